What follows belongs to an exercise in optimizing a design on an open flow for small area, a short achievable clock period and few clock cycles; a production flow would make more cautious choices.
Where RTL was checked, it was by simulation tests only, not by an equivalence proof against the original.
The runs stand in the order in which they began. Some may have run side by side, so a run need not build on the results above it, and the first need not be the original design.
The series may have gaps, and a smaller design here may also do less where the tests do not look.
No functional check of the RTL was part of runs 2 and 3.
No activity file was given, so power comes from the tool's default toggle rates.

File: design.v
`timescale 1ns / 1ps
module mips_pipeline(
input clk,
input rst_n,
output [6:0] imem_addr,
input [31:0] imem_rdata,
output [6:0] dmem_addr,
output [31:0] dmem_wdata,
output dmem_we,
input [31:0] dmem_rdata,
output wb_en,
output [4:0] wb_addr,
output [31:0] wb_data
    );
wire RegWriteW;
wire Zero;
assign wb_en = RegWriteW;
assign wb_addr = RegWriteAddrW;
assign wb_data = RegWriteDataW;
wire [31:0] InstrF;
wire [31:0] InstrD;
wire [31:0] PCF;
wire [31:0] PCD;
wire [31:0] PCPlus4F;
wire [31:0] PCPlus4D;
wire [31:0] PCBranch;
wire [31:0] RegD1D;
wire [31:0]	RegD2D;
wire [31:0] RegD1E;
wire [31:0] RegD2E1;
wire [31:0] RegD2E;
wire [31:0] RegD2M;
wire [4:0]  ShamtD;
wire [4:0]  ShamtE;
wire [31:0] SignImmD;
wire [31:0] SignImmE;
wire [4:0]  RegWriteAddrE1;
wire [4:0]  RegWriteAddrE2;
wire [4:0]  RegWriteAddrM;
wire [4:0]  RegWriteAddrW;
wire [4:0]  RegWriteAddrE;
wire [31:0] ALUResE;
wire [31:0] ALUResM;
wire [31:0] ALUResW;
wire [31:0] DataMemDM;
wire [31:0] DataMemDW;
wire [31:0] RegWriteDataW;
wire RegWriteD;
wire RegWriteE;
wire RegWriteM;
wire MemtoRegD;
wire MemtoRegE;
wire MemtoRegM;
wire MemtoRegW;
wire MemWriteD;
wire MemWriteE;
wire MemWriteM;
wire ALUSrcAD;
wire ALUSrcAE;
wire ALUSrcBD;
wire ALUSrcBE;
wire RegDstD;
wire RegDstE;
wire [4:0] ALUopD;
wire [4:0] ALUopE;
wire PCSrcD;
wire PCSrcE;
wire BranchD;
wire BranchE;
wire JumpD;
wire JumpE;
wire JumpRD;
wire JumpRE;
wire JumpPredictF;
wire JumpPredictD;
wire JumpPredictE;
wire [4:0]  RegRsE;
wire [4:0]  RegRtE;
wire StallF;
wire StallD;
wire [1:0] ForwardAE;
wire [1:0] ForwardBE;
wire FlushD;
wire [1:0] ForwardDs;
wire [1:0] ForwardDt;
IF					u_IF(
.clk				(clk),
.rst_n			(rst_n),
.PCSrcD			(PCSrcD),
.PCBranch		(PCBranch),
.PCD				(PCD),
.PCPlus4F		(PCPlus4F),
.InstrF			(InstrF),
.PC				(PCF),
.imem_addr		(imem_addr),
.imem_rdata		(imem_rdata),
.JumpPredictF	(JumpPredictF),
.JumpPredictD	(JumpPredictD),
.StallF			(StallF)
);
IFID 				u_IFID(
.clk				(clk),
.rst_n			(rst_n),
.PCPlus4F		(PCPlus4F),
.InstrF			(InstrF),
.JumpPredictF	(JumpPredictF),
.PCF				(PCF),
.PCPlus4D		(PCPlus4D),
.InstrD			(InstrD),
.JumpPredictD	(JumpPredictD),
.PCD				(PCD),
.StallD			(StallD)
);
ID					u_ID(
.clk				(clk),
.rst_n			(rst_n),
.InstrD			(InstrD),
.RegWriteW		(RegWriteW),
.RegWriteAddrW	(RegWriteAddrW),
.RegWriteDataW	(RegWriteDataW),
.SignImmD		(SignImmD),
.RegD1D			(RegD1D),
.RegD2D			(RegD2D),
.ShamtD			(ShamtD)
);
IDEX				u_IDEX(
.clk					(clk),
.rst_n				(rst_n),
.PCPlus4D			(PCPlus4D),
.RegD1D				(RegD1D),
.RegD2D				(RegD2D),
.SignImmD			(SignImmD),
.ShamtD				(ShamtD),
.RegWriteAddrD1	(InstrD[20:16]),
.RegWriteAddrD2	(InstrD[15:11]),
.RegD1E				(RegD1E),		
.RegD2E1				(RegD2E1),		
.SignImmE			(SignImmE),
.ShamtE				(ShamtE),
.RegWriteAddrE1	(RegWriteAddrE1),
.RegWriteAddrE2	(RegWriteAddrE2),
.RegWriteD			(RegWriteD),
.MemtoRegD			(MemtoRegD),
.MemWriteD			(MemWriteD),
.ALUSrcAD			(ALUSrcAD),
.ALUSrcBD			(ALUSrcBD),
.RegDstD				(RegDstD),	
.ALUopD				(ALUopD),
.JumpD				(JumpD),
.JumpRD				(JumpRD),
.BranchD				(BranchD),
.PCSrcD				(PCSrcD),
.JumpPredictD		(JumpPredictD),
.RegWriteE			(RegWriteE),
.MemtoRegE			(MemtoRegE),
.MemWriteE			(MemWriteE),
.ALUSrcAE			(ALUSrcAE),
.ALUSrcBE			(ALUSrcBE),
.RegDstE				(RegDstE),
.ALUopE				(ALUopE),
.JumpE				(JumpE),
.JumpRE				(JumpRE),
.BranchE				(BranchE),
.PCSrcE				(PCSrcE),
.JumpPredictE		(JumpPredictE),
.RegRsD				(InstrD[25:21]),
.RegRtD				(InstrD[20:16]),
.RegRsE				(RegRsE),
.RegRtE				(RegRtE)
);
EX						u_EX(
.rst_n				(rst_n),
.RegD1E				(RegD1E),
.RegD2E1				(RegD2E1),
.SignImmE			(SignImmE),
.ShamtE				(ShamtE),
.RegWriteAddrE1 	(RegWriteAddrE1),
.RegWriteAddrE2	(RegWriteAddrE2),
.ALUSrcAE			(ALUSrcAE),
.ALUSrcBE			(ALUSrcBE),
.ALUopE				(ALUopE),
.RegDstE				(RegDstE),	
.Zero					(Zero),
.ALUResE				(ALUResE),
.RegWriteAddrE		(RegWriteAddrE),
.RegD2E				(RegD2E),
.ALUResM				(ALUResM),
.RegWriteDataW		(RegWriteDataW),
.DataMemDM			(DataMemDM),
.ForwardAE			(ForwardAE),
.ForwardBE			(ForwardBE)
);
EXMEM				u_EXMEM(
.clk					(clk),
.rst_n				(rst_n),
.ALUResE				(ALUResE),
.RegD2E				(RegD2E),
.RegWriteAddrE		(RegWriteAddrE),
.ALUResM				(ALUResM),
.RegD2M				(RegD2M),
.RegWriteAddrM		(RegWriteAddrM),
.RegWriteE			(RegWriteE),
.MemtoRegE			(MemtoRegE),
.MemWriteE			(MemWriteE),
.RegWriteM			(RegWriteM),
.MemtoRegM			(MemtoRegM),
.MemWriteM			(MemWriteM)
);
MEM				u_MEM(
.clk				(clk),
.rst_n			(rst_n),
.ALUResM			(ALUResM),
.RegD2M			(RegD2M),
.MemWriteM		(MemWriteM),
.DataMemDM		(DataMemDM),
.dmem_addr		(dmem_addr),
.dmem_wdata		(dmem_wdata),
.dmem_we			(dmem_we),
.dmem_rdata		(dmem_rdata)
);
MEMWB				u_MEMWB(
.clk					(clk),
.rst_n				(rst_n),
.DataMemDM			(DataMemDM),		 
.ALUResM				(ALUResM),
.RegWriteAddrM		(RegWriteAddrM),
.DataMemDW			(DataMemDW),
.ALUResW				(ALUResW),
.RegWriteAddrW		(RegWriteAddrW),
.MemtoRegM			(MemtoRegM),
.RegWriteM			(RegWriteM),
.MemtoRegW			(MemtoRegW),
.RegWriteW			(RegWriteW)
);
WB					u_WB(
.rst_n			(rst_n),
.MemtoRegW		(MemtoRegW),
.DataMemDW		(DataMemDW),
.ALUResW			(ALUResW),
.RegWriteDataW	(RegWriteDataW)
);
control			u_control(
.clk				(clk),
.rst_n			(rst_n),
.op				(InstrD[31:26]),
.funct			(InstrD[5:0]),
.SignImmD		(SignImmD),
.Zero				(Zero),
.RegAddrD1		(InstrD[25:21]),
.RegAddrD2		(InstrD[20:16]),
.RegD1D			(RegD1D),
.RegD2D			(RegD2D),
.ALUResM			(ALUResM),
.RegWriteDataW	(RegWriteDataW),
.PCPlus4D		(PCPlus4D),
.ALUopD			(ALUopD),
.ALUSrcAD		(ALUSrcAD),
.ALUSrcBD		(ALUSrcBD),
.RegDstD			(RegDstD),
.MemWriteD		(MemWriteD),
.MemtoRegD		(MemtoRegD),
.RegWriteD		(RegWriteD),
.JumpD			(JumpD),
.JumpRD			(JumpRD),
.BranchD			(BranchD),
.PCSrcD			(PCSrcD),
.PCBranch		(PCBranch),
.ForwardDs		(ForwardDs),
.ForwardDt		(ForwardDt),
.FlushD			(FlushD),
.ALUResE			(ALUResE)
);
HazardSignal		u_HazardSignal(
.rst_n				(rst_n),
.MemtoRegE			(MemtoRegE),
.MemtoRegW			(MemtoRegW),
.MemtoRegM			(MemtoRegM),
.RegWriteM			(RegWriteM),
.RegWriteD			(RegWriteD),
.RegWriteE			(RegWriteE),
.RegWriteW			(RegWriteW),
.RegDstD				(RegDstD),
.JumpE				(JumpE),
.JumpRE				(JumpRE),
.BranchE				(BranchE),
.PCSrcE				(PCSrcE),
.JumpPredictE		(JumpPredictE),
.RegRsE				(RegRsE),
.RegRtE				(RegRtE),
.RegRsD				(InstrD[25:21]),
.RegRtD				(InstrD[20:16]),
.RegWriteAddrE		(RegWriteAddrE),
.RegWriteAddrM		(RegWriteAddrM),
.RegWriteAddrW		(RegWriteAddrW),
.StallF				(StallF),
.StallD				(StallD),
.ForwardAE			(ForwardAE),
.ForwardBE			(ForwardBE),
.FlushD				(FlushD),
.ForwardDs			(ForwardDs),
.ForwardDt			(ForwardDt)
);
endmodule
`timescale 1ns / 1ps
module IF(
input clk,
input rst_n,
input PCSrcD,
input [31:0] PCBranch,
input [31:0] PCD,
output reg [31:0] PCPlus4F,
output [31:0] InstrF,
output reg [31:0] PC,
output [6:0] imem_addr,
input [31:0] imem_rdata,
output reg JumpPredictF,
input JumpPredictD,
input StallF
    );
reg [31:0] nPC;
reg [31:0] JPC;
reg [31:0] JPCStore;
assign imem_addr = PC[8:2];
assign InstrF = imem_rdata;
always@(posedge clk or negedge rst_n) begin
	if(~rst_n) begin
		PC <= 0;
	end
	else begin
		if(StallF)
			PC <= PC;
		else
			PC <= nPC;
	end
end
always@(*) begin
	if(~rst_n) begin
		PCPlus4F <= 0; 
	end
	else begin
		PCPlus4F <= PC + 32'd4;
	end
end
always@(*) begin
	if(~rst_n) begin
		nPC <= 0;
		JumpPredictF <= 0;
	end
	else if(PC == JPC && PC != 0) begin
		nPC <= JPCStore;
		JumpPredictF <= 1;
	end
	else if(StallF) begin
		nPC <= PC;
		JumpPredictF <= 0;
	end
	else begin
		if(~JumpPredictD && PCSrcD) begin
			nPC <= PCBranch;
			JumpPredictF <= 0;
		end
		else if(JumpPredictD && ~PCSrcD) begin
			nPC <= PCD + 32'd4;
			JumpPredictF <= 0;
		end
		else begin
			nPC <= PCPlus4F;
			JumpPredictF <= 0;
		end
	end
end
always@(negedge clk or negedge rst_n) begin
	if(~rst_n) begin
		JPCStore <= 0; JPC <= 0;
	end
	else begin
		if(~JumpPredictD && PCSrcD) begin
			JPCStore <= PCBranch;
			JPC <= PCD;
		end
		else begin
			JPCStore <= JPCStore;
			JPC <= JPC;
		end
	end
end
endmodule
`timescale 1ns / 1ps
module IFID(
input clk,
input rst_n,
input [31:0] InstrF,
input [31:0] PCPlus4F,
input JumpPredictF,
input [31:0] PCF,
output reg [31:0] InstrD,
output reg [31:0] PCPlus4D,
output reg JumpPredictD,
output reg [31:0] PCD,
input StallD
    );
always@(posedge clk or negedge rst_n) begin
	if(~rst_n) begin
		InstrD <= 0; PCPlus4D <= 0; JumpPredictD <= 0; PCD <= 0;
	end
	else begin
		if(StallD) begin
			InstrD <= InstrD;
			PCPlus4D <= PCPlus4D;
			JumpPredictD <= JumpPredictD;
			PCD <= PCD;
		end
		else begin
			InstrD <= InstrF;
			PCPlus4D <= PCPlus4F;
			JumpPredictD <= JumpPredictF;
			PCD <= PCF;
		end
	end
end
endmodule
`timescale 1ns / 1ps
module ID(
input clk,
input rst_n,
input [31:0] InstrD,
input RegWriteW,
input [4:0] RegWriteAddrW,
input [31:0] RegWriteDataW,
output [31:0] SignImmD,
output [31:0] RegD1D,
output [31:0] RegD2D,
output [4:0] ShamtD
    );
SignExtend		u_SignExtend(		 
.Imm				(InstrD[15:0]),
.SignImm			(SignImmD)
);
RegFile			u_RegFile(
.clk				(clk),
.rst_n			(rst_n),
.r1_addr			(InstrD[25:21]),
.r2_addr			(InstrD[20:16]),
.r3_addr			(RegWriteAddrW),
.r3_wr			(RegWriteW),
.din				(RegWriteDataW),
.r1_dout			(RegD1D),
.r2_dout			(RegD2D)
);
assign ShamtD = InstrD[10:6];
endmodule
`timescale 1ns / 1ps
module RegFile(
    input clk,
    input rst_n,
    input [4:0] r1_addr,
    input [4:0] r2_addr,
    input [4:0] r3_addr,
    input [31:0] din,
    input r3_wr,
    output reg [31:0] r1_dout,
    output reg [31:0] r2_dout
);
reg [31:0] Reg[0:31];
integer i;
always@(*) begin
  r1_dout = Reg[r1_addr];
  r2_dout = Reg[r2_addr];
end
always@(negedge clk or negedge rst_n) begin
	if(~rst_n) begin
		for(i=0;i<32;i=i+1)
			Reg[i] <= 0;
	end
	else begin
		if(r3_wr == 1'b1 && r3_addr != 5'd0)
			Reg[r3_addr] <= din;
	end
end
endmodule
`timescale 1ns / 1ps
module SignExtend(
input signed [15:0] Imm,
output reg [31:0] SignImm
    );
always@(*) begin
	if(Imm[15:15] == 1)
		SignImm = {16'b1111111111111111,Imm};
	else
		SignImm = {16'b0,Imm};
end
endmodule
`timescale 1ns / 1ps
module control(
input clk,
input rst_n,
input [5:0] op,
input [5:0] funct,
input Zero,
input [31:0] RegD1D,
input [31:0] RegD2D,
input [4:0] RegAddrD1,
input [4:0] RegAddrD2,
input [31:0] SignImmD,
input [31:0] PCPlus4D,
input [31:0] ALUResE,
input [31:0] ALUResM,
input [31:0] RegWriteDataW,
output reg [4:0] ALUopD,
output reg ALUSrcAD,
output reg ALUSrcBD,
output reg RegDstD,
output reg MemWriteD,
output reg MemtoRegD,
output reg RegWriteD,
output reg JumpD,
output reg JumpRD,
output reg BranchD,
output reg PCSrcD,
output reg [31:0] PCBranch,
input [1:0] ForwardDs,
input [1:0] ForwardDt,
input FlushD
    );
reg [31:0] Compares;
reg [31:0] Comparet;
reg [2:0] BranchOp;
reg ConditionD;
always@(*) begin
	if(~rst_n) begin
		Compares <= 0; Comparet <= 0;
	end
	else begin
		case(ForwardDs)
		2'b00: Compares <= RegD1D;
		2'b01: Compares <= ALUResE;
		2'b10: Compares <= ALUResM;
		2'b11: Compares <= RegWriteDataW;
		endcase
		case(ForwardDt)
		2'b00: Comparet <= RegD2D;
		2'b01: Comparet <= ALUResE;
		2'b10: Comparet <= ALUResM;
		2'b11: Comparet <= RegWriteDataW;
		endcase
	end
end
always@(*) begin    
	if(~rst_n) begin
		MemtoRegD <= 0; MemWriteD <= 0; BranchD <= 0; JumpD <= 0; BranchOp <= 0;
		RegWriteD <= 0; ALUopD <= 0; ALUSrcAD <= 0; ALUSrcBD <= 0; RegDstD <= 0; JumpRD <= 0;
	end
	else if(FlushD) begin
		MemtoRegD <= 0; MemWriteD <= 0; BranchD <= 0; JumpD <= 0; BranchOp <= 0;
		RegWriteD <= 0; ALUopD <= 0; ALUSrcAD <= 0; ALUSrcBD <= 0; RegDstD <= 0; JumpRD <= 0;
	end
	else begin
		case(op)
		6'b000000: begin 
			case(funct)
			6'b100000: begin	 
				MemtoRegD <= 0; MemWriteD <= 0; BranchD <= 0; JumpD <= 0; BranchOp <= 0;
				RegWriteD <= 1; ALUopD <= 5'h1; ALUSrcAD <= 0; ALUSrcBD <= 0; RegDstD <= 1; JumpRD <= 0;
			end
			6'b100001: begin  
				MemtoRegD <= 0; MemWriteD <= 0; BranchD <= 0; JumpD <= 0; BranchOp <= 0;
				RegWriteD <= 1; ALUopD <= 5'h1; ALUSrcAD <= 0; ALUSrcBD <= 0; RegDstD <= 1; JumpRD <= 0;
			end
			6'b100010: begin   
				MemtoRegD <= 0; MemWriteD <= 0; BranchD <= 0; JumpD <= 0; BranchOp <= 0;
				RegWriteD <= 1; ALUopD <= 5'h2; ALUSrcAD <= 0; ALUSrcBD <= 0; RegDstD <= 1; JumpRD <= 0;
			end
			6'b100011: begin  
				MemtoRegD <= 0; MemWriteD <= 0; BranchD <= 0; JumpD <= 0; BranchOp <= 0;
				RegWriteD <= 1; ALUopD <= 5'h2; ALUSrcAD <= 0; ALUSrcBD <= 0; RegDstD <= 1; JumpRD <= 0;
			end
			6'b100100: begin  
				MemtoRegD <= 0; MemWriteD <= 0; BranchD <= 0; JumpD <= 0; BranchOp <= 0;
				RegWriteD <= 1; ALUopD <= 5'h3; ALUSrcAD <= 0; ALUSrcBD <= 0; RegDstD <= 1; JumpRD <= 0;
			end
			6'b100110: begin  
				MemtoRegD <= 0; MemWriteD <= 0; BranchD <= 0; JumpD <= 0; BranchOp <= 0;
				RegWriteD <= 1; ALUopD <= 5'h5; ALUSrcAD <= 0; ALUSrcBD <= 0; RegDstD <= 1; JumpRD <= 0;
			end
			6'b100101: begin  
				MemtoRegD <= 0; MemWriteD <= 0; BranchD <= 0; JumpD <= 0; BranchOp <= 0;
				RegWriteD <= 1; ALUopD <= 5'h4;ALUSrcAD <= 0; ALUSrcBD <= 0; RegDstD <= 1; JumpRD <= 0;
			end
			6'b100111: begin  
				MemtoRegD <= 0; MemWriteD <= 0; BranchD <= 0; JumpD <= 0; BranchOp <= 0;
				RegWriteD <= 1; ALUopD <= 5'h6; ALUSrcAD <= 0; ALUSrcBD <= 0; RegDstD <= 1; JumpRD <= 0;
			end
			6'b001000: begin  
				MemtoRegD <= 0; MemWriteD <= 0; BranchD <= 0; JumpD <= 0; BranchOp <= 3'h2;
				RegWriteD <= 0; ALUopD <= 5'h7; ALUSrcAD <= 0; ALUSrcBD <= 0; RegDstD <= 0; JumpRD <= 1;
			end
			6'b000000: begin  
				MemtoRegD <= 0; MemWriteD <= 0; BranchD <= 0; JumpD <= 0; BranchOp <= 0;
				RegWriteD <= 1; ALUopD <= 5'h9; ALUSrcAD <= 1; ALUSrcBD <= 0; RegDstD <= 1; JumpRD <= 0;
			end
			6'b000100: begin  
				MemtoRegD <= 0; MemWriteD <= 0; BranchD <= 0; JumpD <= 0; BranchOp <= 0;
				RegWriteD <= 1; ALUopD <= 5'h9; ALUSrcAD <= 0; ALUSrcBD <= 0; RegDstD <= 1; JumpRD <= 0;
			end
			6'b000010: begin  
				MemtoRegD <= 0; MemWriteD <= 0; BranchD <= 0; JumpD <= 0; BranchOp <= 0;
				RegWriteD <= 1; ALUopD <= 5'h10; ALUSrcAD <= 1; ALUSrcBD <= 0; RegDstD <= 1; JumpRD <= 0;
			end
			6'b000110: begin  
				MemtoRegD <= 0; MemWriteD <= 0; BranchD <= 0; JumpD <= 0; BranchOp <= 0;
				RegWriteD <= 1; ALUopD <= 5'h10; ALUSrcAD <= 0; ALUSrcBD <= 0; RegDstD <= 1; JumpRD <= 0;
			end
			default: begin
				MemtoRegD <= 0; MemWriteD <= 0; BranchD <= 0; JumpD <= 0; BranchOp <= 0;
				RegWriteD <= 0; ALUopD <= 5'h7; ALUSrcAD <= 0; ALUSrcBD <= 0; RegDstD <= 1; JumpRD <= 0;
			end
			endcase
		end
		6'b001000: begin  
			MemtoRegD <= 0; MemWriteD <= 0; BranchD <= 0; JumpD <= 0; BranchOp <= 0;
			RegWriteD <= 1; ALUopD <= 5'h1;ALUSrcAD <= 0; ALUSrcBD <= 1;; RegDstD <= 0; JumpRD <= 0;
		end
		6'b001100: begin  
			MemtoRegD <= 0; MemWriteD <= 0; BranchD <= 0; JumpD <= 0; BranchOp <= 0;
			RegWriteD <= 1; ALUopD <= 5'h3; ALUSrcAD <= 0; ALUSrcBD <= 1; RegDstD <= 0; JumpRD <= 0;
		end
		6'b100011: begin  
			MemtoRegD <= 1; MemWriteD <= 0; BranchD <= 0; JumpD <= 0; BranchOp <= 0;
			RegWriteD <= 1; ALUopD <= 5'h1; ALUSrcAD <= 0; ALUSrcBD <= 1; RegDstD <= 0; JumpRD <= 0;
		end
		6'b101011: begin  
			MemtoRegD <= 1; MemWriteD <= 1; BranchD <= 0; JumpD <= 0; BranchOp <= 0;
			RegWriteD <= 0; ALUopD <= 5'h1; ALUSrcAD <= 0; ALUSrcBD <= 1; RegDstD <= 0;JumpRD <= 0;
		end
		6'b000111: begin  
			MemtoRegD <= 0; MemWriteD <= 0; BranchD <= 1;JumpD <= 0; BranchOp <= 3'h1;
			RegWriteD <= 0; ALUopD <= 5'h7; ALUSrcAD <= 0; ALUSrcBD <= 0; RegDstD <= 0; JumpRD <= 0;
		end
		6'b000101: begin  
			MemtoRegD <= 0; MemWriteD <= 0; BranchD <= 1; JumpD <= 0; BranchOp <= 3'h4;
			RegWriteD <= 0; ALUopD <= 5'h7; ALUSrcAD <= 0; ALUSrcBD <= 0; RegDstD <= 0; JumpRD <= 0;
		end
		6'b000100: begin  
			MemtoRegD <= 0; MemWriteD <= 0; BranchD <= 1; JumpD <= 0; BranchOp <= 3'h5;
			RegWriteD <= 0; ALUopD <= 5'h7; ALUSrcAD <= 0; ALUSrcBD <= 0; RegDstD <= 0; JumpRD <= 0;
		end
		6'b000001: begin
			case(RegAddrD2)
			5'b00000: begin  
				MemtoRegD <= 0; MemWriteD <= 0; BranchD <= 1; JumpD <= 0; BranchOp <= 3'h3;
				RegWriteD <= 0; ALUopD <= 5'h7; ALUSrcAD <= 0; ALUSrcBD <= 0; RegDstD <= 0; JumpRD <= 0;
			end
			5'b00001: begin  
				MemtoRegD <= 0; MemWriteD <= 0; BranchD <= 1; JumpD <= 0; BranchOp <= 3'h6;
				RegWriteD <= 0; ALUopD <= 5'h7; ALUSrcAD <= 0; ALUSrcBD <= 0; RegDstD <= 0; JumpRD <= 0;
			end
			default: begin
				MemtoRegD <= 0; MemWriteD <= 0; BranchD <= 0; JumpD <= 0; BranchOp <= 3'h6;
				RegWriteD <= 0; ALUopD <= 5'h7; ALUSrcAD <= 0; ALUSrcBD <= 0; RegDstD <= 0; JumpRD <= 0;
			end
			endcase
		end
		6'b000010: begin  
			MemtoRegD <= 0; MemWriteD <= 0; BranchD <= 0; JumpD <= 1; BranchOp <= 3'h2;
			RegWriteD <= 0; ALUopD <= 5'h7; ALUSrcAD <= 0; ALUSrcBD <= 0; RegDstD <= 0; JumpRD <= 0;
		end
		6'b001101: begin  
			MemtoRegD <= 0; MemWriteD <= 0; BranchD <= 0; JumpD <= 0; BranchOp <= 0;
			RegWriteD <= 1; ALUopD <= 5'h4; ALUSrcAD <= 0; ALUSrcBD <= 1; RegDstD <= 0; JumpRD <= 0;
		end
		6'b001111: begin  
			MemtoRegD <= 0; MemWriteD <= 0; BranchD <= 0; JumpD <= 0; BranchOp <= 0;
			RegWriteD <= 1; ALUopD <= 5'h8; ALUSrcAD <= 0; ALUSrcBD <= 1; RegDstD <= 0; JumpRD <= 0;
		end
		6'b000000: begin  
			MemtoRegD <= 0; MemWriteD <= 0; BranchD <= 0; JumpD <= 0; BranchOp <= 0;
			RegWriteD <= 0; ALUopD <= 5'h0; ALUSrcAD <= 0; ALUSrcBD <= 0; RegDstD <= 0; JumpRD <= 0;
		end
		default: begin
			MemtoRegD <= 0; MemWriteD <= 0; BranchD <= 0; JumpD <= 0; BranchOp <= 0;
			RegWriteD <= 0; ALUopD <= 5'h0; ALUSrcAD <= 0; ALUSrcBD <= 0; RegDstD <= 0; JumpRD <= 0;
		end
		endcase
	end
end
always@(*) begin
	if(~rst_n) begin
		ConditionD <= 0;
	end
	else begin
		case(BranchOp)
			3'h0: ConditionD <= 0;
			3'h1: begin									 
				if(Compares[31:31] == 0 && Compares > 0)
					ConditionD <= 1;
				else
					ConditionD <= 0;
			end
			3'h2: ConditionD <= 1;					 
			3'h3: begin									 
				if(Compares[31:31] == 1)
					ConditionD <= 1;
				else
					ConditionD <= 0;
			end
			3'h4: begin									 
				if(Compares != Comparet) 
					ConditionD <= 1;
				else
					ConditionD <= 0;
			end
			3'h5: begin									 
				if(Compares == Comparet)
					ConditionD <= 1;
				else
					ConditionD <= 0;
			end
			3'h6: begin									 
				if(Compares[31:31] == 0)
					ConditionD <= 1;
				else
					ConditionD <= 0;
			end
			default: ConditionD <= 0;
		endcase
	end
end
always@(*) begin
	PCSrcD <= ConditionD;
end
always@(*) begin
	if(~rst_n) begin
		PCBranch <= 0;
	end
	else begin
		if(JumpD == 1)
			PCBranch <= (SignImmD << 2);
		else if(JumpRD == 1)
			PCBranch <= Compares;
		else 
			PCBranch <= PCPlus4D + (SignImmD << 2);
	end
end
endmodule
`timescale 1ns / 1ps
module IDEX(
input clk,
input rst_n,
input [31:0] PCPlus4D,
input [31:0] RegD1D,
input [31:0] RegD2D,
input [31:0] SignImmD,
input [4:0]  ShamtD,
input [4:0]  RegWriteAddrD1,
input [4:0]  RegWriteAddrD2,
output reg [31:0] RegD1E,
output reg [31:0] RegD2E1,
output reg [31:0] SignImmE,
output reg [4:0]  ShamtE,
output reg [4:0]  RegWriteAddrE1,
output reg [4:0]  RegWriteAddrE2,
input RegWriteD,
input MemtoRegD,
input MemWriteD,
input ALUSrcAD,
input ALUSrcBD,
input RegDstD,
input [4:0] ALUopD,
input JumpD,
input JumpRD,
input BranchD,
input PCSrcD,
input JumpPredictD,
output reg RegWriteE,
output reg MemtoRegE,
output reg MemWriteE,
output reg ALUSrcAE,
output reg ALUSrcBE,
output reg RegDstE,
output reg [4:0] ALUopE,
output reg JumpE,
output reg JumpRE,
output reg BranchE,
output reg PCSrcE,
output reg JumpPredictE,
input [4:0] RegRsD,
input [4:0] RegRtD,
output reg [4:0] RegRsE,
output reg [4:0] RegRtE
    );
always@(posedge clk or negedge rst_n) begin
	if(~rst_n) begin
		RegD1E <= 0; RegD2E1 <= 0; ShamtE <= 0; PCSrcE <= 0;
		SignImmE <= 0; RegWriteAddrE1 <= 0; RegWriteAddrE2 <= 0;
		RegWriteE <= 0; MemtoRegE <= 0; MemWriteE <= 0; JumpPredictE <= 0;
		RegDstE <= 0; ALUopE <= 0; ALUSrcAE <= 0; ALUSrcBE <= 0;
		RegRsE <= 0; RegRtE <= 0; JumpE <= 0; JumpRE <= 0; BranchE <= 0;
	end
	else begin
		RegD1E <= RegD1D;
		RegD2E1 <= RegD2D;
		SignImmE <= SignImmD;
		ShamtE <= ShamtD;
		RegWriteAddrE1 <= RegWriteAddrD1;
		RegWriteAddrE2 <= RegWriteAddrD2;
		RegWriteE <= RegWriteD;
		MemtoRegE <= MemtoRegD;
		MemWriteE <= MemWriteD;
		ALUSrcAE <= ALUSrcAD;
		ALUSrcBE <= ALUSrcBD;
		RegDstE <= RegDstD;
		ALUopE <= ALUopD;
		RegRsE <= RegRsD;
		RegRtE <= RegRtD;
		JumpE <= JumpD;
		JumpRE <= JumpRD;
		BranchE <= BranchD;
		PCSrcE <= PCSrcD;
		JumpPredictE <= JumpPredictD;
	end
end
endmodule
`timescale 1ns / 1ps
module EX(
input rst_n,
input [31:0] RegD1E,
input [31:0] RegD2E1,
input [31:0] SignImmE,
input [4:0]  ShamtE,
input [4:0] RegWriteAddrE1,
input [4:0] RegWriteAddrE2,
input ALUSrcAE,
input ALUSrcBE,
input [4:0] ALUopE,
input RegDstE,
output Zero,
output [31:0] ALUResE,
output reg [4:0] RegWriteAddrE,
output reg [31:0] RegD2E,
input [31:0] ALUResM,
input [31:0] RegWriteDataW,
input [31:0] DataMemDM,
input [1:0] ForwardAE,
input [1:0] ForwardBE
    );
reg [31:0] ALUR2;
reg [31:0] ALUR1;
reg [31:0] ALUR2t;
reg [31:0] ALUR1t;
ALU				u_ALU(
.alu_a			(ALUR1),
.alu_b			(ALUR2),
.alu_op			(ALUopE),
.zero				(Zero),
.alu_out			(ALUResE)
);
always@(*) begin
	case(ForwardAE)
	2'b00: ALUR1t = RegD1E;
	2'b01: ALUR1t = RegWriteDataW;
	2'b10: ALUR1t = ALUResM;
	2'b11: ALUR1t = DataMemDM;
	endcase
	case(ForwardBE)
	2'b00: ALUR2t = RegD2E1;
	2'b01: ALUR2t = RegWriteDataW;
	2'b10: ALUR2t = ALUResM;
	2'b11: ALUR2t = DataMemDM;
	endcase
end
always@(*) begin
	if(~rst_n) begin
		ALUR2 <= 0; ALUR1<= 0;
		RegD2E <= 0;
		RegWriteAddrE <= 0;
	end
	else begin
		if(ALUSrcBE == 1)
			ALUR2 <= SignImmE;
		else
			ALUR2 <= ALUR2t;
		if(ALUSrcAE == 1)
			ALUR1 <= ShamtE;
		else
			ALUR1 <= ALUR1t;
		RegD2E <= ALUR2t;
		if(RegDstE == 1)
			RegWriteAddrE <= RegWriteAddrE2;
		else
			RegWriteAddrE <= RegWriteAddrE1;
	end
end
endmodule
`timescale 1ns / 1ps
module ALU(
input signed [31:0] alu_a,
input signed [31:0] alu_b,
input [4:0] alu_op,
output reg [31:0] alu_out,
output reg zero
);
parameter A_NOP = 5'h0, A_ADD = 5'h1, A_SUB = 5'h2;
parameter A_AND = 5'h3, A_OR = 5'h4, A_XOR = 5'h5;
parameter A_NOR = 5'h6, A_ZERO = 5'h7, A_LShift16 = 5'h8;
parameter A_SLL = 5'h9, A_SRL = 5'h10;
always@(*) begin
	case(alu_op)
	A_ADD: alu_out = alu_a + alu_b;
	A_SUB: alu_out = alu_a - alu_b;
	A_AND: alu_out = alu_a & alu_b;
	A_OR : alu_out = alu_a | alu_b;
	A_XOR: alu_out = alu_a ^ alu_b;
	A_NOR: alu_out = ~(alu_a | alu_b);
	A_ZERO: alu_out = 0;
	A_LShift16: alu_out = alu_b << 16;
	A_SLL: alu_out = alu_b << alu_a[4:0];
	A_SRL: alu_out = alu_b >> alu_a[4:0];
	default: alu_out = 0;
	endcase
end
always@(*) begin
	if(alu_out == 0)
		zero = 1'b1;
	else
		zero = 1'b0;
end
endmodule
`timescale 1ns / 1ps
module EXMEM(
input clk,
input rst_n,
input [31:0] ALUResE,
input [31:0] RegD2E,
input [4:0] RegWriteAddrE,
output reg [31:0] ALUResM,
output reg [31:0] RegD2M,
output reg [4:0] RegWriteAddrM,
input RegWriteE,
input MemtoRegE,
input MemWriteE,
output reg RegWriteM,
output reg MemtoRegM,
output reg MemWriteM
    );
always@(posedge clk or negedge rst_n) begin
	if(~rst_n) begin
		ALUResM <= 0; RegD2M <= 0; RegWriteAddrM <= 0;
		RegWriteM <= 0; MemtoRegM <= 0; MemWriteM <= 0;
	end
	else begin
		ALUResM <= ALUResE;
		RegD2M <= RegD2E;
		RegWriteAddrM <= RegWriteAddrE;
		RegWriteM <= RegWriteE;
		MemtoRegM <= MemtoRegE;
		MemWriteM <= MemWriteE;
	end
end	
endmodule
`timescale 1ns / 1ps
module MEM(
input clk,
input rst_n,
input [31:0] ALUResM,
input [31:0] RegD2M,
input MemWriteM,
output [31:0] DataMemDM,
output [6:0] dmem_addr,
output [31:0] dmem_wdata,
output dmem_we,
input [31:0] dmem_rdata
    );
reg [6:0] DataAddrChoice;
assign dmem_addr = DataAddrChoice;
assign dmem_wdata = RegD2M;
assign dmem_we = MemWriteM;
assign DataMemDM = dmem_rdata;
always@(*) begin
	if(~rst_n) begin
		DataAddrChoice <= 0;
	end
	else
		DataAddrChoice <= ALUResM[8:2];
end
endmodule
`timescale 1ns / 1ps
module MEMWB(
input clk,
input rst_n,
input [31:0] DataMemDM,
input [31:0] ALUResM,
input [4:0] RegWriteAddrM,
output reg [31:0] DataMemDW,
output reg [31:0] ALUResW,
output reg [4:0] RegWriteAddrW,
input MemtoRegM,
input RegWriteM,
output reg MemtoRegW,
output reg RegWriteW
);
always@(posedge clk or negedge rst_n) begin
	if(~rst_n) begin
		DataMemDW <= 0; ALUResW <= 0; RegWriteAddrW <= 0; MemtoRegW <= 0; RegWriteW <= 0;
	end
	else begin
		DataMemDW <= DataMemDM;
		ALUResW <= ALUResM;
		RegWriteAddrW <= RegWriteAddrM;
		MemtoRegW <= MemtoRegM;
		RegWriteW <= RegWriteM;
	end
end
endmodule
`timescale 1ns / 1ps
module WB(
input rst_n,
input MemtoRegW,
input [31:0] DataMemDW,
input [31:0] ALUResW,
output reg [31:0] RegWriteDataW
    );
always@(*) begin
	if(~rst_n) begin
		RegWriteDataW <= 0;
	end
	else begin
		if(MemtoRegW == 1)
			RegWriteDataW <= DataMemDW;
		else
			RegWriteDataW <= ALUResW;
	end
end
endmodule
`timescale 1ns / 1ps
module HazardSignal(
input rst_n,
input BranchE,
input MemtoRegE,
input MemtoRegM,
input MemtoRegW,
input RegWriteM,
input RegWriteD,
input RegWriteE,
input RegWriteW,
input RegDstD,
input JumpE,
input JumpRE,
input PCSrcE,
input JumpPredictE,
input [4:0] RegRsE,
input [4:0] RegRtE,
input [4:0] RegRsD,
input [4:0] RegRtD,
input [4:0] RegWriteAddrE,
input [4:0] RegWriteAddrM,
input [4:0] RegWriteAddrW,
output reg StallF,
output reg StallD,
output reg [1:0] ForwardAE,
output reg [1:0] ForwardBE,
output reg FlushD,
output reg [1:0] ForwardDs,		 
output reg [1:0] ForwardDt
    );
always@(*) begin
	if(~rst_n) begin
		StallF = 0; StallD = 0; FlushD = 0;
		ForwardAE = 0; ForwardBE = 0;
		ForwardDt = 0; ForwardDs = 0;
	end
	else begin
		StallF = 0; StallD = 0; FlushD = 0;
		ForwardAE = 0; ForwardBE = 0;
		ForwardDt = 0; ForwardDs = 0;
		if(RegWriteW) begin		 
			if(RegWriteAddrW) begin
				if(RegWriteAddrW == RegRsE)
					ForwardAE = 2'b01;
				if(RegWriteAddrW == RegRtE)
					ForwardBE = 2'b01;
				if(RegWriteAddrW == RegRsD)
					ForwardDs = 2'b11;
				if(RegWriteAddrW == RegRtD)
					ForwardDt = 2'b11;
			end
		end
		if(RegWriteM & ~MemtoRegM) begin	 
			if(RegWriteAddrM) begin
				if(RegWriteAddrM == RegRsE)
					ForwardAE = 2'b10;
				if(RegWriteAddrM == RegRtE)
					ForwardBE = 2'b10;
				if(RegWriteAddrM == RegRsD)
					ForwardDs = 2'b10;
				if(RegWriteAddrM == RegRtD)
					ForwardDt = 2'b10;
			end		
		end
		if(RegWriteE & ~MemtoRegE) begin  
			if(RegWriteAddrE) begin
				if(RegWriteAddrE == RegRsD)
					ForwardDs = 2'b01;
				if(RegWriteAddrE == RegRtD)
					ForwardDt = 2'b01;
			end
		end
		if(RegWriteM & MemtoRegM) begin		 
			if(RegWriteAddrM) begin
				if(RegWriteAddrM == RegRsE)
					ForwardAE = 2'b11;
				if(RegWriteAddrM == RegRtE)
					ForwardBE = 2'b11;
			end
		end
		if(BranchE || JumpE || JumpRE) begin
			if((PCSrcE && ~JumpPredictE) || (~PCSrcE && JumpPredictE))
				FlushD = 1;
			else 
				FlushD = 0;
		end
	end
end
endmodule
File: run.sh
#!/bin/bash
# synth_recipe.tcl (not shown) runs the flow's synth.tcl, then flattens the netlist and writes it again
# the make line also repeats each setting of config.mk as NAME=value (left out here)
make -C /OpenROAD-flow-scripts/flow DESIGN_CONFIG=/design/flow/config.mk WORK_HOME=/design/flow/orfs CLKGATE_MAP_FILE= SYNTH_SCRIPT=/design/flow/synth_recipe.tcl finish
File: config.mk
export PLATFORM = sky130hd
export DESIGN_NAME = mips_pipeline
export DESIGN_NICKNAME = mips_pipeline
export VERILOG_FILES = /design/flow/design.v
export SDC_FILE = /design/flow/constraint.sdc
export NUM_CORES = 4
export LEC_CHECK = 0
export CAP_MARGIN = 20
export CORE_MARGIN = 2
export CORE_UTILIZATION = 30
export PLACE_DENSITY = 0.5
export SLEW_MARGIN = 20
File: constraint.sdc
create_clock -name core_clock -period 24.0 [get_ports {clk}]
set_input_delay 4.8000 -clock core_clock [delete_from_list [all_inputs] [get_ports {clk}]]
set_output_delay 4.8000 -clock core_clock [all_outputs]
set_load 0.01 [all_outputs]
==> impl_metrics.py, run 1 <==
metrics = {
    "status": {
        "outcome": "complete, no violations",
    },
    "yosys": {
        "netlist_top_cells_count": "sky130_fd_sc_hd__nand2_1 (1,706), sky130_fd_sc_hd__o21ai_0 (1,344), sky130_fd_sc_hd__dfrtn_1 (1,088), sky130_fd_sc_hd__a22oi_1 (775), sky130_fd_sc_hd__clkbuf_1 (697)",
        "yosys.cell_count.top_type": "sky130_fd_sc_hd__nand2_1",
        "synth_xor_area_share_pct": 2.33,
        "synth_area_leaders": "sky130_fd_sc_hd__dfrtn_1 (33%), sky130_fd_sc_hd__dfrtp_1 (12%), sky130_fd_sc_hd__o21ai_0 (8.2%), sky130_fd_sc_hd__nand2_1 (7.8%), sky130_fd_sc_hd__a22oi_1 (7.1%)",
        "synth_adder_area_share_pct": 2.04,
        "edff_count_synth": 0,
        "post_synth_top_area_cell": "sky130_fd_sc_hd__dfrtn_1",
        "synth_compound_area_share_pct": 27.0,
        "synthesis.nets": 9823,
        "seq_area_frac_synth_pct": 44.6,
        "ys_async_sr_fraction_pct": 100,
        "share_of_the_synthesized_area_in_the_top_cell_type_pct": 33.1,
        "synth_top_family_by_area": "compound AO/OA/AOI/OAI gates",
        "post_synth.cell_area_avg_um2": 8.55,
        "synth.mux.area_fraction_pct": 1.28,
        "ys_seq_elements": 1466,
        "synthesis.area_um2": 82200,
        "synth_cell_types": 115,
        "synth_simple_gate_area_share_pct": 17.7,
        "yosys_most_used_dff": "sky130_fd_sc_hd__dfrtn_1",
        "synth-warning-count": 14,
        "synthesis.instances": 9624,
    },
    "worst_setup_path": {
        "critical_path_buf_inv_count": 8,
        "timing.setup.critical_path_class": "in2reg",
        "critical_path_most_common_cell": "sky130_fd_sc_hd__nand2_1",
        "cp_max_fo": 12,
        "worst_path_max_delay_cell": "sky130_fd_sc_hd__or4_4",
        "r2r_setup_slack_ps": 2160,
        "worst_setup_path_start_kind": "input pin",
        "timing.reg2reg.worst_path_depth": 38,
        "required_ps": 12620,
        "cpPeakStageDelay_ps": 490,
        "r2r-end": "u_IF.JPCStore[31]",
        "critical_path.top_delay_family": "simple AND/OR/NAND/NOR gates",
        "setup.worst_path.end_class": "flip-flop",
        "critPathArrivalTime_ps": 12190,
        "timing.rr.start": "u_MEMWB.RegWriteAddrW[1]",
    },
    "floorplanning": {
        "core_region_area_um2": 273000,
        "die_w_um": 528,
        "core_rows": 192,
        "floorplan.initialDensity_pct": 30.1,
        "dieArea_um2": 278000,
        "top_level_ports": 151,
        "chipHeight_um": 528,
    },
    "drt": {
        "drt-initial-drc-count": 16400,
        "post_dr_vias_cell": 6.49,
        "totalWireLength_um": 533000,
        "drt.antenna.violating_nets": 0,
        "post_dr_wirelength_cell_um": 38.1,
        "dr.pass1.iters": 13,
        "detail_route.drc_violations": 0,
        "vias": 90800,
    },
    "hold_path": {
        "worstHoldStart": "u_ID.u_RegFile.Reg[0][0]",
        "worst_hold_path.num_cells": 0,
        "hold-path-endpoint": "u_ID.u_RegFile.Reg[0][0]",
        "hold_path.class": "reg2reg",
    },
    "run": {
        "timing.max_cap.violations": 0,
    },
    "clocking": {
        "cts_buffer_depth": 4,
        "cts-hold-fix-buffers": 0,
        "cts_made_buffers": 179,
        "cts-htree-levels": 4,
        "clock_slew_at_the_register_clock_pins_of_the_worst_setup_and_hold_paths_ps": 50,
        "clock_root_cell": "sky130_fd_sc_hd__clkbuf_16",
        "clock_insertion_delay_worst_skew_ps": 870,
        "clock_sink_count": 1466,
        "tritoncts": "yes",
    },
    "power": {
        "leakagePower_nw": 45.1,
        "power.density_cell_area_nw_per_um2": 80.6,
        "vdd.ir_drop.worst_v": 0.0000583,
    },
    "timing": {
        "unrepaired_setup_endpoints_after_global_routing": "no",
        "final.hold.worst_slack_ps": 352,
        "worst_slew_pin_slew_ps": 1320,
        "report.final.hold_viol_count": 0,
        "finalSetupViolCount": 0,
        "fin_worst_skew_ps": 110,
        "slew_headroom_pct": 10.9,
        "setup_ws_final_ps": 426,
        "fin_max_slew_vios": 0,
    },
    "placed_design": {
        "routability_congestion_estimate_from_global_placement": 1.11,
        "io_buffers": 150,
        "placement.cell_area_um2": 94200,
        "dp_hpwl_um": 359000,
        "preCtsSetupSlack_ps": -1170,
    },
    "final_layout": {
        "nNetsFinal": 10400,
        "share_of_post_route_cells_with_drive_strength_above_1_pct": 16.7,
        "flow.area_growth_from_synthesis_pct": 22.6,
        "post-route-util_pct": 36.9,
        "final_design_area_no_fill_um2": 101000,
    },
    "global_route": {
        "wire_length_of_the_first_global_routing_pass_um": 721000,
        "grt_pass1_vias": 84400,
        "overflow": 0,
        "number_of_antenna_violations_at_the_first_check_in_global_routing": 56,
        "grt_util_met3_pct": 14.2,
        "grt.total_usage_pct": 37.0,
        "groute.layer.met2.usage_pct": 49.9,
        "maximum_number_of_pins_on_one_net_before_global_route_repair": 162,
        "global_route.usage.met1_pct": 48.6,
        "grt-busiest-layer": "met2",
    },
}
## flip-flops by register name, summed over array words and instances, names as in the netlist, 4 cells and up
signal,cells
u_ID.u_RegFile.Reg,1024
u_EXMEM.ALUResM,32
u_EXMEM.RegD2M,32
u_IDEX.RegD1E,32
u_IDEX.RegD2E1,32
u_IF.JPCStore,32
u_IF.JPC,32
u_IF.PC,32
u_IFID.InstrD,32
u_IFID.PCD,32
u_IFID.PCPlus4D,32
u_MEMWB.ALUResW,32
u_MEMWB.DataMemDW,32
u_IDEX.SignImmE,12
u_EXMEM.RegWriteAddrM,5
u_IDEX.ALUopE,5
u_IDEX.RegRsE,5
u_IDEX.RegWriteAddrE1,5
u_MEMWB.RegWriteAddrW,5
u_IDEX.ShamtE,4
## cell usage in the layout, fill, tap and decap left out, drive strengths merged, types with 192 or more instances in the layout
| master | instances |
|---|---|
| a21oi | 380 |
| a22oi | 775 |
| buf | 1136 |
| clkbuf | 255 |
| dfrtn | 1088 |
| dfrtp | 378 |
| nand2 | 1708 |
| nand3 | 244 |
| nor2 | 505 |
| nor3 | 192 |
| o21ai | 1362 |
## worst max-delay path by stage
stage | slack, ps | startpoint | cells after the start | endpoint
finish | 430 | rst_n | 40 | u_IF.JPCStore[31]
global placement | -1080 | dmem_rdata[0] | 39 | u_IF.JPCStore[3]
CTS | 8 | dmem_rdata[0] | 41 | u_IF.JPCStore[3]
detailed placement | -1170 | dmem_rdata[0] | 39 | u_IF.JPCStore[3]
floorplan | 40 | rst_n | 36 | u_IF.JPCStore[31]
global route | 140 | rst_n | 34 | u_IF.JPCStore[9]
## metal layers
layer	share of wire [%]	routed length, um	up-vias
met5	0.043	229	-
met4	8.0	42700	26
met3	14	75300	1984
met2	39	207000	7754
met1	39	208000	44600
li1	-	-	36400
## layout make-up
cell class / instances / area (um2)
Fill cell: 27800 / 172000
Multi-Input combinational cell: 7122 / 42500
Sequential cell: 1466 / 36700
Timing Repair Buffer: 1288 / 10400
Clock buffer: 252 / 5150
Tap cell: 3589 / 4490
Clock inverter: 64 / 817
Inverter: 170 / 643
Antenna cell: 40 / 100
## stage by stage
step	setup TNS (ps)	instances	power, mW
2_1_floorplan	0	9624	3.94
3_3_place_gp	-57590	13600	5.18
3_5_place_dp	-63740	13600	5.18
4_1_cts	0	13900	8.02
5_1_grt	0	14000	8.34
6_report	0	14000	8.13
## logic make-up (layout without fill, tap and decap cells)
group                      count (synthesis)  count (layout)
DFF                                     1466            1466
buffers and inverters                   1036            1774
other                                      0              40
muxes                                     98              98
adders and majority gates                133             133
xor gates and xnor gates                 218             218
AOI/OAI and AO/OA                       3424            3424
and+or+nand+nor                         3249            3249
## worst register-to-register path: cells and delay by family, from the launching register on
| family | cells | cell delay [ps] |
|---|---|---|
| and+or+nand+nor | 18 | 3600 |
| AOI/OAI and AO/OA | 12 | 3330 |
| DFF | 1 | 770 |
| muxes | 1 | 740 |
| buffers and inverters | 5 | 690 |
| adders and majority gates | 1 | 320 |
| xor gates and xnor gates | 1 | 140 |
## report_power, final
part / leakage, nW / switching [mW] / internal [mW]
clock network: 2.94 / 1.17 / 1.68
logic: 27.2 / 1.46 / 0.815
registers: 14.9 / 0.282 / 2.72
total: 45.1 / 2.91 / 5.22
## timing repair
| action | CTS | global route |
|---|---|---|
| cloned | 0 | 3 |
| buffers inserted | 0 | 9 |
| resized for setup | 10 | 58 |
| pin swaps | 0 | 30 |
| endpoints found under the setup margin | 64 | 64 |
Testbench counts, summed over its fixed seeds: cycles 29,124.
==> run 2: changes to the inputs <==
==> design.v (replaced) <==
module mips_pipeline(
input clk,
input rst_n,
output [6:0] imem_addr,
input [31:0] imem_rdata,
output [6:0] dmem_addr,
output [31:0] dmem_wdata,
output dmem_we,
input [31:0] dmem_rdata,
output wb_en,
output [4:0] wb_addr,
output [31:0] wb_data
    );
parameter BTB_N = 4;
reg  [6:0]  pc_f;           
reg  [31:0] ir;             
reg  [6:0]  pc_e;           
reg         v_e;            
reg         m_we;           
reg         m_load;         
reg         m_store;        
reg  [4:0]  m_rd;
reg  [31:0] m_res;          
reg  [6:0]  m_addr;         
reg         w_en;
reg  [4:0]  w_rd;
reg  [31:0] w_data;
reg  [31:0] rf [1:31];
reg  [31:1] rf_v;           
wire [5:0] op = ir[31:26];
wire [4:0] rs = ir[25:21];
wire [4:0] rt = ir[20:16];
wire [4:0] rd = ir[15:11];
wire [4:0] sa = ir[10:6];
wire [5:0] fn = ir[5:0];
wire [31:0] simm = {{16{ir[15]}}, ir[15:0]};
wire op_r    = (op == 6'h00);
wire op_jr   = op_r & fn[3];
wire op_sh   = op_r & ~fn[5] & ~fn[3];    
wire op_shv  = op_sh & fn[2];             
wire op_addi = (op == 6'h08);
wire op_andi = (op == 6'h0C);
wire op_ori  = (op == 6'h0D);
wire op_lui  = (op == 6'h0F);
wire op_lw   = (op == 6'h23);
wire op_sw   = (op == 6'h2B);
wire op_beq  = (op == 6'h04);
wire op_bne  = (op == 6'h05);
wire op_bgtz = (op == 6'h07);
wire op_bz   = (op == 6'h01);             
wire op_j    = (op == 6'h02);
wire wr_rt   = op_addi | op_andi | op_ori | op_lui | op_lw;
wire wr_rd   = op_r & ~op_jr;
wire [4:0] dst = op_r ? rd : rt;
wire use_rs  = ~(op_j | op_lui | (op_sh & ~op_shv));
wire use_rt  = op_r | op_beq | op_bne | op_sw;
wire [31:0] rf_rs = (rs != 5'd0 && rf_v[rs]) ? rf[rs] : 32'd0;
wire [31:0] rf_rt = (rt != 5'd0 && rf_v[rt]) ? rf[rt] : 32'd0;
wire fwd_rs = m_we & ~m_load & (m_rd == rs) & (rs != 5'd0);
wire fwd_rt = m_we & ~m_load & (m_rd == rt) & (rt != 5'd0);
wire [31:0] a  = fwd_rs ? m_res : rf_rs;
wire [31:0] bt = fwd_rt ? m_res : rf_rt;
wire stall = v_e & m_we & m_load & (m_rd != 5'd0) &
             ((use_rs & (m_rd == rs)) | (use_rt & (m_rd == rt)));
wire [31:0] b = op_r ? bt : simm;
wire sub = op_r & fn[1];
wire [31:0] sum = a + (sub ? ~b : b) + {31'd0, sub};
wire [1:0] lsel = op_r ? fn[1:0] : {1'b0, op_ori};
reg  [31:0] logic_r;
always @(*) begin
	case (lsel)
	2'd0: logic_r = a & b;
	2'd1: logic_r = a | b;
	2'd2: logic_r = a ^ b;
	default: logic_r = ~(a | b);
	endcase
end
wire [4:0]  shamt = op_lui ? 5'd16 : (op_shv ? a[4:0] : sa);
wire        shr   = op_sh & fn[1];
wire [31:0] shifted = shr ? (b >> shamt) : (b << shamt);
wire is_logic = (op_r & fn[5] & fn[2]) | op_andi | op_ori;
wire is_shift = op_sh | op_lui;
wire [31:0] result = op_sw ? bt : is_shift ? shifted : is_logic ? logic_r : sum;
wire eq    = (a == bt);
wire azero = (a == 32'd0);
wire cond  = (op_beq & eq) | (op_bne & ~eq) | (op_bgtz & ~a[31] & ~azero) |
             (op_bz & (rt[0] ^ a[31]));
wire [6:0] pc_seq = pc_e + 7'd1;
wire [6:0] pc_br  = pc_seq + ir[6:0];
wire [6:0] pc_next = op_j ? ir[6:0] : op_jr ? a[8:2] : cond ? pc_br : pc_seq;
wire go = v_e & ~stall;
wire redirect = go & (pc_next != pc_f);
reg  [6:0] btb_tag [0:BTB_N-1];
reg  [6:0] btb_tgt [0:BTB_N-1];
reg  [BTB_N-1:0] btb_v;
reg  [$clog2(BTB_N)-1:0] btb_ptr;
reg  [6:0] pred;
integer k;
always @(*) begin
	pred = pc_f + 7'd1;
	for (k = 0; k < BTB_N; k = k + 1)
		if (btb_v[k] && btb_tag[k] == pc_f) pred = btb_tgt[k];
end
reg btb_hit_e;
reg [$clog2(BTB_N)-1:0] btb_idx_e;
always @(*) begin
	btb_hit_e = 1'b0; btb_idx_e = btb_ptr;
	for (k = 0; k < BTB_N; k = k + 1)
		if (btb_v[k] && btb_tag[k] == pc_e) begin btb_hit_e = 1'b1; btb_idx_e = k; end
end
wire jumped = (pc_next != pc_seq);
always @(posedge clk or negedge rst_n) begin
	if (!rst_n) begin
		btb_v <= 0; btb_ptr <= 0;
	end else if (go) begin
		if (jumped) begin
			btb_v[btb_idx_e] <= 1'b1;
			if (!btb_hit_e) btb_ptr <= btb_ptr + 1'b1;
		end else if (btb_hit_e) begin
			btb_v[btb_idx_e] <= 1'b0;
		end
	end
end
always @(posedge clk) begin
	if (go && jumped) begin
		btb_tag[btb_idx_e] <= pc_e;
		btb_tgt[btb_idx_e] <= pc_next;
	end
end
assign imem_addr = pc_f;
always @(posedge clk or negedge rst_n) begin
	if (!rst_n) begin
		pc_f <= 7'd0; v_e <= 1'b0;
	end else if (redirect) begin
		pc_f <= pc_next; v_e <= 1'b0;
	end else if (!stall) begin
		pc_f <= pred; v_e <= 1'b1;
	end
end
always @(posedge clk) begin
	if (!stall) begin
		ir <= imem_rdata; pc_e <= pc_f;
	end
end
always @(posedge clk or negedge rst_n) begin
	if (!rst_n) begin
		m_we <= 1'b0; m_store <= 1'b0;
	end else begin
		m_we <= go & (wr_rt | wr_rd);
		m_store <= go & op_sw;
	end
end
always @(posedge clk) begin
	m_load <= op_lw;
	m_rd <= dst;
	m_res <= result;
	m_addr <= sum[8:2];
end
assign dmem_addr = m_addr;
assign dmem_wdata = m_res;
assign dmem_we = m_store;
wire [31:0] wr_data = m_load ? dmem_rdata : m_res;
always @(posedge clk) begin
	if (m_we && m_rd != 5'd0) rf[m_rd] <= wr_data;
end
always @(posedge clk or negedge rst_n) begin
	if (!rst_n) rf_v <= 31'd0;
	else if (m_we && m_rd != 5'd0) rf_v[m_rd] <= 1'b1;
end
always @(posedge clk or negedge rst_n) begin
	if (!rst_n) w_en <= 1'b0;
	else w_en <= m_we;
end
always @(posedge clk) begin
	w_rd <= m_rd;
	w_data <= wr_data;
end
assign wb_en = w_en;
assign wb_addr = w_rd;
assign wb_data = w_data;
endmodule
==> impl_metrics.py, run 2 <==
metrics = {
    "power": {
        "power.density_cell_area_nw_per_um2": 77.9,
        "leakagePower_nw": 25.9,
        "report.power.total_mw": 5.98,
        "vdd.ir_drop.worst_v": 0.0000745,
    },
    "timing": {
        "slew_headroom_pct": 11.3,
        "worst_slew_pin_slew_ps": 1330,
        "unrepaired_setup_endpoints_after_global_routing": "no",
        "setup_ws_final_ps": 14830,
        "min_period_ps": 9170,
        "timing.final.crit_share_pct": 38.2,
        "fin_tns_setup_ps": 0,
        "report.final.hold_viol_count": 0,
        "final.hold.worst_slack_ps": 466,
        "finalSetupViolCount": 0,
        "fin_worst_skew_ps": 44.4,
        "fin_max_slew_vios": 0,
        "clock.fmax_ghz": 0.109,
    },
    "clocking": {
        "tritoncts": "yes",
        "cts-hold-fix-buffers": 0,
        "clock_root_cell": "sky130_fd_sc_hd__clkbuf_16",
        "cts_post_setup_buffers_inserted": 0,
        "cts.repair.resized": 0,
        "cts_buffer_depth": 3,
        "cts-htree-levels": 4,
        "clock_insertion_delay_worst_skew_ps": 800,
        "cts_made_buffers": 141,
        "clock_slew_at_the_register_clock_pins_of_the_worst_setup_and_hold_paths_ps": 60,
        "clock_sink_count": 1227,
    },
    "yosys": {
        "ys_seq_elements": 1227,
        "synthesis.nets": 5145,
        "yosys.cell_count.top_type": "sky130_fd_sc_hd__edfxtp_1",
        "edff_count_synth": 1087,
        "netlist_top_cells_count": "sky130_fd_sc_hd__edfxtp_1 (1,087), sky130_fd_sc_hd__mux4_2 (443), sky130_fd_sc_hd__nand2_1 (396), sky130_fd_sc_hd__nor2_1 (313), sky130_fd_sc_hd__mux2i_1 (311)",
        "ys_async_sr_fraction_pct": 3.91,
        "seq_area_frac_synth_pct": 53.5,
        "post_synth_top_area_cell": "sky130_fd_sc_hd__edfxtp_1",
        "yosys_most_used_dff": "sky130_fd_sc_hd__edfxtp_1",
        "synth_cell_types": 100,
        "synthesis.instances": 4961,
        "synthesis.area_um2": 66700,
        "synth-warning-count": 1,
        "synth_area_leaders": "sky130_fd_sc_hd__edfxtp_1 (49%), sky130_fd_sc_hd__mux4_2 (15%), sky130_fd_sc_hd__mux2i_1 (4.7%), sky130_fd_sc_hd__dfxtp_1 (2.8%), sky130_fd_sc_hd__nand2_1 (2.2%)",
        "post_synth.cell_area_avg_um2": 13.4,
        "share_of_the_synthesized_area_in_the_top_cell_type_pct": 48.9,
    },
    "worst_setup_path": {
        "timing.setup.critical_path_class": "reg2reg",
        "setup.worst_path.end_class": "flip-flop",
        "required_ps": 24390,
        "r2r-end": "btb_tgt[3][0]",
        "critPathArrivalTime_ps": 9560,
        "cp_max_fo": 79,
        "critical_path.top_delay_family": "compound AO/OA/AOI/OAI gates",
        "cp.depth": 20,
        "worst_setup_path_start_kind": "flip-flop",
        "r2r_setup_slack_ps": 14830,
        "critical_path_most_common_cell": "sky130_fd_sc_hd__a211oi_1",
        "cpPeakStageDelay_ps": 880,
        "critical_path_buf_inv_count": 4,
        "critical_path.cell_chain": "buf_12 > buf_4 > buf_4 > mux2i_1 > a211oi_1 > a211oi_1 > a211oi_1 > a21oi_1 > o21ai_0 > inv_1 > xnor2_1 > nor4_1 > nand4_1 > o41ai_4 > nand4_1 > a31oi_1 > a21o_1 > xnor2_1 > o311ai_2 > nor3b_4",
        "timing.reg2reg.worst_path_depth": 20,
        "worst_path_max_delay_cell": "sky130_fd_sc_hd__dfxtp_4",
    },
    "final_layout": {
        "layoutNonFillerInstCount": 8133,
        "flow.area_growth_from_synthesis_pct": 15.1,
        "largest_register_ff_count": 992,
        "mostFrequentLayoutCell": "sky130_fd_sc_hd__edfxtp_1",
        "fill_cells": 21500,
        "top_register": "rf",
        "sequential_cell_area_um2": 35700,
        "multi_input_comb_area_um2": 29300,
        "nNetsFinal": 5220,
        "share_of_post_route_cells_with_drive_strength_above_1_pct": 19.6,
        "final_cell_mix": "sky130_fd_sc_hd__edfxtp_1 (1,087), sky130_fd_sc_hd__mux4_2 (443), sky130_fd_sc_hd__nand2_1 (394)",
    },
    "hold_path": {
        "worst_hold_path.num_cells": 1,
        "worstHoldStart": "btb_ptr[1]",
        "hold-path-endpoint": "btb_ptr[1]",
        "hold_path.class": "reg2reg",
    },
    "global_route": {
        "grt.total_usage_pct": 22.9,
        "overflow": 0,
        "wire_length_of_the_first_global_routing_pass_um": 366000,
        "maximum_number_of_pins_on_one_net_before_global_route_repair": 98,
        "number_of_antenna_violations_at_the_first_check_in_global_routing": 12,
        "grt_pass1_vias": 46000,
    },
    "placed_design": {
        "io_buffers": 150,
        "routability_congestion_estimate_from_global_placement": 0.918,
        "dp_hpwl_um": 165000,
        "post-place-cells": 7868,
        "preCtsSetupSlack_ps": 14520,
    },
    "status": {
        "outcome": "complete, no violations",
    },
    "floorplanning": {
        "core_region_area_um2": 222000,
        "chipHeight_um": 476,
        "core_rows": 173,
        "die_w_um": 476,
        "dieArea_um2": 226000,
        "floorplan.initialDensity_pct": 30.1,
        "top_level_ports": 151,
    },
    "run": {
        "timing.max_cap.violations": 0,
    },
    "drt": {
        "detail_route.drc_violations": 0,
        "vias": 47800,
        "drt.antenna.violating_nets": 0,
        "totalWireLength_um": 264000,
        "post_dr_wirelength_cell_um": 32.5,
        "post_dr_vias_cell": 5.87,
        "drt-initial-drc-count": 6829,
        "dr.pass1.iters": 8,
    },
}
run 2: worst max-delay path by stage:
stage | slack, ps | end | startpoint
2_1_floorplan | 16910 | btb_tag[0][0] | ir[16]
3_3_place_gp | 14360 | btb_tgt[3][0] | flip-flop
3_5_place_dp | 14520 | btb_tag[1][4] | flip-flop
4_1_cts | 14470 | btb_tag[1][1] | flip-flop
5_1_grt | 14320 | btb_tgt[3][0] | flip-flop
6_report | 14830 | btb_tgt[3][0] | flip-flop
run 2: metal layers:
| metal | track usage [%] | routed length, um | up-vias |
|---|---|---|---|
| met4 | 7.66 | 9380 | 2 |
| met2 | 36.1 | 121000 | 2497 |
| li1 | - | - | 19800 |
| met5 | 0 | 14 | - |
| met1 | 32.0 | 111000 | 25000 |
| met3 | 3.70 | 22300 | 421 |
run 2: where the power goes:
group          switching [mW]  internal [mW]
clock network           0.942           1.35
logic                   0.691          0.408
registers               0.113           2.48
run 2: final cells by class:
type,instances,area share [%]
Antenna cell,4,0.0130
Clock buffer,174,4.93
Clock inverter,87,1.42
Inverter,121,0.591
Multi-Input combinational cell,3246,38.2
Sequential cell,1227,46.5
Tap cell,2975,4.85
Timing Repair Buffer,299,3.48
run 2: through the flow:
stage | util, % | instance area (um2)
final | 34.6 | 76800
after global routing | 34.6 | 76800
after CTS | 34.6 | 76800
after detailed placement | 32.4 | 71900
after global placement | 32.4 | 71900
after floorplan | - | 66700
run 2: cell families after synthesis:
logic type                 count (synthesis)  synth area share, %
DFF                                     1227                 53.5
buffers and inverters                    488                 3.12
AOI/OAI and AO/OA                       1035                 10.5
and+or+nand+nor                         1091                 7.49
xor gates and xnor gates                 166                 2.19
muxes                                    836                 21.0
adders and majority gates                118                 2.24
==> run 3: changes to the inputs <==
--- a/design.v
+++ b/design.v
@@ -11,9 +11,11 @@
 output [4:0] wb_addr,
 output [31:0] wb_data
     );
-parameter BTB_N = 4;
+parameter BTB_N = 0;        
+parameter STATIC = 1;       
 reg  [6:0]  pc_f;           
 reg  [31:0] ir;             
+reg  [31:1] s_rs, s_rt;     
 reg  [6:0]  pc_e;           
 reg         v_e;            
 reg         m_we;           
@@ -27,6 +29,19 @@
 reg  [31:0] w_data;
 reg  [31:0] rf [1:31];
 reg  [31:1] rf_v;           
+integer i;
+function [6:0] spred(input [31:0] w, input [6:0] pc);
+	reg [5:0] o;
+	begin
+		o = w[31:26];
+		if (o == 6'h02)
+			spred = w[6:0];
+		else if (w[15] && (o == 6'h04 || o == 6'h05 || o == 6'h07 || o == 6'h01))
+			spred = pc + 7'd1 + w[6:0];
+		else
+			spred = pc + 7'd1;
+	end
+endfunction
 wire [5:0] op = ir[31:26];
 wire [4:0] rs = ir[25:21];
 wire [4:0] rt = ir[20:16];
@@ -54,14 +69,21 @@
 wire [4:0] dst = op_r ? rd : rt;
 wire use_rs  = ~(op_j | op_lui | (op_sh & ~op_shv));
 wire use_rt  = op_r | op_beq | op_bne | op_sw;
-wire [31:0] rf_rs = (rs != 5'd0 && rf_v[rs]) ? rf[rs] : 32'd0;
-wire [31:0] rf_rt = (rt != 5'd0 && rf_v[rt]) ? rf[rt] : 32'd0;
-wire fwd_rs = m_we & ~m_load & (m_rd == rs) & (rs != 5'd0);
-wire fwd_rt = m_we & ~m_load & (m_rd == rt) & (rt != 5'd0);
-wire [31:0] a  = fwd_rs ? m_res : rf_rs;
-wire [31:0] bt = fwd_rt ? m_res : rf_rt;
-wire stall = v_e & m_we & m_load & (m_rd != 5'd0) &
-             ((use_rs & (m_rd == rs)) | (use_rt & (m_rd == rt)));
+reg  [31:0] rf_rs, rf_rt;
+always @(*) begin
+	rf_rs = 32'd0; rf_rt = 32'd0;
+	for (i = 1; i < 32; i = i + 1) begin
+		rf_rs = rf_rs | ({32{s_rs[i]}} & rf[i]);
+		rf_rt = rf_rt | ({32{s_rt[i]}} & rf[i]);
+	end
+end
+wire v_rs = |(s_rs & rf_v);
+wire v_rt = |(s_rt & rf_v);
+wire fwd_rs = m_we & (m_rd == rs);
+wire fwd_rt = m_we & (m_rd == rt);
+wire [31:0] a  = ({32{fwd_rs}} & m_res) | ({32{~fwd_rs & v_rs}} & rf_rs);
+wire [31:0] bt = ({32{fwd_rt}} & m_res) | ({32{~fwd_rt & v_rt}} & rf_rt);
+wire replay = m_load & ((fwd_rs & use_rs) | (fwd_rt & use_rt));
 wire [31:0] b = op_r ? bt : simm;
 wire sub = op_r & fn[1];
 wire [31:0] sum = a + (sub ? ~b : b) + {31'd0, sub};
@@ -88,65 +110,85 @@
 wire [6:0] pc_seq = pc_e + 7'd1;
 wire [6:0] pc_br  = pc_seq + ir[6:0];
 wire [6:0] pc_next = op_j ? ir[6:0] : op_jr ? a[8:2] : cond ? pc_br : pc_seq;
-wire go = v_e & ~stall;
-wire redirect = go & (pc_next != pc_f);
-reg  [6:0] btb_tag [0:BTB_N-1];
-reg  [6:0] btb_tgt [0:BTB_N-1];
-reg  [BTB_N-1:0] btb_v;
-reg  [$clog2(BTB_N)-1:0] btb_ptr;
+wire go = v_e & ~replay;
+wire redirect = v_e & (replay | (pc_next != pc_f));
+wire [6:0] pc_redir = replay ? pc_e : pc_next;
+wire [6:0] pred_s = STATIC ? spred(imem_rdata, pc_f) : pc_f + 7'd1;
 reg  [6:0] pred;
-integer k;
-always @(*) begin
-	pred = pc_f + 7'd1;
-	for (k = 0; k < BTB_N; k = k + 1)
-		if (btb_v[k] && btb_tag[k] == pc_f) pred = btb_tgt[k];
-end
-reg btb_hit_e;
-reg [$clog2(BTB_N)-1:0] btb_idx_e;
-always @(*) begin
-	btb_hit_e = 1'b0; btb_idx_e = btb_ptr;
-	for (k = 0; k < BTB_N; k = k + 1)
-		if (btb_v[k] && btb_tag[k] == pc_e) begin btb_hit_e = 1'b1; btb_idx_e = k; end
-end
-wire jumped = (pc_next != pc_seq);
-always @(posedge clk or negedge rst_n) begin
-	if (!rst_n) begin
-		btb_v <= 0; btb_ptr <= 0;
-	end else if (go) begin
-		if (jumped) begin
-			btb_v[btb_idx_e] <= 1'b1;
-			if (!btb_hit_e) btb_ptr <= btb_ptr + 1'b1;
-		end else if (btb_hit_e) begin
-			btb_v[btb_idx_e] <= 1'b0;
+generate if (BTB_N > 0) begin : g_btb
+	localparam IW = (BTB_N > 1) ? $clog2(BTB_N) : 1;
+	reg  [6:0] btb_tag [0:BTB_N-1];
+	reg  [6:0] btb_tgt [0:BTB_N-1];
+	reg  [BTB_N-1:0] btb_v;
+	reg  [IW-1:0] btb_ptr;
+	integer k;
+	always @(*) begin
+		pred = pred_s;
+		for (k = 0; k < BTB_N; k = k + 1)
+			if (btb_v[k] && btb_tag[k] == pc_f) pred = btb_tgt[k];
+	end
+	reg        u_go, u_hit, u_ins;
+	reg  [IW-1:0] u_idx;
+	reg  [6:0] u_pc, u_tgt;
+	reg        hit_e;
+	reg  [IW-1:0] idx_e;
+	always @(*) begin
+		hit_e = 1'b0; idx_e = btb_ptr;
+		for (k = 0; k < BTB_N; k = k + 1)
+			if (btb_v[k] && btb_tag[k] == pc_e) begin hit_e = 1'b1; idx_e = k; end
+	end
+	wire [6:0] spred_e = STATIC ? spred(ir, pc_e) : pc_seq;
+	always @(posedge clk or negedge rst_n) begin
+		if (!rst_n) u_go <= 1'b0;
+		else u_go <= go;
+	end
+	always @(posedge clk) begin
+		u_hit <= hit_e; u_idx <= idx_e; u_pc <= pc_e; u_tgt <= pc_next;
+		u_ins <= (pc_next != spred_e);
+	end
+	always @(posedge clk or negedge rst_n) begin
+		if (!rst_n) begin
+			btb_v <= 0; btb_ptr <= 0;
+		end else if (u_go) begin
+			if (u_ins) begin
+				btb_v[u_idx] <= 1'b1;
+				if (!u_hit) btb_ptr <= btb_ptr + 1'b1;
+			end else if (u_hit) begin
+				btb_v[u_idx] <= 1'b0;
+			end
 		end
 	end
-end
-always @(posedge clk) begin
-	if (go && jumped) begin
-		btb_tag[btb_idx_e] <= pc_e;
-		btb_tgt[btb_idx_e] <= pc_next;
-	end
-end
+	always @(posedge clk) begin
+		if (u_go && u_ins) begin
+			btb_tag[u_idx] <= u_pc;
+			btb_tgt[u_idx] <= u_tgt;
+		end
+	end
+end else begin : g_nobtb
+	always @(*) pred = pred_s;
+end endgenerate
 assign imem_addr = pc_f;
 always @(posedge clk or negedge rst_n) begin
 	if (!rst_n) begin
 		pc_f <= 7'd0; v_e <= 1'b0;
 	end else if (redirect) begin
-		pc_f <= pc_next; v_e <= 1'b0;
-	end else if (!stall) begin
+		pc_f <= pc_redir; v_e <= 1'b0;
+	end else begin
 		pc_f <= pred; v_e <= 1'b1;
 	end
 end
 always @(posedge clk) begin
-	if (!stall) begin
-		ir <= imem_rdata; pc_e <= pc_f;
+	ir <= imem_rdata; pc_e <= pc_f;
+	for (i = 1; i < 32; i = i + 1) begin
+		s_rs[i] <= (imem_rdata[25:21] == i);
+		s_rt[i] <= (imem_rdata[20:16] == i);
 	end
 end
 always @(posedge clk or negedge rst_n) begin
 	if (!rst_n) begin
 		m_we <= 1'b0; m_store <= 1'b0;
 	end else begin
-		m_we <= go & (wr_rt | wr_rd);
+		m_we <= go & (wr_rt | wr_rd) & (dst != 5'd0);
 		m_store <= go & op_sw;
 	end
 end
@@ -161,11 +203,11 @@
 assign dmem_we = m_store;
 wire [31:0] wr_data = m_load ? dmem_rdata : m_res;
 always @(posedge clk) begin
-	if (m_we && m_rd != 5'd0) rf[m_rd] <= wr_data;
+	if (m_we) rf[m_rd] <= wr_data;
 end
 always @(posedge clk or negedge rst_n) begin
 	if (!rst_n) rf_v <= 31'd0;
-	else if (m_we && m_rd != 5'd0) rf_v[m_rd] <= 1'b1;
+	else if (m_we) rf_v[m_rd] <= 1'b1;
 end
 always @(posedge clk or negedge rst_n) begin
 	if (!rst_n) w_en <= 1'b0;
==> impl_metrics.py, run 3 <==
metrics = {
    "status": {
        "outcome": "complete, no violations",
    },
    "drt": {
        "post_dr_wirelength_cell_um": 40.2,
        "drt-initial-drc-count": 10800,
        "detail_route.drc_violations": 0,
        "dr.pass1.iters": 13,
        "post_dr_vias_cell": 6.71,
        "vias": 50100,
        "drt.antenna.violating_nets": 0,
        "totalWireLength_um": 300000,
    },
    "final_layout": {
        "nNetsFinal": 5009,
        "mostFrequentLayoutCell": "sky130_fd_sc_hd__edfxtp_1",
        "flow.area_growth_from_synthesis_pct": 15.5,
        "final_cell_mix": "sky130_fd_sc_hd__edfxtp_1 (992), sky130_fd_sc_hd__a22oi_1 (800), sky130_fd_sc_hd__nand2_1 (251)",
        "share_of_post_route_cells_with_drive_strength_above_1_pct": 11.3,
        "largest_register_ff_count": 992,
        "top_register": "rf",
    },
    "worst_setup_path": {
        "r2r_setup_slack_ps": 16170,
        "setup.worst_path.end_class": "flip-flop",
        "timing.setup.critical_path_class": "reg2reg",
        "cp_max_fo": 19,
        "worst_path_max_delay_cell": "sky130_fd_sc_hd__or4_1",
        "critical_path.cell_chain": "buf_4 > a22o_1 > a221oi_1 > nand3_1 > or4_1 > a22oi_1 > o21ai_1 > inv_1 > o21ai_0 > ha_1 > o21ai_0 > a21boi_0 > o21ai_0 > a21boi_0 > nor2_1 > o31ai_1 > o41ai_1 > o21ai_0 > a211oi_1 > nor3_1 > o32ai_1 > o21bai_1 > or4b_2 > a31oi_1",
        "critPathArrivalTime_ps": 8570,
        "worst_setup_path_start_kind": "flip-flop",
        "required_ps": 24730,
        "critical_path_most_common_cell": "sky130_fd_sc_hd__o21ai_0",
        "cpPeakStageDelay_ps": 690,
    },
    "hold_path": {
        "hold_path.class": "reg2reg",
    },
    "run": {
        "timing.max_cap.violations": 0,
    },
    "global_route": {
        "grt-busiest-layer": "met2",
        "overflow": 0,
        "grt_pass1_vias": 47600,
        "global_route.usage.met1_pct": 36.0,
        "grt.total_usage_pct": 29.3,
        "maximum_number_of_pins_on_one_net_before_global_route_repair": 91,
        "number_of_antenna_violations_at_the_first_check_in_global_routing": 31,
        "groute.layer.met2.usage_pct": 43.8,
        "wire_length_of_the_first_global_routing_pass_um": 402000,
        "grt_util_met3_pct": 11.7,
    },
    "clocking": {
        "clock_sink_count": 1217,
        "clock_root_cell": "sky130_fd_sc_hd__clkbuf_16",
        "cts-hold-fix-buffers": 0,
        "clock_slew_at_the_register_clock_pins_of_the_worst_setup_and_hold_paths_ps": 60,
        "cts_post_setup_buffers_inserted": 0,
        "cts_buffer_depth": 3,
        "tritoncts": "yes",
        "cts_made_buffers": 138,
        "cts.repair.resized": 0,
        "cts-htree-levels": 4,
        "clock_insertion_delay_worst_skew_ps": 830,
    },
    "timing": {
        "fin_worst_skew_ps": 59.5,
        "clock.fmax_ghz": 0.128,
        "unrepaired_setup_endpoints_after_global_routing": "no",
        "fin_tns_setup_ps": 0,
        "final.hold.worst_slack_ps": 507,
        "timing.final.crit_share_pct": 32.6,
        "finalSetupViolCount": 0,
        "report.final.hold_viol_count": 0,
        "slew_headroom_pct": 22.5,
        "fin_max_slew_vios": 0,
        "worst_slew_pin_slew_ps": 1160,
        "min_period_ps": 7830,
    },
    "yosys": {
        "share_of_the_synthesized_area_in_the_top_cell_type_pct": 51.0,
        "ys_seq_elements": 1217,
        "post_synth_top_area_cell": "sky130_fd_sc_hd__edfxtp_1",
        "netlist_top_cells_count": "sky130_fd_sc_hd__edfxtp_1 (992), sky130_fd_sc_hd__a22oi_1 (800), sky130_fd_sc_hd__nand2_1 (253), sky130_fd_sc_hd__clkbuf_1 (226), sky130_fd_sc_hd__nand3_1 (212)",
        "yosys_most_used_dff": "sky130_fd_sc_hd__edfxtp_1",
        "ys_async_sr_fraction_pct": 3.45,
        "synth_area_leaders": "sky130_fd_sc_hd__edfxtp_1 (51%), sky130_fd_sc_hd__a22oi_1 (10%), sky130_fd_sc_hd__dfxtp_1 (6.3%), sky130_fd_sc_hd__mux2i_1 (2.8%), sky130_fd_sc_hd__ha_1 (2.6%)",
        "yosys.cell_count.top_type": "sky130_fd_sc_hd__edfxtp_1",
        "post_synth.cell_area_avg_um2": 12.3,
        "seq_area_frac_synth_pct": 59.1,
        "synth-warning-count": 1,
        "synthesis.instances": 4761,
        "synth_cell_types": 86,
        "synthesis.area_um2": 58400,
        "edff_count_synth": 992,
        "synthesis.nets": 4950,
    },
    "power": {
        "leakagePower_nw": 22.9,
        "power.density_cell_area_nw_per_um2": 80.9,
        "report.power.total_mw": 5.45,
        "vdd.ir_drop.worst_v": 0.0000677,
    },
    "floorplanning": {
        "core_region_area_um2": 193000,
        "dieArea_um2": 198000,
        "top_level_ports": 151,
        "die_w_um": 445,
        "core_rows": 161,
        "chipHeight_um": 445,
        "floorplan.initialDensity_pct": 30.2,
    },
    "placed_design": {
        "io_buffers": 150,
        "routability_congestion_estimate_from_global_placement": 0.956,
        "dp_hpwl_um": 173000,
    },
}
[run 3: cell count changes in the layout (fill, tap and decap cells not counted), sizes merged, moves of 64 or more]
cell	previous run	this run
nand2	397	253
o21ai	230	140
a22oi	29	807
edfxtp	1087	992
a22o	12	99
a221oi	18	99
a222oi	2	66
mux2i	311	167
nand4	35	123
mux4	443	0
a21oi	214	136
nor2	313	183
dfxtp	92	183
nand3	62	212
[run 3: cell type report]
cell class | instances | area, um2
diodes | 8 | 20.0
clock buffers | 176 | 3750
clock inverters | 79 | 911
fillers | 18900 | 126000
inverters | 105 | 394
multi-input cells | 3063 | 22000
flip-flops and latches | 1217 | 34600
well taps | 2526 | 3160
repair buffers | 295 | 2590
[run 3: kinds of logic after synthesis]
| group | Yosys count | synth area share, % |
|---|---|---|
| AO/OA/AOI/OAI | 1597 | 20.5 |
| XOR/XNOR | 94 | 1.41 |
| adder cells (fa/ha/maj) | 123 | 2.68 |
| buffers and inverters | 481 | 3.65 |
| flip-flops | 1217 | 59.1 |
| multiplexers | 210 | 3.73 |
| AND/OR/NAND/NOR | 1039 | 8.94 |
[run 3: final timing paths]
path | cells past startpoint | to | startpoint
max | 24 | m_res[30] | s_rt[16]
min in group asynchronous | 1 | rf_v[11] | rst_n
max in group asynchronous | 1 | w_en | rst_n
min | 2 | m_rd[0] | ir[11]
max reg2reg | 24 | m_res[30] | s_rt[16]
min reg2reg | 2 | m_rd[0] | ir[11]
[run 3: where the power goes]
part / leakage (nW) / switching (mW) / total (mW) / internal (mW)
Clock: 2.26 / 0.957 / 2.19 / 1.24
Sequential: 11.0 / 0.0773 / 2.46 / 2.39
Combinational: 9.62 / 0.518 / 0.797 / 0.278
[run 3: layer usage]
layer / vias up / part of all wire, %
met4: 48 / 6.9
li1: 19400 / -
met5: - / 0.16
met2: 4722 / 42
met1: 24500 / 36
met3: 1422 / 15
[run 3: metrics by stage]
stage / utilization, % / instance area, um2 / worst slack, ps / cells
floorplan: - / 58400 / 17260 / 4761
CTS: 34.9 / 67400 / 16500 / 7461
finish: 34.9 / 67400 / 16170 / 7469
detailed placement: 32.5 / 62700 / 16520 / 7206
global route: 34.9 / 67400 / 15850 / 7461
global placement: 32.5 / 62700 / 16510 / 7206
[run 3: critical path: cells and delay by family (launching register included)]
kind | cells | cell delay [ps]
AOI/OAI and AO/OA | 16 | 4340
and+or+nand+nor | 5 | 1750
adders and majority gates | 1 | 380
buffers and inverters | 2 | 580
DFF | 1 | 640
==> run 4: changes to the inputs <==
==> design.v (replaced) <==
module mips_pipeline(
input clk,
input rst_n,
output [6:0] imem_addr,
input [31:0] imem_rdata,
output [6:0] dmem_addr,
output [31:0] dmem_wdata,
output dmem_we,
input [31:0] dmem_rdata,
output wb_en,
output [4:0] wb_addr,
output [31:0] wb_data
    );
reg  [6:0]  pc_f;           
reg  [31:0] ir;             
reg  [31:1] s_rs, s_rt;     
reg  [6:0]  pc_e;           
reg         fwd_rs, fwd_rt; 
reg         v_e;            
reg         m_we;           
reg         m_load;         
reg         m_store;        
reg  [4:0]  m_rd;
reg  [31:0] m_res;          
reg  [31:0] m_sd;           
reg  [6:0]  m_addr;         
reg         w_en;
reg  [4:0]  w_rd;
reg  [31:0] w_data;
reg  [31:0] rf [1:31];
reg  [31:1] rf_v;           
integer i;
wire [5:0] op = ir[31:26];
wire [4:0] rs = ir[25:21];
wire [4:0] rt = ir[20:16];
wire [4:0] rd = ir[15:11];
wire [5:0] fn = ir[5:0];
wire op_r    = (op == 6'h00);
wire op_jr   = op_r & fn[3];
wire op_sh   = op_r & ~fn[5] & ~fn[3];    
wire op_shv  = op_sh & fn[2];             
wire op_lui  = (op == 6'h0F);
wire op_lw   = (op == 6'h23);
wire op_sw   = (op == 6'h2B);
wire op_beq  = (op == 6'h04);
wire op_bne  = (op == 6'h05);
wire op_j    = (op == 6'h02);
wire wr_rt   = (op == 6'h08) | (op == 6'h0C) | (op == 6'h0D) | op_lui | op_lw;
wire wr_rd   = op_r & ~op_jr;
wire [4:0] dst = op_r ? rd : rt;
wire use_rs  = ~(op_j | op_lui | (op_sh & ~op_shv));
wire use_rt  = op_r | op_beq | op_bne | op_sw;
wire wr_any  = (wr_rt | wr_rd) & (dst != 5'd0);
wire [32*31-1:0] rf_flat;
genvar gi;
generate for (gi = 1; gi < 32; gi = gi + 1) begin : g_rf
	assign rf_flat[32*(gi-1) +: 32] = rf[gi];
end endgenerate
wire [31:0] a, bt;
operand u_rs(.sel(s_rs), .vld(rf_v), .rfd(rf_flat), .fwd(fwd_rs & m_we), .fv(m_res), .o(a));
operand u_rt(.sel(s_rt), .vld(rf_v), .rfd(rf_flat), .fwd(fwd_rt & m_we), .fv(m_res), .o(bt));
wire replay = m_we & m_load & ((fwd_rs & use_rs) | (fwd_rt & use_rt));
wire go = v_e & ~replay;
wire [31:0] result;
wire [6:0]  addr;
alu u_alu(.ir(ir), .a(a), .bt(bt), .result(result), .addr(addr));
wire redirect;
wire [6:0] pc_redir;
branch u_br(.ir(ir), .a(a), .bt(bt), .pc_e(pc_e), .pc_f(pc_f), .v_e(v_e),
            .replay(replay), .redirect(redirect), .pc_redir(pc_redir));
wire [6:0] pred;
predict u_pred(.w(imem_rdata), .pc(pc_f), .pred(pred));
assign imem_addr = pc_f;
always @(posedge clk or negedge rst_n) begin
	if (!rst_n) begin
		pc_f <= 7'd0; v_e <= 1'b0;
	end else if (redirect) begin
		pc_f <= pc_redir; v_e <= 1'b0;
	end else begin
		pc_f <= pred; v_e <= 1'b1;
	end
end
always @(posedge clk) begin
	ir <= imem_rdata; pc_e <= pc_f;
	fwd_rs <= (imem_rdata[25:21] == dst) & wr_any;
	fwd_rt <= (imem_rdata[20:16] == dst) & wr_any;
	for (i = 1; i < 32; i = i + 1) begin
		s_rs[i] <= (imem_rdata[25:21] == i);
		s_rt[i] <= (imem_rdata[20:16] == i);
	end
end
always @(posedge clk or negedge rst_n) begin
	if (!rst_n) begin
		m_we <= 1'b0; m_store <= 1'b0;
	end else begin
		m_we <= go & wr_any;
		m_store <= go & op_sw;
	end
end
always @(posedge clk) begin
	m_load <= op_lw;
	m_rd <= dst;
	m_res <= result;
	m_sd <= bt;
	m_addr <= addr;
end
assign dmem_addr = m_addr;
assign dmem_wdata = m_sd;
assign dmem_we = m_store;
wire [31:0] wr_data = m_load ? dmem_rdata : m_res;
always @(posedge clk) begin
	if (m_we) rf[m_rd] <= wr_data;
end
always @(posedge clk or negedge rst_n) begin
	if (!rst_n) rf_v <= 31'd0;
	else if (m_we) rf_v[m_rd] <= 1'b1;
end
always @(posedge clk or negedge rst_n) begin
	if (!rst_n) w_en <= 1'b0;
	else w_en <= m_we;
end
always @(posedge clk) begin
	w_rd <= m_rd;
	w_data <= wr_data;
end
assign wb_en = w_en;
assign wb_addr = w_rd;
assign wb_data = w_data;
endmodule
module operand(
input [31:1] sel,
input [31:1] vld,
input [32*31-1:0] rfd,
input fwd,
input [31:0] fv,
output [31:0] o
);
reg [31:0] r;
reg v;
integer i;
always @(*) begin
	r = 32'd0; v = 1'b0;
	for (i = 1; i < 32; i = i + 1) begin
		r = r | ({32{sel[i]}} & rfd[32*(i-1) +: 32]);
		v = v | (sel[i] & vld[i]);
	end
end
assign o = ({32{fwd}} & fv) | ({32{~fwd & v}} & r);
endmodule
module alu(
input [31:0] ir,
input [31:0] a,
input [31:0] bt,
output [31:0] result,
output [6:0] addr
);
wire [5:0] op = ir[31:26];
wire [5:0] fn = ir[5:0];
wire op_r   = (op == 6'h00);
wire op_sh  = op_r & ~fn[5] & ~fn[3];
wire op_shv = op_sh & fn[2];
wire op_lui = (op == 6'h0F);
wire op_ori = (op == 6'h0D);
wire [31:0] simm = {{16{ir[15]}}, ir[15:0]};
wire [31:0] b = op_r ? bt : simm;
wire sub = op_r & fn[1];
wire [31:0] sum;
adder32 u_add(.x(a), .y(sub ? ~b : b), .cin(sub), .s(sum));
assign addr = sum[8:2];
wire [1:0] lsel = op_r ? fn[1:0] : {1'b0, op_ori};
reg  [31:0] logic_r;
always @(*) begin
	case (lsel)
	2'd0: logic_r = a & b;
	2'd1: logic_r = a | b;
	2'd2: logic_r = a ^ b;
	default: logic_r = ~(a | b);
	endcase
end
wire [4:0]  shamt = op_lui ? 5'd16 : (op_shv ? a[4:0] : ir[10:6]);
wire        shr   = op_sh & fn[1];
function [31:0] rev(input [31:0] x);
	integer k;
	for (k = 0; k < 32; k = k + 1) rev[k] = x[31-k];
endfunction
wire [31:0] sh_in = shr ? rev(b) : b;
wire [31:0] sh_out = sh_in << shamt;
wire [31:0] shifted = shr ? rev(sh_out) : sh_out;
wire is_logic = (op_r & fn[5] & fn[2]) | (op == 6'h0C) | op_ori;
wire is_shift = op_sh | op_lui;
assign result = is_shift ? shifted : is_logic ? logic_r : sum;
endmodule
module adder32(input [31:0] x, input [31:0] y, input cin, output [31:0] s);
reg [31:0] g, p, pp;
integer l, j;
always @(*) begin
	g = x & y; p = x ^ y; pp = p;
	g[0] = g[0] | (p[0] & cin);
	for (l = 1; l < 32; l = l * 2)
		for (j = 31; j >= l; j = j - 1) begin
			g[j] = g[j] | (pp[j] & g[j-l]);
			pp[j] = pp[j] & pp[j-l];
		end
end
assign s = p ^ {g[30:0], cin};
endmodule
module branch(
input [31:0] ir,
input [31:0] a,
input [31:0] bt,
input [6:0] pc_e,
input [6:0] pc_f,
input v_e,
input replay,
output redirect,
output [6:0] pc_redir
);
wire [5:0] op = ir[31:26];
wire op_r    = (op == 6'h00);
wire op_jr   = op_r & ir[3];
wire op_beq  = (op == 6'h04);
wire op_bne  = (op == 6'h05);
wire op_bgtz = (op == 6'h07);
wire op_bz   = (op == 6'h01);
wire op_j    = (op == 6'h02);
wire is_b    = op_beq | op_bne | op_bgtz | op_bz;
wire [6:0] pc_seq = pc_e + 7'd1;
wire [6:0] pc_br  = pc_seq + ir[6:0];
wire mis_seq = (pc_seq != pc_f);
wire mis_br  = (pc_br != pc_f);
wire mis_j   = (ir[6:0] != pc_f);
wire mis_jr  = (a[8:2] != pc_f);
wire eq    = (a == bt);
wire azero = (a == 32'd0);
wire cond  = (op_beq & eq) | (op_bne & ~eq) | (op_bgtz & ~a[31] & ~azero) |
             (op_bz & (ir[16] ^ a[31]));
assign redirect = v_e & (replay | (op_j & mis_j) | (op_jr & mis_jr) |
                         (is_b & (cond ? mis_br : mis_seq)) |
                         (~op_j & ~op_jr & ~is_b & mis_seq));
assign pc_redir = replay ? pc_e : op_j ? ir[6:0] : op_jr ? a[8:2] :
                  (is_b & cond) ? pc_br : pc_seq;
endmodule
module predict(input [31:0] w, input [6:0] pc, output [6:0] pred);
wire [5:0] o = w[31:26];
wire br = (o == 6'h04) | (o == 6'h05) | (o == 6'h07) | (o == 6'h01);
assign pred = (o == 6'h02) ? w[6:0] :
              (br & w[15]) ? pc + 7'd1 + w[6:0] : pc + 7'd1;
endmodule
--- a/config.mk
+++ b/config.mk
@@ -7,6 +7,8 @@
 export LEC_CHECK = 0
 export CAP_MARGIN = 20
 export CORE_MARGIN = 2
-export CORE_UTILIZATION = 30
-export PLACE_DENSITY = 0.5
+export CORE_UTILIZATION = 60
+export PLACE_DENSITY = 0.75
 export SLEW_MARGIN = 20
+export SYNTH_HIERARCHICAL = 1
+export SYNTH_MINIMUM_KEEP_SIZE = 0
==> impl_metrics.py, run 4 <==
metrics = {
    "floorplanning": {
        "core_rows": 115,
        "floorplan.initialDensity_pct": 60.4,
        "core_region_area_um2": 98300,
        "die_w_um": 319,
        "dieArea_um2": 101000,
        "chipHeight_um": 319,
        "top_level_ports": 151,
    },
    "worst_setup_path": {
        "critical_path.cell_chain": "buf_4 > a22o_1 > a221oi_1 > nand4_1 > nor3_1 > o21ai_0 > buf_4 > xnor2_1 > o21ai_0 > ha_1 > a21oi_1 > o21ai_0 > nor2_1 > nand3b_1 > and3b_1 > nor3_1 > o211ai_1 > o21a_1 > o21ai_0",
        "setup.worst_path.end_class": "flip-flop",
        "cpPeakStageDelay_ps": 1060,
        "timing.setup.critical_path_class": "reg2reg",
        "worst_path_max_delay_cell": "sky130_fd_sc_hd__nor3_1",
        "worst_setup_path_start_kind": "flip-flop",
        "critical_path_buf_inv_count": 2,
        "cp_max_fo": 19,
        "critical_path_most_common_cell": "sky130_fd_sc_hd__o21ai_0",
        "required_ps": 24570,
        "critPathArrivalTime_ps": 7730,
        "critical_path.top_delay_family": "compound AO/OA/AOI/OAI gates",
    },
    "power": {
        "leakagePower_nw": 22.6,
        "power.density_cell_area_nw_per_um2": 79.4,
        "vdd.ir_drop.worst_v": 0.0000881,
    },
    "final_layout": {
        "sequential_cell_area_um2": 35200,
        "flow.area_growth_from_synthesis_pct": 12.8,
        "post-route-util_pct": 68.2,
        "largest_register_ff_count": 992,
        "nNetsFinal": 5021,
        "final_cell_mix": "sky130_fd_sc_hd__edfxtp_1 (992), sky130_fd_sc_hd__a22oi_1 (422), sky130_fd_sc_hd__a221oi_1 (261)",
        "layoutNonFillerInstCount": 6236,
        "share_of_post_route_cells_with_drive_strength_above_1_pct": 12.5,
        "fill_cells": 6844,
        "top_register": "rf",
        "multi_input_comb_area_um2": 22700,
        "mostFrequentLayoutCell": "sky130_fd_sc_hd__edfxtp_1",
    },
    "yosys": {
        "synth-warning-count": 10,
        "post_synth.cell_area_avg_um2": 12.6,
        "synthesis.area_um2": 59400,
        "synthesis.instances": 4730,
        "synthesis.nets": 4921,
    },
    "timing": {
        "fin_tns_setup_ps": 0,
        "min_period_ps": 7150,
        "unrepaired_setup_endpoints_after_global_routing": "no",
        "final.hold.worst_slack_ps": 468,
        "worst_slew_pin_slew_ps": 1360,
        "slew_headroom_pct": 8.76,
        "finalSetupViolCount": 0,
        "clock.fmax_ghz": 0.140,
        "fin_max_slew_vios": 0,
        "timing.final.crit_share_pct": 29.8,
        "report.final.hold_viol_count": 0,
        "fin_worst_skew_ps": 35.0,
    },
    "clocking": {
        "clock_insertion_delay_worst_skew_ps": 790,
        "clock_root_cell": "sky130_fd_sc_hd__clkbuf_16",
        "tritoncts": "yes",
        "cts-hold-fix-buffers": 0,
        "cts.repair.resized": 0,
        "cts_post_setup_buffers_inserted": 0,
        "cts_buffer_depth": 3,
        "cts-htree-levels": 4,
        "cts_made_buffers": 132,
        "clock_slew_at_the_register_clock_pins_of_the_worst_setup_and_hold_paths_ps": 60,
        "clock_sink_count": 1246,
    },
    "global_route": {
        "grt.total_usage_pct": 51.2,
        "number_of_antenna_violations_at_the_first_check_in_global_routing": 16,
        "groute.layer.met2.usage_pct": 67.0,
        "wire_length_of_the_first_global_routing_pass_um": 363000,
        "maximum_number_of_pins_on_one_net_before_global_route_repair": 65,
        "overflow": 0,
        "grt_util_met3_pct": 27.7,
        "grt_pass1_vias": 48700,
        "global_route.usage.met1_pct": 62.6,
        "grt-busiest-layer": "met2",
    },
    "drt": {
        "detail_route.drc_violations": 0,
        "drt-initial-drc-count": 13000,
        "drt.antenna.violating_nets": 0,
        "dr.pass1.iters": 22,
        "post_dr_wirelength_cell_um": 42.8,
        "totalWireLength_um": 267000,
        "vias": 52400,
        "post_dr_vias_cell": 8.40,
    },
    "placed_design": {
        "dp_hpwl_um": 153000,
        "io_buffers": 150,
        "post-place-cells": 5981,
        "routability_congestion_estimate_from_global_placement": 1.12,
    },
    "run": {
        "timing.max_cap.violations": 0,
    },
    "hold_path": {
        "hold_path.class": "reg2reg",
    },
    "status": {
        "outcome": "complete, no violations",
    },
}
## run 4: worst paths after layout
check	startpoint	to	slack, ps	depth (start not counted)
max	s_rt[25]	m_res[31]	16850	19
min	m_rd[1]	w_rd[1]	470	0
max reg2reg	s_rt[25]	m_res[31]	16850	19
min reg2reg	m_rd[1]	w_rd[1]	470	0
max in group asynchronous	rst_n	rf_v[27]	19570	1
min in group asynchronous	rst_n	m_we	4020	1
## run 4: worst register-to-register path: stages (launching register included)
cell and delay, ps:
sky130_fd_sc_hd__dfxtp_2 640, sky130_fd_sc_hd__buf_4 460, sky130_fd_sc_hd__a22o_1 290, sky130_fd_sc_hd__a221oi_1 230, sky130_fd_sc_hd__nand4_1 190, sky130_fd_sc_hd__nor3_1 1060
sky130_fd_sc_hd__o21ai_0 190, sky130_fd_sc_hd__buf_4 240, sky130_fd_sc_hd__xnor2_1 130, sky130_fd_sc_hd__o21ai_0 700, sky130_fd_sc_hd__ha_1 470, sky130_fd_sc_hd__a21oi_1 320
sky130_fd_sc_hd__o21ai_0 190, sky130_fd_sc_hd__nor2_1 200, sky130_fd_sc_hd__nand3b_1 210, sky130_fd_sc_hd__and3b_1 220, sky130_fd_sc_hd__nor3_1 560, sky130_fd_sc_hd__o211ai_1 180
sky130_fd_sc_hd__o21a_1 130, sky130_fd_sc_hd__o21ai_0 340
## run 4: final cells by class
cell class	count	share of cell area (%)
clock buffers	179	5.42
inverters	95	0.532
well taps	1287	2.40
flip-flops and latches	1246	52.5
multi-input cells	3040	34.0
diodes	12	0.0448
repair buffers	315	4.09
clock inverters	62	1.07
## run 4: through the flow
stage	area, um2	setup WS (ps)	power, mW
floorplan	59400	17480	2.95
global placement	62500	16740	3.22
detailed placement	62500	16760	3.23
CTS	66900	17170	5.25
global route	67000	16900	5.42
finish	67000	16850	5.32
## run 4: power by group
part           internal (mW)  leakage [nW]  total [mW]  switching (mW)
Sequential              2.41          11.3        2.49          0.0755
Combinational          0.270          9.21       0.755           0.484
Clock                   1.18          2.09        2.08           0.898
## run 4: per-layer routing
layer	up-vias	wire length [um]	part of all wire, %
met4	25	27300	10
met1	24500	83400	31
met3	1882	54200	20
met2	6339	102000	38
li1	19700	-	-
met5	-	556	0.21
Testbench counts for the RTL of run 4, summed over its fixed seeds: cycles 26,801.
==> run 5: changes to the inputs <==
--- a/design.v
+++ b/design.v
@@ -12,6 +12,7 @@
 output [31:0] wb_data
     );
 reg  [6:0]  pc_f;           
+reg  [6:0]  pc_on;          
 reg  [31:0] ir;             
 reg  [31:1] s_rs, s_rt;     
 reg  [6:0]  pc_e;           
@@ -68,17 +69,23 @@
 wire [6:0] pc_redir;
 branch u_br(.ir(ir), .a(a), .bt(bt), .pc_e(pc_e), .pc_f(pc_f), .v_e(v_e),
             .replay(replay), .redirect(redirect), .pc_redir(pc_redir));
-wire [6:0] pred;
-predict u_pred(.w(imem_rdata), .pc(pc_f), .pred(pred));
-assign imem_addr = pc_f;
+wire e_addsub = v_e & ((op_r & fn[5] & ~fn[2]) | (op == 6'h08));
+wire jr_fwd = e_addsub & ~imem_rdata[31] & ~imem_rdata[29] & ~imem_rdata[28] &
+              ~imem_rdata[27] & ~imem_rdata[26] & imem_rdata[3] & ~imem_rdata[5];
+wire [6:0] npc;
+nextpc u_npc(.w(imem_rdata), .pc(pc_f), .jr_fwd(jr_fwd), .jr_tgt(addr),
+             .redirect(redirect), .pc_redir(pc_redir), .npc(npc));
+assign imem_addr = ~pc_on;
 always @(posedge clk or negedge rst_n) begin
 	if (!rst_n) begin
 		pc_f <= 7'd0; v_e <= 1'b0;
-	end else if (redirect) begin
-		pc_f <= pc_redir; v_e <= 1'b0;
 	end else begin
-		pc_f <= pred; v_e <= 1'b1;
-	end
+		pc_f <= npc; v_e <= ~redirect;
+	end
+end
+always @(posedge clk or negedge rst_n) begin
+	if (!rst_n) pc_on <= 7'h7f;
+	else pc_on <= ~npc;
 end
 always @(posedge clk) begin
 	ir <= imem_rdata; pc_e <= pc_f;
@@ -240,9 +247,36 @@
 assign pc_redir = replay ? pc_e : op_j ? ir[6:0] : op_jr ? a[8:2] :
                   (is_b & cond) ? pc_br : pc_seq;
 endmodule
-module predict(input [31:0] w, input [6:0] pc, output [6:0] pred);
+module nextpc(
+input [31:0] w,
+input [6:0] pc,
+input jr_fwd,
+input [6:0] jr_tgt,
+input redirect,
+input [6:0] pc_redir,
+output [6:0] npc
+);
 wire [5:0] o = w[31:26];
-wire br = (o == 6'h04) | (o == 6'h05) | (o == 6'h07) | (o == 6'h01);
-assign pred = (o == 6'h02) ? w[6:0] :
-              (br & w[15]) ? pc + 7'd1 + w[6:0] : pc + 7'd1;
-endmodule
+wire lo = ~o[5] & ~o[3];
+wire j  = lo & o[1] & ~o[2];
+wire bb = lo & (o[2] | o[0]) & w[15];
+wire [6:0] seq = pc + 7'd1;
+reg [6:0] g, p, pp;
+integer l, k;
+always @(*) begin
+	g = seq & w[6:0]; p = seq ^ w[6:0]; pp = p;
+	for (l = 1; l < 7; l = l * 2)
+		for (k = 6; k >= l; k = k - 1) begin
+			g[k] = g[k] | (pp[k] & g[k-l]);
+			pp[k] = pp[k] & pp[k-l];
+		end
+end
+wire [6:0] tgt = p ^ {g[5:0], 1'b0};
+wire s_r  = redirect;
+wire s_jr = ~redirect & jr_fwd;
+wire s_j  = ~redirect & ~jr_fwd & j;
+wire s_t  = ~redirect & ~jr_fwd & ~j & bb;
+wire s_s  = ~redirect & ~jr_fwd & ~j & ~bb;
+assign npc = ({7{s_r}} & pc_redir) | ({7{s_jr}} & jr_tgt) | ({7{s_j}} & w[6:0]) |
+             ({7{s_t}} & tgt) | ({7{s_s}} & seq);
+endmodule
==> flow/run.sh (new file) <==
#!/bin/bash
# Own flow: the standard flow, with every port buffer a buf_2 instead of
# the cell buffer_ports picks by default (a delay cell, slow and larger).
set -euo pipefail
export BUFFER_PORTS_ARGS="-buffer_cell sky130_fd_sc_hd__buf_2"
bash standard.sh synth > synth.log 2>&1
bash standard.sh > layout.log 2>&1
==> standard.sh (new file) <==
#!/bin/bash
# synth_recipe.tcl (not shown) runs the flow's synth.tcl, then flattens the netlist and writes it again
# the make line also repeats each setting of config.mk as NAME=value (left out here)
make -C /OpenROAD-flow-scripts/flow DESIGN_CONFIG=/design/flow/config.mk WORK_HOME=/design/flow/orfs CLKGATE_MAP_FILE= SYNTH_SCRIPT=/design/flow/synth_recipe.tcl "${@:-finish}"
--- a/config.mk
+++ b/config.mk
@@ -7,8 +7,10 @@
 export LEC_CHECK = 0
 export CAP_MARGIN = 20
 export CORE_MARGIN = 2
-export CORE_UTILIZATION = 60
-export PLACE_DENSITY = 0.75
-export SLEW_MARGIN = 20
+export CORE_UTILIZATION = 45
+export CTS_CLUSTER_DIAMETER = 60
+export CTS_CLUSTER_SIZE = 30
+export PLACE_DENSITY = 0.6
+export SLEW_MARGIN = 40
 export SYNTH_HIERARCHICAL = 1
 export SYNTH_MINIMUM_KEEP_SIZE = 0
removed: run.sh
==> impl_metrics.py, run 5 <==
metrics = {
    "drt": {
        "totalWireLength_um": 283000,
        "drt.antenna.violating_nets": 0,
        "drt-initial-drc-count": 11200,
        "detail_route.drc_violations": 0,
        "dr.pass1.iters": 11,
        "post_dr_wirelength_cell_um": 42.3,
        "vias": 50900,
        "post_dr_vias_cell": 7.61,
    },
    "global_route": {
        "grt.total_usage_pct": 40.7,
        "wire_length_of_the_first_global_routing_pass_um": 382000,
        "overflow": 0,
        "number_of_antenna_violations_at_the_first_check_in_global_routing": 29,
        "grt_pass1_vias": 46700,
        "maximum_number_of_pins_on_one_net_before_global_route_repair": 68,
    },
    "final_layout": {
        "final_cell_mix": "sky130_fd_sc_hd__edfxtp_1 (992), sky130_fd_sc_hd__a22oi_1 (421), sky130_fd_sc_hd__a22o_1 (262), sky130_fd_sc_hd__a221oi_1 (262), sky130_fd_sc_hd__nand2_1 (207)",
        "largest_register_ff_count": 992,
        "fill_cells": 11400,
        "flow.area_growth_from_synthesis_pct": 12.6,
        "top_register": "rf",
        "multi_input_comb_area_um2": 22700,
        "sequential_cell_area_um2": 35400,
        "final_design_area_no_fill_um2": 66800,
        "nNetsFinal": 5012,
        "share_of_post_route_cells_with_drive_strength_above_1_pct": 16.5,
        "mostFrequentLayoutCell": "sky130_fd_sc_hd__edfxtp_1",
    },
    "status": {
        "outcome": "complete, no violations",
    },
    "floorplanning": {
        "dieArea_um2": 135000,
        "floorplan.initialDensity_pct": 45.2,
        "chipHeight_um": 367,
        "top_level_ports": 151,
        "core_region_area_um2": 131000,
        "die_w_um": 367,
        "core_rows": 133,
    },
    "timing": {
        "fin_tns_setup_ps": 0,
        "unrepaired_setup_endpoints_after_global_routing": "no",
        "finalSetupViolCount": 0,
        "clock.fmax_ghz": 0.153,
        "setup_ws_final_ps": 17450,
        "report.final.hold_viol_count": 0,
        "fin_max_slew_vios": 0,
        "fin_worst_skew_ps": 59.6,
        "worst_slew_pin_slew_ps": 989,
        "slew_headroom_pct": 34.1,
        "min_period_ps": 6550,
        "timing.final.crit_share_pct": 27.3,
    },
    "worst_setup_path": {
        "critical_path_buf_inv_count": 3,
        "cp_max_fo": 26,
        "worst_path_max_delay_cell": "sky130_fd_sc_hd__nor3_1",
        "critPathArrivalTime_ps": 7200,
        "timing.setup.critical_path_class": "reg2reg",
        "cpPeakStageDelay_ps": 720,
        "critical_path.cell_chain": "buf_4 > a22o_1 > a221oi_1 > nand3_1 > nor3_1 > o21ai_0 > xnor2_1 > nand4_1 > nor4_2 > a21oi_1 > nor3_4 > o311ai_1 > buf_4 > nor3b_4 > nand2_1 > o311ai_1 > inv_1",
        "worst_setup_path_start_kind": "flip-flop",
        "setup.worst_path.end_class": "flip-flop",
        "critical_path.top_delay_family": "simple AND/OR/NAND/NOR gates",
        "required_ps": 24650,
    },
    "clocking": {
        "cts_buffer_depth": 3,
        "cts_made_buffers": 104,
        "clock_sink_count": 1253,
        "cts.repair.resized": 0,
        "tritoncts": "yes",
        "clock_insertion_delay_worst_skew_ps": 780,
        "cts-hold-fix-buffers": 0,
        "clock_root_cell": "sky130_fd_sc_hd__clkbuf_16",
        "cts-htree-levels": 3,
        "cts_post_setup_buffers_inserted": 0,
        "clock_slew_at_the_register_clock_pins_of_the_worst_setup_and_hold_paths_ps": 70,
    },
    "yosys": {
        "synthesis.instances": 4728,
        "post_synth.cell_area_avg_um2": 12.5,
        "synth-warning-count": 11,
        "synthesis.nets": 4918,
        "synthesis.area_um2": 59300,
    },
    "placed_design": {
        "placement.cell_area_um2": 62700,
        "dp_hpwl_um": 167000,
        "routability_congestion_estimate_from_global_placement": 0.987,
        "preCtsSetupSlack_ps": 16950,
        "io_buffers": 150,
    },
    "run": {
        "timing.max_cap.violations": 0,
    },
    "power": {
        "vdd.ir_drop.worst_v": 0.0000663,
        "report.power.total_mw": 5.14,
        "leakagePower_nw": 22.4,
        "power.density_cell_area_nw_per_um2": 76.9,
    },
    "hold_path": {
        "hold_path.class": "reg2reg",
    },
}
run 5: cell types whose count changed in the layout (fill, tap and decap cells not counted), moves of 16 or more:
cell                              delta
sky130_fd_sc_hd__inv_1              +21
sky130_fd_sc_hd__buf_6              +23
sky130_fd_sc_hd__clkbuf_16          -29
sky130_fd_sc_hd__nor2_1             -16
sky130_fd_sc_hd__buf_2             +150
sky130_fd_sc_hd__clkdlybuf4s50_1   -149
sky130_fd_sc_hd__nor3_1             -19
sky130_fd_sc_hd__clkinv_1           -18
sky130_fd_sc_hd__xor2_1             -31
sky130_fd_sc_hd__clkbuf_1           -29
sky130_fd_sc_hd__xnor2_1            +38
run 5: layout make-up:
type,instances,share of cell area (%)
antenna,17,0.0637
clock buffer,115,4.07
clock inverter,82,1.70
inverter,117,0.658
multi-input combinational,3016,33.9
sequential,1253,53.0
tap,1755,3.29
timing repair buffer,330,3.34
run 5: through the flow:
step	hold WS, ps	instances	util [%]
after detailed placement	472	6469	47.9
final	496	6685	50.9
after global placement	470	6467	47.6
after global routing	522	6668	50.9
after CTS	492	6666	50.8
after floorplan	326	4728	-
run 5: path summary, 6_finish.rpt:
check / start / endpoint / slack (ps) / cells after the start
setup reg to reg: s_rs[12] / pc_on[4] / 17450 / 17
hold / removal: rf_v[30] / rf_v[30] / 500 / 1
max in group asynchronous: rst_n / w_en / 19370 / 2
min in group asynchronous: rst_n / pc_f[3] / 4180 / 2
hold reg to reg: rf_v[30] / rf_v[30] / 500 / 1
setup / recovery: s_rs[12] / pc_on[4] / 17450 / 17
run 5: worst reg2reg max path, cell delays in order, from the launching register on:
cell                       delay, ps
sky130_fd_sc_hd__dfxtp_2         500
sky130_fd_sc_hd__buf_4           440
sky130_fd_sc_hd__a22o_1          350
sky130_fd_sc_hd__a221oi_1        250
sky130_fd_sc_hd__nand3_1         160
sky130_fd_sc_hd__nor3_1          720
sky130_fd_sc_hd__o21ai_0         500
sky130_fd_sc_hd__xnor2_1         710
sky130_fd_sc_hd__nand4_1         190
sky130_fd_sc_hd__nor4_2          410
sky130_fd_sc_hd__a21oi_1         190
sky130_fd_sc_hd__nor3_4          610
sky130_fd_sc_hd__o311ai_1        180
sky130_fd_sc_hd__buf_4           210
sky130_fd_sc_hd__nor3b_4         250
sky130_fd_sc_hd__nand2_1         210
sky130_fd_sc_hd__o311ai_1        460
sky130_fd_sc_hd__inv_1            90
run 5: layer usage:
metal | wire, um | global-route usage [%]
met2 | 116000 | 57.9
met5 | 339 | 0
met1 | 96200 | 51.2
met4 | 23600 | 26.4
met3 | 46700 | 16.3
run 5: power breakdown:
part	leakage [nW]	internal, mW	total [mW]	switching (mW)
Clock	1.84	0.939	1.91	0.967
Sequential	11.4	2.43	2.51	0.0780
Combinational	9.16	0.239	0.725	0.486
Testbench counts for the RTL of run 5, summed over its fixed seeds: cycles 26,140.
==> run 6: changes to the inputs <==
==> design.v (replaced) <==
module mips_pipeline(
input clk,
input rst_n,
output [6:0] imem_addr,
input [31:0] imem_rdata,
output [6:0] dmem_addr,
output [31:0] dmem_wdata,
output dmem_we,
input [31:0] dmem_rdata,
output wb_en,
output [4:0] wb_addr,
output [31:0] wb_data
    );
reg  [6:0]  pc_f;           
reg  [6:0]  pc_on;          
reg  [31:0] ir;             
reg  [31:1] s_rs, s_rt;     
reg  [6:0]  pc_e;           
reg         fwd_rs, fwd_rt; 
reg  c_bimm, c_sub, c_lgc, c_sh, c_lui, c_shr, c_shv, c_j, c_jr, c_beq, c_bne,
     c_bgtz, c_bz, c_lw, c_sw, c_use_rs, c_use_rt, c_wr, c_addsub;
reg  [1:0] c_lsel;
reg  [4:0] c_dst;
reg         v_e;            
reg         m_we;           
reg         m_load;         
reg         m_store;        
reg  [4:0]  m_rd;
reg  [31:0] m_res;          
reg  [31:0] m_sd;           
reg  [6:0]  m_addr;         
reg         w_en;
reg  [4:0]  w_rd;
reg  [31:0] w_data;
reg  [31:0] rf [1:31];
reg  [31:1] rf_v;           
integer i;
wire [31:0] w = imem_rdata;
wire [5:0] o = w[31:26];
wire [5:0] f = w[5:0];
wire d_lo   = ~o[5] & ~o[3];
wire d_r    = d_lo & ~o[2] & ~o[1] & ~o[0];
wire d_jr   = d_r & ~f[5] & f[3];
wire d_lui  = ~o[5] & o[3] & o[2] & o[1];
wire d_j    = d_lo & o[1] & ~o[2];
wire d_beq  = d_lo & o[2] & ~o[1] & ~o[0];
wire d_bne  = d_lo & o[2] & ~o[1] & o[0];
wire d_sw   = o[5] & o[3];
wire d_lw   = o[5] & ~o[3];
wire [4:0] d_dst = d_r ? w[15:11] : w[20:16];
wire d_wr   = ((d_r & ~d_jr) | (~o[5] & o[3]) | d_lw) & (d_dst != 5'd0);
always @(posedge clk) begin
	c_bimm   <= o[5] | o[3];
	c_sub    <= d_r & f[5] & ~f[2] & f[1];
	c_lgc    <= (d_r & f[5] & f[2]) | (~o[5] & o[3] & o[2] & ~o[1]);
	c_sh     <= (d_r & ~f[5] & ~f[3]) | d_lui;
	c_lui    <= d_lui;
	c_shr    <= d_r & ~f[5] & f[1];
	c_shv    <= d_r & ~f[5] & f[2];
	c_lsel   <= d_r ? f[1:0] : {1'b0, o[0]};
	c_j      <= d_j;
	c_jr     <= d_jr;
	c_beq    <= d_beq;
	c_bne    <= d_bne;
	c_bgtz   <= d_lo & o[2] & o[1];
	c_bz     <= d_lo & ~o[2] & ~o[1] & o[0];
	c_lw     <= d_lw;
	c_sw     <= d_sw;
	c_use_rs <= ~(d_j | d_lui | (d_r & ~f[5] & ~f[3] & ~f[2]));
	c_use_rt <= d_r | d_beq | d_bne | d_sw;
	c_wr     <= d_wr;
	c_dst    <= d_dst;
	c_addsub <= (d_r & f[5] & ~f[2]) | (~o[5] & o[3] & ~o[2]);
end
wire [32*31-1:0] rf_flat;
genvar gi;
generate for (gi = 1; gi < 32; gi = gi + 1) begin : g_rf
	assign rf_flat[32*(gi-1) +: 32] = rf[gi];
end endgenerate
wire [31:0] a, bt;
operand u_rs(.sel(s_rs), .vld(rf_v), .rfd(rf_flat), .fwd(fwd_rs & m_we), .fv(m_res), .o(a));
operand u_rt(.sel(s_rt), .vld(rf_v), .rfd(rf_flat), .fwd(fwd_rt & m_we), .fv(m_res), .o(bt));
wire replay = m_we & m_load & ((fwd_rs & c_use_rs) | (fwd_rt & c_use_rt));
wire go = v_e & ~replay;
wire [31:0] result;
wire [6:0]  addr;
alu u_alu(.imm(ir[15:0]), .bimm(c_bimm), .sub(c_sub), .lgc(c_lgc), .sh(c_sh),
          .lui(c_lui), .shr(c_shr), .shv(c_shv), .lsel(c_lsel),
          .a(a), .bt(bt), .result(result), .addr(addr));
wire redirect;
wire [6:0] pc_redir;
branch u_br(.imm(ir[6:0]), .bzge(ir[16]), .j(c_j), .jr(c_jr), .beq(c_beq),
            .bne(c_bne), .bgtz(c_bgtz), .bz(c_bz), .a(a), .bt(bt), .pc_e(pc_e),
            .pc_f(pc_f), .v_e(v_e), .replay(replay), .redirect(redirect),
            .pc_redir(pc_redir));
wire [6:0] npc;
nextpc u_npc(.w(imem_rdata), .pc(pc_f), .e_addsub(v_e & c_addsub), .jr_tgt(addr),
             .redirect(redirect), .pc_redir(pc_redir), .npc(npc));
assign imem_addr = ~pc_on;
always @(posedge clk or negedge rst_n) begin
	if (!rst_n) begin
		pc_f <= 7'd0; v_e <= 1'b0;
	end else begin
		pc_f <= npc; v_e <= ~redirect;
	end
end
always @(posedge clk or negedge rst_n) begin
	if (!rst_n) pc_on <= 7'h7f;
	else pc_on <= ~npc;
end
always @(posedge clk) begin
	ir <= imem_rdata; pc_e <= pc_f;
	fwd_rs <= (imem_rdata[25:21] == c_dst) & c_wr;
	fwd_rt <= (imem_rdata[20:16] == c_dst) & c_wr;
	for (i = 1; i < 32; i = i + 1) begin
		s_rs[i] <= (imem_rdata[25:21] == i);
		s_rt[i] <= (imem_rdata[20:16] == i);
	end
end
always @(posedge clk or negedge rst_n) begin
	if (!rst_n) begin
		m_we <= 1'b0; m_store <= 1'b0;
	end else begin
		m_we <= go & c_wr;
		m_store <= go & c_sw;
	end
end
always @(posedge clk) begin
	m_load <= c_lw;
	m_rd <= c_dst;
	m_res <= result;
	m_sd <= bt;
	m_addr <= addr;
end
assign dmem_addr = m_addr;
assign dmem_wdata = m_sd;
assign dmem_we = m_store;
wire [31:0] wr_data = m_load ? dmem_rdata : m_res;
always @(posedge clk) begin
	if (m_we) rf[m_rd] <= wr_data;
end
always @(posedge clk or negedge rst_n) begin
	if (!rst_n) rf_v <= 31'd0;
	else if (m_we) rf_v[m_rd] <= 1'b1;
end
always @(posedge clk or negedge rst_n) begin
	if (!rst_n) w_en <= 1'b0;
	else w_en <= m_we;
end
always @(posedge clk) begin
	w_rd <= m_rd;
	w_data <= wr_data;
end
assign wb_en = w_en;
assign wb_addr = w_rd;
assign wb_data = w_data;
endmodule
module operand(
input [31:1] sel,
input [31:1] vld,
input [32*31-1:0] rfd,
input fwd,
input [31:0] fv,
output [31:0] o
);
reg [31:0] r;
reg v;
integer i;
always @(*) begin
	r = 32'd0; v = 1'b0;
	for (i = 1; i < 32; i = i + 1) begin
		r = r | ({32{sel[i]}} & rfd[32*(i-1) +: 32]);
		v = v | (sel[i] & vld[i]);
	end
end
assign o = ({32{fwd}} & fv) | ({32{~fwd & v}} & r);
endmodule
module alu(
input [15:0] imm,
input bimm,         
input sub,          
input lgc,          
input sh,           
input lui,
input shr,          
input shv,          
input [1:0] lsel,   
input [31:0] a,
input [31:0] bt,
output [31:0] result,
output [6:0] addr
);
wire [31:0] simm = {{16{imm[15]}}, imm};
wire [31:0] b = bimm ? simm : bt;
wire [31:0] sum;
adder32 u_add(.x(a), .y(bimm ? simm : (bt ^ {32{sub}})), .cin(sub), .s(sum));
assign addr = sum[8:2];
reg  [31:0] logic_r;
always @(*) begin
	case (lsel)
	2'd0: logic_r = a & b;
	2'd1: logic_r = a | b;
	2'd2: logic_r = a ^ b;
	default: logic_r = ~(a | b);
	endcase
end
wire [4:0]  shamt = lui ? 5'd16 : (shv ? a[4:0] : imm[10:6]);
function [31:0] rev(input [31:0] x);
	integer k;
	for (k = 0; k < 32; k = k + 1) rev[k] = x[31-k];
endfunction
wire [31:0] sh_in = shr ? rev(b) : b;
wire [31:0] sh_out = sh_in << shamt;
wire [31:0] shifted = shr ? rev(sh_out) : sh_out;
assign result = ({32{sh}} & shifted) | ({32{lgc}} & logic_r) | ({32{~sh & ~lgc}} & sum);
endmodule
module adder32(input [31:0] x, input [31:0] y, input cin, output [31:0] s);
reg [31:0] g, p, pp;
integer l, j;
always @(*) begin
	g = x & y; p = x ^ y; pp = p;
	for (l = 1; l < 32; l = l * 2)
		for (j = 31; j >= l; j = j - 1) begin
			g[j] = g[j] | (pp[j] & g[j-l]);
			pp[j] = pp[j] & pp[j-l];
		end
end
wire [31:0] c = {g[30:0] | (pp[30:0] & {31{cin}}), cin};
assign s = p ^ c;
endmodule
module branch(
input [6:0] imm,
input bzge,         
input j,
input jr,
input beq,
input bne,
input bgtz,
input bz,
input [31:0] a,
input [31:0] bt,
input [6:0] pc_e,
input [6:0] pc_f,
input v_e,
input replay,
output redirect,
output [6:0] pc_redir
);
wire is_b = beq | bne | bgtz | bz;
wire [6:0] pc_seq = pc_e + 7'd1;
wire [6:0] pc_br  = pc_seq + imm;
wire mis_seq = (pc_seq != pc_f);
wire mis_br  = (pc_br != pc_f);
wire mis_j   = (imm != pc_f);
wire mis_jr  = (a[8:2] != pc_f);
wire eq    = (a == bt);
wire azero = (a == 32'd0);
wire cond  = (beq & eq) | (bne & ~eq) | (bgtz & ~a[31] & ~azero) |
             (bz & (bzge ^ a[31]));
assign redirect = v_e & (replay | (j & mis_j) | (jr & mis_jr) |
                         (is_b & (cond ? mis_br : mis_seq)) |
                         (~j & ~jr & ~is_b & mis_seq));
assign pc_redir = replay ? pc_e : j ? imm : jr ? a[8:2] :
                  (is_b & cond) ? pc_br : pc_seq;
endmodule
module nextpc(
input [31:0] w,
input [6:0] pc,
input e_addsub,     
input [6:0] jr_tgt,   
input redirect,
input [6:0] pc_redir,
output [6:0] npc
);
wire [5:0] o = w[31:26];
wire lo = ~o[5] & ~o[3];
wire j  = lo & o[1] & ~o[2];
wire bb = lo & (o[2] | o[0]) & w[15];
wire jr_fwd = e_addsub & lo & ~o[2] & ~o[1] & ~o[0] & ~w[5] & w[3];
wire [6:0] seq = pc + 7'd1;
reg [6:0] g, p, pp;
integer l, k;
always @(*) begin
	g = seq & w[6:0]; p = seq ^ w[6:0]; pp = p;
	for (l = 1; l < 7; l = l * 2)
		for (k = 6; k >= l; k = k - 1) begin
			g[k] = g[k] | (pp[k] & g[k-l]);
			pp[k] = pp[k] & pp[k-l];
		end
end
wire [6:0] tgt = p ^ {g[5:0], 1'b0};
wire s_r  = redirect;
wire s_jr = ~redirect & jr_fwd;
wire s_j  = ~redirect & ~jr_fwd & j;
wire s_t  = ~redirect & ~jr_fwd & ~j & bb;
wire s_s  = ~redirect & ~jr_fwd & ~j & ~bb;
assign npc = ({7{s_r}} & pc_redir) | ({7{s_jr}} & jr_tgt) | ({7{s_j}} & w[6:0]) |
             ({7{s_t}} & tgt) | ({7{s_s}} & seq);
endmodule
==> impl_metrics.py, run 6 <==
metrics = {
    "status": {
        "outcome": "complete, no violations",
    },
    "floorplanning": {
        "die_w_um": 368,
        "core_rows": 133,
        "top_level_ports": 151,
        "dieArea_um2": 135000,
        "core_region_area_um2": 131000,
        "chipHeight_um": 368,
        "floorplan.initialDensity_pct": 45.3,
    },
    "worst_setup_path": {
        "timing.setup.critical_path_class": "reg2reg",
        "worst_path_max_delay_cell": "sky130_fd_sc_hd__dfxtp_2",
        "cp_max_fo": 32,
        "critPathArrivalTime_ps": 7440,
        "worst_setup_path_start_kind": "flip-flop",
        "r2r_setup_slack_ps": 17140,
        "required_ps": 24580,
        "critical_path.cell_chain": "buf_4 > a22oi_1 > nand4_1 > o41ai_4 > buf_4 > o21ai_1 > xor2_1 > nor4_1 > nand4_1 > o211ai_2 > nand2_4 > a31oi_1 > o31a_1 > nor2b_1 > a222oi_1 > o211ai_1",
        "worstSetupStartpoint": "s_rs[20]",
        "critical_path.top_delay_family": "compound AO/OA/AOI/OAI gates",
        "critical_path_buf_inv_count": 2,
        "timing.rr.start": "s_rs[20]",
        "setup.worst_path.end_class": "flip-flop",
        "cpPeakStageDelay_ps": 990,
    },
    "final_layout": {
        "mostFrequentLayoutCell": "sky130_fd_sc_hd__edfxtp_1",
        "top_register": "rf",
        "nNetsFinal": 4995,
        "final_cell_mix": "sky130_fd_sc_hd__edfxtp_1 (992), sky130_fd_sc_hd__a22oi_1 (428), sky130_fd_sc_hd__a22o_1 (272)",
        "share_of_post_route_cells_with_drive_strength_above_1_pct": 16.9,
        "final_design_area_no_fill_um2": 67000,
        "sequential_cell_area_um2": 35700,
        "multi_input_comb_area_um2": 22400,
        "flow.area_growth_from_synthesis_pct": 12.4,
        "fill_cells": 11500,
        "largest_register_ff_count": 992,
    },
    "drt": {
        "detail_route.drc_violations": 0,
        "totalWireLength_um": 280000,
        "vias": 50000,
        "post_dr_vias_cell": 7.50,
        "post_dr_wirelength_cell_um": 42.0,
        "dr.pass1.iters": 10,
        "drt.antenna.violating_nets": 0,
        "drt-initial-drc-count": 9857,
    },
    "yosys": {
        "synth-warning-count": 11,
        "synth_cell_types": 124,
        "synthesis.area_um2": 59600,
        "yosys_most_used_dff": "sky130_fd_sc_hd__edfxtp_1",
        "post_synth_top_area_cell": "sky130_fd_sc_hd__edfxtp_1",
        "ys_seq_elements": 1269,
        "share_of_the_synthesized_area_in_the_top_cell_type_pct": 50.0,
        "yosys.cell_count.top_type": "sky130_fd_sc_hd__edfxtp_1",
        "synthesis.nets": 4897,
        "post_synth.cell_area_avg_um2": 12.7,
        "seq_area_frac_synth_pct": 59.7,
        "edff_count_synth": 992,
        "synthesis.instances": 4707,
        "netlist_top_cells_count": "sky130_fd_sc_hd__edfxtp_1 (992), sky130_fd_sc_hd__a22oi_1 (428), sky130_fd_sc_hd__a22o_1 (272), sky130_fd_sc_hd__a221oi_1 (262)",
        "ys_async_sr_fraction_pct": 3.86,
        "synth_area_leaders": "sky130_fd_sc_hd__edfxtp_1 (50%), sky130_fd_sc_hd__dfxtp_1 (7.7%), sky130_fd_sc_hd__a22oi_1 (5.4%), sky130_fd_sc_hd__a22o_1 (4.0%), sky130_fd_sc_hd__a221oi_1 (3.9%)",
    },
    "hold_path": {
        "worstHoldStart": "c_lw",
        "hold_path.class": "reg2reg",
    },
    "clocking": {
        "cts-hold-fix-buffers": 0,
        "cts_made_buffers": 107,
        "cts-htree-levels": 3,
        "cts.repair.resized": 0,
        "clock_insertion_delay_worst_skew_ps": 770,
        "tritoncts": "yes",
        "cts_post_setup_buffers_inserted": 0,
        "cts_buffer_depth": 3,
        "clock_root_cell": "sky130_fd_sc_hd__clkbuf_16",
        "clock_sink_count": 1269,
        "clock_slew_at_the_register_clock_pins_of_the_worst_setup_and_hold_paths_ps": 70,
    },
    "timing": {
        "slew_headroom_pct": 32.5,
        "min_period_ps": 6860,
        "fin_worst_skew_ps": 49.3,
        "final.hold.worst_slack_ps": 330,
        "finalSetupViolCount": 0,
        "report.final.hold_viol_count": 0,
        "timing.final.crit_share_pct": 28.6,
        "worst_slew_pin_slew_ps": 1010,
        "fin_max_slew_vios": 0,
        "unrepaired_setup_endpoints_after_global_routing": "no",
        "fin_tns_setup_ps": 0,
        "clock.fmax_ghz": 0.146,
    },
    "power": {
        "pwr-share-comb_pct": 22.0,
        "power_frac_clock_pct": 32.0,
        "leakagePower_nw": 22.9,
        "report.power.total_mw": 6.09,
        "power.share.switching_pct": 32.9,
        "total_switching_power_mw": 2.00,
        "sequential_power_share_pct": 46.0,
        "vdd.ir_drop.worst_v": 0.0000648,
        "power.density_cell_area_nw_per_um2": 90.9,
        "internal_power_mw": 4.08,
    },
    "global_route": {
        "grt.total_usage_pct": 40.1,
        "wire_length_of_the_first_global_routing_pass_um": 378000,
        "overflow": 0,
        "number_of_antenna_violations_at_the_first_check_in_global_routing": 21,
        "maximum_number_of_pins_on_one_net_before_global_route_repair": 92,
        "grt_pass1_vias": 46700,
    },
    "placed_design": {
        "routability_congestion_estimate_from_global_placement": 1.00,
        "placement.cell_area_um2": 63000,
        "dp_hpwl_um": 169000,
        "io_buffers": 149,
    },
    "run": {
        "timing.max_cap.violations": 0,
    },
}
==> run 6: cells by family (layout without fill, tap and decap cells) <==
kind of cell,after synthesis,after routing,share of synthesized area [%]
adder cells (fa/ha/maj),124,124,2.64
XOR/XNOR,164,164,2.51
AO/OA/AOI/OAI,1608,1608,21.0
multiplexers,112,112,2.69
other,0,12,0
flip-flops,1269,1269,59.7
AND/OR/NAND/NOR,947,947,8.11
buffers and inverters,483,676,3.39
==> run 6: layout make-up <==
cell class                      instances  area share [%]
Multi-Input combinational cell       2955            33.4
Antenna cell                           12          0.0448
Sequential cell                      1269            53.3
Clock buffer                          120            4.29
Tap cell                             1755            3.28
Inverter                              143           0.805
Clock inverter                         84            1.60
Timing Repair Buffer                  329            3.29
==> run 6: routing by layer <==
metal / track usage, % / wire (um) / part of all wire (%)
met5: 0 / 151 / 0.054
met2: 59.1 / 118000 / 42
met4: 27.5 / 24700 / 8.8
met1: 49.8 / 95800 / 34
met3: 13.4 / 41500 / 15
==> run 6: path summary, 6_finish.rpt <==
check / cells past startpoint / to
worst max register to register: 16 / pc_f[2]
worst max-delay path: 16 / pc_f[2]
worst min register to register: 0 / m_load
max in group asynchronous: 2 / rf_v[15]
worst min-delay path: 0 / m_load
min in group asynchronous: 2 / w_en
==> run 6: per-stage QoR <==
stage               worst slack [ps]  instances  utilization, %
global placement               17280       6446            47.7
CTS                            17600       6654            50.9
floorplan                      17780       4707               -
finish                         17140       6667            50.9
global route                   17140       6658            50.9
detailed placement             17270       6450            47.9
==> run 6: Yosys stat by module (local to each module, per instance) <==
module / flops+latches / copies in the design
adder32: 0 / 1
alu: 0 / 1
branch: 0 / 1
mips_pipeline: 1269 / 1
nextpc: 0 / 1
operand: 0 / 2
==> run 6: power groups by stage <==
stage | clock (mW) | combinational [mW] | sequential, mW
2_1_floorplan | 0 | 0.752 | 2.79
3_3_place_gp | 0 | 1.26 | 2.83
3_5_place_dp | 0 | 1.28 | 2.84
4_1_cts | 1.95 | 1.29 | 2.79
5_1_grt | 2.03 | 1.39 | 2.80
6_report | 1.95 | 1.34 | 2.80
Testbench counts for the RTL of run 6, summed over its fixed seeds: cycles 26,140.
==> run 7: changes to the inputs <==
--- a/design.v
+++ b/design.v
@@ -87,15 +87,17 @@
 alu u_alu(.imm(ir[15:0]), .bimm(c_bimm), .sub(c_sub), .lgc(c_lgc), .sh(c_sh),
           .lui(c_lui), .shr(c_shr), .shv(c_shv), .lsel(c_lsel),
           .a(a), .bt(bt), .result(result), .addr(addr));
-wire redirect;
-wire [6:0] pc_redir;
+wire redirect, take_br;
+wire [6:0] pc_br, pc_other;
 branch u_br(.imm(ir[6:0]), .bzge(ir[16]), .j(c_j), .jr(c_jr), .beq(c_beq),
             .bne(c_bne), .bgtz(c_bgtz), .bz(c_bz), .a(a), .bt(bt), .pc_e(pc_e),
             .pc_f(pc_f), .v_e(v_e), .replay(replay), .redirect(redirect),
-            .pc_redir(pc_redir));
-wire [6:0] npc;
+            .take_br(take_br), .pc_br(pc_br), .pc_other(pc_other));
+wire [6:0] pred, npc;
 nextpc u_npc(.w(imem_rdata), .pc(pc_f), .e_addsub(v_e & c_addsub), .jr_tgt(addr),
-             .redirect(redirect), .pc_redir(pc_redir), .npc(npc));
+             .pred(pred));
+pcsel u_pcsel(.redirect(redirect), .take_br(take_br), .pc_br(pc_br),
+              .pc_other(pc_other), .pred(pred), .npc(npc));
 assign imem_addr = ~pc_on;
 always @(posedge clk or negedge rst_n) begin
 	if (!rst_n) begin
@@ -192,18 +194,12 @@
 );
 wire [31:0] simm = {{16{imm[15]}}, imm};
 wire [31:0] b = bimm ? simm : bt;
-wire [31:0] sum;
-adder32 u_add(.x(a), .y(bimm ? simm : (bt ^ {32{sub}})), .cin(sub), .s(sum));
+wire [31:0] sum, ag, ap;
+wire [31:0] other;
+adder32 u_add(.x(a), .y(bimm ? simm : (bt ^ {32{sub}})), .cin(sub), .s(sum), .g0(ag), .p0(ap),
+              .en(~sh & ~lgc), .other(other), .r(result));
 assign addr = sum[8:2];
-reg  [31:0] logic_r;
-always @(*) begin
-	case (lsel)
-	2'd0: logic_r = a & b;
-	2'd1: logic_r = a | b;
-	2'd2: logic_r = a ^ b;
-	default: logic_r = ~(a | b);
-	endcase
-end
+wire [31:0] logic_r = lsel[1] ? (lsel[0] ? ~(ag | ap) : ap) : (lsel[0] ? (ag | ap) : ag);
 wire [4:0]  shamt = lui ? 5'd16 : (shv ? a[4:0] : imm[10:6]);
 function [31:0] rev(input [31:0] x);
 	integer k;
@@ -212,10 +208,14 @@
 wire [31:0] sh_in = shr ? rev(b) : b;
 wire [31:0] sh_out = sh_in << shamt;
 wire [31:0] shifted = shr ? rev(sh_out) : sh_out;
-assign result = ({32{sh}} & shifted) | ({32{lgc}} & logic_r) | ({32{~sh & ~lgc}} & sum);
+assign other = ({32{sh}} & shifted) | ({32{lgc}} & logic_r);
 endmodule
-module adder32(input [31:0] x, input [31:0] y, input cin, output [31:0] s);
+module adder32(input [31:0] x, input [31:0] y, input cin, output [31:0] s,
+               output [31:0] g0, output [31:0] p0,
+               input en, input [31:0] other, output [31:0] r);
 reg [31:0] g, p, pp;
+assign g0 = x & y;
+assign p0 = x ^ y;
 integer l, j;
 always @(*) begin
 	g = x & y; p = x ^ y; pp = p;
@@ -227,6 +227,7 @@
 end
 wire [31:0] c = {g[30:0] | (pp[30:0] & {31{cin}}), cin};
 assign s = p ^ c;
+assign r = other | ({32{en}} & s);
 endmodule
 module branch(
 input [6:0] imm,
@@ -244,11 +245,13 @@
 input v_e,
 input replay,
 output redirect,
-output [6:0] pc_redir
+output take_br,         
+output [6:0] pc_br,
+output [6:0] pc_other
 );
 wire is_b = beq | bne | bgtz | bz;
 wire [6:0] pc_seq = pc_e + 7'd1;
-wire [6:0] pc_br  = pc_seq + imm;
+assign pc_br = pc_seq + imm;
 wire mis_seq = (pc_seq != pc_f);
 wire mis_br  = (pc_br != pc_f);
 wire mis_j   = (imm != pc_f);
@@ -260,17 +263,15 @@
 assign redirect = v_e & (replay | (j & mis_j) | (jr & mis_jr) |
                          (is_b & (cond ? mis_br : mis_seq)) |
                          (~j & ~jr & ~is_b & mis_seq));
-assign pc_redir = replay ? pc_e : j ? imm : jr ? a[8:2] :
-                  (is_b & cond) ? pc_br : pc_seq;
+assign take_br = ~replay & is_b & cond;
+assign pc_other = replay ? pc_e : j ? imm : jr ? a[8:2] : pc_seq;
 endmodule
 module nextpc(
 input [31:0] w,
 input [6:0] pc,
 input e_addsub,     
 input [6:0] jr_tgt,   
-input redirect,
-input [6:0] pc_redir,
-output [6:0] npc
+output [6:0] pred
 );
 wire [5:0] o = w[31:26];
 wire lo = ~o[5] & ~o[3];
@@ -289,11 +290,21 @@
 		end
 end
 wire [6:0] tgt = p ^ {g[5:0], 1'b0};
-wire s_r  = redirect;
-wire s_jr = ~redirect & jr_fwd;
-wire s_j  = ~redirect & ~jr_fwd & j;
-wire s_t  = ~redirect & ~jr_fwd & ~j & bb;
-wire s_s  = ~redirect & ~jr_fwd & ~j & ~bb;
-assign npc = ({7{s_r}} & pc_redir) | ({7{s_jr}} & jr_tgt) | ({7{s_j}} & w[6:0]) |
-             ({7{s_t}} & tgt) | ({7{s_s}} & seq);
+wire s_jr = jr_fwd;
+wire s_j  = ~jr_fwd & j;
+wire s_t  = ~jr_fwd & ~j & bb;
+wire s_s  = ~jr_fwd & ~j & ~bb;
+assign pred = ({7{s_jr}} & jr_tgt) | ({7{s_j}} & w[6:0]) |
+              ({7{s_t}} & tgt) | ({7{s_s}} & seq);
+endmodule
+module pcsel(
+input redirect,
+input take_br,
+input [6:0] pc_br,
+input [6:0] pc_other,
+input [6:0] pred,
+output [6:0] npc
+);
+assign npc = ({7{redirect & take_br}} & pc_br) | ({7{redirect & ~take_br}} & pc_other) |
+             ({7{~redirect}} & pred);
 endmodule
==> impl_metrics.py, run 7 <==
metrics = {
    "timing": {
        "finalSetupViolCount": 0,
        "clock.fmax_ghz": 0.158,
        "fin_tns_setup_ps": 0,
        "final.hold.worst_slack_ps": 328,
        "min_period_ps": 6330,
        "setup_ws_final_ps": 17670,
        "report.final.hold_viol_count": 0,
        "slew_headroom_pct": 30.7,
        "unrepaired_setup_endpoints_after_global_routing": "no",
        "fin_max_slew_vios": 0,
        "fin_worst_skew_ps": 111,
        "worst_slew_pin_slew_ps": 1040,
        "timing.final.crit_share_pct": 26.4,
    },
    "global_route": {
        "overflow": 0,
        "number_of_antenna_violations_at_the_first_check_in_global_routing": 22,
        "groute.layer.met2.usage_pct": 57.8,
        "grt_util_met3_pct": 13.7,
        "maximum_number_of_pins_on_one_net_before_global_route_repair": 67,
        "grt_pass1_vias": 45200,
        "global_route.usage.met1_pct": 51.6,
        "grt.total_usage_pct": 40.5,
        "wire_length_of_the_first_global_routing_pass_um": 370000,
        "grt-busiest-layer": "met2",
    },
    "yosys": {
        "synth-warning-count": 11,
        "synthesis.nets": 4642,
        "synthesis.area_um2": 58600,
        "synthesis.instances": 4514,
        "post_synth.cell_area_avg_um2": 13.0,
    },
    "status": {
        "outcome": "complete, no violations",
    },
    "final_layout": {
        "share_of_post_route_cells_with_drive_strength_above_1_pct": 17.4,
        "sequential_cell_area_um2": 35700,
        "fill_cells": 11200,
        "largest_register_ff_count": 992,
        "final_cell_mix": "sky130_fd_sc_hd__edfxtp_1 (992), sky130_fd_sc_hd__a22oi_1 (427), sky130_fd_sc_hd__a22o_1 (264)",
        "final_design_area_no_fill_um2": 65700,
        "nNetsFinal": 4731,
        "post-route-util_pct": 50.8,
        "multi_input_comb_area_um2": 21600,
        "flow.area_growth_from_synthesis_pct": 12.3,
        "layoutNonFillerInstCount": 6443,
        "mostFrequentLayoutCell": "sky130_fd_sc_hd__edfxtp_1",
        "top_register": "rf",
    },
    "worst_setup_path": {
        "cp_max_fo": 32,
        "critical_path_most_common_cell": "sky130_fd_sc_hd__buf_4",
        "worst_path_max_delay_cell": "sky130_fd_sc_hd__a221oi_1",
        "timing.rr.start": "s_rt[16]",
        "critPathArrivalTime_ps": 6980,
        "r2r_setup_slack_ps": 17670,
        "required_ps": 24650,
        "r2r-end": "m_res[25]",
        "worst_setup_path_start_kind": "flip-flop",
        "critical_path.top_delay_family": "compound AO/OA/AOI/OAI gates",
        "critical_path.cell_chain": "buf_4 > a222oi_1 > nand3_1 > o41ai_4 > buf_4 > o21ai_0 > buf_4 > xnor2_1 > o21ai_0 > ha_1 > a41oi_2 > o21ai_2 > a31o_1 > a221oi_1 > a21oi_1 > or3_1 > a31o_2",
        "cpPeakStageDelay_ps": 840,
        "setup.worst_path.end_class": "flip-flop",
        "critical_path_buf_inv_count": 3,
        "timing.setup.critical_path_class": "reg2reg",
        "timing.reg2reg.worst_path_depth": 17,
    },
    "clocking": {
        "cts.repair.resized": 0,
        "clock_insertion_delay_worst_skew_ps": 800,
        "tritoncts": "yes",
        "cts-hold-fix-buffers": 0,
        "cts_made_buffers": 104,
        "clock_root_cell": "sky130_fd_sc_hd__clkbuf_16",
        "clock_slew_at_the_register_clock_pins_of_the_worst_setup_and_hold_paths_ps": 100,
        "clock_sink_count": 1269,
        "cts-htree-levels": 3,
        "cts_buffer_depth": 3,
        "cts_post_setup_buffers_inserted": 0,
    },
    "placed_design": {
        "io_buffers": 149,
        "preCtsSetupSlack_ps": 17230,
        "post-place-cells": 6238,
        "dp_hpwl_um": 161000,
        "placement.cell_area_um2": 61800,
        "routability_congestion_estimate_from_global_placement": 1.02,
    },
    "hold_path": {
        "hold-path-endpoint": "m_load",
        "worst_hold_path.num_cells": 0,
        "worstHoldStart": "c_lw",
        "hold_path.class": "reg2reg",
    },
    "floorplanning": {
        "dieArea_um2": 133000,
        "die_w_um": 365,
        "chipHeight_um": 365,
        "floorplan.initialDensity_pct": 45.3,
        "core_rows": 132,
        "top_level_ports": 151,
        "core_region_area_um2": 129000,
    },
    "drt": {
        "vias": 48800,
        "totalWireLength_um": 276000,
        "drt.antenna.violating_nets": 0,
        "post_dr_wirelength_cell_um": 42.8,
        "drt-initial-drc-count": 10200,
        "dr.pass1.iters": 9,
        "detail_route.drc_violations": 0,
        "post_dr_vias_cell": 7.57,
    },
    "power": {
        "leakagePower_nw": 22.4,
        "power.density_cell_area_nw_per_um2": 91.6,
        "report.power.total_mw": 6.02,
        "vdd.ir_drop.worst_v": 0.0000609,
    },
    "run": {
        "timing.max_cap.violations": 0,
    },
}
run 7: area by class of cell:
| class | count | area share (%) |
|---|---|---|
| flip-flops and latches | 1269 | 54.3 |
| multi-input cells | 2862 | 32.9 |
| clock buffers | 108 | 4.00 |
| well taps | 1742 | 3.32 |
| repair buffers | 312 | 3.20 |
| clock inverters | 90 | 1.96 |
| inverters | 54 | 0.308 |
| diodes | 6 | 0.0228 |
run 7: worst max-delay path by stage:
stage / to / start / cells past startpoint / slack (ps)
2_1_floorplan: pc_on[6] / imem_rdata[0] / 11 / 17650
3_3_place_gp: pc_f[4] / imem_rdata[0] / 11 / 17210
3_5_place_dp: pc_on[6] / imem_rdata[0] / 12 / 17230
4_1_cts: wb_data[20] / w_data[20] / 1 / 17580
5_1_grt: wb_data[20] / w_data[20] / 1 / 17590
6_report: m_res[25] / s_rt[16] / 17 / 17670
run 7: where the power goes:
part / switching (mW) / total, mW / internal (mW)
logic: 0.863 / 1.29 / 0.423
registers: 0.142 / 2.79 / 2.65
clock network: 0.998 / 1.94 / 0.942
run 7: routing by layer:
| layer | share of wire [%] | routed length, um |
|---|---|---|
| met5 | 0.071 | 195 |
| met4 | 8.6 | 23600 |
| met3 | 16 | 42800 |
| met2 | 41 | 113000 |
| met1 | 35 | 95700 |
Testbench counts for the RTL of run 7, summed over its fixed seeds: cycles 26,140.
==> run 8: changes to the inputs <==
==> flow/run.sh (replaced) <==
#!/bin/bash
# Own flow: the standard flow, with every port buffer a buf_2 instead of
# the cell buffer_ports picks by default (a delay cell, slow and larger), and
# the flip-flops that drive output ports upsized after placement.
set -euo pipefail
export BUFFER_PORTS_ARGS="-buffer_cell sky130_fd_sc_hd__buf_2"
R=orfs/results/sky130hd/mips_pipeline/base
bash standard.sh synth > synth.log 2>&1
bash standard.sh place > place.log 2>&1
cp $R/3_place.odb $R/3_place_std.odb
FANOUT_MIN=6 ODB_IN=$R/3_place_std.odb ODB_OUT=$R/3_place.odb openroad -no_init -exit flow/upsize.tcl > upsize.log 2>&1
bash standard.sh > layout.log 2>&1
==> flow/upsize.tcl (new file) <==
# Upsize flip-flops after placement, then legalise the placement again:
# those that drive an output port (through its port buffer) and those whose
# output drives many pins go to drive strength 4.
read_db $::env(ODB_IN)
set db [ord::get_db]
set block [ord::get_db_block]
set todo {}
# flip-flops driving output ports
foreach bt [$block getBTerms] {
  if {[$bt getIoType] ne "OUTPUT"} continue
  set net [$bt getNet]
  if {$net eq "NULL"} continue
  foreach it [$net getITerms] {
    if {![$it isOutputSignal]} continue
    foreach bi [[$it getInst] getITerms] {
      if {![$bi isInputSignal]} continue
      set n2 [$bi getNet]
      if {$n2 eq "NULL"} continue
      foreach di [$n2 getITerms] {
        if {[$di isOutputSignal]} { lappend todo [$di getInst] }
      }
    }
  }
}
# flip-flops with a high fanout
foreach inst [$block getInsts] {
  if {![string match sky130_fd_sc_hd__df* [[$inst getMaster] getName]]} continue
  foreach it [$inst getITerms] {
    if {![$it isOutputSignal]} continue
    set net [$it getNet]
    if {$net eq "NULL"} continue
    if {[llength [$net getITerms]] > $::env(FANOUT_MIN)} { lappend todo $inst }
  }
}
set n 0
foreach ff [lsort -unique $todo] {
  set mname [[$ff getMaster] getName]
  if {[regexp {^(sky130_fd_sc_hd__df[a-z]+)_[12]$} $mname -> base]} {
    set m [$db findMaster ${base}_4]
    if {$m ne "NULL"} { $ff swapMaster $m; incr n }
  }
}
puts "upsized $n flip-flops"
detailed_placement
check_placement
write_db $::env(ODB_OUT)
==> impl_metrics.py, run 8 <==
metrics = {
    "floorplanning": {
        "chipHeight_um": 365,
        "dieArea_um2": 133000,
        "core_rows": 132,
        "floorplan.initialDensity_pct": 45.3,
        "top_level_ports": 151,
        "die_w_um": 365,
        "core_region_area_um2": 129000,
    },
    "final_layout": {
        "post-route-util_pct": 51.1,
        "nNetsFinal": 4731,
        "multi_input_comb_area_um2": 21600,
        "share_of_post_route_cells_with_drive_strength_above_1_pct": 19.5,
        "sequential_cell_area_um2": 36200,
        "top_register": "rf",
        "flow.area_growth_from_synthesis_pct": 12.7,
        "layoutNonFillerInstCount": 6444,
        "fill_cells": 11100,
        "largest_register_ff_count": 992,
        "final_cell_mix": "sky130_fd_sc_hd__edfxtp_1 (992), sky130_fd_sc_hd__a22oi_1 (427), sky130_fd_sc_hd__a22o_1 (264)",
        "mostFrequentLayoutCell": "sky130_fd_sc_hd__edfxtp_1",
    },
    "status": {
        "outcome": "complete, no violations",
    },
    "placed_design": {
        "dp_hpwl_um": 161000,
        "post-place-cells": 6238,
        "io_buffers": 149,
        "routability_congestion_estimate_from_global_placement": 1.02,
    },
    "worst_setup_path": {
        "worst_setup_path_start_kind": "flip-flop",
        "required_ps": 19200,
        "critical_path.top_delay_family": "flip-flops",
        "setup.worst_path.end_class": "output pin",
        "worst_path_max_delay_cell": "sky130_fd_sc_hd__dfrtp_4",
        "r2r_setup_slack_ps": 17880,
        "critical_path_buf_inv_count": 1,
        "timing.rr.start": "s_rt[16]",
        "cp_max_fo": 1,
        "critPathArrivalTime_ps": 1390,
        "cpPeakStageDelay_ps": 470,
        "critical_path.cell_chain": "buf_2",
        "timing.setup.critical_path_class": "reg2out",
        "timing.reg2reg.worst_path_depth": 17,
        "worstSetupStartpoint": "w_en",
        "cp.depth": 1,
    },
    "global_route": {
        "overflow": 0,
        "maximum_number_of_pins_on_one_net_before_global_route_repair": 67,
        "wire_length_of_the_first_global_routing_pass_um": 370000,
        "grt.total_usage_pct": 40.4,
        "number_of_antenna_violations_at_the_first_check_in_global_routing": 25,
        "grt_pass1_vias": 45300,
    },
    "clocking": {
        "cts-hold-fix-buffers": 0,
        "cts_buffer_depth": 3,
        "clock_insertion_delay_worst_skew_ps": 800,
        "cts_made_buffers": 104,
        "cts_post_setup_buffers_inserted": 0,
        "clock_sink_count": 1269,
        "cts-htree-levels": 3,
        "tritoncts": "yes",
        "cts.repair.resized": 0,
        "clock_slew_at_the_register_clock_pins_of_the_worst_setup_and_hold_paths_ps": 80,
        "clock_root_cell": "sky130_fd_sc_hd__clkbuf_16",
    },
    "power": {
        "vdd.ir_drop.worst_v": 0.0000687,
        "leakagePower_nw": 22.4,
        "power.density_cell_area_nw_per_um2": 90.3,
        "report.power.total_mw": 5.96,
    },
    "timing": {
        "timing.final.crit_share_pct": 25.8,
        "final.hold.worst_slack_ps": 328,
        "fin_max_slew_vios": 0,
        "worst_slew_pin_slew_ps": 1020,
        "fin_tns_setup_ps": 0,
        "min_period_ps": 6190,
        "fin_worst_skew_ps": 112,
        "clock.fmax_ghz": 0.162,
        "unrepaired_setup_endpoints_after_global_routing": "no",
        "slew_headroom_pct": 31.2,
        "finalSetupViolCount": 0,
        "report.final.hold_viol_count": 0,
    },
    "drt": {
        "dr.pass1.iters": 7,
        "vias": 48900,
        "post_dr_wirelength_cell_um": 42.8,
        "detail_route.drc_violations": 0,
        "totalWireLength_um": 276000,
        "post_dr_vias_cell": 7.58,
        "drt.antenna.violating_nets": 0,
        "drt-initial-drc-count": 9754,
    },
    "yosys": {
        "synthesis.area_um2": 58600,
        "synthesis.instances": 4514,
        "synth-warning-count": 11,
        "post_synth.cell_area_avg_um2": 13.0,
        "synthesis.nets": 4642,
    },
    "hold_path": {
        "worst_hold_path.num_cells": 0,
        "hold_path.class": "reg2reg",
        "worstHoldStart": "c_lw",
    },
    "run": {
        "timing.max_cap.violations": 0,
    },
}
## run 8: per-stage QoR
stage | worst slack [ps] | instance area [um2]
floorplan | 17650 | 58600
finish | 17810 | 66000
CTS | 17780 | 66000
global placement | 17210 | 61600
detailed placement | 17230 | 61800
global route | 17720 | 66000
## run 8: final timing paths
check	end
setup reg to reg	m_res[31]
max in group asynchronous	pc_on[1]
setup / recovery	wb_en
hold reg to reg	m_load
hold / removal	m_load
min in group asynchronous	m_we
## run 8: report_power, final
group / switching, mW / internal (mW) / total, mW
Combinational: 0.864 / 0.424 / 1.29
Sequential: 0.142 / 2.67 / 2.81
Clock: 0.958 / 0.904 / 1.86
## run 8: final cells by class
| class | instances | share of cell area [%] |
|---|---|---|
| Sequential cell | 1269 | 54.8 |
| Multi-Input combinational cell | 2862 | 32.8 |
| Clock buffer | 108 | 3.96 |
| Tap cell | 1742 | 3.30 |
| Timing Repair Buffer | 312 | 3.18 |
| Clock inverter | 89 | 1.64 |
| Inverter | 54 | 0.307 |
| Antenna cell | 8 | 0.0303 |
## run 8: per-layer routing
metal	up-vias	GRT usage, %	wire [um]
li1	18800	-	-
met1	24200	51.3	96600
met2	4622	57.8	114000
met3	1234	13.9	41600
met4	28	28.3	23300
met5	-	0	234
==> run 9: changes to the inputs <==
--- a/flow/run.sh
+++ b/flow/run.sh
@@ -1,7 +1,7 @@
 #!/bin/bash
 # Own flow: the standard flow, with every port buffer a buf_2 instead of
 # the cell buffer_ports picks by default (a delay cell, slow and larger), and
-# the flip-flops that drive output ports upsized after placement.
+# flip-flops upsized after placement (see upsize.tcl).
 set -euo pipefail
 export BUFFER_PORTS_ARGS="-buffer_cell sky130_fd_sc_hd__buf_2"
 R=orfs/results/sky130hd/mips_pipeline/base
--- a/config.mk
+++ b/config.mk
@@ -11,6 +11,6 @@
 export CTS_CLUSTER_DIAMETER = 60
 export CTS_CLUSTER_SIZE = 30
 export PLACE_DENSITY = 0.6
-export SLEW_MARGIN = 40
+export SLEW_MARGIN = 55
 export SYNTH_HIERARCHICAL = 1
 export SYNTH_MINIMUM_KEEP_SIZE = 0
==> impl_metrics.py, run 9 <==
metrics = {
    "status": {
        "outcome": "complete, no violations",
    },
    "final_layout": {
        "largest_register_ff_count": 992,
        "share_of_post_route_cells_with_drive_strength_above_1_pct": 20.2,
        "nNetsFinal": 4739,
        "top_register": "rf",
        "final_cell_mix": "sky130_fd_sc_hd__edfxtp_1 (992), sky130_fd_sc_hd__a22oi_1 (427), sky130_fd_sc_hd__a22o_1 (264)",
        "mostFrequentLayoutCell": "sky130_fd_sc_hd__edfxtp_1",
        "flow.area_growth_from_synthesis_pct": 14.0,
    },
    "worst_setup_path": {
        "required_ps": 19200,
        "critPathArrivalTime_ps": 1380,
        "cp_max_fo": 1,
        "timing.setup.critical_path_class": "reg2out",
        "timing.reg2reg.worst_path_depth": 17,
        "worst_setup_path_start_kind": "flip-flop",
        "setup.worst_path.end_class": "output pin",
    },
    "global_route": {
        "grt_pass1_vias": 45100,
        "number_of_antenna_violations_at_the_first_check_in_global_routing": 25,
        "overflow": 0,
        "grt.total_usage_pct": 40.4,
        "maximum_number_of_pins_on_one_net_before_global_route_repair": 67,
        "wire_length_of_the_first_global_routing_pass_um": 370000,
    },
    "timing": {
        "unrepaired_setup_endpoints_after_global_routing": "no",
        "clock.fmax_ghz": 0.162,
        "worst_slew_pin_slew_ps": 763,
        "min_period_ps": 6180,
        "timing.final.crit_share_pct": 25.7,
        "report.final.hold_viol_count": 0,
        "fin_max_slew_vios": 0,
        "finalSetupViolCount": 0,
        "fin_worst_skew_ps": 90.4,
        "slew_headroom_pct": 48.8,
        "fin_tns_setup_ps": 0,
    },
    "clocking": {
        "cts-htree-levels": 3,
        "cts_post_setup_buffers_inserted": 0,
        "clock_root_cell": "sky130_fd_sc_hd__clkbuf_16",
        "clock_insertion_delay_worst_skew_ps": 790,
        "cts_buffer_depth": 3,
        "cts-hold-fix-buffers": 0,
        "clock_sink_count": 1269,
        "tritoncts": "yes",
        "cts_made_buffers": 105,
        "cts.repair.resized": 0,
        "clock_slew_at_the_register_clock_pins_of_the_worst_setup_and_hold_paths_ps": 80,
    },
    "floorplanning": {
        "die_w_um": 365,
        "floorplan.initialDensity_pct": 45.3,
        "top_level_ports": 151,
        "core_rows": 132,
        "core_region_area_um2": 129000,
        "chipHeight_um": 365,
        "dieArea_um2": 133000,
    },
    "yosys": {
        "synth-warning-count": 11,
        "synthesis.instances": 4514,
        "post_synth.cell_area_avg_um2": 13.0,
        "synthesis.area_um2": 58600,
        "synthesis.nets": 4642,
    },
    "hold_path": {
        "hold_path.class": "reg2reg",
        "worst_hold_path.num_cells": 0,
    },
    "drt": {
        "drt-initial-drc-count": 10000,
        "post_dr_wirelength_cell_um": 42.6,
        "post_dr_vias_cell": 7.58,
        "dr.pass1.iters": 9,
        "detail_route.drc_violations": 0,
        "totalWireLength_um": 275000,
        "vias": 48900,
        "drt.antenna.violating_nets": 0,
    },
    "power": {
        "leakagePower_nw": 22.7,
        "power.density_cell_area_nw_per_um2": 90.9,
        "report.power.total_mw": 6.07,
        "vdd.ir_drop.worst_v": 0.0000630,
    },
    "run": {
        "timing.max_cap.violations": 0,
    },
    "placed_design": {
        "dp_hpwl_um": 161000,
        "io_buffers": 149,
        "routability_congestion_estimate_from_global_placement": 1.02,
    },
}
run 9: per-layer routing:
metal / up-vias / track usage (%) / part of all wire, %
met1: 24200 / 51.3 / 35
met2: 4676 / 57.3 / 41
met4: 40 / 28.6 / 8.7
met5: - / 0.218 / 0.11
met3: 1220 / 14.2 / 15
li1: 18800 / - / -
run 9: final timing paths:
path | from | endpoint | slack (ps)
min in group asynchronous | rst_n | rf_v[14] | 4100
worst max register to register | s_rt[16] | m_res[31] | 18010
worst max-delay path | pc_on[3] | imem_addr[3] | 17820
worst min register to register | c_lw | m_load | 330
worst min-delay path | c_lw | m_load | 330
max in group asynchronous | rst_n | pc_f[3] | 19340
run 9: layout make-up:
class | count | area (um2)
inverters | 54 | 203
clock inverters | 81 | 1190
multi-input cells | 2862 | 21900
flip-flops and latches | 1269 | 36200
repair buffers | 319 | 2370
clock buffers | 118 | 2740
well taps | 1742 | 2180
diodes | 6 | 15.0
fillers | 11100 | 62500
run 9: where the power goes:
| part | switching (mW) | internal, mW | total, mW |
|---|---|---|---|
| logic | 0.869 | 0.436 | 1.31 |
| registers | 0.141 | 2.67 | 2.81 |
| clock network | 0.920 | 1.04 | 1.96 |
run 9: metrics by stage:
step                util, %  setup WS [ps]  area [um2]  hold slack, ps  instances
floorplan                 -          17650       58600             310       4514
global placement       47.6          17210       61600             313       6235
detailed placement     48.1          17230       62100             323       6242
CTS                    51.5          17780       66500             337       6441
global route           51.6          17750       66800             346       6446
finish                 51.6          17820       66800             333       6451
run 9: worst max-delay path, cell delays in order, from the launching register on:
cell and delay, ps:
sky130_fd_sc_hd__dfstp_2 520, sky130_fd_sc_hd__inv_1 30, sky130_fd_sc_hd__buf_2 120
==> run 10: changes to the inputs <==
--- a/config.mk
+++ b/config.mk
@@ -7,10 +7,10 @@
 export LEC_CHECK = 0
 export CAP_MARGIN = 20
 export CORE_MARGIN = 2
-export CORE_UTILIZATION = 45
+export CORE_UTILIZATION = 50
 export CTS_CLUSTER_DIAMETER = 60
 export CTS_CLUSTER_SIZE = 30
-export PLACE_DENSITY = 0.6
-export SLEW_MARGIN = 55
+export PLACE_DENSITY = 0.65
+export SLEW_MARGIN = 40
 export SYNTH_HIERARCHICAL = 1
 export SYNTH_MINIMUM_KEEP_SIZE = 0
==> impl_metrics.py, run 10 <==
metrics = {
    "floorplanning": {
        "dieArea_um2": 120000,
        "core_region_area_um2": 116000,
        "floorplan.initialDensity_pct": 50.4,
        "top_level_ports": 151,
        "core_rows": 125,
        "chipHeight_um": 346,
        "die_w_um": 346,
    },
    "yosys": {
        "synthesis.area_um2": 58600,
        "synth-warning-count": 11,
        "synthesis.nets": 4642,
        "synthesis.instances": 4514,
        "post_synth.cell_area_avg_um2": 13.0,
    },
    "worst_setup_path": {
        "r2r_setup_slack_ps": 18100,
        "timing.setup.critical_path_class": "reg2out",
        "r2r-end": "m_res[27]",
        "critPathArrivalTime_ps": 1450,
        "cp_max_fo": 1,
        "worst_setup_path_start_kind": "flip-flop",
        "setup.worst_path.end_class": "output pin",
        "timing.rr.start": "s_rt[27]",
        "timing.reg2reg.worst_path_depth": 17,
        "required_ps": 19200,
    },
    "clocking": {
        "clock_insertion_delay_worst_skew_ps": 760,
        "clock_slew_at_the_register_clock_pins_of_the_worst_setup_and_hold_paths_ps": 80,
        "tritoncts": "yes",
        "cts-hold-fix-buffers": 0,
        "clock_sink_count": 1269,
        "clock_root_cell": "sky130_fd_sc_hd__clkbuf_16",
        "cts.repair.resized": 0,
        "cts_buffer_depth": 3,
        "cts-htree-levels": 3,
        "cts_made_buffers": 99,
        "cts_post_setup_buffers_inserted": 0,
    },
    "drt": {
        "vias": 49000,
        "drt-initial-drc-count": 10200,
        "post_dr_wirelength_cell_um": 42.7,
        "detail_route.drc_violations": 0,
        "drt.antenna.violating_nets": 0,
        "post_dr_vias_cell": 7.86,
        "totalWireLength_um": 267000,
        "dr.pass1.iters": 10,
    },
    "timing": {
        "finalSetupViolCount": 0,
        "timing.final.crit_share_pct": 26.0,
        "fin_worst_skew_ps": 43.5,
        "unrepaired_setup_endpoints_after_global_routing": "no",
        "clock.fmax_ghz": 0.160,
        "report.final.hold_viol_count": 0,
        "fin_tns_setup_ps": 0,
        "slew_headroom_pct": 34.6,
        "fin_max_slew_vios": 0,
        "min_period_ps": 6250,
        "worst_slew_pin_slew_ps": 980,
        "final.hold.worst_slack_ps": 320,
    },
    "global_route": {
        "grt.total_usage_pct": 43.1,
        "wire_length_of_the_first_global_routing_pass_um": 360000,
        "number_of_antenna_violations_at_the_first_check_in_global_routing": 18,
        "grt_pass1_vias": 45200,
        "maximum_number_of_pins_on_one_net_before_global_route_repair": 50,
        "overflow": 0,
    },
    "power": {
        "leakagePower_nw": 22.5,
        "power.density_cell_area_nw_per_um2": 90.3,
        "report.power.total_mw": 5.95,
        "vdd.ir_drop.worst_v": 0.0000686,
    },
    "final_layout": {
        "mostFrequentLayoutCell": "sky130_fd_sc_hd__edfxtp_1",
        "share_of_post_route_cells_with_drive_strength_above_1_pct": 20.0,
        "flow.area_growth_from_synthesis_pct": 12.5,
        "final_cell_mix": "sky130_fd_sc_hd__edfxtp_1 (992), sky130_fd_sc_hd__a22oi_1 (427), sky130_fd_sc_hd__a22o_1 (264)",
        "post-route-util_pct": 56.7,
        "top_register": "rf",
        "nNetsFinal": 4744,
        "largest_register_ff_count": 992,
    },
    "hold_path": {
        "hold_path.class": "reg2reg",
        "worstHoldStart": "c_lw",
        "hold-path-endpoint": "m_load",
        "worst_hold_path.num_cells": 0,
    },
    "placed_design": {
        "dp_hpwl_um": 159000,
        "routability_congestion_estimate_from_global_placement": 1.01,
        "io_buffers": 149,
    },
    "status": {
        "outcome": "complete, no violations",
    },
    "run": {
        "timing.max_cap.violations": 0,
    },
}
## run 10: layer usage
metal / global-route usage, % / wire (um)
met3: 17.3 / 44700
met5: 0 / 138
met4: 29.8 / 23300
met1: 54.2 / 89600
met2: 60.7 / 109000
## run 10: power by group
group          switching (mW)  internal (mW)  total (mW)
clock                   0.953          0.881        1.83
sequential              0.136           2.67        2.81
combinational           0.878          0.428        1.31
total                    1.97           3.98        5.95
## run 10: metrics by stage
step | cell area [um2] | instances | setup WS [ps]
2_1_floorplan | 58600 | 4514 | 17650
3_3_place_gp | 61400 | 6033 | 17170
3_5_place_dp | 61600 | 6035 | 17220
4_1_cts | 65700 | 6223 | 17720
5_1_grt | 65800 | 6227 | 17710
6_report | 65900 | 6237 | 17750
## run 10: critical path, cell delays in order, from the launching register on
cell,delay [ps]
sky130_fd_sc_hd__dfstp_2,530
sky130_fd_sc_hd__inv_1,40
sky130_fd_sc_hd__buf_2,130
## run 10: worst max path at each step
stage	startpoint	end	slack [ps]	depth (start not counted)
after global placement	imem_rdata[0]	pc_on[6]	17170	12
after CTS	pc_on[5]	imem_addr[5]	17720	2
final	pc_on[5]	imem_addr[5]	17750	2
after floorplan	imem_rdata[0]	pc_on[6]	17650	11
after detailed placement	imem_rdata[0]	pc_on[6]	17220	12
after global routing	pc_on[1]	imem_addr[1]	17710	2
## run 10: final cells by class
class,instances,area (um2)
diodes,10,25.0
clock buffers,112,2650
clock inverters,76,988
fillers,9409,50300
inverters,54,203
multi-input cells,2862,21700
flip-flops and latches,1269,36100
well taps,1524,1910
repair buffers,330,2210

-- re-timing with driven ports --
The results above use ideal ports. As a check the final layouts listed here were re-extracted and re-timed, cells and wires unchanged. Step 1 (the two cells are an assumption about what drives the block):
set clk [get_ports {clk}]
set_driving_cell -lib_cell sky130_fd_sc_hd__clkbuf_16 $clk
set_driving_cell -lib_cell sky130_fd_sc_hd__buf_2 [delete_from_list [all_inputs] $clk]
Step 2 times the ports against the registers' clock, not the clock port: input delays grow and output delays shrink by t, the midpoint of the rising clock arrivals with the driver on. Slacks: ideal ports / drivers / drivers and shift; pairs: ideal ports / drivers.
run | shift t [ns] | setup slack, ns | pins driven straight from the clock port
run 2 | 0.862 | 14.832 / 14.832 / 14.832 | 1
run 3 | 0.885 | 16.166 / 16.166 / 16.166 | 1
run 4 | 0.845 | 16.845 / 16.845 / 16.728 | 1
run 5 | 0.838 | 17.450 / 17.450 / 17.142 | 1
run 6 | 0.828 | 17.143 / 17.143 / 17.143 | 1
run 7 | 0.822 | 17.667 / 17.604 / 17.187 | 1
run 8 | 0.818 | 17.809 / 17.732 / 17.174 | 1
run 9 | 0.825 | 17.821 / 17.741 / 17.139 | 1
run 10 | 0.812 | 17.750 / 17.678 / 17.182 | 1
After both steps setup and hold are still met in every run listed. For run 9, which loses most, drivers alone change the setup slack by -0.080 ns; drivers and shift together by -0.682 ns.
